What follows belongs to an exercise in optimizing a design on an open flow for small area; a production flow would make more cautious choices. At most, simulation tests tie the RTL to the original design; equivalence was not proved. The runs stand in the order in which they began. Some may have run side by side, so a run need not build on the results above it, and the first need not be the original design. The series may have gaps, and a smaller design here may also do less where the tests do not look. No functional check of the RTL was part of runs 4 to 6. No activity file was given, so power comes from the tool's default toggle rates.

==> design/flow/design.v <==
module debounce(btn,clk,btn_pulse);
    parameter times=5000;
    input btn,clk;
    output reg btn_pulse;
    reg [12:0] N;		     
    always@(posedge clk) begin
        if (btn_pulse) begin
            if (btn==0&&N>0) begin
                N<=N-1;
            end
            else if(btn==0&&N==0) begin
                N<=0;
                btn_pulse<=0;
            end
            else begin
                N<=5000;
            end
        end
        else begin
            if (btn&&N<times) begin
                N<=N+1;
            end
            else if(btn&&N==times) begin
                N<=N;
                btn_pulse<=1;
            end
            else begin
                N<=0;
            end
        end
    end
endmodule
module rand_gen (clk,sw7,out);
    input clk,sw7;
    output reg [6:0] out;
    reg [31:0] state;
    always @(posedge clk) begin
        if (!sw7) begin
            state <= 0;
        end
        else begin
            state <= state * 32'h343fd + 32'h269EC3;
        end
        out <= (state >> 16) & 16'h7fff;
    end
endmodule
module segment (seg_data,seg_led);
    input [3:0] seg_data;
    output [7:0] seg_led;
    reg [7:0] seg_led_r;
    always @(*) begin
        case (seg_data)
            4'd0: seg_led_r = 8'h3f;
            4'd1: seg_led_r = 8'h06;
            4'd2: seg_led_r = 8'h5b;
            4'd3: seg_led_r = 8'h4f;
            4'd4: seg_led_r = 8'h66;
            4'd5: seg_led_r = 8'h6d;
            4'd6: seg_led_r = 8'h7d;
            4'd7: seg_led_r = 8'h07;
            4'd8: seg_led_r = 8'h7f;
            4'd9: seg_led_r = 8'h6f;
            default: seg_led_r = 8'h00;
        endcase
    end
    assign seg_led = seg_led_r;
endmodule
module countdown(clk,countdown_times,leave_times,sw7,game_state,countdown_state);
    input clk,sw7;
    input [1:0] game_state;
    input [4:0] countdown_times;
    output reg [4:0] leave_times;
    output reg [1:0] countdown_state;
    reg [19:0] second;           
    always @(posedge clk) begin
        if (!sw7) begin
            leave_times<=0;
            countdown_state<=0;
            second<=0;
        end
        else begin
            if (game_state==1) begin
                if (countdown_state==0) begin
                    leave_times<=countdown_times;
                    countdown_state<=1;
                end
                else begin
                    if (second==999999) begin
                        if (leave_times>1) begin
                            leave_times<=leave_times-1;
                            second<=0;
                        end
                        else begin
                            countdown_state<=2;
                            leave_times<=0;
                            second<=0;
                        end
                    end
                    else begin
                        second<=second+1;
                    end
                end
            end
            else if (game_state==2) begin
                if(countdown_state==2) begin
                    leave_times<=countdown_times;
                    countdown_state<=3;
                end
                else begin
                    if (second==999999) begin
                        if (leave_times>1) begin
                            leave_times<=leave_times-1;
                            second<=0;
                        end
                        else begin
                            countdown_state<=0;
                            leave_times<=0;
                            second<=0;
                        end
                    end
                    else begin
                        second<=second+1;
                    end
                end
            end
            else begin
                leave_times<=0;
                countdown_state<=0;
                second<=0;
            end
        end
    end
endmodule
module disp(clk,sw7,game_state,leave_times,seg_cat,seg_led,user_defined_cdtime);
    input clk;
    input sw7;
    input [4:0] leave_times;
    input [1:0] game_state;
    input [4:0] user_defined_cdtime;
    output reg [7:0] seg_cat;
    output [7:0] seg_led;
    reg [3:0] num [0:1];     
    always @(posedge clk) begin
        if (!sw7) begin
            num[0]<=15;
            num[1]<=15;
            seg_cat<=8'b11111111;
        end
        else begin
            if(game_state==0) begin
                if (seg_cat==8'b11111111) begin
                    seg_cat<=8'b11111110;
                end
                else begin
                    if (user_defined_cdtime>=30) begin
                        num[1]<=3;
                        num[0]<=0;
                    end
                    else if (user_defined_cdtime>=20) begin
                        num[1]<=2;
                        num[0]<=user_defined_cdtime-20;
                    end
                    else if (user_defined_cdtime>=10) begin
                        num[1]<=1;
                        num[0]<=user_defined_cdtime-10;
                    end
                    else begin
                        num[1]<=0;
                        num[0]<=user_defined_cdtime;
                    end
                    if (seg_cat==8'b11111110) begin
                        seg_cat<=8'b11111101;
                    end
                    else if(seg_cat==8'b11111101) begin
                        seg_cat<=8'b11111110;
                    end
                    else begin
                        seg_cat<=8'b11111111;
                    end
                end
            end
            else if (game_state==1||game_state==2) begin
                if (seg_cat==8'b11111111) begin
                    seg_cat<=8'b11111110;
                end
                else begin
                    if (leave_times-1>=20) begin
                        num[1]<=2;
                        num[0]<=leave_times-21;
                    end
                    else if (leave_times-1>=10) begin
                        num[1]<=1;
                        num[0]<=leave_times-11;
                    end
                    else begin
                        num[1]<=0;
                        num[0]<=leave_times-1;
                    end
                    if (seg_cat==8'b11111110) begin
                        seg_cat<=8'b11111101;
                    end
                    else if(seg_cat==8'b11111101) begin
                        seg_cat<=8'b11111110;
                    end
                    else begin
                        seg_cat<=8'b11111111;
                    end
                end
            end
            else begin
                num[0]<=15;
                num[1]<=15;
                seg_cat<=8'b11111111;
            end
        end
    end
    segment segment1(
                .seg_data(num[seg_cat[0]]),
                .seg_led(seg_led)
            );
endmodule
module music(clk,sw7,buzzer,success,music_state,game_state,leave_times);
    input clk,sw7,success;
    input [4:0] leave_times;
    input [1:0] game_state;
    output reg buzzer;
    output reg [1:0] music_state;
    reg [10:0] per;
    reg [6:0] cnt0;
    reg [16:0] time_cnt;
    reg [11:0] one_cnt;
    reg di;
    localparam
        A2 = 110,
        A2_ = 117,
        B2 = 123,
        C3 = 131,
        C3_ = 139,
        D3 = 147,
        D3_ = 156,
        E3 = 165,
        F3 = 175,
        F3_ = 185,
        G3 = 196,
        G3_ = 208,
        A3 = 220,
        A3_ = 233,
        B3 = 247,
        C4 = 262,
        C4_ = 277,
        D4 = 294,
        D4_ = 311,
        E4 = 330,
        F4 = 349,
        F4_ = 370,
        G4 = 392,
        G4_ = 415,
        A4 = 440,
        A4_ = 466,
        B4 = 494,
        C5 = 522,
        C5_ = 554,
        D5 = 587,
        D5_ = 622,
        E5 = 659,
        F5 = 698,
        F5_ = 740,
        G5 = 784,
        G5_ = 831,
        A5 = 880,
        A5_ = 932,
        B5 = 988,
        C6 = 1047;
    always @(posedge clk) begin
        if (!sw7) begin
            per<=0;
            cnt0<=0;
            time_cnt<=0;
            one_cnt<=0;
            music_state<=0;
            buzzer<=0;
            di<=0;
        end
        else
        if (game_state==2) begin
            if (di==1) begin
                if (one_cnt<958) begin
                    one_cnt<=one_cnt+1;
                end
                else begin
                    one_cnt<=0;
                    buzzer<=!buzzer;
                end
                if (per<=1023) begin
                    if (cnt0<121) begin
                        cnt0<=cnt0+1;
                    end
                    else begin
                        cnt0<=0;
                        per<=per+1;
                    end
                end
                else begin
                    buzzer<=0;
                    one_cnt<=0;
                    per<=0;
                    cnt0<=0;
                    di<=0;
                end
            end
            else begin
                if (one_cnt<15+leave_times*43) begin
                    if(per<999) begin
                        per<=per+1;
                    end
                    else begin
                        per<=0;
                        one_cnt<=one_cnt+1;
                    end
                end
                else begin
                    one_cnt<=0;
                    per<=0;
                    di<=1;
                end
            end
        end
        else if (game_state==3) begin
            if (music_state==0) begin
                music_state<=1;
                one_cnt<=0;
                time_cnt<=0;
                buzzer<=0;
                per<=0;
                cnt0<=0;
            end
            else begin
                if (success==1) begin
                    case (cnt0)
                        0:
                            per=G3;
                        1:
                            per=G3;
                        2:
                            per=G3;
                        3:
                            per=C4;
                        4:
                            per=C4;
                        5:
                            per=E4;
                        6:
                            per=E4;
                        7:
                            per=E4;
                        8:
                            per=G4;
                        9:
                            per=G4;
                        10:
                            per=G4;
                        11:
                            per=C5;
                        12:
                            per=C5;
                        13:
                            per=E5;
                        14:
                            per=E5;
                        15:
                            per=E5;
                        16:
                            per=G5;
                        17:
                            per=G5;
                        18:
                            per=G5;
                        19:
                            per=G5;
                        20:
                            per=G5;
                        21:
                            per=G5;
                        22:
                            per=G5;
                        23:
                            per=G5;
                        24:
                            per=E5;
                        25:
                            per=E5;
                        26:
                            per=E5;
                        27:
                            per=E5;
                        28:
                            per=E5;
                        29:
                            per=E5;
                        30:
                            per=E5;
                        31:
                            per=E5;
                        32:
                            per=G3_;
                        33:
                            per=G3_;
                        34:
                            per=G3_;
                        35:
                            per=C4;
                        36:
                            per=C4;
                        37:
                            per=D4_;
                        38:
                            per=D4_;
                        39:
                            per=D4_;
                        40:
                            per=G4_;
                        41:
                            per=G4_;
                        42:
                            per=G4_;
                        43:
                            per=C5;
                        44:
                            per=C5;
                        45:
                            per=D5_;
                        46:
                            per=D5_;
                        47:
                            per=D5_;
                        48:
                            per=A5_;
                        49:
                            per=A5_;
                        50:
                            per=A5_;
                        51:
                            per=A5_;
                        52:
                            per=A5_;
                        53:
                            per=A5_;
                        54:
                            per=A5_;
                        55:
                            per=A5_;
                        56:
                            per=D5_;
                        57:
                            per=D5_;
                        58:
                            per=D5_;
                        59:
                            per=D5_;
                        60:
                            per=D5_;
                        61:
                            per=D5_;
                        62:
                            per=D5_;
                        63:
                            per=D5_;
                        64:
                            per=A3_;
                        65:
                            per=A3_;
                        66:
                            per=A3_;
                        67:
                            per=D4;
                        68:
                            per=D4;
                        69:
                            per=F4;
                        70:
                            per=F4;
                        71:
                            per=F4;
                        72:
                            per=A4_;
                        73:
                            per=A4_;
                        74:
                            per=A4_;
                        75:
                            per=D5;
                        76:
                            per=D5;
                        77:
                            per=F5;
                        78:
                            per=F5;
                        79:
                            per=F5;
                        80:
                            per=A5_;
                        81:
                            per=A5_;
                        82:
                            per=A5_;
                        83:
                            per=A5_;
                        84:
                            per=A5_;
                        85:
                            per=A5_;
                        86:
                            per=A5_;
                        87:
                            per=A5_;
                        88:
                            per=A5_;
                        89:
                            per=A5_;
                        90:
                            per=A5_;
                        91:
                            per=A5_;
                        92:
                            per=A5_;
                        93:
                            per=A5_;
                        94:
                            per=A5_;
                        95:
                            per=A5_;
                        96:
                            per=C6;
                        97:
                            per=C6;
                        98:
                            per=C6;
                        99:
                            per=C6;
                        100:
                            per=C6;
                        101:
                            per=C6;
                        102:
                            per=C6;
                        103:
                            per=C6;
                        104:
                            per=C6;
                        105:
                            per=C6;
                        106:
                            per=C6;
                        107:
                            per=C6;
                        108:
                            per=C6;
                        109:
                            per=C6;
                        110:
                            per=C6;
                        111:
                            per=C6;
                        default: begin
                            music_state<=2;
                        end
                    endcase
                end
                else begin
                    case (cnt0)
                        0:
                            per=C5;
                        1:
                            per=C5;
                        2:
                            per=C5;
                        3:
                            per=C5;
                        4:
                            per=C5;
                        5:
                            per=G4;
                        6:
                            per=G4;
                        7:
                            per=G4;
                        8:
                            per=G4;
                        9:
                            per=G4;
                        10:
                            per=E4;
                        11:
                            per=E4;
                        12:
                            per=E4;
                        13:
                            per=E4;
                        14:
                            per=A4;
                        15:
                            per=A4;
                        16:
                            per=B4;
                        17:
                            per=B4;
                        18:
                            per=A4;
                        19:
                            per=A4;
                        20:
                            per=G4_;
                        21:
                            per=G4_;
                        22:
                            per=A4_;
                        23:
                            per=A4_;
                        24:
                            per=G4_;
                        25:
                            per=G4_;
                        26:
                            per=E4;
                        27:
                            per=E4;
                        28:
                            per=D4;
                        29:
                            per=D4;
                        30:
                            per=E4;
                        31:
                            per=E4;
                        32:
                            per=E4;
                        33:
                            per=E4;
                        34:
                            per=E4;
                        35:
                            per=E4;
                        36:
                            per=E4;
                        37:
                            per=E4;
                        default: begin
                            music_state<=2;
                        end
                    endcase
                end
                if (time_cnt<=120000-success*60000-1) begin
                    time_cnt<=time_cnt+1;
                    if(one_cnt*per<=500000) begin
                        one_cnt<=one_cnt+1;
                    end
                    else begin
                        one_cnt<=0;
                        buzzer<=!buzzer;
                    end
                end
                else begin
                    buzzer<=0;
                    time_cnt<=0;
                    cnt0<=cnt0+1;
                    one_cnt<=0;
                end
            end
        end
        else begin
            music_state<=0;
            buzzer<=0;
            per<=0;
            cnt0<=0;
            time_cnt<=0;
            one_cnt<=0;
        end
    end
endmodule
module cartoon (sw7,game_state,clk,green,red,row,leave_times,success);
    input [1:0] game_state;
    input success;
    input clk,sw7;
    input [4:0] leave_times;
    output [7:0] green,red;
    output reg [7:0] row;
    reg [7:0] red_cartoon [7:0];     
    reg [7:0] green_cartoon [7:0];   
    wire [7:0] scan [7:0];           
    reg [2:0] cnt;                   
    reg [20:0] times;                
    assign scan[0]=8'b11111110;
    assign scan[1]=8'b11111101;
    assign scan[2]=8'b11111011;
    assign scan[3]=8'b11110111;
    assign scan[4]=8'b11101111;
    assign scan[5]=8'b11011111;
    assign scan[6]=8'b10111111;
    assign scan[7]=8'b01111111;
    always @(posedge clk) begin
        if (!sw7) begin
            cnt<=0;
            row<=scan[0];
        end
        else begin
            cnt<=cnt+3'd1;
            row<=scan[cnt+3'd1];
        end
    end
    always @(posedge clk) begin
        if (!sw7) begin
            times<=0;
            red_cartoon[0]<=8'b00000000;
            red_cartoon[1]<=8'b00000000;
            red_cartoon[2]<=8'b00000000;
            red_cartoon[3]<=8'b00000000;
            red_cartoon[4]<=8'b00000000;
            red_cartoon[5]<=8'b00000000;
            red_cartoon[6]<=8'b00000000;
            red_cartoon[7]<=8'b00000000;
            green_cartoon[0]<=8'b00000000;
            green_cartoon[1]<=8'b00000000;
            green_cartoon[2]<=8'b00000000;
            green_cartoon[3]<=8'b00000000;
            green_cartoon[4]<=8'b00000000;
            green_cartoon[5]<=8'b00000000;
            green_cartoon[6]<=8'b00000000;
            green_cartoon[7]<=8'b00000000;
        end
        else begin 
            if (game_state==0) begin
                red_cartoon[0]<=8'b00011000;
                red_cartoon[1]<=8'b00011000;
                red_cartoon[2]<=8'b00011000;
                red_cartoon[3]<=8'b00011000;
                red_cartoon[4]<=8'b00011000;
                red_cartoon[5]<=8'b00100100;
                red_cartoon[6]<=8'b00100100;
                red_cartoon[7]<=8'b00011000;
                green_cartoon[0]<=8'b00011000;
                green_cartoon[1]<=8'b00011000;
                green_cartoon[2]<=8'b00011000;
                green_cartoon[3]<=8'b00011000;
                green_cartoon[4]<=8'b00000000;
                green_cartoon[5]<=8'b00000000;
                green_cartoon[6]<=8'b00000000;
                green_cartoon[7]<=8'b00000000;
            end
            else if (game_state==1) begin
                red_cartoon[0]<=8'b00011000;
                red_cartoon[1]<=8'b00011000;
                red_cartoon[2]<=8'b00011000;
                red_cartoon[3]<=8'b00011000;
                red_cartoon[4]<=8'b00011000;
                red_cartoon[5]<=8'b00100100;
                red_cartoon[6]<=8'b00100100;
                red_cartoon[7]<=8'b00011000;
                green_cartoon[0]<=8'b00011000;
                green_cartoon[1]<=8'b00011000;
                green_cartoon[2]<=8'b00011000;
                green_cartoon[3]<=8'b00011000;
                green_cartoon[4]<=8'b00000000;
                green_cartoon[5]<=8'b00000000;
                green_cartoon[6]<=8'b00000000;
                green_cartoon[7]<=8'b00000000;
            end
            else if (game_state==2) begin
                if (leave_times-1>=15) begin
                    red_cartoon[0]<=8'b00011000;
                    red_cartoon[1]<=8'b00011000;
                    red_cartoon[2]<=8'b00011000;
                    red_cartoon[3]<=8'b00011000;
                    red_cartoon[4]<=8'b00011000;
                    red_cartoon[5]<=8'b00100100;
                    red_cartoon[6]<=8'b00100100;
                    red_cartoon[7]<=8'b00011000;
                    green_cartoon[0]<=8'b00011000;
                    green_cartoon[1]<=8'b00011000;
                    green_cartoon[2]<=8'b00011000;
                    green_cartoon[3]<=8'b00011000;
                    green_cartoon[4]<=8'b00000000;
                    green_cartoon[5]<=8'b00000000;
                    green_cartoon[6]<=8'b00000000;
                    green_cartoon[7]<=8'b00000000;
                end
                else if (leave_times-1>=10) begin
                    red_cartoon[0]<=8'b00000000;
                    green_cartoon[0]<=8'b00000000;
                end
                else if(leave_times-1>=5) begin
                    red_cartoon[1]<=8'b00000000;
                    green_cartoon[1]<=8'b00000000;
                end
                else if (leave_times-1>0) begin
                    red_cartoon[2]<=8'b00000000;
                    green_cartoon[2]<=8'b00000000;
                end
                else begin
                    red_cartoon[3]<=8'b00000000;
                    green_cartoon[3]<=8'b00000000;
                end
                times<=0;
            end
            else if(game_state==3) begin
                green_cartoon[0]<=8'b00000000;
                green_cartoon[1]<=8'b00000000;
                green_cartoon[2]<=8'b00000000;
                green_cartoon[3]<=8'b00000000;
                green_cartoon[4]<=8'b00000000;
                green_cartoon[5]<=8'b00000000;
                green_cartoon[6]<=8'b00000000;
                green_cartoon[7]<=8'b00000000;
                if (success==1) begin
                    times<=times+1;
                    if (times<=100000) begin
                        red_cartoon[0]<=8'b00000000;
                        red_cartoon[1]<=8'b01100110;
                        red_cartoon[2]<=8'b00000000;
                        red_cartoon[3]<=8'b00000000;
                        red_cartoon[4]<=8'b00000000;
                        red_cartoon[5]<=8'b00000000;
                        red_cartoon[6]<=8'b00000000;
                        red_cartoon[7]<=8'b00000000;
                    end
                    else if(times<=200000) begin
                        red_cartoon[2]<=8'b11111111;
                    end
                    else if(times<=300000) begin
                        red_cartoon[3]<=8'b11111111;
                    end
                    else if(times<=400000) begin
                        red_cartoon[1]<=8'b00000000;
                        red_cartoon[4]<=8'b11111111;
                    end
                    else if (times<=500000) begin
                        red_cartoon[2]<=8'b00000000;
                        red_cartoon[5]<=8'b01111110;
                    end
                    else if(times<=600000) begin
                        red_cartoon[3]<=8'b00000000;
                        red_cartoon[6]<=8'b00111100;
                    end
                    else if(times<=700000) begin
                        red_cartoon[4]<=8'b00000000;
                        red_cartoon[7]<=8'b00011000;
                    end
                    else if (times<=800000) begin
                        red_cartoon[5]<=8'b00000000;
                    end
                    else if(times<=900000) begin
                        red_cartoon[6]<=8'b00000000;
                    end
                    else if(times<=1000000) begin
                        red_cartoon[7]<=8'b00000000;
                    end
                    else if(times<=1250000) begin
                        red_cartoon[0]<=8'b00000000;
                        red_cartoon[1]<=8'b01100110;
                        red_cartoon[2]<=8'b11111111;
                        red_cartoon[3]<=8'b11111111;
                        red_cartoon[4]<=8'b11111111;
                        red_cartoon[5]<=8'b01111110;
                        red_cartoon[6]<=8'b00111100;
                        red_cartoon[7]<=8'b00011000;
                    end
                    else if(times<=1500000) begin
                        red_cartoon[0]<=8'b00000000;
                        red_cartoon[1]<=8'b00000000;
                        red_cartoon[2]<=8'b00000000;
                        red_cartoon[3]<=8'b00000000;
                        red_cartoon[4]<=8'b00000000;
                        red_cartoon[5]<=8'b00000000;
                        red_cartoon[6]<=8'b00000000;
                        red_cartoon[7]<=8'b00000000;
                    end
                    else if(times<=1750000) begin
                        red_cartoon[0]<=8'b00000000;
                        red_cartoon[1]<=8'b01100110;
                        red_cartoon[2]<=8'b11111111;
                        red_cartoon[3]<=8'b11111111;
                        red_cartoon[4]<=8'b11111111;
                        red_cartoon[5]<=8'b01111110;
                        red_cartoon[6]<=8'b00111100;
                        red_cartoon[7]<=8'b00011000;
                    end
                    else if(times<=2000000) begin
                        red_cartoon[0]<=8'b00000000;
                        red_cartoon[1]<=8'b00000000;
                        red_cartoon[2]<=8'b00000000;
                        red_cartoon[3]<=8'b00000000;
                        red_cartoon[4]<=8'b00000000;
                        red_cartoon[5]<=8'b00000000;
                        red_cartoon[6]<=8'b00000000;
                        red_cartoon[7]<=8'b00000000;
                    end
                    else begin
                        times<=0;
                    end
                end
                else begin
                    if (times<=500000) begin
                        times<=times+1;
                        red_cartoon[0]<=8'b00000000;
                        red_cartoon[1]<=8'b01000000;
                        red_cartoon[2]<=8'b11110111;
                        red_cartoon[3]<=8'b01010101;
                        red_cartoon[4]<=8'b01010101;
                        red_cartoon[5]<=8'b01010101;
                        red_cartoon[6]<=8'b01010111;
                        red_cartoon[7]<=8'b00000000;
                    end
                    else if(times<=1000000) begin
                        times<=times+1;
                        red_cartoon[0]<=8'b00000000;
                        red_cartoon[1]<=8'b11000100;
                        red_cartoon[2]<=8'b00000100;
                        red_cartoon[3]<=8'b11011111;
                        red_cartoon[4]<=8'b00010101;
                        red_cartoon[5]<=8'b00011111;
                        red_cartoon[6]<=8'b01010101;
                        red_cartoon[7]<=8'b10011111;
                    end
                    else begin
                        times<=0;
                    end
                end
            end
        end
    end
    assign red=red_cartoon[cnt];
    assign green=green_cartoon[cnt];
endmodule
module boom_pro(sw7,start,clk,led,seg,sw_input,row,seg_cat,btn6,buzzer,green,red);
    input sw7,start,clk,btn6;        
    input [6:0] sw_input;            
    output buzzer;                   
    output [7:0] row,red,green;      
    output [7:0] seg_cat;            
    output [7:0] seg;                
    output reg [6:0] led;            
    reg [1:0] ps_input_times;        
    reg success;                     
    reg [6:0] password;              
    reg [1:0] game_state;            
    reg [4:0] countdown_times;       
    reg [4:0] user_defined_cdtime;   
    reg btn6_before;                 
    wire [4:0] leave_times;          
    wire [1:0] music_state;          
    wire [1:0] countdown_state;      
    wire [6:0] changing_pw;          
    wire btn6_pulse;                 
    wire start_pulse;                
    always @(posedge clk) begin
        if (!sw7) begin
            btn6_before<=0;
            user_defined_cdtime<=0;
            ps_input_times<=0;
            led<=0;
            success<=0;
            game_state<=0;
            password<=0;
            countdown_times<=0;
            user_defined_cdtime<=0;
        end
        else begin
            if (game_state==0) begin
                if (start_pulse) begin
                    success<=0;
                    btn6_before<=0;
                    game_state<=1;
                    countdown_times<=5;
                    password<=changing_pw;
                end
                if (sw_input[6]==1) begin
                    if (sw_input[4:0]>30) begin
                        user_defined_cdtime<=30;
                    end
                    else begin
                        user_defined_cdtime<=sw_input[4:0];
                    end
                end
                else begin
                    user_defined_cdtime<=20;
                end
            end
            else if (game_state==1) begin
                led<=password;
                if (countdown_state==2&&leave_times==0) begin
                    countdown_times<=user_defined_cdtime;
                    game_state<=2;
                    led<=0;
                end
            end
            else if (game_state==2) begin
                led<=sw_input;
                if (ps_input_times<2) begin
                    if (btn6_pulse==1&&btn6_before==0) begin
                        if (sw_input==password) begin
                            game_state<=3;
                            success<=1;
                            led<=0;
                        end
                        else begin
                            ps_input_times<=ps_input_times+1;
                        end
                    end
                    if (countdown_state==0&&leave_times==0) begin
                        game_state<=3;
                        success<=0;
                        led<=0;
                    end
                end
                else begin
                    game_state<=3;
                    success<=0;
                    led<=0;
                end
                btn6_before<=btn6_pulse;
            end
            else if (game_state==3) begin
                if (music_state==2) begin
                    game_state<=0;
                    success<=0;
                    password<=0;
                    countdown_times<=0;
                    ps_input_times<=0;
                end
            end
        end
    end
    debounce debounce1(
                 .btn(start),
                 .clk(clk),
                 .btn_pulse(start_pulse));
    debounce debounce2(
                 .btn(btn6),
                 .clk(clk),
                 .btn_pulse(btn6_pulse));
    rand_gen rand1(
             .clk(clk),
             .sw7(sw7),
             .out(changing_pw));
    disp disp1(
             .clk(clk),
             .sw7(sw7),
             .leave_times(leave_times),
             .user_defined_cdtime(user_defined_cdtime),
             .game_state (game_state),
             .seg_cat(seg_cat),
             .seg_led(seg));
    countdown countdown1(
                  .clk(clk),
                  .sw7(sw7),
                  .game_state(game_state),
                  .countdown_times(countdown_times),
                  .leave_times(leave_times),
                  .countdown_state(countdown_state));
    music music1(
              .clk(clk),
              .sw7(sw7),
              .success(success),
              .game_state(game_state),
              .leave_times(leave_times),
              .buzzer(buzzer),
              .music_state(music_state));
    cartoon cartoon1(
                .game_state(game_state),
                .success(success),
                .clk(clk),
                .sw7(sw7),
                .leave_times(leave_times),
                .green(green),
                .red(red),
                .row(row)
            );
endmodule
==> design/flow/run.sh <==
#!/bin/bash
# synth_recipe.tcl (not shown) runs the flow's synth.tcl, then flattens the netlist and writes it again
# the make line also repeats each setting of config.mk as NAME=value (left out here)
make -C /OpenROAD-flow-scripts/flow DESIGN_CONFIG=/design/flow/config.mk WORK_HOME=/design/flow/orfs CLKGATE_MAP_FILE= SYNTH_SCRIPT=/design/flow/synth_recipe.tcl finish
==> design/flow/config.mk <==
export PLATFORM = sky130hd
export DESIGN_NAME = boom_pro
export DESIGN_NICKNAME = boom_pro
export VERILOG_FILES = /design/flow/design.v
export SDC_FILE = /design/flow/constraint.sdc
export NUM_CORES = 4
export LEC_CHECK = 0
export CAP_MARGIN = 20
export CORE_MARGIN = 2
export CORE_UTILIZATION = 40
export SLEW_MARGIN = 20
==> design/flow/constraint.sdc <==
create_clock -name core_clock -period 20.0 [get_ports {clk}]
set_input_delay 4.0000 -clock core_clock [delete_from_list [all_inputs] [get_ports {clk}]]
set_output_delay 4.0000 -clock core_clock [all_outputs]
set_load 0.01 [all_outputs]
==> impl_metrics.tcl, run 1 <==
set metrics [dict create \
    postCtsSetupBuffers 0 \
    fin_crit_sh_pct 47.4 \
    clk_pin_slew_ps 60 \
    antenna_found_initial 0 \
    cap_violations 0 \
    post_cts_resized 0 \
    criticalPathCategory "flop to flop" \
    start_kind "flop" \
    postCtsHoldBufs 0 \
    tns_ps 0 \
    rrSetupSlack_ps 10520 \
    synth_edf_count 26 \
    grt.met1_usage_pct 27.6 \
    wl_per_cell_um 17.2 \
    cts_tree "done" \
    vias 21779 \
    synth_top_cell_area_share_pct 17.3 \
    h-tree-depth 1 \
    hold_viol_final 0 \
    drtIter0Drc 1484 \
    wl_um 66200 \
    startpoint "music1.cnt0[0]" \
    gp_congestion 0.917 \
    synthCells 3055 \
    slew_headroom_pct 23.9 \
    clkSinkCount 245 \
    grt_overflow 0 \
    n_antenna_cell 0 \
    core_area_um2 62900 \
    worst-endpoint-required_ps 20500 \
    globalRouteMet2Util_pct 34.1 \
    ant_nets 0 \
    grt_max_degree 78 \
    fp.dieH_um 256 \
    vias_per_cell 5.65 \
    root_buffer "clkbuf_16" \
    layout.filler_cells 6253 \
    place_hpwl_um 50400 \
    yosysSeqAreaShare_pct 20.4 \
    hp-class "flop to flop" \
    synth_flop_cell "dfxtp_1" \
    drive_gt1_share_pct 4.42 \
    worstPathArrival_ps 9980 \
    num_rows 92 \
    status "no timing/DRC/antenna violations" \
    worst_pin_slew_ps 1140 \
    ys_types 107 \
    dr.pass1.iters 8 \
    skew_ps 28.7 \
    port_buffers 45 \
    insertion_delay_ps 580 \
    r2r-start "music1.cnt0[0]" \
    fmax_ghz 0.105 \
    drc 0 \
    period_minus_slack_ps 9480 \
    cp-end-kind "flop" \
    grt.met3_usage_pct 2.02 \
    synthTopCellsByArea "dfxtp_1 17%, fa_1 16%, ha_1 12%" \
    rsz0062_at_grt "no" \
    syn2layout_area_growth_pct 8.07 \
    syn_area_um2 25400 \
    grt_pass1_wl_um 112000 \
    synth_largest_area_cell "dfxtp_1" \
    ys_warn_count 12 \
    numCtsBuffers 29 \
    top_usage_layer "met2" \
    synth-seq-cells 245 \
    start_util_pct 40.4 \
    num_io_pins 59 \
    min_from "rand1.state[22]" \
    syn_avg_cell_area_um2 8.30 \
    finalNetCount 3442 \
    grt_pass1_vias 21756 \
    crit_fanout 13 \
    die_x_um 256 \
    async_reset_ff_share_pct 0 \
    cts_buffer_depth 3 \
    slew_violations 0 \
    grt_usage_pct 20.1 \
    dieArea_um2 65400 \
    setup_viol_count_final 0 \
]
## synth_stat cells, types with 8 or more instances
cell type / n
a211o_1: 8
and3_1: 45
buf_1: 8
xnor2_1: 70
a21oi_1: 175
o21a_1: 23
a21o_1: 24
a31oi_1: 28
o22a_1: 10
nand2b_1: 28
nand3b_1: 9
mux2i_1: 20
or4_1: 9
or3_1: 17
a211oi_1: 28
a22oi_1: 38
o31ai_1: 17
nor3_1: 82
xor2_1: 66
buf_2: 23
ha_1: 238
inv_1: 284
or2_2: 12
o211ai_1: 20
a221oi_1: 19
nor4_1: 24
nand2_1: 270
nor2b_1: 26
and2_1: 81
clkbuf_1: 118
o22ai_1: 16
buf_4: 15
o21ai_0: 116
nor3b_1: 8
o21bai_1: 9
nand3_1: 94
nor2_1: 278
o21ai_1: 38
dfxtp_1: 219
edfxtp_1: 26
nand4_1: 32
fa_1: 203
## kinds of logic (layout without fill, tap and decap cells)
logic type / count (synthesis) / after routing / share of synthesized area (%)
and+or+nand+nor: 1067 / 1067 / 21.0
other: 2 / 13 / 0.0296
adders and majority gates: 441 / 441 / 27.8
xor gates and xnor gates: 136 / 136 / 4.70
AOI/OAI and AO/OA: 686 / 686 / 18.0
buffers and inverters: 452 / 397 / 7.08
DFF: 245 / 245 / 20.4
muxes: 26 / 26 / 1.07
## sequential cells by signal (all words and copies together), names as in the netlist, 3 cells and up
| name | cells |
|---|---|
| debounce1.N | 13 |
| cartoon1.cnt | 3 |
| cartoon1.row | 8 |
| debounce2.N | 13 |
| cartoon1.times | 21 |
| music1.per | 11 |
| rand1.state | 23 |
| cartoon1.red_cartoon | 34 |
| disp1.num | 7 |
| password | 7 |
| countdown_times | 5 |
| rand1.out | 7 |
| music1.one_cnt | 12 |
| music1.time_cnt | 17 |
| countdown1.leave_times | 5 |
| cartoon1.green_cartoon | 4 |
| user_defined_cdtime | 5 |
| led | 7 |
| countdown1.second | 20 |
| music1.cnt0 | 7 |
## path summary, 6_finish.rpt
check | endpoint | cells past startpoint
setup / recovery | music1.one_cnt[5] | 27
hold / removal | rand1.out[6] | 0
setup reg to reg | music1.one_cnt[5] | 27
hold reg to reg | rand1.out[6] | 0
## per-stage QoR
| stage | util, % | cells | worst slack (ps) | hold slack [ps] | area [µm²] |
|---|---|---|---|---|---|
| finish | 43.6 | 3857 | 10520 | 372 | 27400 |
| global route | 43.6 | 3857 | 9780 | 385 | 27400 |
| CTS | 43.6 | 3857 | 10620 | 376 | 27400 |
| detailed placement | 41.8 | 3805 | 10650 | 360 | 26300 |
| global placement | 41.8 | 3805 | 10930 | 359 | 26300 |
| floorplan | - | 3066 | 12210 | 349 | 25400 |
## final cells by class
type	instances	area (µm²)	area share [%]
clock buffer	36	845	3.08
timing repair buffer	59	551	2.01
clock inverter	16	264	0.963
inverter	286	1070	3.92
tap	846	1060	3.86
multi-input combinational	2369	18500	67.3
sequential	245	5160	18.8
## critical path: stages, from the launching register on
cell and delay (ps):
dfxtp_1 460, inv_1 140, ha_1 360, nor3_2 430
o22ai_1 250, a22oi_1 260, and2_1 200, nand2_1 110
nor2_1 330, o31ai_1 160, a21oi_1 880, and2_1 260
fa_1 450, fa_1 540, fa_1 540, fa_1 520
fa_1 500, ha_1 450, nand4_1 150, nor4_1 500
nor3_1 220, mux2i_1 220, o2111a_1 240, a41oi_1 110
and3_4 250, o31ai_4 450, nand2_1 190, o211ai_1 230
## layout by cell type (no fill, tap or decap), drive strengths merged, types with 31 or more instances in the layout
master and instances:
dfxtp 219, a21oi 179, xor2 66, inv 284
and3 46, nor2 280, nor3 87, xnor2 70
a211oi 31, fa 203, nand4 32, clkbuf 36
clkdlybuf4s50 44, and2 82, nand3 94, nand2 270
o21ai 155, a22oi 38, ha 238
## layer usage
layer,routed length (µm),vias to the layer above
li1,-,10474
met1,30200,10636
met2,31500,560
met3,3200,109
met4,1290,0
met5,0,-
Power of run 1 is not shown: default switching activity piles up to over one toggle a cycle in this logic, so the estimate is an artifact.
==> inputs of run 2 (changes only) <==
==> design/flow/design.v (replaced) <==
module debounce(btn,clk,btn_pulse);
    input btn,clk;
    output reg btn_pulse;
    reg [12:0] M;
    always @(posedge clk) begin
        if (btn == btn_pulse) begin
            M <= 0;
        end
        else if (M == 13'd5000) begin
            M <= 0;
            btn_pulse <= btn;
        end
        else begin
            M <= M + 13'd1;
        end
    end
endmodule
module rand_gen (clk,sw7,out);
    input clk,sw7;
    output [6:0] out;
    reg [22:0] S;
    reg sw7d;
    always @(posedge clk) begin
        sw7d <= sw7;
        if (!sw7d)
            S <= 0;
        else
            S <= S * 23'h343fd + 23'h269EC3;
    end
    assign out = S[22:16];
endmodule
module segment (seg_data,seg_led);
    input [3:0] seg_data;
    output reg [7:0] seg_led;
    always @(*) begin
        case (seg_data)
            4'd0: seg_led = 8'h3f;
            4'd1: seg_led = 8'h06;
            4'd2: seg_led = 8'h5b;
            4'd3: seg_led = 8'h4f;
            4'd4: seg_led = 8'h66;
            4'd5: seg_led = 8'h6d;
            4'd6: seg_led = 8'h7d;
            4'd7: seg_led = 8'h07;
            4'd8: seg_led = 8'h7f;
            4'd9: seg_led = 8'h6f;
            default: seg_led = 8'h00;
        endcase
    end
endmodule
module boom_pro(sw7,start,clk,led,seg,sw_input,row,seg_cat,btn6,buzzer,green,red);
    input sw7,start,clk,btn6;
    input [6:0] sw_input;
    output reg buzzer;
    output [7:0] row,red,green;
    output [7:0] seg_cat;
    output [7:0] seg;
    output [6:0] led;
    function [11:0] tog_at;
        input succ;
        input [6:0] note;
        begin
            if (succ) begin
                case (note)
                    7'd0: tog_at = 12'd2552;
                    7'd1: tog_at = 12'd2552;
                    7'd2: tog_at = 12'd2552;
                    7'd3: tog_at = 12'd1909;
                    7'd4: tog_at = 12'd1909;
                    7'd5: tog_at = 12'd1516;
                    7'd6: tog_at = 12'd1516;
                    7'd7: tog_at = 12'd1516;
                    7'd8: tog_at = 12'd1276;
                    7'd9: tog_at = 12'd1276;
                    7'd10: tog_at = 12'd1276;
                    7'd11: tog_at = 12'd958;
                    7'd12: tog_at = 12'd958;
                    7'd13: tog_at = 12'd759;
                    7'd14: tog_at = 12'd759;
                    7'd15: tog_at = 12'd759;
                    7'd16: tog_at = 12'd638;
                    7'd17: tog_at = 12'd638;
                    7'd18: tog_at = 12'd638;
                    7'd19: tog_at = 12'd638;
                    7'd20: tog_at = 12'd638;
                    7'd21: tog_at = 12'd638;
                    7'd22: tog_at = 12'd638;
                    7'd23: tog_at = 12'd638;
                    7'd24: tog_at = 12'd759;
                    7'd25: tog_at = 12'd759;
                    7'd26: tog_at = 12'd759;
                    7'd27: tog_at = 12'd759;
                    7'd28: tog_at = 12'd759;
                    7'd29: tog_at = 12'd759;
                    7'd30: tog_at = 12'd759;
                    7'd31: tog_at = 12'd759;
                    7'd32: tog_at = 12'd2404;
                    7'd33: tog_at = 12'd2404;
                    7'd34: tog_at = 12'd2404;
                    7'd35: tog_at = 12'd1909;
                    7'd36: tog_at = 12'd1909;
                    7'd37: tog_at = 12'd1608;
                    7'd38: tog_at = 12'd1608;
                    7'd39: tog_at = 12'd1608;
                    7'd40: tog_at = 12'd1205;
                    7'd41: tog_at = 12'd1205;
                    7'd42: tog_at = 12'd1205;
                    7'd43: tog_at = 12'd958;
                    7'd44: tog_at = 12'd958;
                    7'd45: tog_at = 12'd804;
                    7'd46: tog_at = 12'd804;
                    7'd47: tog_at = 12'd804;
                    7'd48: tog_at = 12'd537;
                    7'd49: tog_at = 12'd537;
                    7'd50: tog_at = 12'd537;
                    7'd51: tog_at = 12'd537;
                    7'd52: tog_at = 12'd537;
                    7'd53: tog_at = 12'd537;
                    7'd54: tog_at = 12'd537;
                    7'd55: tog_at = 12'd537;
                    7'd56: tog_at = 12'd804;
                    7'd57: tog_at = 12'd804;
                    7'd58: tog_at = 12'd804;
                    7'd59: tog_at = 12'd804;
                    7'd60: tog_at = 12'd804;
                    7'd61: tog_at = 12'd804;
                    7'd62: tog_at = 12'd804;
                    7'd63: tog_at = 12'd804;
                    7'd64: tog_at = 12'd2146;
                    7'd65: tog_at = 12'd2146;
                    7'd66: tog_at = 12'd2146;
                    7'd67: tog_at = 12'd1701;
                    7'd68: tog_at = 12'd1701;
                    7'd69: tog_at = 12'd1433;
                    7'd70: tog_at = 12'd1433;
                    7'd71: tog_at = 12'd1433;
                    7'd72: tog_at = 12'd1073;
                    7'd73: tog_at = 12'd1073;
                    7'd74: tog_at = 12'd1073;
                    7'd75: tog_at = 12'd852;
                    7'd76: tog_at = 12'd852;
                    7'd77: tog_at = 12'd717;
                    7'd78: tog_at = 12'd717;
                    7'd79: tog_at = 12'd717;
                    7'd80: tog_at = 12'd537;
                    7'd81: tog_at = 12'd537;
                    7'd82: tog_at = 12'd537;
                    7'd83: tog_at = 12'd537;
                    7'd84: tog_at = 12'd537;
                    7'd85: tog_at = 12'd537;
                    7'd86: tog_at = 12'd537;
                    7'd87: tog_at = 12'd537;
                    7'd88: tog_at = 12'd537;
                    7'd89: tog_at = 12'd537;
                    7'd90: tog_at = 12'd537;
                    7'd91: tog_at = 12'd537;
                    7'd92: tog_at = 12'd537;
                    7'd93: tog_at = 12'd537;
                    7'd94: tog_at = 12'd537;
                    7'd95: tog_at = 12'd537;
                    7'd96: tog_at = 12'd478;
                    7'd97: tog_at = 12'd478;
                    7'd98: tog_at = 12'd478;
                    7'd99: tog_at = 12'd478;
                    7'd100: tog_at = 12'd478;
                    7'd101: tog_at = 12'd478;
                    7'd102: tog_at = 12'd478;
                    7'd103: tog_at = 12'd478;
                    7'd104: tog_at = 12'd478;
                    7'd105: tog_at = 12'd478;
                    7'd106: tog_at = 12'd478;
                    7'd107: tog_at = 12'd478;
                    7'd108: tog_at = 12'd478;
                    7'd109: tog_at = 12'd478;
                    7'd110: tog_at = 12'd478;
                    7'd111: tog_at = 12'd478;
                    default: tog_at = 12'd478;
                endcase
            end else begin
                case (note)
                    7'd0: tog_at = 12'd958;
                    7'd1: tog_at = 12'd958;
                    7'd2: tog_at = 12'd958;
                    7'd3: tog_at = 12'd958;
                    7'd4: tog_at = 12'd958;
                    7'd5: tog_at = 12'd1276;
                    7'd6: tog_at = 12'd1276;
                    7'd7: tog_at = 12'd1276;
                    7'd8: tog_at = 12'd1276;
                    7'd9: tog_at = 12'd1276;
                    7'd10: tog_at = 12'd1516;
                    7'd11: tog_at = 12'd1516;
                    7'd12: tog_at = 12'd1516;
                    7'd13: tog_at = 12'd1516;
                    7'd14: tog_at = 12'd1137;
                    7'd15: tog_at = 12'd1137;
                    7'd16: tog_at = 12'd1013;
                    7'd17: tog_at = 12'd1013;
                    7'd18: tog_at = 12'd1137;
                    7'd19: tog_at = 12'd1137;
                    7'd20: tog_at = 12'd1205;
                    7'd21: tog_at = 12'd1205;
                    7'd22: tog_at = 12'd1073;
                    7'd23: tog_at = 12'd1073;
                    7'd24: tog_at = 12'd1205;
                    7'd25: tog_at = 12'd1205;
                    7'd26: tog_at = 12'd1516;
                    7'd27: tog_at = 12'd1516;
                    7'd28: tog_at = 12'd1701;
                    7'd29: tog_at = 12'd1701;
                    7'd30: tog_at = 12'd1516;
                    7'd31: tog_at = 12'd1516;
                    7'd32: tog_at = 12'd1516;
                    7'd33: tog_at = 12'd1516;
                    7'd34: tog_at = 12'd1516;
                    7'd35: tog_at = 12'd1516;
                    7'd36: tog_at = 12'd1516;
                    7'd37: tog_at = 12'd1516;
                    default: tog_at = 12'd1516;
                endcase
            end
        end
    endfunction
    reg  [1:0]  game_state;
    reg  [1:0]  pit;           
    reg         btn6_before;
    reg  [6:0]  password;
    reg  [6:0]  swd;           
    reg  [4:0]  leave_times;
    reg  [1:0]  cs;            
    reg  [20:0] sec;           
    reg  [1:0]  sc;            
    reg  [4:0]  dv;            
    reg  [16:0] tcnt;          
    reg  [11:0] one_cnt;
    reg  [6:0]  note;          
    reg         di;
    reg  [2:0]  cnt;           
    reg  [4:0]  fc;            
    wire start_pulse, btn6_pulse;
    wire [6:0] changing_pw;
    debounce debounce1(.btn(start), .clk(clk), .btn_pulse(start_pulse));
    debounce debounce2(.btn(btn6),  .clk(clk), .btn_pulse(btn6_pulse));
    rand_gen rand1(.clk(clk), .sw7(sw7), .out(changing_pw));
    wire gs0 = game_state == 2'd0;
    wire gs1 = game_state == 2'd1;
    wire gs2 = game_state == 2'd2;
    wire gs3 = game_state == 2'd3;
    wire success = pit == 2'd3;
    wire first3 = gs3 && sc != 2'b11;       
    wire [4:0] udc = swd[6] ? ((swd[4:0] > 5'd30) ? 5'd30 : swd[4:0]) : 5'd20;
    wire last_note = success ? (note >= 7'd112) : (note >= 7'd38);
    wire music_done = gs3 && !first3 && last_note && tcnt[0];    
    wire entry = btn6_pulse && !btn6_before;
    wire timeout = cs == 2'd0 && leave_times == 5'd0;
    always @(posedge clk) begin
        if (!game_state[0])
            swd <= sw_input;
        if (gs0 && start_pulse)
            password <= changing_pw;
        btn6_before <= sw7 && gs2 && btn6_pulse;
    end
    always @(posedge clk) begin
        if (!sw7) begin
            game_state <= 0;
            pit <= 0;
        end
        else begin
            case (game_state)
                2'd0: if (start_pulse) game_state <= 1;
                2'd1: if (cs == 2'd2 && leave_times == 5'd0) game_state <= 2;
                2'd2: begin
                    if (!pit[1]) begin
                        if (entry) begin
                            if (sw_input == password) begin
                                game_state <= 3;
                                pit <= 3;
                            end
                            else
                                pit <= pit + 2'd1;
                        end
                        if (timeout) begin
                            game_state <= 3;
                            if (entry) pit <= (sw_input == password) ? pit : pit + 2'd1;
                        end
                    end
                    else
                        game_state <= 3;
                end
                2'd3: if (music_done) begin
                    game_state <= 0;
                    pit <= 0;
                end
            endcase
        end
    end
    assign led = (gs1 && cs != 2'd0) ? password :
                 (gs2 && cs != 2'd2) ? swd : 7'd0;
    always @(posedge clk) begin
        if (!sw7) begin
            leave_times <= 0;
            cs <= 0;
            sec <= 0;
        end
        else if (gs1 || gs2) begin
            if (gs1 ? cs == 2'd0 : cs == 2'd2) begin
                leave_times <= gs1 ? 5'd5 : udc;
                cs <= gs1 ? 2'd1 : 2'd3;
            end
            else if (sec == 21'd999999) begin
                sec <= 0;
                if (leave_times > 5'd1)
                    leave_times <= leave_times - 5'd1;
                else begin
                    leave_times <= 0;
                    cs <= gs1 ? 2'd2 : 2'd0;
                end
            end
            else
                sec <= sec + 21'd1;
        end
        else begin
            leave_times <= 0;
            cs <= 0;
            if (gs3) begin
                if (first3)
                    sec <= 21'd1;
                else if (success ? sec == 21'd2000001 : sec == 21'd1000001)
                    sec <= 0;
                else
                    sec <= sec + 21'd1;
            end
            else
                sec <= 0;
        end
    end
    always @(posedge clk) begin
        if (!sw7 || gs3) begin
            sc <= 2'b11;
            dv <= 5'd31;
        end
        else if (sc == 2'b11)
            sc <= 2'b10;
        else begin
            dv <= gs0 ? udc : leave_times - 5'd1;
            sc <= (sc == 2'b10) ? 2'b01 : (sc == 2'b01) ? 2'b10 : 2'b11;
        end
    end
    reg [3:0] tens, units;
    always @(*) begin
        if (dv == 5'd31) begin
            tens = 2; units = 11;
        end
        else if (dv >= 5'd30) begin
            tens = 3; units = 0;
        end
        else if (dv >= 5'd20) begin
            tens = 2; units = dv - 5'd20;
        end
        else if (dv >= 5'd10) begin
            tens = 1; units = dv - 5'd10;
        end
        else begin
            tens = 0; units = dv[3:0];
        end
    end
    wire [7:0] seg_raw;
    segment segment1(.seg_data(sc[0] ? tens : units), .seg_led(seg_raw));
    assign seg = (sc == 2'b11) ? 8'h00 : seg_raw;
    assign seg_cat = {6'b111111, sc};
    wire [11:0] tog = tog_at(success, note);
    always @(posedge clk) begin
        if (!sw7) begin
            buzzer <= 0;
            tcnt <= 0;
            one_cnt <= 0;
            di <= 0;
        end
        else if (gs2) begin
            if (di) begin
                if (one_cnt != 12'd958)
                    one_cnt <= one_cnt + 12'd1;
                else begin
                    one_cnt <= 0;
                    buzzer <= !buzzer;
                end
                if (tcnt != 17'd124928)
                    tcnt <= tcnt + 17'd1;
                else begin
                    buzzer <= 0;
                    one_cnt <= 0;
                    tcnt <= 0;
                    di <= 0;
                end
            end
            else begin
                if (one_cnt < 12'd15 + leave_times * 12'd43) begin
                    if (tcnt != 17'd999)
                        tcnt <= tcnt + 17'd1;
                    else begin
                        tcnt <= 0;
                        one_cnt <= one_cnt + 12'd1;
                    end
                end
                else begin
                    one_cnt <= 0;
                    tcnt <= 0;
                    di <= 1;
                end
            end
        end
        else if (gs3) begin
            if (first3) begin
                one_cnt <= 0;
                tcnt <= 0;
                buzzer <= 0;
                note <= 0;
            end
            else if (tcnt != (success ? 17'd60000 : 17'd120000)) begin
                tcnt <= tcnt + 17'd1;
                if (one_cnt != tog)
                    one_cnt <= one_cnt + 12'd1;
                else begin
                    one_cnt <= 0;
                    buzzer <= !buzzer;
                end
            end
            else begin
                buzzer <= 0;
                tcnt <= 0;
                note <= note + 7'd1;
                one_cnt <= 0;
            end
        end
        else begin
            buzzer <= 0;
            tcnt <= 0;
            one_cnt <= 0;
        end
    end
    always @(posedge clk) begin
        if (!sw7)
            cnt <= 0;
        else
            cnt <= cnt + 3'd1;
    end
    assign row = ~(8'd1 << cnt);
    always @(posedge clk) begin
        if (!sw7)
            fc <= 5'd0;
        else if (gs0 || gs1)
            fc <= 5'b10000;
        else if (gs2) begin
            if (leave_times == 5'd0 || leave_times >= 5'd16)
                fc <= 5'b10000;
            else if (leave_times >= 5'd11)
                fc <= fc | 5'b10001;
            else if (leave_times >= 5'd6)
                fc <= fc | 5'b10010;
            else if (leave_times >= 5'd2)
                fc <= fc | 5'b10100;
            else
                fc <= fc | 5'b11000;
        end
        else if (first3)
            fc <= success ? 5'd1 : 5'd11;
        else if (success) begin
            if      (sec <= 21'd100000)  fc <= 5'd1;
            else if (sec <= 21'd200000)  fc <= 5'd2;
            else if (sec <= 21'd300000)  fc <= 5'd3;
            else if (sec <= 21'd400000)  fc <= 5'd4;
            else if (sec <= 21'd500000)  fc <= 5'd5;
            else if (sec <= 21'd600000)  fc <= 5'd6;
            else if (sec <= 21'd700000)  fc <= 5'd7;
            else if (sec <= 21'd800000)  fc <= 5'd8;
            else if (sec <= 21'd900000)  fc <= 5'd9;
            else if (sec <= 21'd1000000) fc <= 5'd0;
            else if (sec <= 21'd1250000) fc <= 5'd10;
            else if (sec <= 21'd1500000) fc <= 5'd0;
            else if (sec <= 21'd1750000) fc <= 5'd10;
            else                         fc <= 5'd0;
        end
        else begin
            if (sec <= 21'd500000)       fc <= 5'd11;
            else                         fc <= 5'd12;
        end
    end
    reg [7:0] r, g;
    always @(*) begin
        r = 8'h00;
        g = 8'h00;
        if (fc[4]) begin
            case (cnt)
                3'd5, 3'd6: r = 8'h24;
                default:    r = 8'h18;
            endcase
            g = (cnt[2] == 1'b0) ? 8'h18 : 8'h00;
            if (cnt[2] == 1'b0 && fc[cnt[1:0]]) begin
                r = 8'h00;
                g = 8'h00;
            end
        end
        else begin
            case (fc[3:0])
                4'd1: case (cnt) 3'd1: r = 8'h66; default: r = 8'h00; endcase
                4'd2: case (cnt) 3'd1: r = 8'h66; 3'd2: r = 8'hff; default: r = 8'h00; endcase
                4'd3: case (cnt) 3'd1: r = 8'h66; 3'd2, 3'd3: r = 8'hff; default: r = 8'h00; endcase
                4'd4: case (cnt) 3'd2, 3'd3, 3'd4: r = 8'hff; default: r = 8'h00; endcase
                4'd5: case (cnt) 3'd3, 3'd4: r = 8'hff; 3'd5: r = 8'h7e; default: r = 8'h00; endcase
                4'd6: case (cnt) 3'd4: r = 8'hff; 3'd5: r = 8'h7e; 3'd6: r = 8'h3c; default: r = 8'h00; endcase
                4'd7: case (cnt) 3'd5: r = 8'h7e; 3'd6: r = 8'h3c; 3'd7: r = 8'h18; default: r = 8'h00; endcase
                4'd8: case (cnt) 3'd6: r = 8'h3c; 3'd7: r = 8'h18; default: r = 8'h00; endcase
                4'd9: case (cnt) 3'd7: r = 8'h18; default: r = 8'h00; endcase
                4'd10: case (cnt)
                    3'd0: r = 8'h00; 3'd1: r = 8'h66; 3'd2, 3'd3, 3'd4: r = 8'hff;
                    3'd5: r = 8'h7e; 3'd6: r = 8'h3c; default: r = 8'h18;
                endcase
                4'd11: case (cnt)
                    3'd1: r = 8'h40; 3'd2: r = 8'hf7; 3'd6: r = 8'h57;
                    3'd3, 3'd4, 3'd5: r = 8'h55; default: r = 8'h00;
                endcase
                4'd12: case (cnt)
                    3'd0: r = 8'h00; 3'd1: r = 8'hc4; 3'd2: r = 8'h04; 3'd3: r = 8'hdf;
                    3'd4: r = 8'h15; 3'd5: r = 8'h1f; 3'd6: r = 8'h55; default: r = 8'h9f;
                endcase
                default: r = 8'h00;
            endcase
        end
    end
    assign red = r;
    assign green = g;
endmodule
==> impl_metrics.tcl, run 2 <==
set metrics [dict create \
    status "no timing/DRC/antenna violations" \
    slew_headroom_pct 39.0 \
    synthCells 1950 \
    fin_hold_ws_ps 439 \
    worst_pin_slew_ps 913 \
    synth_compound_area_share_pct 16.8 \
    period_minus_slack_ps 7950 \
    fin_crit_sh_pct 39.7 \
    synthAdderAreaFrac_pct 26.2 \
    drtIter0Drc 1110 \
    ys_types 97 \
    r2r-start "rand1.S[4]" \
    synth_commonest_cells "259 x inv_1, 173 x ha_1, 159 x nor2_1, 150 x dfxtp_1, 112 x nand2_1" \
    fmax_ghz 0.126 \
    dr.max_layer_used "met4" \
    ys_warn_count 4 \
    synth_flop_cell "dfxtp_1" \
    setup_viol_count_final 0 \
    slew_violations 0 \
    final_cell_area_um2 18000 \
    postCtsSetupBuffers 0 \
    worst-endpoint-required_ps 16000 \
    async_reset_ff_share_pct 0 \
    num_io_pins 59 \
    yosysSeqAreaShare_pct 22.3 \
    final_core_util_pct 44.0 \
    dr.pass1.iters 7 \
    worstPathArrival_ps 3950 \
    wl_per_cell_um 16.3 \
    synthTopCellsByArea "dfxtp_1 18%, fa_1 13%, ha_1 13%" \
    place_hpwl_um 31700 \
    crit_fanout 9 \
    syn2layout_area_growth_pct 8.59 \
    drive_gt1_share_pct 4.34 \
    synth-seq-cells 173 \
    vias 13526 \
    h-tree-depth 4 \
    synth_top_cell_area_share_pct 18.1 \
    synth_edf_count 23 \
    antenna_found_initial 0 \
    insertion_delay_ps 450 \
    route.met3.wl_um 1470 \
    wl_met2_um 19300 \
    cts_tree "done" \
    ff_latch_area_um2 3690 \
    grt_max_degree 25 \
    grt_pass1_vias 13177 \
    tns_ps 0 \
    skew_ps 9.43 \
    grt_usage_pct 19.1 \
    final_cell_mix "259 x inv_1, 173 x ha_1, 159 x nor2_1" \
    root_buffer "clkbuf_16" \
    hold_viol_final 0 \
    criticalPathCategory "flop to output port" \
    vias_per_cell 5.43 \
    gp_congestion 0.906 \
    wl_um 40700 \
    n_antenna_cell 0 \
    start_util_pct 40.5 \
    grt_pass1_wl_um 68400 \
    multiInputGateArea_um2 11600 \
    postCtsHoldBufs 0 \
    yosysMostFrequentCell "inv_1" \
    wl_met1_um 19200 \
    synthSimpleGateAreaFrac_pct 18.7 \
    finalNetCount 2240 \
    min_from "sc[1]" \
    die_x_um 208 \
    syn_avg_cell_area_um2 8.51 \
    rsz0062_at_grt "no" \
    cts_buffer_depth 2 \
    drc 0 \
    cp-end-kind "output port" \
    cap_violations 0 \
    place_area_um2 17400 \
    post_cts_resized 0 \
    start_kind "flop" \
    synth_xor_area_share_pct 6.97 \
    ant_nets 0 \
    syn_area_um2 16600 \
    port_buffers 45 \
    fp.dieH_um 208 \
    final_common_cell "inv_1" \
    muxShareOfSynthArea_pct 0.762 \
    grt_overflow 0 \
    dieArea_um2 43100 \
    clk_pin_slew_ps 70 \
    num_rows 74 \
    layout.filler_cells 4056 \
    synth_largest_area_cell "dfxtp_1" \
    synth_top_family_by_area "adder cells" \
    startpoint "dv[1]" \
    hp-class "flop to flop" \
    core_area_um2 40900 \
    clkSinkCount 173 \
    numCtsBuffers 17 \
]
run 2: cell count changes after synthesis, sizes merged, moves of 62 or more:
cell   before  now
o21ai     155   93
ha        238  173
dfxtp     219  150
nand2     270  115
nor2      280  160
a21oi     179  101
fa        203  109
run 2: per-stage QoR:
step / std cells / worst slack, ps
floorplan: 1961 / 13400
global placement: 2459 / 12680
detailed placement: 2460 / 12540
finish: 2492 / 12050
global route: 2492 / 11670
CTS: 2492 / 12030
run 2: cell type report:
cell class | count | area share [%]
clock inverters | 12 | 0.847
clock buffers | 20 | 2.54
well taps | 532 | 3.69
inverters | 259 | 5.40
flip-flops and latches | 173 | 20.5
multi-input cells | 1444 | 64.2
repair buffers | 52 | 2.79
run 2: metal layers:
metal | GRT usage, % | up-vias
li1 | - | 6689
met1 | 26.2 | 6474
met2 | 31.9 | 320
met3 | 2.31 | 43
met4 | 5.18 | 0
met5 | 0 | -
run 2: worst max-delay path, stage by stage, from the launching register on:
cell and delay, ps:
dfxtp_1 490, inv_1 110, ha_1 200, nor2b_1 140, o31ai_1 470, nand3_1 130
a21boi_0 610, inv_1 160, ha_1 330, mux2i_1 140, nor2_1 60, nor2_1 120
clkdlybuf4s50_1 550
run 2: cell families (layout without fill, tap and decap cells):
family          Yosys count  after routing
fa+ha+maj               282            282
buf+inv                 344            343
mux                      11             11
xor+xnor                132            132
simple gates            600            600
other cells               2             13
compound gates          406            406
flops                   173            173
run 2: final timing paths:
check,endpoint,slack (ps),cells after the start
worst max-delay path,seg[3],12050,12
worst min-delay path,sc[1],440,1
worst max register to register,rand1.S[21],13690,17
worst min register to register,sc[1],440,1
Power of run 2 is left out for the same reason.
==> inputs of run 3 (changes only) <==
==> design/flow/design.v (replaced) <==
module debounce(btn,clk,btn_pulse);
    input btn,clk;
    output reg btn_pulse;
    reg [12:0] M;
    always @(posedge clk) begin
        if (btn == btn_pulse) begin
            M <= 0;
        end
        else if (M == 13'd5000) begin
            M <= 0;
            btn_pulse <= btn;
        end
        else begin
            M <= M + 13'd1;
        end
    end
endmodule
module rand_gen (clk,sw7,out);
    input clk,sw7;
    output [6:0] out;
    reg [22:0] R;
    reg sw7d;
    wire s1 = R[0] ^ R[1];
    wire c2 = R[0] | R[1];
    wire s3 = R[1] ^ R[2] ^ c2;
    wire c4 = (R[1] & R[2]) | (R[1] & c2) | (R[2] & c2);
    wire s5 = R[2] ^ R[3] ^ c4;
    wire c6 = (R[2] & R[3]) | (R[2] & c4) | (R[3] & c4);
    wire s7 = s3 ^ s5;
    wire c8 = s3 & s5;
    wire s9 = R[3] ^ R[4] ^ c6;
    wire c10 = (R[3] & R[4]) | (R[3] & c6) | (R[4] & c6);
    wire s11 = c8 ^ s9;
    wire c12 = c8 & s9;
    wire s13 = R[4] ^ R[5] ^ c10;
    wire c14 = (R[4] & R[5]) | (R[4] & c10) | (R[5] & c10);
    wire s15 = c12 ^ s13;
    wire c16 = c12 & s13;
    wire s17 = R[5] ^ R[6];
    wire c18 = R[5] | R[6];
    wire s19 = c14 ^ c16 ^ ~s17;
    wire c20 = (c14 & c16) | (c14 & ~s17) | (c16 & ~s17);
    wire s21 = R[6] ^ R[7];
    wire c22 = R[6] | R[7];
    wire s23 = c18 ^ c20 ^ ~s21;
    wire c24 = (c18 & c20) | (c18 & ~s21) | (c20 & ~s21);
    wire s25 = R[7] ^ R[8] ^ c22;
    wire c26 = (R[7] & R[8]) | (R[7] & c22) | (R[8] & c22);
    wire s27 = c24 ^ s25;
    wire c28 = c24 & s25;
    wire s29 = R[8] ^ R[9];
    wire c30 = R[8] | R[9];
    wire s31 = c26 ^ c28 ^ ~s29;
    wire c32 = (c26 & c28) | (c26 & ~s29) | (c28 & ~s29);
    wire s33 = R[9] ^ R[10] ^ c30;
    wire c34 = (R[9] & R[10]) | (R[9] & c30) | (R[10] & c30);
    wire s35 = c32 ^ s33;
    wire c36 = c32 | s33;
    wire s37 = R[0] ^ s35;
    wire c38 = ~(R[0] | s35);
    wire s39 = R[10] ^ R[11];
    wire c40 = R[10] | R[11];
    wire s41 = c34 ^ c36 ^ c38;
    wire c42 = (c34 & c36) | (c34 & c38) | (c36 & c38);
    wire s43 = ~R[1] ^ ~s39 ^ s41;
    wire c44 = (~R[1] & ~s39) | (~R[1] & s41) | (~s39 & s41);
    wire s45 = R[11] ^ R[12];
    wire c46 = R[11] | R[12];
    wire s47 = c40 ^ c42 ^ c44;
    wire c48 = (c40 & c42) | (c40 & c44) | (c42 & c44);
    wire s49 = ~R[2] ^ ~s45 ^ s47;
    wire c50 = (~R[2] & ~s45) | (~R[2] & s47) | (~s45 & s47);
    wire s51 = R[12] ^ R[13] ^ c46;
    wire c52 = (R[12] & R[13]) | (R[12] & c46) | (R[13] & c46);
    wire s53 = c48 ^ c50 ^ s51;
    wire c54 = (c48 & c50) | (c48 & s51) | (c50 & s51);
    wire s55 = R[3] ^ s53;
    wire c56 = ~R[3] & s53;
    wire s57 = R[13] ^ R[14] ^ c52;
    wire c58 = (R[13] & R[14]) | (R[13] & c52) | (R[14] & c52);
    wire s59 = c54 ^ c56 ^ s57;
    wire c60 = (c54 & c56) | (c54 & s57) | (c56 & s57);
    wire s61 = ~R[0] ^ ~R[4] ^ s59;
    wire c62 = (~R[0] & ~R[4]) | (~R[0] & s59) | (~R[4] & s59);
    wire s63 = R[14] ^ R[15] ^ c58;
    wire c64 = (R[14] & R[15]) | (R[14] & c58) | (R[15] & c58);
    wire s65 = c60 ^ c62 ^ s63;
    wire c66 = (c60 & c62) | (c60 & s63) | (c62 & s63);
    wire s67 = R[1] ^ R[5];
    wire c68 = R[1] & R[5];
    wire s69 = s65 ^ s67;
    wire c70 = s65 & ~s67;
    wire s71 = R[15] ^ R[16] ^ c64;
    wire c72 = (R[15] & R[16]) | (R[15] & c64) | (R[16] & c64);
    wire s73 = c66 ^ c70 ^ s71;
    wire c74 = (c66 & c70) | (c66 & s71) | (c70 & s71);
    wire s75 = R[0] ^ R[2] ^ R[6];
    wire c76 = (R[0] & R[2]) | (R[0] & R[6]) | (R[2] & R[6]);
    wire s77 = ~c68 ^ s73 ^ ~s75;
    wire c78 = (~c68 & s73) | (~c68 & ~s75) | (s73 & ~s75);
    wire s79 = R[16] ^ R[17];
    wire c80 = R[16] | R[17];
    wire s81 = c72 ^ c74 ^ c78;
    wire c82 = (c72 & c74) | (c72 & c78) | (c74 & c78);
    wire s83 = R[0] ^ R[1] ^ R[3];
    wire c84 = (R[0] & R[1]) | (R[0] & R[3]) | (R[1] & R[3]);
    wire s85 = R[7] ^ c76 ^ s79;
    wire c86 = (R[7] & c76) | (R[7] & s79) | (c76 & s79);
    wire s87 = s81 ^ ~s83 ^ ~s85;
    wire c88 = (s81 & ~s83) | (s81 & ~s85) | (~s83 & ~s85);
    wire s89 = R[17] ^ R[18] ^ c80;
    wire c90 = (R[17] & R[18]) | (R[17] & c80) | (R[18] & c80);
    wire s91 = c82 ^ c88 ^ s89;
    wire c92 = (c82 & c88) | (c82 & s89) | (c88 & s89);
    wire s93 = R[1] ^ R[2] ^ R[4];
    wire c94 = (R[1] & R[2]) | (R[1] & R[4]) | (R[2] & R[4]);
    wire s95 = R[8] ^ c84 ^ c86;
    wire c96 = (R[8] & c84) | (R[8] & c86) | (c84 & c86);
    wire s97 = s93 ^ s95;
    wire c98 = s93 & s95;
    wire s99 = s91 ^ s97;
    wire c100 = s91 & ~s97;
    wire s101 = R[18] ^ R[19] ^ c90;
    wire c102 = (R[18] & R[19]) | (R[18] & c90) | (R[19] & c90);
    wire s103 = c92 ^ c100 ^ s101;
    wire c104 = (c92 & c100) | (c92 & s101) | (c100 & s101);
    wire s105 = R[2] ^ R[3] ^ R[5];
    wire c106 = (R[2] & R[3]) | (R[2] & R[5]) | (R[3] & R[5]);
    wire s107 = R[9] ^ c94 ^ c96;
    wire c108 = (R[9] & c94) | (R[9] & c96) | (c94 & c96);
    wire s109 = c98 ^ s105 ^ s107;
    wire c110 = (c98 & s105) | (c98 & s107) | (s105 & s107);
    wire s111 = s103 ^ s109;
    wire c112 = s103 & ~s109;
    wire s113 = R[19] ^ R[20] ^ c102;
    wire c114 = (R[19] & R[20]) | (R[19] & c102) | (R[20] & c102);
    wire s115 = c104 ^ c112 ^ s113;
    wire c116 = (c104 & c112) | (c104 & s113) | (c112 & s113);
    wire s117 = R[3] ^ R[4] ^ R[6];
    wire c118 = (R[3] & R[4]) | (R[3] & R[6]) | (R[4] & R[6]);
    wire s119 = R[10] ^ c106 ^ c108;
    wire c120 = (R[10] & c106) | (R[10] & c108) | (c106 & c108);
    wire s121 = c110 ^ s117 ^ s119;
    wire c122 = (c110 & s117) | (c110 & s119) | (s117 & s119);
    wire s123 = s115 ^ s121;
    wire c124 = s115 & ~s121;
    wire s125 = R[20] ^ R[21];
    wire c126 = R[20] | R[21];
    wire s127 = c114 ^ c116 ^ c124;
    wire c128 = (c114 & c116) | (c114 & c124) | (c116 & c124);
    wire s129 = R[4] ^ R[5] ^ R[7];
    wire c130 = (R[4] & R[5]) | (R[4] & R[7]) | (R[5] & R[7]);
    wire s131 = R[11] ^ c118 ^ c120;
    wire c132 = (R[11] & c118) | (R[11] & c120) | (c118 & c120);
    wire s133 = c122 ^ s125 ^ s129;
    wire c134 = (c122 & s125) | (c122 & s129) | (s125 & s129);
    wire s135 = s127 ^ ~s131 ^ ~s133;
    wire c136 = (s127 & ~s131) | (s127 & ~s133) | (~s131 & ~s133);
    wire x137 = ~R[5] ^ ~R[6] ^ ~R[8] ^ ~R[12] ^ R[21] ^ R[22] ^ c126 ^ c128 ^ ~c130 ^ ~c132 ^ ~c134 ^ c136;
    wire [22:0] nxt = {~x137, ~s135, s123, s111, s99, ~s87, ~s77, s69, ~s61, s55, ~s49, ~s43, ~s37, ~s31, ~s27, ~s23, ~s19, ~s15, ~s11, ~s7, s3, s1, ~R[0]};
    always @(posedge clk) begin
        sw7d <= sw7;
        if (!sw7d)
            R <= 23'b11111111111111111111111;
        else
            R <= nxt;
    end
    assign out = {~R[22], ~R[21], ~R[20], ~R[19], ~R[18], ~R[17], ~R[16]};
endmodule
module segment (seg_data,seg_led);
    input [3:0] seg_data;
    output reg [7:0] seg_led;
    always @(*) begin
        case (seg_data)
            4'd0: seg_led = 8'h3f;
            4'd1: seg_led = 8'h06;
            4'd2: seg_led = 8'h5b;
            4'd3: seg_led = 8'h4f;
            4'd4: seg_led = 8'h66;
            4'd5: seg_led = 8'h6d;
            4'd6: seg_led = 8'h7d;
            4'd7: seg_led = 8'h07;
            4'd8: seg_led = 8'h7f;
            4'd9: seg_led = 8'h6f;
            default: seg_led = 8'h00;
        endcase
    end
endmodule
module boom_pro(sw7,start,clk,led,seg,sw_input,row,seg_cat,btn6,buzzer,green,red);
    input sw7,start,clk,btn6;
    input [6:0] sw_input;
    output reg buzzer;
    output [7:0] row,red,green;
    output [7:0] seg_cat;
    output [7:0] seg;
    output [6:0] led;
    function [11:0] tog_at;
        input succ;
        input [6:0] note;
        begin
            if (succ) begin
                if (note <= 7'd2) tog_at = 12'd3791;
                else if (note <= 7'd4) tog_at = 12'd2833;
                else if (note <= 7'd7) tog_at = 12'd2251;
                else if (note <= 7'd10) tog_at = 12'd1885;
                else if (note <= 7'd12) tog_at = 12'd1420;
                else if (note <= 7'd15) tog_at = 12'd1116;
                else if (note <= 7'd23) tog_at = 12'd932;
                else if (note <= 7'd31) tog_at = 12'd1116;
                else if (note <= 7'd34) tog_at = 12'd3559;
                else if (note <= 7'd36) tog_at = 12'd2833;
                else if (note <= 7'd39) tog_at = 12'd2385;
                else if (note <= 7'd42) tog_at = 12'd1793;
                else if (note <= 7'd44) tog_at = 12'd1420;
                else if (note <= 7'd47) tog_at = 12'd1182;
                else if (note <= 7'd55) tog_at = 12'd789;
                else if (note <= 7'd63) tog_at = 12'd1182;
                else if (note <= 7'd66) tog_at = 12'd3175;
                else if (note <= 7'd68) tog_at = 12'd2520;
                else if (note <= 7'd71) tog_at = 12'd2126;
                else if (note <= 7'd74) tog_at = 12'd1577;
                else if (note <= 7'd76) tog_at = 12'd1251;
                else if (note <= 7'd79) tog_at = 12'd1053;
                else if (note <= 7'd95) tog_at = 12'd789;
                else tog_at = 12'd709;
            end else begin
                if (note <= 7'd4) tog_at = 12'd1420;
                else if (note <= 7'd9) tog_at = 12'd1885;
                else if (note <= 7'd13) tog_at = 12'd2251;
                else if (note <= 7'd15) tog_at = 12'd1683;
                else if (note <= 7'd17) tog_at = 12'd1496;
                else if (note <= 7'd19) tog_at = 12'd1683;
                else if (note <= 7'd21) tog_at = 12'd1793;
                else if (note <= 7'd23) tog_at = 12'd1577;
                else if (note <= 7'd25) tog_at = 12'd1793;
                else if (note <= 7'd27) tog_at = 12'd2251;
                else if (note <= 7'd29) tog_at = 12'd2520;
                else tog_at = 12'd2251;
            end
        end
    endfunction
    reg  [1:0]  game_state;
    reg  [1:0]  pit;           
    reg         btn6_before;
    reg  [6:0]  password;
    reg  [6:0]  swd;           
    reg  [4:0]  leave_times;
    reg  [1:0]  cs;            
    reg  [5:0]  sech;
    reg  [15:0] secl;
    reg  [1:0]  sc;            
    reg  [4:0]  dv;            
    reg  [16:0] tcnt;          
    reg  [5:0]  oq;
    reg  [5:0]  orr;
    reg  [6:0]  note;          
    reg         di;
    reg  [2:0]  cnt;           
    reg  [4:0]  fc;            
    wire start_pulse, btn6_pulse;
    wire [6:0] changing_pw;
    debounce debounce1(.btn(start), .clk(clk), .btn_pulse(start_pulse));
    debounce debounce2(.btn(btn6),  .clk(clk), .btn_pulse(btn6_pulse));
    rand_gen rand1(.clk(clk), .sw7(sw7), .out(changing_pw));
    wire gs0 = game_state == 2'd0;
    wire gs1 = game_state == 2'd1;
    wire gs2 = game_state == 2'd2;
    wire gs3 = game_state == 2'd3;
    wire success = pit == 2'd3;
    wire first3 = gs3 && sc != 2'b11;       
    wire [4:0] udc = swd[6] ? ((swd[4:0] > 5'd30) ? 5'd30 : swd[4:0]) : 5'd20;
    wire last_note = success ? (note >= 7'd112) : (note >= 7'd38);
    wire music_done = gs3 && !first3 && last_note && tcnt[0];    
    wire entry = btn6_pulse && !btn6_before;
    wire timeout = cs == 2'd0 && leave_times == 5'd0;
    always @(posedge clk) begin
        if (!game_state[0])
            swd <= sw_input;
        if (gs0 && start_pulse)
            password <= changing_pw;
        btn6_before <= sw7 && gs2 && btn6_pulse;
    end
    always @(posedge clk) begin
        if (!sw7) begin
            game_state <= 0;
            pit <= 0;
        end
        else begin
            case (game_state)
                2'd0: if (start_pulse) game_state <= 1;
                2'd1: if (cs == 2'd2 && leave_times == 5'd0) game_state <= 2;
                2'd2: begin
                    if (!pit[1]) begin
                        if (entry) begin
                            if (sw_input == password) begin
                                game_state <= 3;
                                pit <= 3;
                            end
                            else
                                pit <= pit + 2'd1;
                        end
                        if (timeout) begin
                            game_state <= 3;
                            if (entry) pit <= (sw_input == password) ? pit : pit + 2'd1;
                        end
                    end
                    else
                        game_state <= 3;
                end
                2'd3: if (music_done) begin
                    game_state <= 0;
                    pit <= 0;
                end
            endcase
        end
    end
    assign led = (gs1 && cs != 2'd0) ? password :
                 (gs2 && cs != 2'd2) ? swd : 7'd0;
    wire secl_end = secl == 16'd49999;
    wire sec_tick = sech == 6'd19 && secl_end;           
    always @(posedge clk) begin
        if (!sw7) begin
            leave_times <= 0;
            cs <= 0;
            sech <= 0;
            secl <= 0;
        end
        else if (gs1 || gs2) begin
            if (gs1 ? cs == 2'd0 : cs == 2'd2) begin
                leave_times <= gs1 ? 5'd5 : udc;
                cs <= gs1 ? 2'd1 : 2'd3;
            end
            else if (sec_tick) begin
                sech <= 0;
                secl <= 0;
                if (leave_times > 5'd1)
                    leave_times <= leave_times - 5'd1;
                else begin
                    leave_times <= 0;
                    cs <= gs1 ? 2'd2 : 2'd0;
                end
            end
            else begin
                secl <= secl_end ? 16'd0 : secl + 16'd1;
                if (secl_end) sech <= sech + 6'd1;
            end
        end
        else begin
            leave_times <= 0;
            cs <= 0;
            if (gs3) begin
                if (first3) begin
                    sech <= 0;
                    secl <= 0;
                end
                else if (secl == 16'd0 && sech == (success ? 6'd40 : 6'd20)) begin
                    sech <= 6'd63;
                    secl <= 16'd49999;
                end
                else begin
                    secl <= secl_end ? 16'd0 : secl + 16'd1;
                    if (secl_end) sech <= sech + 6'd1;
                end
            end
            else begin
                sech <= 0;
                secl <= 0;
            end
        end
    end
    always @(posedge clk) begin
        if (!sw7 || gs3) begin
            sc <= 2'b11;
            dv <= 5'd31;
        end
        else if (sc == 2'b11)
            sc <= 2'b10;
        else begin
            dv <= gs0 ? udc : leave_times - 5'd1;
            sc <= (sc == 2'b10) ? 2'b01 : (sc == 2'b01) ? 2'b10 : 2'b11;
        end
    end
    reg [3:0] tens, units;
    always @(*) begin
        if (dv == 5'd31) begin
            tens = 2; units = 11;
        end
        else if (dv >= 5'd30) begin
            tens = 3; units = 0;
        end
        else if (dv >= 5'd20) begin
            tens = 2; units = dv - 5'd20;
        end
        else if (dv >= 5'd10) begin
            tens = 1; units = dv - 5'd10;
        end
        else begin
            tens = 0; units = dv[3:0];
        end
    end
    wire [7:0] seg_raw;
    segment segment1(.seg_data(sc[0] ? tens : units), .seg_led(seg_raw));
    assign seg = (sc == 2'b11) ? 8'h00 : seg_raw;
    assign seg_cat = {6'b111111, sc};
    wire [11:0] tog = tog_at(success, note);
    wire orr_end = orr == 6'd42;
    wire [5:0] oq_inc = orr_end ? oq + 6'd1 : oq;
    wire [5:0] orr_inc = orr_end ? 6'd0 : orr + 6'd1;
    wire ms_wait = ({1'b0, leave_times} > oq) || ({1'b0, leave_times} == oq && orr < 6'd15);
    always @(posedge clk) begin
        if (!sw7) begin
            buzzer <= 0;
            tcnt <= 0;
            oq <= 0;
            orr <= 0;
            di <= 0;
        end
        else if (gs2) begin
            if (di) begin
                if (!(oq == 6'd22 && orr == 6'd12)) begin       
                    oq <= oq_inc;
                    orr <= orr_inc;
                end
                else begin
                    oq <= 0;
                    orr <= 0;
                    buzzer <= !buzzer;
                end
                if (tcnt != 17'd124928)
                    tcnt <= tcnt + 17'd1;
                else begin
                    buzzer <= 0;
                    oq <= 0;
                    orr <= 0;
                    tcnt <= 0;
                    di <= 0;
                end
            end
            else begin
                if (ms_wait) begin
                    if (tcnt != 17'd999)
                        tcnt <= tcnt + 17'd1;
                    else begin
                        tcnt <= 0;
                        oq <= oq_inc;
                        orr <= orr_inc;
                    end
                end
                else begin
                    oq <= 0;
                    orr <= 0;
                    tcnt <= 0;
                    di <= 1;
                end
            end
        end
        else if (gs3) begin
            if (first3) begin
                oq <= 0;
                orr <= 0;
                tcnt <= 0;
                buzzer <= 0;
                note <= 0;
            end
            else if (tcnt != (success ? 17'd60000 : 17'd120000)) begin
                tcnt <= tcnt + 17'd1;
                if ({oq, orr} != tog) begin
                    oq <= oq_inc;
                    orr <= orr_inc;
                end
                else begin
                    oq <= 0;
                    orr <= 0;
                    buzzer <= !buzzer;
                end
            end
            else begin
                buzzer <= 0;
                tcnt <= 0;
                note <= note + 7'd1;
                oq <= 0;
                orr <= 0;
            end
        end
        else begin
            buzzer <= 0;
            tcnt <= 0;
            oq <= 0;
            orr <= 0;
        end
    end
    always @(posedge clk) begin
        if (!sw7)
            cnt <= 0;
        else
            cnt <= cnt + 3'd1;
    end
    assign row = ~(8'd1 << cnt);
    always @(posedge clk) begin
        if (!sw7)
            fc <= 5'd0;
        else if (gs0 || gs1)
            fc <= 5'b10000;
        else if (gs2) begin
            if (leave_times == 5'd0 || leave_times >= 5'd16)
                fc <= 5'b10000;
            else if (leave_times >= 5'd11)
                fc <= fc | 5'b10001;
            else if (leave_times >= 5'd6)
                fc <= fc | 5'b10010;
            else if (leave_times >= 5'd2)
                fc <= fc | 5'b10100;
            else
                fc <= fc | 5'b11000;
        end
        else if (first3)
            fc <= success ? 5'd1 : 5'd11;
        else if (success) begin
            if (sech == 6'd63)
                fc <= 5'd1;
            else if (sech < 6'd18)
                fc <= {1'b0, sech[4:1]} + 5'd1;
            else if (sech >= 6'd20 && sech <= 6'd24 || sech >= 6'd30 && sech <= 6'd34)
                fc <= 5'd10;
            else
                fc <= 5'd0;
        end
        else begin
            if (sech <= 6'd9 || sech == 6'd63) fc <= 5'd11;
            else                               fc <= 5'd12;
        end
    end
    reg [7:0] r, g;
    always @(*) begin
        r = 8'h00;
        g = 8'h00;
        if (fc[4]) begin
            case (cnt)
                3'd5, 3'd6: r = 8'h24;
                default:    r = 8'h18;
            endcase
            g = (cnt[2] == 1'b0) ? 8'h18 : 8'h00;
            if (cnt[2] == 1'b0 && fc[cnt[1:0]]) begin
                r = 8'h00;
                g = 8'h00;
            end
        end
        else begin
            case (fc[3:0])
                4'd1: case (cnt) 3'd1: r = 8'h66; default: r = 8'h00; endcase
                4'd2: case (cnt) 3'd1: r = 8'h66; 3'd2: r = 8'hff; default: r = 8'h00; endcase
                4'd3: case (cnt) 3'd1: r = 8'h66; 3'd2, 3'd3: r = 8'hff; default: r = 8'h00; endcase
                4'd4: case (cnt) 3'd2, 3'd3, 3'd4: r = 8'hff; default: r = 8'h00; endcase
                4'd5: case (cnt) 3'd3, 3'd4: r = 8'hff; 3'd5: r = 8'h7e; default: r = 8'h00; endcase
                4'd6: case (cnt) 3'd4: r = 8'hff; 3'd5: r = 8'h7e; 3'd6: r = 8'h3c; default: r = 8'h00; endcase
                4'd7: case (cnt) 3'd5: r = 8'h7e; 3'd6: r = 8'h3c; 3'd7: r = 8'h18; default: r = 8'h00; endcase
                4'd8: case (cnt) 3'd6: r = 8'h3c; 3'd7: r = 8'h18; default: r = 8'h00; endcase
                4'd9: case (cnt) 3'd7: r = 8'h18; default: r = 8'h00; endcase
                4'd10: case (cnt)
                    3'd0: r = 8'h00; 3'd1: r = 8'h66; 3'd2, 3'd3, 3'd4: r = 8'hff;
                    3'd5: r = 8'h7e; 3'd6: r = 8'h3c; default: r = 8'h18;
                endcase
                4'd11: case (cnt)
                    3'd1: r = 8'h40; 3'd2: r = 8'hf7; 3'd6: r = 8'h57;
                    3'd3, 3'd4, 3'd5: r = 8'h55; default: r = 8'h00;
                endcase
                4'd12: case (cnt)
                    3'd0: r = 8'h00; 3'd1: r = 8'hc4; 3'd2: r = 8'h04; 3'd3: r = 8'hdf;
                    3'd4: r = 8'h15; 3'd5: r = 8'h1f; 3'd6: r = 8'h55; default: r = 8'h9f;
                endcase
                default: r = 8'h00;
            endcase
        end
    end
    assign red = r;
    assign green = g;
endmodule
==> impl_metrics.tcl, run 3 <==
set metrics [dict create \
    syn_area_um2 12200 \
    cp-end-kind "flop" \
    holdPathStages 1 \
    finalNetCount 1646 \
    top_register "rand1.R" \
    antenna_found_initial 0 \
    num_rows 63 \
    fin_crit_sh_pct 73.5 \
    insertion_delay_ps 430 \
    setup_viol_count_final 0 \
    ant_nets 0 \
    clk_pin_slew_ps 70 \
    root_buffer "clkbuf_16" \
    vias 10595 \
    synth_commonest_cells "167 x nor2_1, 143 x nand2_1, 132 x inv_1, 130 x dfxtp_1, 91 x o21ai_0" \
    critical-path-max-stage-delay_ps 540 \
    worstPathArrival_ps 14990 \
    vias_per_cell 5.52 \
    max-vdd-ir-drop_v 0.000870 \
    fmax_ghz 0.0680 \
    start_util_pct 40.9 \
    grt_overflow 0 \
    grt_usage_pct 18.7 \
    final_cell_area_um2 13300 \
    rsz0062_at_grt "no" \
    top_regs "rand1.R (23), tcnt (17), secl (16)" \
    place_area_um2 12700 \
    drtIter0Drc 978 \
    clkSinkCount 153 \
    final_cell_mix "167 x nor2_1, 143 x nand2_1, 132 x inv_1" \
    gp_congestion 0.900 \
    dr.pass1.iters 5 \
    synthTopCellsByArea "dfxtp_1 21%, fa_1 7.7%, ha_1 7.5%" \
    n_antenna_cell 0 \
    cap_violations 0 \
    wl_per_cell_um 15.2 \
    cp_common_cell "fa_1" \
    drive_gt1_share_pct 4.84 \
    hp-class "flop to flop" \
    dieArea_um2 31900 \
    finalNonFillerCells 1918 \
    numCtsBuffers 17 \
    postCtsSetupBuffers 0 \
    synth_flop_cell "dfxtp_1" \
    synthCells 1521 \
    crit_fanout 5 \
    grt_pass1_vias 9856 \
    syn2layout_area_growth_pct 9.38 \
    slew_headroom_pct 31.7 \
    cts_tree "done" \
    core_area_um2 29800 \
    criticalPathCategory "flop to flop" \
    syn_avg_cell_area_um2 8.01 \
    grt_max_degree 38 \
    synth_edf_count 23 \
    slew_violations 0 \
    whs_endpoint "sc[1]" \
    cpMaxStageDelayCell "fa_1" \
    leakage_nw 5.19 \
    largest_register_ff_count 23 \
    synth_largest_area_cell "dfxtp_1" \
    num_io_pins 59 \
    synth-seq-cells 153 \
    start_kind "flop" \
    grt_pass1_wl_um 49000 \
    wl_um 29200 \
    place_hpwl_um 21600 \
    h-tree-depth 4 \
    async_reset_ff_share_pct 0 \
    place_inst 1886 \
    ys_types 94 \
    ys_warn_count 4 \
    drc 0 \
    fin_hold_ws_ps 468 \
    yosysSeqAreaShare_pct 27.0 \
    power-per-cell-area_nw_per_um2 152 \
    hold_viol_final 0 \
    period_minus_slack_ps 14710 \
    worst-endpoint-required_ps 20290 \
    reg2reg_to "rand1.R[22]" \
    cts_buffer_depth 2 \
    finalPower_mw 2.02 \
    yosysMostFrequentCell "nor2_1" \
    min_from "sc[1]" \
    port_buffers 45 \
    worst_pin_slew_ps 1020 \
    status "no timing/DRC/antenna violations" \
    fp.dieH_um 179 \
    skew_ps 9.90 \
    postCtsHoldBufs 0 \
    post_cts_resized 0 \
    r2r_cells 56 \
    rrSetupSlack_ps 5290 \
    r2r-start "rand1.R[0]" \
    die_x_um 179 \
    final_common_cell "nor2_1" \
    tns_ps 0 \
    synth_top_cell_area_share_pct 21.4 \
]
[run 3: critical path, delay by kind of cell, from the launching register on]
| family | cells | cell delay, ps |
|---|---|---|
| simple gates | 1 | 60 |
| flops | 1 | 520 |
| buf+inv | 17 | 1010 |
| fa+ha+maj | 34 | 12310 |
| xor+xnor | 4 | 660 |
[run 3: cells by family (layout without fill, tap and decap cells)]
logic type | count (synthesis) | count (layout) | synth area share (%)
compound gates | 334 | 334 | 18.2
xor+xnor | 80 | 80 | 5.75
fa+ha+maj | 120 | 120 | 15.2
buf+inv | 220 | 216 | 7.98
flops | 153 | 153 | 27.0
mux | 18 | 18 | 1.64
other cells | 2 | 13 | 0.0616
simple gates | 594 | 594 | 24.1
[run 3: cell type report]
class	count	area (µm²)
clock buffer	18	450
inverter	132	495
clock inverter	14	131
sequential	153	3290
fill	2988	16500
tap	390	488
multi-input combinational	1159	7970
timing repair buffer	52	503
[run 3: worst max-delay path by stage]
| stage | end | slack (ps) | depth (start not counted) | start |
|---|---|---|---|---|
| global route | rand1.R[22] | 4540 | 56 | rand1.R[0] |
| CTS | rand1.R[22] | 5180 | 56 | rand1.R[0] |
| detailed placement | rand1.R[22] | 5260 | 56 | rand1.R[0] |
| finish | rand1.R[22] | 5290 | 56 | rand1.R[0] |
| global placement | rand1.R[22] | 5410 | 56 | rand1.R[0] |
| floorplan | rand1.R[22] | 5880 | 56 | rand1.R[0] |
[run 3: through the flow]
step | worst slack, ps | utilization (%)
3_5_place_dp | 5260 | 42.8
2_1_floorplan | 5880 | -
6_report | 5290 | 44.7
5_1_grt | 4540 | 44.7
3_3_place_gp | 5410 | 42.8
4_1_cts | 5180 | 44.7
[run 3: report_power, final]
group | internal (mW) | total (mW) | switching (mW)
Combinational | 0.606 | 1.28 | 0.672
Clock | 0.172 | 0.319 | 0.147
Sequential | 0.373 | 0.429 | 0.0557
Total | 1.15 | 2.02 | 0.874
[run 3: per-layer routing]
layer | track usage [%] | part of all wire [%] | up-vias
met5 | 0 | 0 | -
met4 | 5.45 | 1.9 | 0
met3 | 3.01 | 4.6 | 42
met2 | 29.4 | 45 | 295
met1 | 26.4 | 48 | 5011
li1 | - | - | 5247
==> inputs of run 4 (changes only) <==
--- a/design/flow/design.v
+++ b/design/flow/design.v
@@ -7,10 +7,10 @@
             M <= 0;
         end
-        else if (M == 13'd5000) begin
+        else if (M == 13'hd82 || M == 13'h1fff) begin
             M <= 0;
             btn_pulse <= btn;
         end
         else begin
-            M <= M + 13'd1;
+            M <= {M[11:0], ~(M[12] ^ M[3] ^ M[2] ^ M[0])};
         end
     end
@@ -198,44 +198,69 @@
         input succ;
         input [6:0] note;
+        reg [4:0] c;
         begin
             if (succ) begin
-                if (note <= 7'd2) tog_at = 12'd3791;
-                else if (note <= 7'd4) tog_at = 12'd2833;
-                else if (note <= 7'd7) tog_at = 12'd2251;
-                else if (note <= 7'd10) tog_at = 12'd1885;
-                else if (note <= 7'd12) tog_at = 12'd1420;
-                else if (note <= 7'd15) tog_at = 12'd1116;
-                else if (note <= 7'd23) tog_at = 12'd932;
-                else if (note <= 7'd31) tog_at = 12'd1116;
-                else if (note <= 7'd34) tog_at = 12'd3559;
-                else if (note <= 7'd36) tog_at = 12'd2833;
-                else if (note <= 7'd39) tog_at = 12'd2385;
-                else if (note <= 7'd42) tog_at = 12'd1793;
-                else if (note <= 7'd44) tog_at = 12'd1420;
-                else if (note <= 7'd47) tog_at = 12'd1182;
-                else if (note <= 7'd55) tog_at = 12'd789;
-                else if (note <= 7'd63) tog_at = 12'd1182;
-                else if (note <= 7'd66) tog_at = 12'd3175;
-                else if (note <= 7'd68) tog_at = 12'd2520;
-                else if (note <= 7'd71) tog_at = 12'd2126;
-                else if (note <= 7'd74) tog_at = 12'd1577;
-                else if (note <= 7'd76) tog_at = 12'd1251;
-                else if (note <= 7'd79) tog_at = 12'd1053;
-                else if (note <= 7'd95) tog_at = 12'd789;
-                else tog_at = 12'd709;
+                if (note <= 7'd2) c = 5'd0;
+                else if (note <= 7'd4) c = 5'd3;
+                else if (note <= 7'd7) c = 5'd6;
+                else if (note <= 7'd10) c = 5'd8;
+                else if (note <= 7'd12) c = 5'd13;
+                else if (note <= 7'd15) c = 5'd16;
+                else if (note <= 7'd23) c = 5'd18;
+                else if (note <= 7'd31) c = 5'd16;
+                else if (note <= 7'd34) c = 5'd1;
+                else if (note <= 7'd36) c = 5'd3;
+                else if (note <= 7'd39) c = 5'd5;
+                else if (note <= 7'd42) c = 5'd9;
+                else if (note <= 7'd44) c = 5'd13;
+                else if (note <= 7'd47) c = 5'd15;
+                else if (note <= 7'd55) c = 5'd19;
+                else if (note <= 7'd63) c = 5'd15;
+                else if (note <= 7'd66) c = 5'd2;
+                else if (note <= 7'd68) c = 5'd4;
+                else if (note <= 7'd71) c = 5'd7;
+                else if (note <= 7'd74) c = 5'd11;
+                else if (note <= 7'd76) c = 5'd14;
+                else if (note <= 7'd79) c = 5'd17;
+                else if (note <= 7'd95) c = 5'd19;
+                else c = 5'd20;
             end else begin
-                if (note <= 7'd4) tog_at = 12'd1420;
-                else if (note <= 7'd9) tog_at = 12'd1885;
-                else if (note <= 7'd13) tog_at = 12'd2251;
-                else if (note <= 7'd15) tog_at = 12'd1683;
-                else if (note <= 7'd17) tog_at = 12'd1496;
-                else if (note <= 7'd19) tog_at = 12'd1683;
-                else if (note <= 7'd21) tog_at = 12'd1793;
-                else if (note <= 7'd23) tog_at = 12'd1577;
-                else if (note <= 7'd25) tog_at = 12'd1793;
-                else if (note <= 7'd27) tog_at = 12'd2251;
-                else if (note <= 7'd29) tog_at = 12'd2520;
-                else tog_at = 12'd2251;
-            end
+                if (note <= 7'd4) c = 5'd13;
+                else if (note <= 7'd9) c = 5'd8;
+                else if (note <= 7'd13) c = 5'd6;
+                else if (note <= 7'd15) c = 5'd10;
+                else if (note <= 7'd17) c = 5'd12;
+                else if (note <= 7'd19) c = 5'd10;
+                else if (note <= 7'd21) c = 5'd9;
+                else if (note <= 7'd23) c = 5'd11;
+                else if (note <= 7'd25) c = 5'd9;
+                else if (note <= 7'd27) c = 5'd6;
+                else if (note <= 7'd29) c = 5'd4;
+                else c = 5'd6;
+            end
+            case (c)
+                5'd0: tog_at = 12'd3791;    
+                5'd1: tog_at = 12'd3559;    
+                5'd2: tog_at = 12'd3175;    
+                5'd3: tog_at = 12'd2833;    
+                5'd4: tog_at = 12'd2520;    
+                5'd5: tog_at = 12'd2385;    
+                5'd6: tog_at = 12'd2251;    
+                5'd7: tog_at = 12'd2126;    
+                5'd8: tog_at = 12'd1885;    
+                5'd9: tog_at = 12'd1793;    
+                5'd10: tog_at = 12'd1683;    
+                5'd11: tog_at = 12'd1577;    
+                5'd12: tog_at = 12'd1496;    
+                5'd13: tog_at = 12'd1420;    
+                5'd14: tog_at = 12'd1251;    
+                5'd15: tog_at = 12'd1182;    
+                5'd16: tog_at = 12'd1116;    
+                5'd17: tog_at = 12'd1053;    
+                5'd18: tog_at = 12'd932;    
+                5'd19: tog_at = 12'd789;    
+                5'd20: tog_at = 12'd709;    
+                default: tog_at = 12'd0;
+            endcase
         end
     endfunction
@@ -248,5 +273,5 @@
     reg  [1:0]  cs;            
     reg  [5:0]  sech;
-    reg  [15:0] secl;
+    reg  [15:0] secl;          
     reg  [1:0]  sc;            
     reg  [4:0]  dv;            
@@ -317,5 +342,6 @@
     assign led = (gs1 && cs != 2'd0) ? password :
                  (gs2 && cs != 2'd2) ? swd : 7'd0;
-    wire secl_end = secl == 16'd49999;
+    wire [15:0] secl_nx = {secl[14:0], ~(secl[15] ^ secl[14] ^ secl[12] ^ secl[3])};
+    wire secl_end = secl == 16'h9487;       
     wire sec_tick = sech == 6'd19 && secl_end;           
     always @(posedge clk) begin
@@ -342,5 +368,5 @@
             end
             else begin
-                secl <= secl_end ? 16'd0 : secl + 16'd1;
+                secl <= secl_end ? 16'd0 : secl_nx;
                 if (secl_end) sech <= sech + 6'd1;
             end
@@ -356,8 +382,8 @@
                 else if (secl == 16'd0 && sech == (success ? 6'd40 : 6'd20)) begin
                     sech <= 6'd63;
-                    secl <= 16'd49999;
+                    secl <= 16'h9487;
                 end
                 else begin
-                    secl <= secl_end ? 16'd0 : secl + 16'd1;
+                    secl <= secl_end ? 16'd0 : secl_nx;
                     if (secl_end) sech <= sech + 6'd1;
                 end
@@ -404,4 +430,5 @@
     assign seg_cat = {6'b111111, sc};
     wire [11:0] tog = tog_at(success, note);
+    wire [16:0] tcnt_nx = {tcnt[15:0], ~(tcnt[16] ^ tcnt[13])};
     wire orr_end = orr == 6'd42;
     wire [5:0] oq_inc = orr_end ? oq + 6'd1 : oq;
@@ -427,6 +454,6 @@
                     buzzer <= !buzzer;
                 end
-                if (tcnt != 17'd124928)
-                    tcnt <= tcnt + 17'd1;
+                if (tcnt != 17'h01469)
+                    tcnt <= tcnt_nx;
                 else begin
                     buzzer <= 0;
@@ -439,6 +466,6 @@
             else begin
                 if (ms_wait) begin
-                    if (tcnt != 17'd999)
-                        tcnt <= tcnt + 17'd1;
+                    if (tcnt != 17'h015a0)
+                        tcnt <= tcnt_nx;
                     else begin
                         tcnt <= 0;
@@ -463,6 +490,6 @@
                 note <= 0;
             end
-            else if (tcnt != (success ? 17'd60000 : 17'd120000)) begin
-                tcnt <= tcnt + 17'd1;
+            else if (tcnt != (success ? 17'h0b4e3 : 17'h1a754)) begin
+                tcnt <= tcnt_nx;
                 if ({oq, orr} != tog) begin
                     oq <= oq_inc;
@@ -531,47 +558,30 @@
         end
     end
-    reg [7:0] r, g;
+    reg [7:0] heart, jia, you, rows;
     always @(*) begin
-        r = 8'h00;
-        g = 8'h00;
-        if (fc[4]) begin
-            case (cnt)
-                3'd5, 3'd6: r = 8'h24;
-                default:    r = 8'h18;
-            endcase
-            g = (cnt[2] == 1'b0) ? 8'h18 : 8'h00;
-            if (cnt[2] == 1'b0 && fc[cnt[1:0]]) begin
-                r = 8'h00;
-                g = 8'h00;
-            end
-        end
-        else begin
-            case (fc[3:0])
-                4'd1: case (cnt) 3'd1: r = 8'h66; default: r = 8'h00; endcase
-                4'd2: case (cnt) 3'd1: r = 8'h66; 3'd2: r = 8'hff; default: r = 8'h00; endcase
-                4'd3: case (cnt) 3'd1: r = 8'h66; 3'd2, 3'd3: r = 8'hff; default: r = 8'h00; endcase
-                4'd4: case (cnt) 3'd2, 3'd3, 3'd4: r = 8'hff; default: r = 8'h00; endcase
-                4'd5: case (cnt) 3'd3, 3'd4: r = 8'hff; 3'd5: r = 8'h7e; default: r = 8'h00; endcase
-                4'd6: case (cnt) 3'd4: r = 8'hff; 3'd5: r = 8'h7e; 3'd6: r = 8'h3c; default: r = 8'h00; endcase
-                4'd7: case (cnt) 3'd5: r = 8'h7e; 3'd6: r = 8'h3c; 3'd7: r = 8'h18; default: r = 8'h00; endcase
-                4'd8: case (cnt) 3'd6: r = 8'h3c; 3'd7: r = 8'h18; default: r = 8'h00; endcase
-                4'd9: case (cnt) 3'd7: r = 8'h18; default: r = 8'h00; endcase
-                4'd10: case (cnt)
-                    3'd0: r = 8'h00; 3'd1: r = 8'h66; 3'd2, 3'd3, 3'd4: r = 8'hff;
-                    3'd5: r = 8'h7e; 3'd6: r = 8'h3c; default: r = 8'h18;
-                endcase
-                4'd11: case (cnt)
-                    3'd1: r = 8'h40; 3'd2: r = 8'hf7; 3'd6: r = 8'h57;
-                    3'd3, 3'd4, 3'd5: r = 8'h55; default: r = 8'h00;
-                endcase
-                4'd12: case (cnt)
-                    3'd0: r = 8'h00; 3'd1: r = 8'hc4; 3'd2: r = 8'h04; 3'd3: r = 8'hdf;
-                    3'd4: r = 8'h15; 3'd5: r = 8'h1f; 3'd6: r = 8'h55; default: r = 8'h9f;
-                endcase
-                default: r = 8'h00;
-            endcase
-        end
+        case (cnt)
+            3'd0: heart = 8'h00; 3'd1: heart = 8'h66; 3'd5: heart = 8'h7e;
+            3'd6: heart = 8'h3c; 3'd7: heart = 8'h18; default: heart = 8'hff;
+        endcase
+        case (cnt)
+            3'd1: jia = 8'h40; 3'd2: jia = 8'hf7; 3'd6: jia = 8'h57;
+            3'd3, 3'd4, 3'd5: jia = 8'h55; default: jia = 8'h00;
+        endcase
+        case (cnt)
+            3'd0: you = 8'h00; 3'd1: you = 8'hc4; 3'd2: you = 8'h04; 3'd3: you = 8'hdf;
+            3'd4: you = 8'h15; 3'd5: you = 8'h1f; 3'd6: you = 8'h55; default: you = 8'h9f;
+        endcase
+        case (fc[3:0])
+            4'd1: rows = 8'b00000011; 4'd2: rows = 8'b00000111; 4'd3: rows = 8'b00001110;
+            4'd4: rows = 8'b00011100; 4'd5: rows = 8'b00111000; 4'd6: rows = 8'b01110000;
+            4'd7: rows = 8'b11100000; 4'd8: rows = 8'b11000000; 4'd9: rows = 8'b10000000;
+            4'd10: rows = 8'b11111111; default: rows = 8'b00000000;
+        endcase
     end
-    assign red = r;
-    assign green = g;
+    wire bomb_on = !(cnt[2] == 1'b0 && fc[cnt[1:0]]);       
+    wire [7:0] bomb = (cnt == 3'd5 || cnt == 3'd6) ? 8'h24 : 8'h18;
+    assign red = fc[4] ? (bomb_on ? bomb : 8'h00) :
+                 fc[3:0] == 4'd11 ? jia : fc[3:0] == 4'd12 ? you :
+                 rows[cnt] ? heart : 8'h00;
+    assign green = (fc[4] && !cnt[2] && bomb_on) ? 8'h18 : 8'h00;
 endmodule
--- a/design/flow/config.mk
+++ b/design/flow/config.mk
@@ -8,4 +8,7 @@
 export CAP_MARGIN = 20
 export CORE_MARGIN = 2
-export CORE_UTILIZATION = 40
+export CORE_UTILIZATION = 60
+export CTS_BUF_LIST = sky130_fd_sc_hd__clkbuf_8
+export CTS_CLUSTER_DIAMETER = 200
+export CTS_CLUSTER_SIZE = 50
 export SLEW_MARGIN = 20
==> impl_metrics.tcl, run 4 <==
set metrics [dict create \
    yosysMostFrequentCell "nand2_1" \
    max-vdd-ir-drop_v 0.000673 \
    fin_crit_sh_pct 73.6 \
    power-per-cell-area_nw_per_um2 160 \
    drive_gt1_share_pct 4.45 \
    finalPower_mw 1.94 \
    critical_path_buf_inv_count 17 \
    slew_violations 0 \
    fp.dieH_um 141 \
    multiInputGateArea_um2 7180 \
    cpMaxStageDelayCell "fa_1" \
    rsz0062_at_grt "no" \
    grt_pass1_vias 8752 \
    syn2layout_area_growth_pct 7.44 \
    yosysSeqAreaShare_pct 29.1 \
    clkSinkCount 153 \
    ant_nets 0 \
    leakage_nw 5.03 \
    postCtsHoldBufs 0 \
    place_ws_ps 5240 \
    drtIter0Drc 647 \
    n_antenna_cell 0 \
    place_hpwl_um 18700 \
    dr.pass1.iters 5 \
    finalNetCount 1493 \
    postCtsSetupBuffers 0 \
    cts_buffer_depth 2 \
    synth_top_cell_area_share_pct 23.0 \
    die_x_um 141 \
    antenna_found_initial 0 \
    drc 0 \
    insertion_delay_ps 470 \
    syn_area_um2 11300 \
    dieArea_um2 20000 \
    core_area_um2 18600 \
    worst-endpoint-required_ps 20330 \
    wl_per_cell_um 15.8 \
    async_reset_ff_share_pct 0 \
    ff_latch_area_um2 3290 \
    top_regs "rand1.R (23), tcnt (17), secl (16)" \
    final_cell_mix "131 x nand2_1, 130 x dfxtp_1, 128 x inv_1" \
    root_buffer "clkbuf_8" \
    tns_ps 0 \
    status "no timing/DRC/antenna violations" \
    skew_ps 17.1 \
    cp-end-kind "flop" \
    worst_slack_ps 5290 \
    numCtsBuffers 17 \
    synthCells 1363 \
    grt_overflow 0 \
    path_delay_family "adder cells" \
    ys_types 96 \
    num_io_pins 59 \
    worstPathArrival_ps 15040 \
    ys_warn_count 4 \
    h-tree-depth 4 \
    cap_violations 0 \
    hold_viol_final 0 \
    clk_pin_slew_ps 100 \
    cts_tree "done" \
    syn_avg_cell_area_um2 8.31 \
    final_common_cell "nand2_1" \
    period_minus_slack_ps 14710 \
    crit_fanout 5 \
    critical-path-max-stage-delay_ps 540 \
    port_buffers 45 \
    fmax_ghz 0.0680 \
    synthTopCellsByArea "dfxtp_1 23%, ha_1 8.5%, fa_1 8.3%" \
    layout.filler_cells 1607 \
    start_kind "flop" \
    synth_flop_cell "dfxtp_1" \
    start_util_pct 60.9 \
    synth-seq-cells 153 \
    vias 9600 \
    setup_viol_count_final 0 \
    post_cts_resized 0 \
    grt_max_degree 32 \
    cp_common_cell "fa_1" \
    synth_commonest_cells "131 x nand2_1, 130 x dfxtp_1, 128 x inv_1, 105 x nor2_1, 79 x o21ai_0" \
    slew_headroom_pct 30.0 \
    vias_per_cell 5.98 \
    num_rows 50 \
    largest_register_ff_count 23 \
    grt_pass1_wl_um 42700 \
    wl_um 25400 \
    synth_largest_area_cell "dfxtp_1" \
    gp_congestion 0.897 \
    grt_usage_pct 25.8 \
    worst_pin_slew_ps 1040 \
    hp-class "flop to flop" \
    criticalPathCategory "flop to flop" \
    top_register "rand1.R" \
    synth_edf_count 23 \
]
run 4: cell count changes in the layout (fill, tap and decap cells not counted), sizes merged, moves of 11 or more:
cell    delta
nor2b     -14
a21boi    -12
and2      +35
nand3     -30
nor2      -64
nand4     -12
o21ai     -17
xnor2     -11
xor2      -23
nand2     -12
run 4: where the power goes:
group | internal, mW | total [mW] | switching, mW | leakage, nW
Sequential | 0.373 | 0.429 | 0.0555 | 1.28
Clock | 0.0957 | 0.237 | 0.141 | 0.206
Combinational | 0.605 | 1.28 | 0.671 | 3.54
Total | 1.07 | 1.94 | 0.868 | 5.03
run 4: per-layer routing:
metal | track usage, % | vias up | routed length (µm)
met3 | 3.31 | 48 | 1100
met2 | 41.5 | 267 | 11700
met4 | 9.16 | 0 | 614
met1 | 35.9 | 4551 | 12000
li1 | - | 4734 | -
met5 | 0 | - | 0
run 4: logic make-up after synthesis:
family / Yosys count / synth area share [%]
other: 2 / 0.0663
XOR/XNOR: 46 / 3.56
AO/OA/AOI/OAI: 327 / 19.5
flip-flops: 153 / 29.1
AND/OR/NAND/NOR: 479 / 21.5
buffers and inverters: 216 / 7.92
adder cells (fa/ha/maj): 124 / 16.8
multiplexers: 16 / 1.56
run 4: cell type report:
class | count | share of cell area, %
Clock inverter | 15 | 1.39
Tap cell | 234 | 2.41
Multi-Input combinational cell | 1005 | 59.0
Clock buffer | 17 | 1.92
Sequential cell | 153 | 27.1
Timing Repair Buffer | 49 | 4.11
Inverter | 132 | 4.07
run 4: metrics by stage:
stage                     cells  hold WS (ps)  cell area, µm²  util, %
after floorplan            1374           407           11400        -
after global placement     1572           430           11700     63.1
after detailed placement   1573           437           11800     63.3
after CTS                  1605           460           12200     65.4
after global routing       1605           477           12200     65.5
final                      1605           456           12200     65.5
run 4: path summary, 6_finish.rpt:
check                 start              to  slack, ps  depth (start not counted)
max              rand1.R[0]     rand1.R[22]       5290                         56
min          debounce1.M[8]  debounce1.M[9]        460                          1
max reg2reg      rand1.R[0]     rand1.R[22]       5290                         56
min reg2reg  debounce1.M[8]  debounce1.M[9]        460                          1
==> inputs of run 5 (changes only) <==
--- a/design/flow/design.v
+++ b/design/flow/design.v
@@ -16,7 +16,8 @@
     end
 endmodule
-module rand_gen (clk,sw7,out);
+module rand_gen (clk,sw7,out,scan);
     input clk,sw7;
     output [6:0] out;
+    output [2:0] scan;
     reg [22:0] R;
     reg sw7d;
@@ -167,4 +168,6 @@
     end
     assign out = {~R[22], ~R[21], ~R[20], ~R[19], ~R[18], ~R[17], ~R[16]};
+    wire [2:0] s_lo = {~R[2], ~R[1], ~R[0]};
+    assign scan = sw7d ? {s_lo[2:1], ~s_lo[0]} : 3'd0;
 endmodule
 module segment (seg_data,seg_led);
@@ -272,4 +275,5 @@
     reg  [4:0]  leave_times;
     reg  [1:0]  cs;            
+    wire [6:0]  note = {cs, leave_times};
     reg  [5:0]  sech;
     reg  [15:0] secl;          
@@ -279,7 +283,5 @@
     reg  [5:0]  oq;
     reg  [5:0]  orr;
-    reg  [6:0]  note;          
     reg         di;
-    reg  [2:0]  cnt;           
     reg  [4:0]  fc;            
     wire start_pulse, btn6_pulse;
@@ -287,5 +289,6 @@
     debounce debounce1(.btn(start), .clk(clk), .btn_pulse(start_pulse));
     debounce debounce2(.btn(btn6),  .clk(clk), .btn_pulse(btn6_pulse));
-    rand_gen rand1(.clk(clk), .sw7(sw7), .out(changing_pw));
+    wire [2:0] cnt;            
+    rand_gen rand1(.clk(clk), .sw7(sw7), .out(changing_pw), .scan(cnt));
     wire gs0 = game_state == 2'd0;
     wire gs1 = game_state == 2'd1;
@@ -344,4 +347,5 @@
     wire [15:0] secl_nx = {secl[14:0], ~(secl[15] ^ secl[14] ^ secl[12] ^ secl[3])};
     wire secl_end = secl == 16'h9487;       
+    wire note_end = tcnt == (success ? 17'h0b4e3 : 17'h1a754);    
     wire sec_tick = sech == 6'd19 && secl_end;           
     always @(posedge clk) begin
@@ -373,6 +377,12 @@
         end
         else begin
-            leave_times <= 0;
-            cs <= 0;
+            if (gs3 && !first3) begin
+                if (note_end)
+                    {cs, leave_times} <= note + 7'd1;
+            end
+            else begin
+                leave_times <= 0;
+                cs <= 0;
+            end
             if (gs3) begin
                 if (first3) begin
@@ -488,7 +498,6 @@
                 tcnt <= 0;
                 buzzer <= 0;
-                note <= 0;
             end
-            else if (tcnt != (success ? 17'h0b4e3 : 17'h1a754)) begin
+            else if (!note_end) begin
                 tcnt <= tcnt_nx;
                 if ({oq, orr} != tog) begin
@@ -505,5 +514,4 @@
                 buzzer <= 0;
                 tcnt <= 0;
-                note <= note + 7'd1;
                 oq <= 0;
                 orr <= 0;
@@ -517,10 +525,4 @@
         end
     end
-    always @(posedge clk) begin
-        if (!sw7)
-            cnt <= 0;
-        else
-            cnt <= cnt + 3'd1;
-    end
     assign row = ~(8'd1 << cnt);
     always @(posedge clk) begin
--- a/design/flow/config.mk
+++ b/design/flow/config.mk
@@ -8,7 +8,5 @@
 export CAP_MARGIN = 20
 export CORE_MARGIN = 2
-export CORE_UTILIZATION = 60
+export CORE_UTILIZATION = 70
 export CTS_BUF_LIST = sky130_fd_sc_hd__clkbuf_8
-export CTS_CLUSTER_DIAMETER = 200
-export CTS_CLUSTER_SIZE = 50
 export SLEW_MARGIN = 20
==> impl_metrics.tcl, run 5 <==
set metrics [dict create \
    status "no timing/DRC/antenna violations" \
    gp_congestion 0.977 \
    cts_buffer_depth 2 \
    place_hpwl_um 19800 \
    critical_path_buf_inv_count 17 \
    yosysSeqAreaShare_pct 27.5 \
    muxShareOfSynthArea_pct 1.28 \
    insertion_delay_ps 460 \
    num_io_pins 59 \
    rsz0062_at_grt "no" \
    synthTopCellsByArea "dfxtp_1 23%, fa_1 8.5%, ha_1 7.8%" \
    port_buffers 45 \
    synth_flop_cell "dfxtp_1" \
    skew_ps 13.8 \
    start_kind "flop" \
    place_ws_ps 4690 \
    grt_overflow 0 \
    vias 9832 \
    criticalPathCategory "flop to flop" \
    wl_per_cell_um 17.2 \
    cts_tree "done" \
    cap_violations 0 \
    synth_compound_area_share_pct 20.8 \
    critical-path-max-stage-delay_ps 780 \
    hold_viol_final 0 \
    syn2layout_area_growth_pct 7.36 \
    worst_pin_slew_ps 1050 \
    period_minus_slack_ps 15330 \
    synth-seq-cells 143 \
    syn_area_um2 11000 \
    top_regs "rand1.R (23), tcnt (17), secl (16)" \
    die_x_um 129 \
    wl_um 26900 \
    post_cts_resized 0 \
    ant_nets 0 \
    ys_types 85 \
    dr.pass1.iters 6 \
    numCtsBuffers 17 \
    synth_edf_count 16 \
    grt_pass1_vias 9144 \
    syn_avg_cell_area_um2 8.18 \
    dieArea_um2 16700 \
    cp-end-kind "flop" \
    slew_headroom_pct 30.2 \
    tns_ps 0 \
    antenna_found_initial 0 \
    clk_pin_slew_ps 100 \
    largest_register_ff_count 23 \
    fp.dieH_um 129 \
    async_reset_ff_share_pct 0 \
    synth_xor_area_share_pct 3.82 \
    synth_top_cell_area_share_pct 23.1 \
    ys_warn_count 4 \
    fmax_ghz 0.0652 \
    final_cell_mix "127 x nand2_1, 127 x dfxtp_1, 124 x inv_1" \
    postCtsSetupBuffers 0 \
    drtIter0Drc 1012 \
    postCtsHoldBufs 0 \
    grt_usage_pct 33.2 \
    hp-class "flop to flop" \
    core_area_um2 15300 \
    worst_slack_ps 4670 \
    setup_viol_count_final 0 \
    synthAdderAreaFrac_pct 16.4 \
    grt_pass1_wl_um 44600 \
    cpMaxStageDelayCell "dfxtp_1" \
    synth_largest_area_cell "dfxtp_1" \
    synthCells 1346 \
    synth_top_family_by_area "simple AND/OR/NAND/NOR gates" \
    num_rows 45 \
    clkSinkCount 143 \
    fin_crit_sh_pct 76.6 \
    drc 0 \
    n_antenna_cell 0 \
    finalNetCount 1465 \
    h-tree-depth 4 \
    worst-endpoint-required_ps 20350 \
    drive_gt1_share_pct 4.59 \
    place_inst 1530 \
    vias_per_cell 6.29 \
    top_register "rand1.R" \
    synth_commonest_cells "127 x dfxtp_1, 127 x nand2_1, 124 x inv_1, 95 x nor2_1" \
    worstPathArrival_ps 15670 \
    layout.filler_cells 1101 \
    start_util_pct 72.1 \
    cp_common_cell "fa_1" \
    finalNonFillerCells 1562 \
    crit_fanout 19 \
    slew_violations 0 \
    fin_hold_ws_ps 457 \
    path_delay_family "adder cells" \
    root_buffer "clkbuf_8" \
    grt_max_degree 38 \
    synthSimpleGateAreaFrac_pct 21.9 \
]
## run 5: cell count changes after synthesis, sizes merged, moves of 6 or more
cell and change:
a21oi -14, a22oi +13, edfxtp -7, ha -8, nor2 -11, nor3 +6
o21a +7, o21ai -13, o31ai +7
## run 5: worst register-to-register path, delay by kind of cell, from the launching register on
kind / cells / cell delay, ps
xor gates and xnor gates: 4 / 650
adders and majority gates: 34 / 12480
buffers and inverters: 17 / 1230
DFF: 1 / 780
and+or+nand+nor: 1 / 60
## run 5: through the flow
step                utilization (%)  instance area, µm²
global route                   77.4               11800
finish                         77.4               11800
floorplan                         -               11000
CTS                            77.4               11800
detailed placement             74.7               11400
global placement               74.7               11400
## run 5: kinds of logic (layout without fill, tap and decap cells)
kind of cell,count (synthesis),in the layout
xor+xnor,48,48
compound gates,330,330
mux,14,14
buf+inv,218,212
simple gates,475,475
flops,143,143
fa+ha+maj,116,116
other cells,2,13
## run 5: path summary, 6_finish.rpt
check / start / end / slack (ps) / cells past startpoint
worst max-delay path: rand1.R[0] / rand1.R[22] / 4670 / 56
worst min-delay path: debounce2.M[8] / debounce2.M[9] / 460 / 1
worst max register to register: rand1.R[0] / rand1.R[22] / 4670 / 56
worst min register to register: debounce2.M[8] / debounce2.M[9] / 460 / 1
## run 5: routing by layer
layer  routed length [µm]  track usage [%]  vias to the layer above
met4                  724             13.1                        0
li1                     -                -                     4712
met3                 1920             6.03                       72
met2                12400             52.5                      439
met5                    0                0                        -
met1                11800             45.5                     4609
## run 5: area by class of cell
cell class              instances  area [µm²]  area share (%)
repair buffers                 53         510            4.32
well taps                     211         264            2.23
flip-flops and latches        143        3020            25.6
multi-input cells             996        7120            60.2
clock buffers                  17         234            1.98
clock inverters                15         190            1.61
inverters                     127         477            4.03
Power of run 5 is not shown: the default activity estimate is doubtful for this run.
==> inputs of run 6 (changes only) <==
--- a/design/flow/config.mk
+++ b/design/flow/config.mk
@@ -9,4 +9,4 @@
 export CORE_MARGIN = 2
 export CORE_UTILIZATION = 70
-export CTS_BUF_LIST = sky130_fd_sc_hd__clkbuf_8
+export CTS_BUF_LIST = sky130_fd_sc_hd__clkbuf_4 sky130_fd_sc_hd__clkbuf_16
 export SLEW_MARGIN = 20
==> impl_metrics.tcl, run 6 <==
set metrics [dict create \
    insertion_delay_ps 440 \
    r2r-start "rand1.R[0]" \
    crit_fanout 19 \
    finalNetCount 1465 \
    worst-endpoint-required_ps 20310 \
    post_cts_resized 0 \
    top_regs "rand1.R (23), tcnt (17), secl (16)" \
    cts_tree "done" \
    slew_headroom_pct 28.2 \
    vias_per_cell 6.38 \
    postCtsSetupBuffers 0 \
    syn_avg_cell_area_um2 8.18 \
    synth_top_family_by_area "simple AND/OR/NAND/NOR gates" \
    synthCells 1346 \
    worst_slack_ps 4530 \
    top_register "rand1.R" \
    n_antenna_cell 0 \
    drc 0 \
    cts_buffer_depth 2 \
    synth_largest_area_cell "dfxtp_1" \
    wl_um 27600 \
    largest_register_ff_count 23 \
    grt_max_degree 38 \
    drive_gt1_share_pct 4.59 \
    gp_congestion 0.977 \
    synth_commonest_cells "127 x dfxtp_1, 127 x nand2_1, 124 x inv_1, 95 x nor2_1" \
    vias 9969 \
    worstPathArrival_ps 15780 \
    setup_viol_count_final 0 \
    grt_pass1_vias 9191 \
    synthSimpleGateAreaFrac_pct 21.9 \
    port_buffers 45 \
    globalRouteMet2Util_pct 53.8 \
    grt_overflow 0 \
    ant_nets 0 \
    numCtsBuffers 17 \
    synth-seq-cells 143 \
    tns_ps 0 \
    cp-end-kind "flop" \
    skew_ps 9.31 \
    core_area_um2 15300 \
    cp_common_cell "fa_1" \
    period_minus_slack_ps 15470 \
    muxShareOfSynthArea_pct 1.28 \
    grt.met3_usage_pct 5.90 \
    critical-path-max-stage-delay_ps 780 \
    grt.met1_usage_pct 46.6 \
    syn_area_um2 11000 \
    fp.dieH_um 129 \
    start_util_pct 72.1 \
    synth_xor_area_share_pct 3.82 \
    clk_pin_slew_ps 70 \
    clkSinkCount 143 \
    grt_pass1_wl_um 45500 \
    hold_viol_final 0 \
    min_from "debounce2.M[8]" \
    yosysSeqAreaShare_pct 27.5 \
    drtIter0Drc 1047 \
    cpMaxStageDelayCell "dfxtp_1" \
    place_hpwl_um 19800 \
    hp-class "flop to flop" \
    rsz0062_at_grt "no" \
    synth_flop_cell "dfxtp_1" \
    async_reset_ff_share_pct 0 \
    num_io_pins 59 \
    synthTopCellsByArea "dfxtp_1 23%, fa_1 8.5%, ha_1 7.8%" \
    wl_per_cell_um 17.7 \
    antenna_found_initial 0 \
    die_x_um 129 \
    layout.filler_cells 1049 \
    synthAdderAreaFrac_pct 16.4 \
    start_kind "flop" \
    ys_warn_count 4 \
    fin_hold_ws_ps 450 \
    top_usage_layer "met2" \
    ys_types 85 \
    rrSetupSlack_ps 4530 \
    num_rows 45 \
    grt_usage_pct 34.1 \
    fmax_ghz 0.0647 \
    dr.pass1.iters 6 \
    dieArea_um2 16700 \
    postCtsHoldBufs 0 \
    root_buffer "clkbuf_16" \
    synth_edf_count 16 \
    worst_pin_slew_ps 1080 \
    cap_violations 0 \
    h-tree-depth 4 \
    final_cell_mix "127 x nand2_1, 127 x dfxtp_1, 124 x inv_1" \
    fin_crit_sh_pct 77.3 \
    syn2layout_area_growth_pct 9.09 \
    synth_top_cell_area_share_pct 23.1 \
    place_ws_ps 4690 \
    criticalPathCategory "flop to flop" \
    synth_compound_area_share_pct 20.8 \
    startpoint "rand1.R[0]" \
    status "no timing/DRC/antenna violations" \
    slew_violations 0 \
]
==> run 6: changes by cell type in the layout (fill, tap and decap cells not counted) <==
cell | previous run | this run
clkbuf_16 | 0 | 17
clkbuf_8 | 17 | 0
==> run 6: cell families (layout without fill, tap and decap cells) <==
group | after synthesis | count (layout)
and+or+nand+nor | 475 | 475
muxes | 14 | 14
DFF | 143 | 143
AOI/OAI and AO/OA | 330 | 330
adders and majority gates | 116 | 116
xor gates and xnor gates | 48 | 48
other | 2 | 13
buffers and inverters | 218 | 212
==> run 6: routing by layer <==
metal,wire length [µm],vias up
li1,-,4716
met1,11700,4654
met2,12800,516
met3,2160,83
met4,953,0
met5,0,-
==> run 6: worst max-delay path, delay by kind of cell, from the launching register on <==
| family | cells | cell delay, ps |
|---|---|---|
| XOR/XNOR | 4 | 650 |
| adder cells (fa/ha/maj) | 34 | 12550 |
| buffers and inverters | 17 | 1280 |
| flip-flops | 1 | 780 |
| AND/OR/NAND/NOR | 1 | 60 |
==> run 6: final cells by class <==
| class | instances | area, µm² | share of cell area (%) |
|---|---|---|---|
| clock buffers | 17 | 425 | 3.54 |
| clock inverters | 15 | 190 | 1.58 |
| inverters | 127 | 477 | 3.97 |
| multi-input cells | 996 | 7120 | 59.3 |
| flip-flops and latches | 143 | 3020 | 25.2 |
| well taps | 211 | 264 | 2.20 |
| repair buffers | 53 | 510 | 4.25 |
==> run 6: final timing paths <==
path | end | cells after the start
max | rand1.R[22] | 56
min | debounce2.M[9] | 1
max reg2reg | rand1.R[22] | 56
min reg2reg | debounce2.M[9] | 1
==> run 6: metrics by stage <==
stage | std cells | utilization [%] | area [µm²]
floorplan | 1357 | - | 11000
global route | 1562 | 78.7 | 12000
CTS | 1562 | 78.7 | 12000
global placement | 1530 | 74.7 | 11400
detailed placement | 1530 | 74.7 | 11400
finish | 1562 | 78.7 | 12000
Power of run 6 is not shown: the default activity estimate is doubtful for this run.
==> inputs of run 7 (changes only) <==
--- a/design/flow/design.v
+++ b/design/flow/design.v
@@ -5,8 +5,8 @@
     always @(posedge clk) begin
         if (btn == btn_pulse) begin
-            M <= 0;
+            M <= 13'h01cc;
         end
-        else if (M == 13'hd82 || M == 13'h1fff) begin
-            M <= 0;
+        else if (&{M[12:4], M[2:0]}) begin
+            M <= 13'h01cc;
             btn_pulse <= btn;
         end
@@ -455,5 +455,5 @@
         else if (gs2) begin
             if (di) begin
-                if (!(oq == 6'd22 && orr == 6'd12)) begin       
+                if (!(oq[4] && oq[2] && oq[1] && orr[3] && orr[2])) begin       
                     oq <= oq_inc;
                     orr <= orr_inc;
@@ -501,5 +501,5 @@
             else if (!note_end) begin
                 tcnt <= tcnt_nx;
-                if ({oq, orr} != tog) begin
+                if ((~{oq, orr} & tog) != 12'd0) begin    
                     oq <= oq_inc;
                     orr <= orr_inc;
--- a/design/flow/config.mk
+++ b/design/flow/config.mk
@@ -9,4 +9,4 @@
 export CORE_MARGIN = 2
 export CORE_UTILIZATION = 70
-export CTS_BUF_LIST = sky130_fd_sc_hd__clkbuf_4 sky130_fd_sc_hd__clkbuf_16
+export CTS_BUF_LIST = sky130_fd_sc_hd__clkbuf_8
 export SLEW_MARGIN = 20
==> impl_metrics.tcl, run 7 <==
set metrics [dict create \
    root_buffer "clkbuf_8" \
    final_core_util_pct 77.4 \
    grt_usage_pct 31.8 \
    final_common_cell "dfxtp_1" \
    ant_nets 0 \
    post_cts_resized 0 \
    gp_congestion 0.954 \
    multiInputGateArea_um2 6600 \
    hp-class "flop to flop" \
    vias_per_cell 6.21 \
    cp-end-kind "flop" \
    holdPathStages 1 \
    synthCells 1265 \
    die_x_um 126 \
    yosysSeqAreaShare_pct 29.0 \
    fin_crit_sh_pct 77.6 \
    postCtsSetupBuffers 0 \
    final_cell_mix "127 x dfxtp_1, 121 x inv_1, 109 x nand2_1" \
    port_buffers 45 \
    wl_per_cell_um 16.8 \
    start_kind "flop" \
    synth_largest_area_cell "dfxtp_1" \
    drtIter0Drc 888 \
    top_register "rand1.R" \
    n_antenna_cell 0 \
    syn2layout_area_growth_pct 7.92 \
    synth_top_cell_area_share_pct 24.4 \
    reg2reg_to "rand1.R[22]" \
    fmax_ghz 0.0644 \
    syn_area_um2 10400 \
    cpMaxStageDelayCell "dfxtp_1" \
    whs_endpoint "debounce1.M[2]" \
    worst_slack_ps 4470 \
    ys_types 85 \
    worst_pin_slew_ps 1030 \
    tns_ps 0 \
    rrSetupSlack_ps 4470 \
    critical-path-max-stage-delay_ps 810 \
    synth_edf_count 16 \
    numCtsBuffers 17 \
    h-tree-depth 4 \
    synth_flop_cell "dfxtp_1" \
    core_area_um2 14500 \
    r2r-start "rand1.R[0]" \
    syn_avg_cell_area_um2 8.24 \
    slew_headroom_pct 31.3 \
    ys_warn_count 4 \
    insertion_delay_ps 470 \
    hold_viol_final 0 \
    place_ws_ps 4460 \
    grt_pass1_vias 8759 \
    worst-endpoint-required_ps 20350 \
    fp.dieH_um 126 \
    vias 9116 \
    grt_pass1_wl_um 41800 \
    dr.pass1.iters 5 \
    synth-seq-cells 143 \
    synthTopCellsByArea "dfxtp_1 24%, fa_1 9.0%, ha_1 8.0%" \
    antenna_found_initial 0 \
    ff_latch_area_um2 3020 \
    cts_tree "done" \
    setup_viol_count_final 0 \
    postCtsHoldBufs 0 \
    worstPathArrival_ps 15880 \
    criticalPathCategory "flop to flop" \
    crit_fanout 18 \
    drc 0 \
    wl_um 24600 \
    period_minus_slack_ps 15530 \
    async_reset_ff_share_pct 0 \
    dieArea_um2 15900 \
    finalNetCount 1395 \
    start_util_pct 71.7 \
    largest_register_ff_count 23 \
    yosysMostFrequentCell "dfxtp_1" \
    slew_violations 0 \
    clk_pin_slew_ps 90 \
    num_rows 44 \
    grt_overflow 0 \
    skew_ps 13.0 \
    top_regs "rand1.R (23), tcnt (17), secl (16)" \
    synth_commonest_cells "127 x dfxtp_1, 121 x inv_1, 109 x nand2_1, 105 x nor2_1, 86 x a21oi_1" \
    num_io_pins 59 \
    status "no timing/DRC/antenna violations" \
    drive_gt1_share_pct 4.60 \
    clkSinkCount 143 \
    r2r_cells 56 \
    min_from "debounce1.M[1]" \
    rsz0062_at_grt "no" \
    grt_max_degree 37 \
    layout.filler_cells 1047 \
    cts_buffer_depth 2 \
    place_hpwl_um 17800 \
    cap_violations 0 \
    cp_common_cell "fa_1" \
]
[run 7: cell types whose count changed in the layout (fill, tap and decap cells not counted), moves of 13 or more]
cell / delta
a21oi_1: +22
clkbuf_16: -17
clkbuf_8: +17
nand2_1: -18
nand2b_1: +13
[run 7: logic make-up (layout without fill, tap and decap cells)]
family	Yosys count	count (layout)	synth area share, %
xor+xnor	38	38	3.19
flops	143	143	29.0
other cells	2	13	0.0720
mux	15	15	1.49
fa+ha+maj	114	114	17.1
compound gates	309	309	19.7
buf+inv	201	208	8.09
simple gates	443	443	21.4
[run 7: worst max-delay path by stage]
stage	from	end	slack [ps]	cells after the start
floorplan	rand1.R[0]	rand1.R[22]	5580	56
global placement	rand1.R[0]	rand1.R[22]	4810	56
detailed placement	rand1.R[0]	rand1.R[22]	4460	56
CTS	rand1.R[0]	rand1.R[22]	4400	56
global route	rand1.R[0]	rand1.R[22]	3680	56
finish	rand1.R[0]	rand1.R[22]	4470	56
[run 7: routing by layer]
| metal | GRT usage [%] | wire length [µm] | up-vias |
|---|---|---|---|
| met5 | 0 | 0 | - |
| met4 | 12.6 | 614 | 0 |
| met3 | 7.01 | 1970 | 50 |
| met2 | 49.9 | 11500 | 447 |
| met1 | 43.3 | 10500 | 4215 |
| li1 | - | - | 4404 |
[run 7: critical path, delay by kind of cell, from the launching register on]
| family | cells | cell delay, ps |
|---|---|---|
| and+or+nand+nor | 1 | 70 |
| adders and majority gates | 34 | 12500 |
| DFF | 1 | 810 |
| buffers and inverters | 17 | 1360 |
| xor gates and xnor gates | 4 | 670 |
[run 7: final cells by class]
class / count / share of cell area [%]
tap: 184 / 2.05
multi-input combinational: 932 / 58.7
inverter: 124 / 4.14
clock buffer: 17 / 2.08
timing repair buffer: 52 / 4.47
sequential: 143 / 26.9
clock inverter: 15 / 1.73
[run 7: metrics by stage]
step / instance area, µm² / hold WS [ps] / std cells
final: 11300 / 451 / 1467
after global routing: 11300 / 482 / 1467
after CTS: 11300 / 453 / 1467
after detailed placement: 10800 / 430 / 1435
after global placement: 10800 / 418 / 1435
after floorplan: 10500 / 411 / 1276
Power of run 7 is not shown: the default activity estimate is doubtful for this run.
==> inputs of run 8 (changes only) <==
==> design/flow/flow/run.sh (new file) <==
#!/bin/bash
# The standard layout (standard.sh: ORFS synthesis to final layout)
# with two changes: the port buffers that global placement inserts are
# buf_1 cells, and clock tree synthesis builds a clkbuf_8 root with clkbuf_4
# leaf buffers and no dummy loads.
set -euo pipefail
export BUFFER_PORTS_ARGS="-buffer_cell sky130_fd_sc_hd__buf_1"
export CTS_ARGS="-sink_clustering_enable -repair_clock_nets -dont_use_dummy_load -buf_list sky130_fd_sc_hd__clkbuf_8 -root_buf sky130_fd_sc_hd__clkbuf_8"
bash standard.sh > standard.log 2>&1
==> design/flow/standard.sh (new file) <==
#!/bin/bash
# synth_recipe.tcl (not shown) runs the flow's synth.tcl, then flattens the netlist and writes it again
# the make line also repeats each setting of config.mk as NAME=value (left out here)
make -C /OpenROAD-flow-scripts/flow DESIGN_CONFIG=/design/flow/config.mk WORK_HOME=/design/flow/orfs CLKGATE_MAP_FILE= SYNTH_SCRIPT=/design/flow/synth_recipe.tcl "${@:-finish}"
--- a/design/flow/config.mk
+++ b/design/flow/config.mk
@@ -9,4 +9,3 @@
 export CORE_MARGIN = 2
 export CORE_UTILIZATION = 70
-export CTS_BUF_LIST = sky130_fd_sc_hd__clkbuf_8
 export SLEW_MARGIN = 20
removed: design/flow/run.sh
==> impl_metrics.tcl, run 8 <==
set metrics [dict create \
    port_buffers 45 \
    h-tree-depth 4 \
    vias 9114 \
    synth_flop_cell "dfxtp_1" \
    place_hpwl_um 17500 \
    async_reset_ff_share_pct 0 \
    cts_buffer_depth 2 \
    largest_register_ff_count 23 \
    synth_commonest_cells "127 x dfxtp_1, 121 x inv_1, 109 x nand2_1, 105 x nor2_1, 86 x a21oi_1" \
    slew_headroom_pct 31.2 \
    insertion_delay_ps 470 \
    grt_max_degree 37 \
    r2r_cells 56 \
    layout.filler_cells 1177 \
    status "no timing/DRC/antenna violations" \
    num_rows 44 \
    grt_usage_pct 31.0 \
    whs_endpoint "sc[1]" \
    cp-end-kind "flop" \
    top_regs "rand1.R (23), tcnt (17), secl (16)" \
    synthCells 1265 \
    rrSetupSlack_ps 4450 \
    die_x_um 126 \
    r2r-start "rand1.R[0]" \
    postCtsHoldBufs 0 \
    critical-path-max-stage-delay_ps 810 \
    cpMaxStageDelayCell "dfxtp_1" \
    grt_pass1_vias 8467 \
    clk_pin_slew_ps 70 \
    period_minus_slack_ps 15550 \
    fin_crit_sh_pct 77.7 \
    grt_overflow 0 \
    skew_ps 35.2 \
    root_buffer "clkbuf_8" \
    syn2layout_area_growth_pct 3.42 \
    ant_nets 0 \
    dieArea_um2 15900 \
    drtIter0Drc 812 \
    synth_top_cell_area_share_pct 24.4 \
    yosysSeqAreaShare_pct 29.0 \
    n_antenna_cell 0 \
    cts_tree "done" \
    wl_per_cell_um 16.5 \
    antenna_found_initial 0 \
    drc 0 \
    crit_fanout 18 \
    finalNetCount 1396 \
    synth-seq-cells 143 \
    drive_gt1_share_pct 3.55 \
    criticalPathCategory "flop to flop" \
    top_register "rand1.R" \
    worst_pin_slew_ps 1030 \
    num_io_pins 59 \
    final_common_cell "dfxtp_1" \
    holdPathStages 1 \
    startpoint "rand1.R[0]" \
    worst-endpoint-required_ps 20320 \
    yosysMostFrequentCell "dfxtp_1" \
    start_kind "flop" \
    syn_area_um2 10400 \
    syn_avg_cell_area_um2 8.24 \
    synthTopCellsByArea "dfxtp_1 24%, fa_1 9.0%, ha_1 8.0%" \
    synth_largest_area_cell "dfxtp_1" \
    dr.pass1.iters 5 \
    tns_ps 0 \
    post_cts_resized 0 \
    slew_violations 0 \
    vias_per_cell 6.27 \
    gp_congestion 0.926 \
    setup_viol_count_final 0 \
    synth_edf_count 16 \
    worstPathArrival_ps 15870 \
    cap_violations 0 \
    hp-class "flop to flop" \
    final_core_util_pct 74.2 \
    wl_um 24000 \
    ys_types 85 \
    start_util_pct 71.7 \
    final_cell_mix "127 x dfxtp_1, 121 x inv_1, 109 x nand2_1" \
    core_area_um2 14500 \
    fp.dieH_um 126 \
    fmax_ghz 0.0643 \
    hold_viol_final 0 \
    cp_common_cell "fa_1" \
    ys_warn_count 4 \
    postCtsSetupBuffers 0 \
    numCtsBuffers 17 \
    clkSinkCount 143 \
    min_from "sc[1]" \
    rsz0062_at_grt "no" \
    reg2reg_to "rand1.R[22]" \
    grt_pass1_wl_um 40800 \
]
[run 8: cell counts after synthesis]
No cell type changed its count.
[run 8: per-stage QoR]
stage	hold WS (ps)	std cells	setup WS [ps]	instance area [µm²]
finish	443	1453	4450	10800
detailed placement	427	1436	4470	10500
global placement	415	1436	4790	10500
CTS	442	1453	4410	10800
global route	467	1453	3710	10800
floorplan	411	1276	5580	10500
[run 8: area by class of cell]
cell class,instances,area [µm²],area share [%]
inverters,124,465,4.32
multi-input cells,932,6600,61.2
clock buffers,17,234,2.17
repair buffers,53,229,2.12
flip-flops and latches,143,3020,28.0
well taps,184,230,2.14
[run 8: cells by family (layout without fill, tap and decap cells)]
logic type,after synthesis,count (layout),synth area share (%)
adders and majority gates,114,114,17.1
muxes,15,15,1.49
AOI/OAI and AO/OA,309,309,19.7
xor gates and xnor gates,38,38,3.19
DFF,143,143,29.0
and+or+nand+nor,443,443,21.4
buffers and inverters,201,194,8.09
other,2,13,0.0720
[run 8: worst max path at each step]
stage | to | slack [ps]
2_1_floorplan | rand1.R[22] | 5580
3_3_place_gp | rand1.R[22] | 4790
3_5_place_dp | rand1.R[22] | 4470
4_1_cts | rand1.R[22] | 4410
5_1_grt | rand1.R[22] | 3710
6_report | rand1.R[22] | 4450
[run 8: worst max-delay path, delay by kind of cell, from the launching register on]
kind                     cells  cell delay, ps
XOR/XNOR                     4             670
flip-flops                   1             810
buffers and inverters       17            1420
AND/OR/NAND/NOR              1              60
adder cells (fa/ha/maj)     34           12450
[run 8: per-layer routing]
layer  global-route usage, %  vias up  wire (µm)
met5                       0        -          0
met4                    11.4        0        582
met3                    5.56       66       1650
met2                    48.1      407      11000
met1                    43.7     4257      10800
li1                        -     4384          -
Power of run 8 is not shown: the default activity estimate is doubtful for this run.
==> inputs of run 9 (changes only) <==
--- a/design/flow/design.v
+++ b/design/flow/design.v
@@ -439,89 +439,40 @@
     assign seg = (sc == 2'b11) ? 8'h00 : seg_raw;
     assign seg_cat = {6'b111111, sc};
-    wire [11:0] tog = tog_at(success, note);
+    wire [11:0] tog = tog_at(gs3 ? success : 1'b1, gs3 ? note : 7'd11);
+    wire hit = (~{oq, orr} & tog) == 12'd0;
     wire [16:0] tcnt_nx = {tcnt[15:0], ~(tcnt[16] ^ tcnt[13])};
+    wire t999 = tcnt == 17'h015a0;
+    wire tend_di = tcnt == 17'h01469;
     wire orr_end = orr == 6'd42;
     wire [5:0] oq_inc = orr_end ? oq + 6'd1 : oq;
     wire [5:0] orr_inc = orr_end ? 6'd0 : orr + 6'd1;
     wire ms_wait = ({1'b0, leave_times} > oq) || ({1'b0, leave_times} == oq && orr < 6'd15);
+    wire play = gs3 && !first3 && !note_end;           
+    wire beep = gs2 && di;                             
+    wire one_clr = !(gs2 || gs3) || (beep && (hit || tend_di)) || (gs2 && !di && !ms_wait) ||
+                   (gs3 && !play) || (play && hit);
+    wire one_inc = beep || (gs2 && t999) || play;
+    wire tcnt_clr = !(gs2 || gs3) || (beep && tend_di) || (gs2 && !di && (!ms_wait || t999)) || (gs3 && !play);
     always @(posedge clk) begin
-        if (!sw7) begin
-            buzzer <= 0;
-            tcnt <= 0;
+        if (!sw7 || one_clr) begin
             oq <= 0;
             orr <= 0;
-            di <= 0;
         end
-        else if (gs2) begin
-            if (di) begin
-                if (!(oq[4] && oq[2] && oq[1] && orr[3] && orr[2])) begin       
-                    oq <= oq_inc;
-                    orr <= orr_inc;
-                end
-                else begin
-                    oq <= 0;
-                    orr <= 0;
-                    buzzer <= !buzzer;
-                end
-                if (tcnt != 17'h01469)
-                    tcnt <= tcnt_nx;
-                else begin
-                    buzzer <= 0;
-                    oq <= 0;
-                    orr <= 0;
-                    tcnt <= 0;
-                    di <= 0;
-                end
-            end
-            else begin
-                if (ms_wait) begin
-                    if (tcnt != 17'h015a0)
-                        tcnt <= tcnt_nx;
-                    else begin
-                        tcnt <= 0;
-                        oq <= oq_inc;
-                        orr <= orr_inc;
-                    end
-                end
-                else begin
-                    oq <= 0;
-                    orr <= 0;
-                    tcnt <= 0;
-                    di <= 1;
-                end
-            end
+        else if (one_inc) begin
+            oq <= oq_inc;
+            orr <= orr_inc;
         end
-        else if (gs3) begin
-            if (first3) begin
-                oq <= 0;
-                orr <= 0;
-                tcnt <= 0;
-                buzzer <= 0;
-            end
-            else if (!note_end) begin
-                tcnt <= tcnt_nx;
-                if ((~{oq, orr} & tog) != 12'd0) begin    
-                    oq <= oq_inc;
-                    orr <= orr_inc;
-                end
-                else begin
-                    oq <= 0;
-                    orr <= 0;
-                    buzzer <= !buzzer;
-                end
-            end
-            else begin
-                buzzer <= 0;
-                tcnt <= 0;
-                oq <= 0;
-                orr <= 0;
-            end
-        end
-        else begin
-            buzzer <= 0;
+        if (!sw7 || tcnt_clr)
             tcnt <= 0;
-            oq <= 0;
-            orr <= 0;
-        end
+        else
+            tcnt <= tcnt_nx;
+        if (!sw7 || !(gs2 || gs3) || (beep && tend_di) || (gs3 && !play))
+            buzzer <= 0;
+        else if ((beep || play) && hit)
+            buzzer <= !buzzer;
+        if (!sw7 || (beep && tend_di))
+            di <= 0;
+        else if (gs2 && !di && !ms_wait)
+            di <= 1;
     end
     assign row = ~(8'd1 << cnt);
--- a/design/flow/flow/run.sh
+++ b/design/flow/flow/run.sh
@@ -2,6 +2,7 @@
 # The standard layout (standard.sh: ORFS synthesis to final layout)
 # with two changes: the port buffers that global placement inserts are
-# buf_1 cells, and clock tree synthesis builds a clkbuf_8 root with clkbuf_4
-# leaf buffers and no dummy loads.
+# buf_1 cells, and clock tree synthesis uses clkbuf_8 cells (root and leaf
+# buffers) and no dummy loads. standard.sh's output goes to standard.log;
+# ORFS keeps each step's log under orfs/logs.
 set -euo pipefail
 export BUFFER_PORTS_ARGS="-buffer_cell sky130_fd_sc_hd__buf_1"
==> impl_metrics.tcl, run 9 <==
set metrics [dict create \
    status "no timing/DRC/antenna violations" \
    largest_register_ff_count 23 \
    place_hpwl_um 17800 \
    ff_latch_area_um2 3020 \
    dr.pass1.iters 7 \
    setup_viol_count_final 0 \
    grt_pass1_vias 8377 \
    slew_headroom_pct 36.2 \
    grt_pass1_wl_um 40900 \
    path_delay_family "adder cells" \
    final_cell_mix "127 x dfxtp_1, 114 x inv_1, 111 x nand2_1" \
    fp.dieH_um 127 \
    top_regs "rand1.R (23), tcnt (17), secl (16)" \
    final_common_cell "dfxtp_1" \
    root_buffer "clkbuf_8" \
    synth_top_cell_area_share_pct 24.1 \
    n_antenna_cell 0 \
    syn2layout_area_growth_pct 3.26 \
    async_reset_ff_share_pct 0 \
    layout.filler_cells 1157 \
    synth-seq-cells 143 \
    port_buffers 45 \
    tns_ps 0 \
    num_rows 44 \
    syn_avg_cell_area_um2 8.29 \
    cap_violations 0 \
    clkSinkCount 143 \
    num_io_pins 59 \
    fmax_ghz 0.0656 \
    min_from "sc[1]" \
    yosysSeqAreaShare_pct 28.7 \
    r2r_cells 56 \
    cpMaxStageDelayCell "dfxtp_1" \
    period_minus_slack_ps 15250 \
    antenna_found_initial 0 \
    cts_tree "done" \
    drtIter0Drc 843 \
    clk_pin_slew_ps 70 \
    slew_violations 0 \
    synthTopCellsByArea "dfxtp_1 24%, fa_1 8.9%, ha_1 8.0%" \
    synthCells 1272 \
    postCtsHoldBufs 0 \
    core_area_um2 14600 \
    crit_fanout 19 \
    critical_path_buf_inv_count 17 \
    reg2reg_to "rand1.R[22]" \
    wl_per_cell_um 16.5 \
    synth_commonest_cells "127 x dfxtp_1, 114 x inv_1, 111 x nand2_1, 95 x nor2_1, 70 x a21oi_1" \
    yosysMostFrequentCell "dfxtp_1" \
    ant_nets 0 \
    rsz0062_at_grt "no" \
    worst-endpoint-required_ps 20330 \
    postCtsSetupBuffers 0 \
    multiInputGateArea_um2 6700 \
    rrSetupSlack_ps 4750 \
    r2r-start "rand1.R[1]" \
    fin_crit_sh_pct 76.2 \
    start_util_pct 72.0 \
    cp_common_cell "fa_1" \
    finalNetCount 1399 \
    gp_congestion 0.910 \
    die_x_um 127 \
    h-tree-depth 4 \
    wl_um 24000 \
    grt_max_degree 40 \
    grt_usage_pct 31.0 \
    ys_warn_count 4 \
    grt_overflow 0 \
    cts_buffer_depth 2 \
    dieArea_um2 16100 \
    numCtsBuffers 17 \
    drc 0 \
    criticalPathCategory "flop to flop" \
    syn_area_um2 10500 \
    hp-class "flop to flop" \
    top_register "rand1.R" \
    holdPathStages 1 \
    synth_flop_cell "dfxtp_1" \
    vias 8987 \
    cp-end-kind "flop" \
    skew_ps 25.1 \
    post_cts_resized 0 \
    drive_gt1_share_pct 4.25 \
    worst_pin_slew_ps 950 \
    synth_largest_area_cell "dfxtp_1" \
    start_kind "flop" \
    insertion_delay_ps 470 \
    ys_types 83 \
    hold_viol_final 0 \
    critical-path-max-stage-delay_ps 760 \
    worstPathArrival_ps 15580 \
    whs_endpoint "sc[1]" \
    synth_edf_count 16 \
    vias_per_cell 6.17 \
]
==> run 9: cell types whose count changed after synthesis, moves of 7 or more <==
cell and delta:
a21oi_1 -16, nor2b_1 +20, nand3_1 +14, buf_2 -7
a21boi_0 +12, a22o_1 -8, clkbuf_1 +8, inv_1 -7
nor2_1 -10
==> run 9: how the worst max path moves through the flow <==
stage / startpoint / cells after the start / end
floorplan: rand1.R[0] / 57 / rand1.R[22]
global placement: rand1.R[1] / 56 / rand1.R[22]
detailed placement: rand1.R[1] / 56 / rand1.R[22]
CTS: rand1.R[1] / 56 / rand1.R[22]
global route: rand1.R[1] / 56 / rand1.R[22]
finish: rand1.R[1] / 56 / rand1.R[22]
==> run 9: logic make-up (layout without fill, tap and decap cells) <==
logic type / after synthesis / in the layout / share of synthesized area (%)
simple gates: 458 / 458 / 22.1
buf+inv: 201 / 190 / 8.16
compound gates: 298 / 298 / 19.4
fa+ha+maj: 114 / 114 / 16.9
flops: 143 / 143 / 28.7
other cells: 2 / 13 / 0.0713
mux: 10 / 10 / 0.962
xor+xnor: 46 / 46 / 3.82
==> run 9: cell type report <==
cell class | instances | share of cell area [%]
Inverter | 115 | 3.97
Sequential cell | 143 | 27.8
Timing Repair Buffer | 58 | 2.45
Tap cell | 184 | 2.12
Multi-Input combinational cell | 939 | 61.5
Clock buffer | 17 | 2.15
==> run 9: metal layers <==
layer	wire length [µm]	vias to the layer above	GRT usage, %
met5	0	-	0
met1	10700	4231	43.0
met4	367	0	8.73
li1	-	4387	-
met3	1530	44	5.48
met2	11400	325	50.6
==> run 9: through the flow <==
step	area [µm²]	utilization (%)	setup WS [ps]	hold WS, ps	std cells
global placement	10600	72.7	5070	416	1439
detailed placement	10600	72.7	4730	425	1439
global route	10900	74.3	3990	453	1456
floorplan	10600	-	5620	411	1283
finish	10900	74.3	4750	431	1456
CTS	10900	74.3	4700	439	1456
Power of run 9 is not shown: the default activity estimate is doubtful for this run.
==> inputs of run 10 (changes only) <==
--- a/design/flow/flow/run.sh
+++ b/design/flow/flow/run.sh
@@ -7,4 +7,4 @@
 set -euo pipefail
 export BUFFER_PORTS_ARGS="-buffer_cell sky130_fd_sc_hd__buf_1"
-export CTS_ARGS="-sink_clustering_enable -repair_clock_nets -dont_use_dummy_load -buf_list sky130_fd_sc_hd__clkbuf_8 -root_buf sky130_fd_sc_hd__clkbuf_8"
+export CTS_ARGS="-sink_clustering_enable -repair_clock_nets -dont_use_dummy_load -buf_list sky130_fd_sc_hd__clkbuf_8 -root_buf sky130_fd_sc_hd__clkbuf_8 -sink_clustering_size 20 -sink_clustering_max_diameter 100"
 bash standard.sh > standard.log 2>&1
==> impl_metrics.tcl, run 10 <==
set metrics [dict create \
    numCtsBuffers 17 \
    synth_edf_count 16 \
    synth-seq-cells 143 \
    gp_congestion 0.910 \
    yosysSeqAreaShare_pct 28.7 \
    synthAdderAreaFrac_pct 16.9 \
    cp_common_cell "fa_1" \
    largest_register_ff_count 23 \
    synth_top_family_by_area "simple AND/OR/NAND/NOR gates" \
    muxShareOfSynthArea_pct 0.962 \
    clkSinkCount 143 \
    finalNetCount 1399 \
    crit_fanout 19 \
    synth_flop_cell "dfxtp_1" \
    wl_um 24000 \
    cap_violations 0 \
    start_util_pct 72.0 \
    synth_xor_area_share_pct 3.82 \
    critical-path-max-stage-delay_ps 760 \
    fin_crit_sh_pct 76.2 \
    vias 8987 \
    syn_area_um2 10500 \
    final_cell_mix "127 x dfxtp_1, 114 x inv_1, 111 x nand2_1" \
    grt_max_degree 40 \
    slew_headroom_pct 36.2 \
    post_cts_resized 0 \
    rsz0062_at_grt "no" \
    synth_top_cell_area_share_pct 24.1 \
    setup_viol_count_final 0 \
    num_rows 44 \
    slew_violations 0 \
    top_regs "rand1.R (23), tcnt (17), secl (16)" \
    wl_per_cell_um 16.5 \
    grt_overflow 0 \
    grt_pass1_wl_um 40900 \
    vias_per_cell 6.17 \
    synth_compound_area_share_pct 19.4 \
    num_io_pins 59 \
    ys_types 83 \
    h-tree-depth 4 \
    cts_buffer_depth 2 \
    synthCells 1272 \
    async_reset_ff_share_pct 0 \
    grt_usage_pct 31.0 \
    root_buffer "clkbuf_8" \
    port_buffers 45 \
    drive_gt1_share_pct 4.25 \
    cpMaxStageDelayCell "dfxtp_1" \
    worst_pin_slew_ps 950 \
    hp-class "flop to flop" \
    postCtsHoldBufs 0 \
    cts_tree "done" \
    place_inst 1439 \
    dieArea_um2 16100 \
    syn_avg_cell_area_um2 8.29 \
    hold_viol_final 0 \
    worstPathArrival_ps 15580 \
    insertion_delay_ps 470 \
    top_register "rand1.R" \
    clk_pin_slew_ps 70 \
    criticalPathCategory "flop to flop" \
    cp-end-kind "flop" \
    antenna_found_initial 0 \
    grt_pass1_vias 8377 \
    tns_ps 0 \
    status "no timing/DRC/antenna violations" \
    synth_largest_area_cell "dfxtp_1" \
    final_common_cell "dfxtp_1" \
    skew_ps 25.1 \
    die_x_um 127 \
    core_area_um2 14600 \
    drtIter0Drc 843 \
    n_antenna_cell 0 \
    synthSimpleGateAreaFrac_pct 22.1 \
    rrSetupSlack_ps 4750 \
    worst-endpoint-required_ps 20330 \
    synth_commonest_cells "127 x dfxtp_1, 114 x inv_1, 111 x nand2_1, 95 x nor2_1, 70 x a21oi_1" \
    yosysMostFrequentCell "dfxtp_1" \
    layout.filler_cells 1157 \
    finalNonFillerCells 1456 \
    postCtsSetupBuffers 0 \
    synthTopCellsByArea "dfxtp_1 24%, fa_1 8.9%, ha_1 8.0%" \
    dr.pass1.iters 7 \
    fp.dieH_um 127 \
    ys_warn_count 4 \
    drc 0 \
    place_hpwl_um 17800 \
    ant_nets 0 \
    start_kind "flop" \
    fmax_ghz 0.0656 \
    syn2layout_area_growth_pct 3.26 \
    period_minus_slack_ps 15250 \
]
[run 10: worst max-delay path: cells and delay by family (launching register included)]
kind,cells,cell delay [ps]
adder cells (fa/ha/maj),34,12430
flip-flops,1,760
AND/OR/NAND/NOR,1,60
buffers and inverters,17,1230
XOR/XNOR,4,640
[run 10: area by class of cell]
| class | instances | area [µm²] | share of cell area (%) |
|---|---|---|---|
| Timing Repair Buffer | 58 | 267 | 2.45 |
| Tap cell | 184 | 230 | 2.12 |
| Sequential cell | 143 | 3020 | 27.8 |
| Clock buffer | 17 | 234 | 2.15 |
| Multi-Input combinational cell | 939 | 6700 | 61.5 |
| Inverter | 115 | 432 | 3.97 |
[run 10: final timing paths]
| check | to | depth (start not counted) | from |
|---|---|---|---|
| setup / recovery | rand1.R[22] | 56 | rand1.R[1] |
| hold / removal | sc[1] | 1 | sc[1] |
| setup reg to reg | rand1.R[22] | 56 | rand1.R[1] |
| hold reg to reg | sc[1] | 1 | sc[1] |
[run 10: cells by family (layout without fill, tap and decap cells)]
logic type	Yosys count	in the layout
muxes	10	10
AOI/OAI and AO/OA	298	298
adders and majority gates	114	114
DFF	143	143
xor gates and xnor gates	46	46
other	2	13
and+or+nand+nor	458	458
buffers and inverters	201	190
[run 10: layer usage]
metal / track usage, % / wire (µm) / share of wire (%)
met1: 43.0 / 10700 / 45
met2: 50.6 / 11400 / 47
met3: 5.48 / 1530 / 6.4
met4: 8.73 / 367 / 1.5
met5: 0 / 0 / 0
[run 10: stage by stage]
step	hold slack (ps)	setup WS, ps	util [%]	area [µm²]
floorplan	411	5620	-	10600
CTS	439	4700	74.3	10900
global placement	416	5070	72.7	10600
detailed placement	425	4730	72.7	10600
global route	453	3990	74.3	10900
finish	431	4750	74.3	10900
Power of run 10 is not shown: the default activity estimate is doubtful for this run.
==> inputs of run 11 (changes only) <==
--- a/design/flow/flow/run.sh
+++ b/design/flow/flow/run.sh
@@ -7,4 +7,4 @@
 set -euo pipefail
 export BUFFER_PORTS_ARGS="-buffer_cell sky130_fd_sc_hd__buf_1"
-export CTS_ARGS="-sink_clustering_enable -repair_clock_nets -dont_use_dummy_load -buf_list sky130_fd_sc_hd__clkbuf_8 -root_buf sky130_fd_sc_hd__clkbuf_8 -sink_clustering_size 20 -sink_clustering_max_diameter 100"
+export CTS_ARGS="-sink_clustering_enable -repair_clock_nets -dont_use_dummy_load -buf_list sky130_fd_sc_hd__clkbuf_8 -root_buf sky130_fd_sc_hd__clkbuf_8 -sink_clustering_size 30 -sink_clustering_max_diameter 150 -sink_buffer_max_cap_derate 1.0"
 bash standard.sh > standard.log 2>&1
==> impl_metrics.tcl, run 11 <==
set metrics [dict create \
    status "no timing/DRC/antenna violations" \
    crit_fanout 19 \
    wl_um 24000 \
    syn_area_um2 10500 \
    skew_ps 25.1 \
    syn2layout_area_growth_pct 3.26 \
    n_antenna_cell 0 \
    num_io_pins 59 \
    criticalPathCategory "flop to flop" \
    place_hpwl_um 17800 \
    fp.dieH_um 127 \
    vias 8987 \
    hold_viol_final 0 \
    numCtsBuffers 17 \
    tns_ps 0 \
    slew_violations 0 \
    post_cts_resized 0 \
    dieArea_um2 16100 \
    start_util_pct 72.0 \
    synth_flop_cell "dfxtp_1" \
    ys_warn_count 4 \
    top_register "rand1.R" \
    cap_violations 0 \
    grt_pass1_wl_um 40900 \
    ff_latch_area_um2 3020 \
    holdPathStages 1 \
    worst_slack_ps 4750 \
    async_reset_ff_share_pct 0 \
    core_area_um2 14600 \
    postCtsHoldBufs 0 \
    final_core_util_pct 74.3 \
    place_inst 1439 \
    cp-end-kind "flop" \
    final_cell_mix "127 x dfxtp_1, 114 x inv_1, 111 x nand2_1" \
    place_ws_ps 4730 \
    synth_edf_count 16 \
    start_kind "flop" \
    synth_top_cell_area_share_pct 24.1 \
    drc 0 \
    ys_types 83 \
    setup_viol_count_final 0 \
    layout.filler_cells 1157 \
    yosysSeqAreaShare_pct 28.7 \
    syn_avg_cell_area_um2 8.29 \
    worst_pin_slew_ps 950 \
    drtIter0Drc 843 \
    grt_pass1_vias 8377 \
    worst-endpoint-required_ps 20330 \
    synthCells 1272 \
    synth-seq-cells 143 \
    dr.pass1.iters 7 \
    synth_commonest_cells "127 x dfxtp_1, 114 x inv_1, 111 x nand2_1, 95 x nor2_1, 70 x a21oi_1" \
    worstPathArrival_ps 15580 \
    yosysMostFrequentCell "dfxtp_1" \
    drive_gt1_share_pct 4.25 \
    ant_nets 0 \
    top_regs "rand1.R (23), tcnt (17), secl (16)" \
    clkSinkCount 143 \
    final_common_cell "dfxtp_1" \
    cpMaxStageDelayCell "dfxtp_1" \
    fmax_ghz 0.0656 \
    synthTopCellsByArea "dfxtp_1 24%, fa_1 8.9%, ha_1 8.0%" \
    root_buffer "clkbuf_8" \
    finalNetCount 1399 \
    die_x_um 127 \
    num_rows 44 \
    r2r_cells 56 \
    cts_buffer_depth 2 \
    hp-class "flop to flop" \
    gp_congestion 0.910 \
    fin_crit_sh_pct 76.2 \
    grt_usage_pct 31.0 \
    rsz0062_at_grt "no" \
    period_minus_slack_ps 15250 \
    clk_pin_slew_ps 70 \
    cp_common_cell "fa_1" \
    postCtsSetupBuffers 0 \
    finalNonFillerCells 1456 \
    synth_largest_area_cell "dfxtp_1" \
    vias_per_cell 6.17 \
    port_buffers 45 \
    critical-path-max-stage-delay_ps 760 \
    grt_overflow 0 \
    wl_per_cell_um 16.5 \
    antenna_found_initial 0 \
    h-tree-depth 4 \
    cts_tree "done" \
    multiInputGateArea_um2 6700 \
    slew_headroom_pct 36.2 \
    grt_max_degree 40 \
    insertion_delay_ps 470 \
    largest_register_ff_count 23 \
]
run 11: logic make-up after synthesis:
family	count (synthesis)	synth area share, %
xor gates and xnor gates	46	3.82
DFF	143	28.7
and+or+nand+nor	458	22.1
other	2	0.0713
muxes	10	0.962
adders and majority gates	114	16.9
AOI/OAI and AO/OA	298	19.4
buffers and inverters	201	8.16
run 11: worst max-delay path, delay by kind of cell (launching register included):
kind | cells | cell delay, ps
fa+ha+maj | 34 | 12430
buf+inv | 17 | 1230
flops | 1 | 760
xor+xnor | 4 | 640
simple gates | 1 | 60
run 11: through the flow:
step	cell area, µm²	hold slack (ps)
2_1_floorplan	10600	411
3_3_place_gp	10600	416
3_5_place_dp	10600	425
4_1_cts	10900	439
5_1_grt	10900	453
6_report	10900	431
run 11: path summary, 6_finish.rpt:
kind                            slack, ps  startpoint          end
worst max-delay path                 4750  rand1.R[1]  rand1.R[22]
worst min-delay path                  430       sc[1]        sc[1]
worst max register to register       4750  rand1.R[1]  rand1.R[22]
worst min register to register        430       sc[1]        sc[1]
run 11: per-layer routing:
metal	vias up	wire [µm]	global-route usage [%]
li1	4387	-	-
met1	4231	10700	43.0
met2	325	11400	50.6
met3	44	1530	5.48
met4	0	367	8.73
met5	-	0	0
run 11: final cells by class:
class,count,area share [%]
Multi-Input combinational cell,939,61.5
Tap cell,184,2.12
Sequential cell,143,27.8
Clock buffer,17,2.15
Timing Repair Buffer,58,2.45
Inverter,115,3.97
Power of run 11 is not shown: the default activity estimate is doubtful for this run.
==> inputs of run 12 (changes only) <==
--- a/design/flow/flow/run.sh
+++ b/design/flow/flow/run.sh
@@ -7,4 +7,4 @@
 set -euo pipefail
 export BUFFER_PORTS_ARGS="-buffer_cell sky130_fd_sc_hd__buf_1"
-export CTS_ARGS="-sink_clustering_enable -repair_clock_nets -dont_use_dummy_load -buf_list sky130_fd_sc_hd__clkbuf_8 -root_buf sky130_fd_sc_hd__clkbuf_8 -sink_clustering_size 30 -sink_clustering_max_diameter 150 -sink_buffer_max_cap_derate 1.0"
+export CTS_ARGS="-sink_clustering_enable -repair_clock_nets -dont_use_dummy_load -buf_list sky130_fd_sc_hd__clkbuf_8 -root_buf sky130_fd_sc_hd__clkbuf_8 -wire_unit 60"
 bash standard.sh > standard.log 2>&1
==> impl_metrics.tcl, run 12 <==
set metrics [dict create \
    slew_headroom_pct 29.3 \
    holdPathStages 1 \
    ant_nets 0 \
    num_io_pins 59 \
    cap_violations 0 \
    fin_hold_ws_ps 431 \
    syn_area_um2 10500 \
    die_x_um 127 \
    final_cell_mix "127 x dfxtp_1, 114 x inv_1, 111 x nand2_1" \
    setup_viol_count_final 0 \
    clk_pin_slew_ps 70 \
    n_antenna_cell 0 \
    clkSinkCount 143 \
    place_hpwl_um 17800 \
    syn_avg_cell_area_um2 8.29 \
    critical-path-max-stage-delay_ps 770 \
    synth_top_cell_area_share_pct 24.1 \
    wl_per_cell_um 16.6 \
    yosysSeqAreaShare_pct 28.7 \
    period_minus_slack_ps 15240 \
    drc 0 \
    tns_ps 0 \
    syn2layout_area_growth_pct 3.79 \
    cp_common_cell "fa_1" \
    synth_commonest_cells "127 x dfxtp_1, 114 x inv_1, 111 x nand2_1, 95 x nor2_1, 70 x a21oi_1" \
    fp.dieH_um 127 \
    hold_viol_final 0 \
    postCtsHoldBufs 0 \
    synthTopCellsByArea "dfxtp_1 24%, fa_1 8.9%, ha_1 8.0%" \
    h-tree-depth 4 \
    port_buffers 45 \
    grt_usage_pct 30.8 \
    yosysMostFrequentCell "dfxtp_1" \
    criticalPathCategory "flop to flop" \
    wl_um 24200 \
    r2r_cells 56 \
    postCtsSetupBuffers 0 \
    final_common_cell "dfxtp_1" \
    core_area_um2 14600 \
    start_util_pct 72.0 \
    top_register "rand1.R" \
    gp_congestion 0.910 \
    skew_ps 35.4 \
    vias_per_cell 6.19 \
    drive_gt1_share_pct 4.55 \
    worstPathArrival_ps 15580 \
    largest_register_ff_count 23 \
    slew_violations 0 \
    insertion_delay_ps 480 \
    worst-endpoint-required_ps 20340 \
    ys_types 83 \
    fmax_ghz 0.0656 \
    post_cts_resized 0 \
    num_rows 44 \
    final_core_util_pct 74.7 \
    start_kind "flop" \
    synth_edf_count 16 \
    crit_fanout 19 \
    grt_pass1_vias 8473 \
    cts_buffer_depth 3 \
    layout.filler_cells 1145 \
    place_area_um2 10600 \
    ys_warn_count 4 \
    cp-end-kind "flop" \
    final_cell_area_um2 10900 \
    rsz0062_at_grt "no" \
    status "no timing/DRC/antenna violations" \
    grt_overflow 0 \
    cpMaxStageDelayCell "dfxtp_1" \
    synth_flop_cell "dfxtp_1" \
    finalNetCount 1403 \
    grt_max_degree 40 \
    synth_largest_area_cell "dfxtp_1" \
    top_regs "rand1.R (23), tcnt (17), secl (16)" \
    ff_latch_area_um2 3020 \
    vias 9035 \
    dieArea_um2 16100 \
    grt_pass1_wl_um 41100 \
    dr.pass1.iters 7 \
    drtIter0Drc 881 \
    async_reset_ff_share_pct 0 \
    root_buffer "clkbuf_8" \
    synthCells 1272 \
    synth-seq-cells 143 \
    worst_pin_slew_ps 1050 \
    numCtsBuffers 21 \
    antenna_found_initial 0 \
    multiInputGateArea_um2 6700 \
    hp-class "flop to flop" \
    cts_tree "done" \
    fin_crit_sh_pct 76.2 \
]
-- run 12: cell count changes in the layout (fill, tap and decap cells not counted), sizes merged --
cell / before / now
clkbuf: 17 / 21
-- run 12: cell type report --
type,instances,area share (%)
Inverter,115,3.95
Multi-Input combinational cell,939,61.2
Tap cell,184,2.10
Clock buffer,21,2.64
Sequential cell,143,27.6
Timing Repair Buffer,58,2.44
-- run 12: critical path, delay by kind of cell (launching register included) --
kind | cells | cell delay [ps]
flip-flops | 1 | 770
buffers and inverters | 17 | 1230
adder cells (fa/ha/maj) | 34 | 12420
XOR/XNOR | 4 | 650
AND/OR/NAND/NOR | 1 | 60
-- run 12: worst paths after layout --
check	from	to	slack [ps]
min reg2reg	sc[1]	sc[1]	430
max	rand1.R[1]	rand1.R[22]	4760
min	sc[1]	sc[1]	430
max reg2reg	rand1.R[1]	rand1.R[22]	4760
-- run 12: logic make-up after synthesis --
kind of cell	synth area share [%]
xor+xnor	3.82
flops	28.7
simple gates	22.1
fa+ha+maj	16.9
other cells	0.0713
mux	0.962
buf+inv	8.16
compound gates	19.4
-- run 12: stage by stage --
step | setup slack [ps] | std cells
6_report | 4760 | 1460
5_1_grt | 3980 | 1460
4_1_cts | 4710 | 1460
3_5_place_dp | 4730 | 1439
3_3_place_gp | 5070 | 1439
2_1_floorplan | 5620 | 1283
-- run 12: metal layers --
layer	share of wire (%)	GRT usage [%]	up-vias
li1	-	-	4394
met1	45	43.0	4274
met2	47	50.7	320
met3	6.4	4.77	47
met4	1.8	7.95	0
met5	0	0	-
Power of run 12 is not shown: the default activity estimate is doubtful for this run.
==> inputs of run 13 (changes only) <==
--- a/design/flow/flow/run.sh
+++ b/design/flow/flow/run.sh
@@ -7,4 +7,4 @@
 set -euo pipefail
 export BUFFER_PORTS_ARGS="-buffer_cell sky130_fd_sc_hd__buf_1"
-export CTS_ARGS="-sink_clustering_enable -repair_clock_nets -dont_use_dummy_load -buf_list sky130_fd_sc_hd__clkbuf_8 -root_buf sky130_fd_sc_hd__clkbuf_8 -wire_unit 60"
+export CTS_ARGS="-sink_clustering_enable -repair_clock_nets -dont_use_dummy_load -buf_list sky130_fd_sc_hd__clkbuf_16 -root_buf sky130_fd_sc_hd__clkbuf_16 -sink_clustering_size 40 -sink_clustering_max_diameter 200 -sink_clustering_levels 1"
 bash standard.sh > standard.log 2>&1
==> impl_metrics.tcl, run 13 <==
set metrics [dict create \
    status "no timing/DRC/antenna violations" \
    antenna_found_initial 0 \
    crit_fanout 19 \
    clkSinkCount 143 \
    synthCells 1272 \
    worst-endpoint-required_ps 20300 \
    min_from "sc[1]" \
    numCtsBuffers 17 \
    top_regs "rand1.R (23), tcnt (17), secl (16)" \
    num_io_pins 59 \
    reg2reg_to "rand1.R[22]" \
    async_reset_ff_share_pct 0 \
    fp.dieH_um 127 \
    root_buffer "clkbuf_16" \
    synth_top_cell_area_share_pct 24.1 \
    grt_overflow 0 \
    hp-class "flop to flop" \
    grt_pass1_wl_um 41900 \
    drtIter0Drc 1072 \
    fmax_ghz 0.0650 \
    start_kind "flop" \
    synth_flop_cell "dfxtp_1" \
    syn_area_um2 10500 \
    synth_commonest_cells "127 x dfxtp_1, 114 x inv_1, 111 x nand2_1, 95 x nor2_1, 70 x a21oi_1" \
    drc 0 \
    finalNetCount 1399 \
    syn2layout_area_growth_pct 5.08 \
    cts_tree "done" \
    top_register "rand1.R" \
    dieArea_um2 16100 \
    grt_max_degree 40 \
    cp-end-kind "flop" \
    grt_usage_pct 31.9 \
    drive_gt1_share_pct 4.25 \
    layout.filler_cells 1105 \
    worst_pin_slew_ps 942 \
    whs_endpoint "sc[1]" \
    cap_violations 0 \
    synth_largest_area_cell "dfxtp_1" \
    period_minus_slack_ps 15370 \
    place_hpwl_um 17800 \
    synth-seq-cells 143 \
    fin_crit_sh_pct 76.9 \
    largest_register_ff_count 23 \
    final_common_cell "dfxtp_1" \
    criticalPathCategory "flop to flop" \
    wl_per_cell_um 16.9 \
    r2r_cells 56 \
    ant_nets 0 \
    holdPathStages 1 \
    tns_ps 0 \
    core_area_um2 14600 \
    path_delay_family "adder cells" \
    ys_warn_count 4 \
    insertion_delay_ps 430 \
    final_cell_mix "127 x dfxtp_1, 114 x inv_1, 111 x nand2_1" \
    worst_slack_ps 4630 \
    num_rows 44 \
    cp_common_cell "fa_1" \
    clk_pin_slew_ps 60 \
    postCtsHoldBufs 0 \
    wl_um 24600 \
    synth_edf_count 16 \
    rrSetupSlack_ps 4630 \
    post_cts_resized 0 \
    critical-path-max-stage-delay_ps 760 \
    vias 9039 \
    die_x_um 127 \
    postCtsSetupBuffers 0 \
    hold_viol_final 0 \
    dr.pass1.iters 5 \
    ys_types 83 \
    gp_congestion 0.910 \
    yosysMostFrequentCell "dfxtp_1" \
    worstPathArrival_ps 15670 \
    grt_pass1_vias 8561 \
    port_buffers 45 \
    vias_per_cell 6.21 \
    r2r-start "rand1.R[1]" \
    syn_avg_cell_area_um2 8.29 \
    synthTopCellsByArea "dfxtp_1 24%, fa_1 8.9%, ha_1 8.0%" \
    cts_buffer_depth 2 \
    skew_ps 20.7 \
    slew_headroom_pct 36.7 \
    slew_violations 0 \
    h-tree-depth 4 \
    place_ws_ps 4730 \
    start_util_pct 72.0 \
    n_antenna_cell 0 \
    rsz0062_at_grt "no" \
    critical_path_buf_inv_count 17 \
    setup_viol_count_final 0 \
    cpMaxStageDelayCell "dfxtp_1" \
    yosysSeqAreaShare_pct 28.7 \
]
[run 13: cell types whose count changed in the layout (fill, tap and decap cells not counted)]
cell | before | now
clkbuf_16 | 0 | 17
clkbuf_8 | 21 | 0
[run 13: cells by family after synthesis]
family	synth area share, %
compound gates	19.4
xor+xnor	3.82
fa+ha+maj	16.9
buf+inv	8.16
flops	28.7
mux	0.962
other cells	0.0713
simple gates	22.1
[run 13: layout make-up]
class	count	area, µm²	area share, %
Multi-Input combinational cell	939	6700	60.5
Sequential cell	143	3020	27.3
Inverter	115	432	3.90
Clock buffer	17	425	3.84
Timing Repair Buffer	58	267	2.41
Tap cell	184	230	2.08
[run 13: metal layers]
layer	wire, µm	GRT usage, %	vias up	share of wire (%)
met5	0	0	-	0
met4	352	8.66	0	1.4
met3	1710	5.78	39	7.0
met2	11800	52.7	368	48
met1	10700	43.7	4247	44
li1	-	-	4385	-
[run 13: worst max-delay path by stage]
stage	endpoint	cells past startpoint	from	slack, ps
final	rand1.R[22]	56	rand1.R[1]	4630
after floorplan	rand1.R[22]	57	rand1.R[0]	5620
after global placement	rand1.R[22]	56	rand1.R[1]	5070
after global routing	rand1.R[22]	56	rand1.R[1]	3880
after detailed placement	rand1.R[22]	56	rand1.R[1]	4730
after CTS	rand1.R[22]	56	rand1.R[1]	4610
[run 13: through the flow]
stage / std cells / utilization (%) / hold slack [ps] / area [µm²]
finish: 1456 / 75.6 / 428 / 11100
floorplan: 1283 / - / 411 / 10600
detailed placement: 1439 / 72.7 / 425 / 10600
global route: 1456 / 75.6 / 454 / 11100
CTS: 1456 / 75.6 / 435 / 11100
global placement: 1439 / 72.7 / 416 / 10600
Power of run 13 is not shown: the default activity estimate is doubtful for this run.
==> inputs of run 14 (changes only) <==
--- a/design/flow/design.v
+++ b/design/flow/design.v
@@ -439,45 +439,94 @@
     assign seg = (sc == 2'b11) ? 8'h00 : seg_raw;
     assign seg_cat = {6'b111111, sc};
-    wire [11:0] tog = tog_at(gs3 ? success : 1'b1, gs3 ? note : 7'd11);
-    wire hit = (~{oq, orr} & tog) == 12'd0;
+    wire [11:0] tog = tog_at(success, note);
     wire [16:0] tcnt_nx = {tcnt[15:0], ~(tcnt[16] ^ tcnt[13])};
-    wire t999 = tcnt == 17'h015a0;
-    wire tend_di = tcnt == 17'h01469;
     wire orr_end = orr == 6'd42;
     wire [5:0] oq_inc = orr_end ? oq + 6'd1 : oq;
     wire [5:0] orr_inc = orr_end ? 6'd0 : orr + 6'd1;
     wire ms_wait = ({1'b0, leave_times} > oq) || ({1'b0, leave_times} == oq && orr < 6'd15);
-    wire play = gs3 && !first3 && !note_end;           
-    wire beep = gs2 && di;                             
-    wire one_clr = !(gs2 || gs3) || (beep && (hit || tend_di)) || (gs2 && !di && !ms_wait) ||
-                   (gs3 && !play) || (play && hit);
-    wire one_inc = beep || (gs2 && t999) || play;
-    wire tcnt_clr = !(gs2 || gs3) || (beep && tend_di) || (gs2 && !di && (!ms_wait || t999)) || (gs3 && !play);
     always @(posedge clk) begin
-        if (!sw7 || one_clr) begin
+        if (!sw7) begin
+            buzzer <= 0;
+            tcnt <= 0;
             oq <= 0;
             orr <= 0;
+            di <= 0;
         end
-        else if (one_inc) begin
-            oq <= oq_inc;
-            orr <= orr_inc;
+        else if (gs2) begin
+            if (di) begin
+                if (!(oq[4] && oq[2] && oq[1] && orr[3] && orr[2])) begin       
+                    oq <= oq_inc;
+                    orr <= orr_inc;
+                end
+                else begin
+                    oq <= 0;
+                    orr <= 0;
+                    buzzer <= !buzzer;
+                end
+                if (tcnt != 17'h01469)
+                    tcnt <= tcnt_nx;
+                else begin
+                    buzzer <= 0;
+                    oq <= 0;
+                    orr <= 0;
+                    tcnt <= 0;
+                    di <= 0;
+                end
+            end
+            else begin
+                if (ms_wait) begin
+                    if (tcnt != 17'h015a0)
+                        tcnt <= tcnt_nx;
+                    else begin
+                        tcnt <= 0;
+                        oq <= oq_inc;
+                        orr <= orr_inc;
+                    end
+                end
+                else begin
+                    oq <= 0;
+                    orr <= 0;
+                    tcnt <= 0;
+                    di <= 1;
+                end
+            end
         end
-        if (!sw7 || tcnt_clr)
-            tcnt <= 0;
-        else
-            tcnt <= tcnt_nx;
-        if (!sw7 || !(gs2 || gs3) || (beep && tend_di) || (gs3 && !play))
+        else if (gs3) begin
+            if (first3) begin
+                oq <= 0;
+                orr <= 0;
+                tcnt <= 0;
+                buzzer <= 0;
+            end
+            else if (!note_end) begin
+                tcnt <= tcnt_nx;
+                if ((~{oq, orr} & tog) != 12'd0) begin    
+                    oq <= oq_inc;
+                    orr <= orr_inc;
+                end
+                else begin
+                    oq <= 0;
+                    orr <= 0;
+                    buzzer <= !buzzer;
+                end
+            end
+            else begin
+                buzzer <= 0;
+                tcnt <= 0;
+                oq <= 0;
+                orr <= 0;
+            end
+        end
+        else begin
             buzzer <= 0;
-        else if ((beep || play) && hit)
-            buzzer <= !buzzer;
-        if (!sw7 || (beep && tend_di))
-            di <= 0;
-        else if (gs2 && !di && !ms_wait)
-            di <= 1;
+            tcnt <= 0;
+            oq <= 0;
+            orr <= 0;
+        end
     end
     assign row = ~(8'd1 << cnt);
     always @(posedge clk) begin
         if (!sw7)
-            fc <= 5'd0;
+            fc <= 5'd9;
         else if (gs0 || gs1)
             fc <= 5'b10000;
@@ -495,14 +544,14 @@
         end
         else if (first3)
-            fc <= success ? 5'd1 : 5'd11;
+            fc <= success ? 5'd0 : 5'd11;
         else if (success) begin
             if (sech == 6'd63)
-                fc <= 5'd1;
+                fc <= 5'd0;
             else if (sech < 6'd18)
-                fc <= {1'b0, sech[4:1]} + 5'd1;
+                fc <= {1'b0, sech[4:1]};
             else if (sech >= 6'd20 && sech <= 6'd24 || sech >= 6'd30 && sech <= 6'd34)
                 fc <= 5'd10;
             else
-                fc <= 5'd0;
+                fc <= 5'd9;
         end
         else begin
@@ -526,7 +575,7 @@
         endcase
         case (fc[3:0])
-            4'd1: rows = 8'b00000011; 4'd2: rows = 8'b00000111; 4'd3: rows = 8'b00001110;
-            4'd4: rows = 8'b00011100; 4'd5: rows = 8'b00111000; 4'd6: rows = 8'b01110000;
-            4'd7: rows = 8'b11100000; 4'd8: rows = 8'b11000000; 4'd9: rows = 8'b10000000;
+            4'd0: rows = 8'b00000011; 4'd1: rows = 8'b00000111; 4'd2: rows = 8'b00001110;
+            4'd3: rows = 8'b00011100; 4'd4: rows = 8'b00111000; 4'd5: rows = 8'b01110000;
+            4'd6: rows = 8'b11100000; 4'd7: rows = 8'b11000000; 4'd8: rows = 8'b10000000;
             4'd10: rows = 8'b11111111; default: rows = 8'b00000000;
         endcase
--- a/design/flow/flow/run.sh
+++ b/design/flow/flow/run.sh
@@ -7,4 +7,4 @@
 set -euo pipefail
 export BUFFER_PORTS_ARGS="-buffer_cell sky130_fd_sc_hd__buf_1"
-export CTS_ARGS="-sink_clustering_enable -repair_clock_nets -dont_use_dummy_load -buf_list sky130_fd_sc_hd__clkbuf_16 -root_buf sky130_fd_sc_hd__clkbuf_16 -sink_clustering_size 40 -sink_clustering_max_diameter 200 -sink_clustering_levels 1"
+export CTS_ARGS="-sink_clustering_enable -repair_clock_nets -dont_use_dummy_load -buf_list sky130_fd_sc_hd__clkbuf_8 -root_buf sky130_fd_sc_hd__clkbuf_8"
 bash standard.sh > standard.log 2>&1
==> impl_metrics.tcl, run 14 <==
set metrics [dict create \
    vias_per_cell 6.22 \
    wl_um 23300 \
    finalNetCount 1355 \
    skew_ps 33.3 \
    cts_buffer_depth 2 \
    clk_pin_slew_ps 80 \
    cts_tree "done" \
    grt_pass1_vias 8342 \
    vias 8827 \
    h-tree-depth 4 \
    synth_top_cell_area_share_pct 24.4 \
    drc 0 \
    async_reset_ff_share_pct 0 \
    die_x_um 126 \
    synth-seq-cells 143 \
    critical_path_buf_inv_count 17 \
    syn2layout_area_growth_pct 2.78 \
    port_buffers 45 \
    hp-class "flop to flop" \
    largest_register_ff_count 23 \
    dr.pass1.iters 6 \
    period_minus_slack_ps 15420 \
    n_antenna_cell 0 \
    critical-path-max-stage-delay_ps 700 \
    wl_per_cell_um 16.4 \
    gp_congestion 0.955 \
    synthCells 1239 \
    start_kind "flop" \
    grt_overflow 0 \
    post_cts_resized 0 \
    insertion_delay_ps 460 \
    crit_fanout 15 \
    postCtsHoldBufs 0 \
    syn_area_um2 10400 \
    synth_top_family_by_area "simple AND/OR/NAND/NOR gates" \
    hold_viol_final 0 \
    final_cell_mix "127 x dfxtp_1, 117 x nand2_1, 110 x inv_1" \
    fmax_ghz 0.0649 \
    numCtsBuffers 17 \
    layout.filler_cells 1157 \
    criticalPathCategory "flop to flop" \
    cp_common_cell "fa_1" \
    yosysSeqAreaShare_pct 29.0 \
    start_util_pct 71.8 \
    worst-endpoint-required_ps 20340 \
    num_rows 44 \
    drtIter0Drc 844 \
    synth_largest_area_cell "dfxtp_1" \
    slew_headroom_pct 32.9 \
    worstPathArrival_ps 15760 \
    dieArea_um2 15900 \
    synth_flop_cell "dfxtp_1" \
    slew_violations 0 \
    grt_usage_pct 30.4 \
    final_common_cell "dfxtp_1" \
    status "no timing/DRC/antenna violations" \
    synth_commonest_cells "127 x dfxtp_1, 117 x nand2_1, 110 x inv_1, 88 x nor2_1" \
    num_io_pins 59 \
    synthTopCellsByArea "dfxtp_1 24%, fa_1 9.0%, ha_1 7.2%" \
    drive_gt1_share_pct 4.62 \
    ys_warn_count 4 \
    ys_types 92 \
    synth_xor_area_share_pct 3.69 \
    cap_violations 0 \
    synth_edf_count 16 \
    postCtsSetupBuffers 0 \
    yosysMostFrequentCell "dfxtp_1" \
    top_register "rand1.R" \
    antenna_found_initial 0 \
    cp-end-kind "flop" \
    ant_nets 0 \
    place_hpwl_um 17300 \
    grt_pass1_wl_um 40300 \
    synthAdderAreaFrac_pct 16.2 \
    synth_compound_area_share_pct 19.3 \
    path_delay_family "adder cells" \
    clkSinkCount 143 \
    grt_max_degree 36 \
    syn_avg_cell_area_um2 8.43 \
    setup_viol_count_final 0 \
    tns_ps 0 \
    rsz0062_at_grt "no" \
    cpMaxStageDelayCell "dfxtp_1" \
    synthSimpleGateAreaFrac_pct 21.9 \
    core_area_um2 14500 \
    fp.dieH_um 126 \
    root_buffer "clkbuf_8" \
    muxShareOfSynthArea_pct 1.51 \
    worst_pin_slew_ps 982 \
    top_regs "rand1.R (23), tcnt (17), secl (16)" \
    fin_crit_sh_pct 77.1 \
]
==> run 14: cells by family after synthesis <==
| family | count (synthesis) |
|---|---|
| compound gates | 285 |
| xor+xnor | 44 |
| fa+ha+maj | 107 |
| buf+inv | 197 |
| flops | 143 |
| mux | 15 |
| other cells | 2 |
| simple gates | 446 |
==> run 14: path summary, 6_finish.rpt <==
check	from	to	slack, ps	cells after the start
setup / recovery	rand1.R[1]	rand1.R[22]	4580	56
hold / removal	sc[1]	sc[1]	440	1
setup reg to reg	rand1.R[1]	rand1.R[22]	4580	56
hold reg to reg	sc[1]	sc[1]	440	1
==> run 14: cell type report <==
class	count	area, µm²	area share [%]
flip-flops and latches	143	3020	28.2
multi-input cells	910	6600	61.5
clock buffers	17	234	2.18
well taps	184	230	2.15
repair buffers	52	221	2.06
inverters	113	424	3.95
==> run 14: metal layers <==
layer / vias up / GRT usage, % / wire length [µm]
met4: 0 / 9.37 / 478
met2: 292 / 50.1 / 11200
met5: - / 0 / 0
met1: 4191 / 41.4 / 10400
li1: 4299 / - / -
met3: 45 / 4.72 / 1190
==> run 14: metrics by stage <==
| step | cells | util, % | area (µm²) | hold slack, ps | setup slack, ps |
|---|---|---|---|---|---|
| after global placement | 1402 | 72.2 | 10500 | 417 | 4950 |
| after floorplan | 1250 | - | 10500 | 411 | 5570 |
| final | 1419 | 73.8 | 10700 | 441 | 4580 |
| after global routing | 1419 | 73.8 | 10700 | 461 | 3700 |
| after detailed placement | 1402 | 72.2 | 10500 | 425 | 4540 |
| after CTS | 1419 | 73.8 | 10700 | 443 | 4530 |
Power of run 14 is not shown: the default activity estimate is doubtful for this run.
==> inputs of run 15 (changes only) <==
--- a/design/flow/design.v
+++ b/design/flow/design.v
@@ -439,89 +439,40 @@
     assign seg = (sc == 2'b11) ? 8'h00 : seg_raw;
     assign seg_cat = {6'b111111, sc};
-    wire [11:0] tog = tog_at(success, note);
+    wire [11:0] tog = tog_at(gs3 ? success : 1'b1, gs3 ? note : 7'd11);
+    wire hit = (~{oq, orr} & tog) == 12'd0;
     wire [16:0] tcnt_nx = {tcnt[15:0], ~(tcnt[16] ^ tcnt[13])};
+    wire t999 = tcnt == 17'h015a0;
+    wire tend_di = tcnt == 17'h01469;
     wire orr_end = orr == 6'd42;
     wire [5:0] oq_inc = orr_end ? oq + 6'd1 : oq;
     wire [5:0] orr_inc = orr_end ? 6'd0 : orr + 6'd1;
     wire ms_wait = ({1'b0, leave_times} > oq) || ({1'b0, leave_times} == oq && orr < 6'd15);
+    wire play = gs3 && !first3 && !note_end;           
+    wire beep = gs2 && di;                             
+    wire one_clr = !(gs2 || gs3) || (beep && (hit || tend_di)) || (gs2 && !di && !ms_wait) ||
+                   (gs3 && !play) || (play && hit);
+    wire one_inc = beep || (gs2 && t999) || play;
+    wire tcnt_clr = !(gs2 || gs3) || (beep && tend_di) || (gs2 && !di && (!ms_wait || t999)) || (gs3 && !play);
     always @(posedge clk) begin
-        if (!sw7) begin
-            buzzer <= 0;
-            tcnt <= 0;
+        if (!sw7 || one_clr) begin
             oq <= 0;
             orr <= 0;
-            di <= 0;
         end
-        else if (gs2) begin
-            if (di) begin
-                if (!(oq[4] && oq[2] && oq[1] && orr[3] && orr[2])) begin       
-                    oq <= oq_inc;
-                    orr <= orr_inc;
-                end
-                else begin
-                    oq <= 0;
-                    orr <= 0;
-                    buzzer <= !buzzer;
-                end
-                if (tcnt != 17'h01469)
-                    tcnt <= tcnt_nx;
-                else begin
-                    buzzer <= 0;
-                    oq <= 0;
-                    orr <= 0;
-                    tcnt <= 0;
-                    di <= 0;
-                end
-            end
-            else begin
-                if (ms_wait) begin
-                    if (tcnt != 17'h015a0)
-                        tcnt <= tcnt_nx;
-                    else begin
-                        tcnt <= 0;
-                        oq <= oq_inc;
-                        orr <= orr_inc;
-                    end
-                end
-                else begin
-                    oq <= 0;
-                    orr <= 0;
-                    tcnt <= 0;
-                    di <= 1;
-                end
-            end
+        else if (one_inc) begin
+            oq <= oq_inc;
+            orr <= orr_inc;
         end
-        else if (gs3) begin
-            if (first3) begin
-                oq <= 0;
-                orr <= 0;
-                tcnt <= 0;
-                buzzer <= 0;
-            end
-            else if (!note_end) begin
-                tcnt <= tcnt_nx;
-                if ((~{oq, orr} & tog) != 12'd0) begin    
-                    oq <= oq_inc;
-                    orr <= orr_inc;
-                end
-                else begin
-                    oq <= 0;
-                    orr <= 0;
-                    buzzer <= !buzzer;
-                end
-            end
-            else begin
-                buzzer <= 0;
-                tcnt <= 0;
-                oq <= 0;
-                orr <= 0;
-            end
-        end
-        else begin
-            buzzer <= 0;
+        if (!sw7 || tcnt_clr)
             tcnt <= 0;
-            oq <= 0;
-            orr <= 0;
-        end
+        else
+            tcnt <= tcnt_nx;
+        if (!sw7 || !(gs2 || gs3) || (beep && tend_di) || (gs3 && !play))
+            buzzer <= 0;
+        else if ((beep || play) && hit)
+            buzzer <= !buzzer;
+        if (!sw7 || (beep && tend_di))
+            di <= 0;
+        else if (gs2 && !di && !ms_wait)
+            di <= 1;
     end
     assign row = ~(8'd1 << cnt);
==> impl_metrics.tcl, run 15 <==
set metrics [dict create \
    worst-endpoint-required_ps 20320 \
    period_minus_slack_ps 15050 \
    syn_area_um2 10300 \
    port_buffers 45 \
    grt_usage_pct 30.3 \
    clkSinkCount 143 \
    grt_overflow 0 \
    numCtsBuffers 17 \
    slew_violations 0 \
    n_antenna_cell 0 \
    final_common_cell "dfxtp_1" \
    largest_register_ff_count 23 \
    num_io_pins 59 \
    wl_um 23200 \
    grt_max_degree 38 \
    synthTopCellsByArea "dfxtp_1 25%, fa_1 9.1%, ha_1 7.3%" \
    finalNetCount 1358 \
    worstPathArrival_ps 15370 \
    core_area_um2 14500 \
    status "no timing/DRC/antenna violations" \
    synth_edf_count 16 \
    insertion_delay_ps 450 \
    fmax_ghz 0.0664 \
    cp_common_cell "fa_1" \
    place_hpwl_um 17100 \
    slew_headroom_pct 40.1 \
    grt_pass1_vias 8233 \
    skew_ps 33.1 \
    fin_crit_sh_pct 75.3 \
    critical_path_buf_inv_count 17 \
    syn2layout_area_growth_pct 3.56 \
    root_buffer "clkbuf_8" \
    dr.pass1.iters 6 \
    critical-path-max-stage-delay_ps 780 \
    place_ws_ps 4820 \
    setup_viol_count_final 0 \
    drive_gt1_share_pct 3.96 \
    final_cell_mix "127 x dfxtp_1, 117 x nand2_1, 111 x inv_1" \
    top_regs "rand1.R (23), tcnt (17), secl (16)" \
    syn_avg_cell_area_um2 8.35 \
    hold_viol_final 0 \
    dieArea_um2 15700 \
    cp-end-kind "flop" \
    start_kind "flop" \
    vias_per_cell 6.18 \
    path_delay_family "adder cells" \
    crit_fanout 18 \
    synthCells 1237 \
    h-tree-depth 4 \
    drtIter0Drc 741 \
    drc 0 \
    cts_buffer_depth 2 \
    worst_pin_slew_ps 897 \
    synth_commonest_cells "127 x dfxtp_1, 117 x nand2_1, 111 x inv_1, 88 x nor2_1, 61 x o21ai_0" \
    post_cts_resized 0 \
    async_reset_ff_share_pct 0 \
    yosysSeqAreaShare_pct 29.3 \
    place_inst 1405 \
    synth-seq-cells 143 \
    cpMaxStageDelayCell "dfxtp_1" \
    gp_congestion 0.918 \
    ys_types 84 \
    rsz0062_at_grt "no" \
    finalNonFillerCells 1422 \
    yosysMostFrequentCell "dfxtp_1" \
    hp-class "flop to flop" \
    fp.dieH_um 125 \
    final_core_util_pct 73.9 \
    wl_per_cell_um 16.3 \
    tns_ps 0 \
    synth_largest_area_cell "dfxtp_1" \
    postCtsHoldBufs 0 \
    postCtsSetupBuffers 0 \
    top_register "rand1.R" \
    clk_pin_slew_ps 90 \
    antenna_found_initial 0 \
    criticalPathCategory "flop to flop" \
    ys_warn_count 4 \
    worst_slack_ps 4950 \
    cts_tree "done" \
    grt_pass1_wl_um 39500 \
    vias 8788 \
    synth_flop_cell "dfxtp_1" \
    num_rows 44 \
    die_x_um 125 \
    synth_top_cell_area_share_pct 24.6 \
    start_util_pct 71.3 \
    cap_violations 0 \
    ant_nets 0 \
]
[run 15: cell types whose count changed in the layout (fill, tap and decap cells not counted), sizes merged, moves of 5 or more]
cell / previous run / this run
a311oi: 3 / 9
nor2b: 20 / 25
o21ai: 60 / 65
o221ai: 4 / 10
and3: 11 / 5
o21a: 2 / 11
nand4: 20 / 25
mux2i: 9 / 16
nand3b: 11 / 3
nor4: 19 / 8
o41ai: 7 / 2
[run 15: final timing paths]
path / startpoint / end / slack [ps] / cells after the start
min reg2reg: debounce1.M[5] / debounce1.M[6] / 440 / 1
min: debounce1.M[5] / debounce1.M[6] / 440 / 1
max: rand1.R[0] / rand1.R[22] / 4950 / 55
max reg2reg: rand1.R[0] / rand1.R[22] / 4950 / 55
[run 15: area by class of cell]
| class | instances | area (µm²) |
|---|---|---|
| tap | 184 | 230 |
| timing repair buffer | 56 | 251 |
| clock buffer | 17 | 234 |
| inverter | 112 | 420 |
| multi-input combinational | 910 | 6540 |
| sequential | 143 | 3020 |
| fill | 1113 | 3780 |
[run 15: logic make-up after synthesis]
group                      count (synthesis)  share of synthesized area, %
AOI/OAI and AO/OA                        280                          18.4
other                                      2                        0.0727
muxes                                     21                          2.10
xor gates and xnor gates                  46                          3.90
adders and majority gates                107                          16.4
DFF                                      143                          29.3
and+or+nand+nor                          443                          22.0
buffers and inverters                    195                          7.89
[run 15: metal layers]
metal | global-route usage (%) | up-vias | part of all wire, %
met2 | 49.2 | 312 | 48
met3 | 4.79 | 37 | 5.9
li1 | - | 4282 | -
met5 | 0 | - | 0
met1 | 42.1 | 4157 | 45
met4 | 9.41 | 0 | 1.7
[run 15: stage by stage]
| step | cell area [µm²] | hold slack [ps] |
|---|---|---|
| 2_1_floorplan | 10400 | 411 |
| 3_3_place_gp | 10500 | 414 |
| 3_5_place_dp | 10500 | 428 |
| 4_1_cts | 10700 | 441 |
| 5_1_grt | 10700 | 455 |
| 6_report | 10700 | 436 |
Power of run 15 is not shown: the default activity estimate is doubtful for this run.

-- static timing again, ports no longer ideal --
No port has a modelled driver above. Below, the same layouts with a new extraction and two added sets of constraints.
Step 1 assumes that a clkbuf_16 drives the clock port and a buf_2 every other input.
Step 2 moves the port delays by t, midway between the first and last clock arrival at a register: inputs arrive t later, outputs are due t later. That takes back most of the time a late clock gives input paths.
a / b / c = ideal / step 1 / step 2; a / b = the first two.
run	shift t [ns]	setup WS [ns]	hold slack, ns	worst setup path after step 2	latest minus earliest clock arrival (ns)
run 1	0.627	10.521 / 10.521 / 10.521	0.372 / 0.372 / 0.372	register to register	0.029 / 0.030
run 2	0.498	12.054 / 12.003 / 12.501	0.439 / 0.439 / 0.439	register to output	0.011 / 0.010
run 3	0.475	5.295 / 5.295 / 5.295	0.468 / 0.468 / 0.468	register to register	0.015 / 0.014
run 4	0.498	5.285 / 5.285 / 5.285	0.456 / 0.456 / 0.456	register to register	0.018 / 0.018
run 5	0.500	4.671 / 4.671 / 4.671	0.457 / 0.457 / 0.457	register to register	0.014 / 0.015
run 6	0.477	4.535 / 4.535 / 4.535	0.450 / 0.450 / 0.450	register to register	0.009 / 0.010
run 7	0.500	4.473 / 4.473 / 4.473	0.451 / 0.451 / 0.451	register to register	0.016 / 0.016
run 8	0.486	4.452 / 4.452 / 4.452	0.443 / 0.443 / 0.443	register to register	0.043 / 0.042
run 9	0.494	4.754 / 4.754 / 4.754	0.431 / 0.431 / 0.431	register to register	0.031 / 0.030
run 10	0.494	4.754 / 4.754 / 4.754	0.431 / 0.431 / 0.431	register to register	0.031 / 0.030
run 11	0.494	4.754 / 4.754 / 4.754	0.431 / 0.431 / 0.431	register to register	0.031 / 0.030
run 12	0.500	4.764 / 4.764 / 4.764	0.431 / 0.431 / 0.431	register to register	0.037 / 0.038
run 13	0.464	4.625 / 4.625 / 4.625	0.428 / 0.428 / 0.428	register to register	0.022 / 0.022
run 14	0.488	4.581 / 4.581 / 4.581	0.441 / 0.441 / 0.441	register to register	0.039 / 0.040
run 15	0.476	4.946 / 4.946 / 4.946	0.436 / 0.436 / 0.436	register to register	0.037 / 0.037
After both steps every run listed still meets setup and hold.
